Background: an optimization exercise with open tools, aiming at small area. Do not read the settings as production practice. RTL that was checked went through simulation tests only; none was proved equivalent to the original. Order is by start time. A run may have started before the one above it ended, and the first run may already hold edits. The series may have gaps, and a smaller design here may also do less where the tests do not look. Function not checked in runs 1, 3, 4 and 14: the RTL went through the layout flow alone.

**flow/design.v**
```verilog
module memory (
    input  wire        clk,
    input  wire        rst,          
    input  wire        we,           
    input  wire [3:0]  write_addr,   
    input  wire [3:0]  read_addr_1,  
    input  wire [3:0]  read_addr_2,  
    input  wire [15:0] write_data,   
    output wire [15:0] read_data_1,  
    output wire [15:0] read_data_2   
);
    reg [15:0] RAM [0:15];
    integer i;
    assign read_data_1 = RAM[read_addr_1];
    assign read_data_2 = RAM[read_addr_2];
    always @(posedge clk) begin
        if (rst) begin
            for (i = 0; i < 16; i = i + 1) begin
                RAM[i] <= 16'd0;
            end
        end else if (we) begin
            RAM[write_addr] <= write_data;
        end
    end
endmodule
module module_alu (
    input  wire [2:0]  opcode,
    input  wire signed [15:0] operand_a,
    input  wire signed [15:0] operand_b,
    output reg  signed [15:0] result
);
    localparam OP_LOAD  = 3'b000;
    localparam OP_ADD   = 3'b001;
    localparam OP_ADDI  = 3'b010;
    localparam OP_SUB   = 3'b011;
    localparam OP_SUBI  = 3'b100;
    localparam OP_MUL   = 3'b101;
    localparam OP_CLEAR = 3'b110;
    localparam OP_DSPLY = 3'b111; 
    always @(*) begin
        case (opcode)
            OP_LOAD:  result = operand_b;         
            OP_ADD:   result = operand_a + operand_b;
            OP_ADDI:  result = operand_a + operand_b;
            OP_SUB:   result = operand_a - operand_b;
            OP_SUBI:  result = operand_a - operand_b;
            OP_MUL:   result = operand_a * operand_b;
            OP_CLEAR: result = 16'd0;             
            OP_DSPLY: result = operand_a;         
            default:  result = 16'd0;
        endcase
    end
endmodule
module module_mini_cpu (
    input  wire        clk,                                    
    input  wire        rst,
    input  wire        button_power,    
    input  wire        button_send,     
    input  wire [17:0] switches,     
    output reg         system_reset_out,     
    output reg         show_splash_req, 
    output reg         force_blank_req, 
    output reg         lcd_start,
    output reg [2:0]   lcd_opcode,
    output reg [3:0]   lcd_reg_index,
    output reg [15:0]  lcd_value,
    input  wire        lcd_busy
);
    localparam [2:0] OP_LOAD    = 3'b000;
    localparam [2:0] OP_ADD     = 3'b001;
    localparam [2:0] OP_ADDI    = 3'b010;
    localparam [2:0] OP_SUB     = 3'b011;
    localparam [2:0] OP_SUBI    = 3'b100;
    localparam [2:0] OP_MUL     = 3'b101;
    localparam [2:0] OP_CLEAR   = 3'b110;
    localparam [2:0] OP_DISPLAY = 3'b111;
    wire [2:0] op_code      = switches[17:15];
    wire [3:0] reg_dest     = switches[14:11];  
    wire [3:0] reg_source_1 = switches[10:7];   
    wire [3:0] reg_source_2 = switches[6:3];    
    wire [6:0] immediate_raw  = switches[6:0]; 
    wire       immediate_sign = immediate_raw[6];
    wire [5:0] immediate_mag  = immediate_raw[5:0];
    reg  memory_write_enable;
    reg  [15:0] memory_write_data;
    wire [15:0] memory_read_1, memory_read_2;
    reg  [15:0] alu_input_a, alu_input_b;
    wire signed [15:0] alu_result;
    reg clear_instruction_signal; 
    wire memory_reset = system_reset_out || clear_instruction_signal;
    wire [3:0] read_address_1;
    assign read_address_1 = (op_code == OP_DISPLAY) ? reg_dest : reg_source_1;
    wire signed [15:0] immediate_extended;
    assign immediate_extended = (immediate_sign) ? -{10'd0, immediate_mag} : {10'd0, immediate_mag};
    reg btn_send_last, btn_power_last;
    wire send_released  = (btn_send_last == 1'b1 && button_send == 1'b0);
    wire power_released = (btn_power_last == 1'b1 && button_power == 1'b0);
    always @(posedge clk) begin
        btn_send_last  <= button_send;
        btn_power_last <= button_power;
    end
    memory mem_unit (
        .clk(clk), 
        .rst(memory_reset), 
        .we(memory_write_enable), 
        .write_addr(reg_dest), 
        .write_data(memory_write_data),
        .read_addr_1(read_address_1),
        .read_addr_2(reg_source_2),
        .read_data_1(memory_read_1), 
        .read_data_2(memory_read_2)
    );
    module_alu alu_unit (
        .opcode(op_code), 
        .operand_a(alu_input_a), 
        .operand_b(alu_input_b), 
        .result(alu_result)
    );
    localparam STATE_OFF        = 0, 
               STATE_WAIT_BOOT  = 1, 
               STATE_SPLASH     = 2, 
               STATE_IDLE       = 3, 
               STATE_EXECUTE    = 4, 
               STATE_LATCH      = 5, 
               STATE_SHUTDOWN   = 6, 
               STATE_UPDATE_LCD = 7, 
               STATE_WAIT_LCD   = 8;
    reg [3:0] current_state;
    reg [15:0] wait_timer; 
    always @(posedge clk) begin
        clear_instruction_signal <= 0; 
        if (rst) begin
            current_state <= STATE_OFF;
            system_reset_out <= 1;
            memory_write_enable <= 0;
            lcd_start <= 0;
            show_splash_req <= 0;
            force_blank_req <= 0;
            wait_timer <= 0;
        end else
        case (current_state)
            STATE_OFF: begin
                system_reset_out <= 1; 
                memory_write_enable <= 0; 
                lcd_start <= 0; 
                show_splash_req <= 0; 
                force_blank_req <= 0; 
                wait_timer <= 0;
                if (power_released) begin 
                    system_reset_out <= 0; 
                    current_state <= STATE_WAIT_BOOT; 
                end
            end
            STATE_WAIT_BOOT: begin
                if (wait_timer < 1000) begin
                    wait_timer <= wait_timer + 1;
                end else if (!lcd_busy) begin
                    current_state <= STATE_SPLASH;
                end
            end
            STATE_SPLASH: begin 
                show_splash_req <= 1; 
                current_state <= STATE_UPDATE_LCD; 
            end
            STATE_IDLE: begin
                memory_write_enable <= 0; 
                lcd_start <= 0; 
                show_splash_req <= 0; 
                force_blank_req <= 0;
                if (power_released) begin
                    current_state <= STATE_SHUTDOWN;
                end else if (send_released) begin
                    current_state <= STATE_EXECUTE;
                end
            end
            STATE_SHUTDOWN: begin 
                force_blank_req <= 1; 
                current_state <= STATE_UPDATE_LCD; 
            end
            STATE_EXECUTE: begin
                case (op_code)
                    OP_LOAD: begin 
                        alu_input_a <= 0; 
                        alu_input_b <= immediate_extended; 
                    end 
                    OP_ADD, OP_SUB: begin 
                        alu_input_a <= memory_read_1; 
                        alu_input_b <= memory_read_2; 
                    end 
                    OP_ADDI, OP_SUBI, OP_MUL: begin 
                        alu_input_a <= memory_read_1; 
                        alu_input_b <= immediate_extended; 
                    end 
                    OP_CLEAR: begin 
                        alu_input_a <= 0; 
                        alu_input_b <= 0; 
                        clear_instruction_signal <= 1; 
                    end 
                    OP_DISPLAY: begin 
                        alu_input_a <= memory_read_1; 
                        alu_input_b <= 0; 
                    end 
                    default: begin alu_input_a <= 0; alu_input_b <= 0; end
                endcase
                current_state <= STATE_LATCH;
            end
            STATE_LATCH: begin
                if (op_code != OP_DISPLAY && op_code != OP_CLEAR) begin 
                    memory_write_enable <= 1; 
                    memory_write_data <= alu_result;
                end
                lcd_opcode <= op_code; 
                lcd_reg_index <= reg_dest; 
                lcd_value <= alu_result;
                current_state <= STATE_UPDATE_LCD;
            end
            STATE_UPDATE_LCD: begin 
                memory_write_enable <= 0; 
                lcd_start <= 1; 
                wait_timer <= 0; 
                current_state <= STATE_WAIT_LCD; 
            end
            STATE_WAIT_LCD: begin
                lcd_start <= 0; 
                if (wait_timer < 15) begin
                    wait_timer <= wait_timer + 1;
                end else if (!lcd_busy) begin
                    if (force_blank_req) current_state <= STATE_OFF;
                    else current_state <= STATE_IDLE;
                end
            end
        endcase
    end
endmodule
module lcd_init_hd44780 (
    input  wire        clk,
    input  wire        rst,
    input  wire        start,
    output reg         done,
    output reg  [7:0]  lcd_data,
    output reg         lcd_rs,
    output reg         lcd_rw,
    output reg         lcd_e
);
    localparam [7:0] CMD_FUNCTION_SET  = 8'h38;
    localparam [7:0] CMD_DISPLAY_ON    = 8'h0C;
    localparam [7:0] CMD_DISPLAY_CLEAR = 8'h01;
    localparam [7:0] CMD_ENTRY_MODE    = 8'h06;
    localparam integer NUM_CMDS = 4;
    localparam [31:0] DELAY_POWER_ON  = 32'd750_000;
    localparam [31:0] DELAY_STD_CMD   = 32'd2_000;
    localparam [31:0] DELAY_CLEAR_CMD = 32'd90_000;
    localparam [31:0] DELAY_PULSE_E   = 32'd50;
    localparam [2:0] S_IDLE=0, S_POWER_WAIT=1, S_SETUP=2, S_PULSE=3, S_WAIT=4, S_DONE=5;
    reg [2:0]  state, next_state;
    reg [31:0] delay_cnt, next_delay_cnt;
    reg [2:0]  cmd_idx, next_cmd_idx;
    reg [7:0] current_cmd;
    function [7:0] command_rom;
        input [2:0] idx;
        case (idx)
            3'd0: command_rom = CMD_FUNCTION_SET;
            3'd1: command_rom = CMD_DISPLAY_ON;
            3'd2: command_rom = CMD_DISPLAY_CLEAR;
            default: command_rom = CMD_ENTRY_MODE;
        endcase
    endfunction
    function [31:0] cmd_delay_rom;
        input [2:0] idx;
        case (idx)
            3'd2: cmd_delay_rom = DELAY_CLEAR_CMD;
            default: cmd_delay_rom = DELAY_STD_CMD;
        endcase
    endfunction
    always @(posedge clk or posedge rst) begin
        if (rst) begin
            state <= S_IDLE; delay_cnt <= 0; cmd_idx <= 0;
        end else begin
            state <= next_state; delay_cnt <= next_delay_cnt; cmd_idx <= next_cmd_idx;
        end
    end
    always @(*) begin
        next_state = state; next_delay_cnt = delay_cnt; next_cmd_idx = cmd_idx;
        case (state)
            S_IDLE: if (start) begin next_state = S_POWER_WAIT; next_delay_cnt = DELAY_POWER_ON; next_cmd_idx = 0; end
            S_POWER_WAIT: if (delay_cnt > 0) next_delay_cnt = delay_cnt - 1; else next_state = S_SETUP;
            S_SETUP: if (cmd_idx < NUM_CMDS) begin next_state = S_PULSE; next_delay_cnt = DELAY_PULSE_E; end else next_state = S_DONE;
            S_PULSE: if (delay_cnt > 0) next_delay_cnt = delay_cnt - 1; else begin next_state = S_WAIT; next_delay_cnt = cmd_delay_rom(cmd_idx); end
            S_WAIT: if (delay_cnt > 0) next_delay_cnt = delay_cnt - 1; else begin next_cmd_idx = cmd_idx + 1; next_state = S_SETUP; end
            S_DONE: next_state = S_DONE;
            default: next_state = S_IDLE;
        endcase
    end
    always @(*) begin
        lcd_data = 0; lcd_rs = 0; lcd_rw = 0; lcd_e = 0; done = 0;
        current_cmd = (cmd_idx < NUM_CMDS) ? command_rom(cmd_idx) : 8'h00;
        case (state)
            S_SETUP: begin lcd_data = current_cmd; end
            S_PULSE: begin lcd_data = current_cmd; lcd_e = 1; end
            S_WAIT:  begin lcd_data = current_cmd; end
            S_DONE:  begin done = 1; end
        endcase
    end
endmodule
module lcd_controller (
    input  wire        clk,
    input  wire        rst,
    input  wire        start_update,    
    input  wire        mode_splash,    
    input  wire        mode_blank,     
    input  wire [2:0]  instruction_opcode,     
    input  wire [3:0]  register_index,    
    input  wire signed [15:0] register_value, 
    output reg         busy_flag,          
    output wire [7:0] lcd_data,
    output wire       lcd_rs,
    output wire       lcd_rw,
    output wire       lcd_e
);
    wire init_done;
    reg  trigger_init;
    wire [7:0] init_data_bus;
    wire init_rs, init_rw, init_e;
    lcd_init_hd44780 lcd_init_inst (
        .clk(clk), .rst(rst), .start(trigger_init), .done(init_done),
        .lcd_data(init_data_bus), .lcd_rs(init_rs), .lcd_rw(init_rw), .lcd_e(init_e)
    );
    reg [7:0] write_data_bus;
    reg write_rs, write_e;
    assign lcd_data = (init_done) ? write_data_bus : init_data_bus;
    assign lcd_rs   = (init_done) ? write_rs       : init_rs;
    assign lcd_rw   = 1'b0;  
    assign lcd_e    = (init_done) ? write_e        : init_e;
    reg [7:0] lcd_buffer [0:31];  
    reg [15:0] absolute_value;
    reg [3:0]  digit_thou, digit_hund, digit_tens, digit_ones, digit_ten_thou; 
    integer i;
    function [39:0] get_opcode_string; 
        input [2:0] op;
        case(op)
            3'b000: get_opcode_string = "LOAD ";
            3'b001: get_opcode_string = "ADD  ";
            3'b010: get_opcode_string = "ADDI ";
            3'b011: get_opcode_string = "SUB  ";
            3'b100: get_opcode_string = "SUBI ";
            3'b101: get_opcode_string = "MUL  ";
            3'b110: get_opcode_string = "CLEAR"; 
            3'b111: get_opcode_string = "DPL  "; 
            default: get_opcode_string = "UNK  ";
        endcase
    endfunction
    reg [39:0] current_op_str;
    localparam S_IDLE        = 0, 
               S_FORMAT_TEXT = 1, 
               S_CMD_CLEAR   = 2, S_WAIT_CLEAR   = 3, 
               S_WRITE_LINE1 = 4, 
               S_CMD_NEWLINE = 5, S_WAIT_NEWLINE = 6, 
               S_WRITE_LINE2 = 7, 
               S_PULSE_EN    = 8; 
    reg [3:0] state;
    reg [3:0] return_state; 
    reg [31:0] delay_counter;
    reg [5:0] char_pointer;
    localparam DELAY_PULSE = 32'd50;     
    localparam DELAY_CHAR  = 32'd2500;   
    localparam DELAY_CMD   = 32'd80000;  
    always @(posedge clk or posedge rst) begin
        if (rst) begin
            state <= S_IDLE;
            trigger_init <= 0;
            busy_flag <= 1;
            write_e <= 0;
            write_rs <= 0;
            write_data_bus <= 8'h00;
            char_pointer <= 0;
        end else begin
            if (!trigger_init && !init_done) trigger_init <= 1;
            case (state)
                S_IDLE: begin
                    write_e <= 0;
                    if (init_done) begin
                        busy_flag <= 0;
                        if (start_update) begin
                            busy_flag <= 1;
                            state <= S_FORMAT_TEXT;
                        end
                    end
                end
                S_FORMAT_TEXT: begin
                    if (mode_blank) begin
                        for(i=0; i<32; i=i+1) lcd_buffer[i] = " "; 
                    end
                    else if (mode_splash) begin
                        lcd_buffer[0] = "-"; lcd_buffer[1] = "-"; 
                        lcd_buffer[2] = "-"; lcd_buffer[3] = "-";
                        for(i=4; i<10; i=i+1) lcd_buffer[i] = " ";
                        lcd_buffer[10] = "[";
                        lcd_buffer[11] = "0"; lcd_buffer[12] = "0";
                        lcd_buffer[13] = "0"; lcd_buffer[14] = "0";
                        lcd_buffer[15] = "]";
                        for(i=16; i<26; i=i+1) lcd_buffer[i] = " "; 
                        lcd_buffer[26] = "+";
                        for(i=27; i<32; i=i+1) lcd_buffer[i] = "0";
                    end 
                    else if (instruction_opcode == 3'b110) begin 
                        current_op_str = get_opcode_string(instruction_opcode); 
                        {lcd_buffer[0], lcd_buffer[1], lcd_buffer[2], lcd_buffer[3], lcd_buffer[4]} = current_op_str;
                        for(i=5; i<32; i=i+1) lcd_buffer[i] = " ";
                    end
                    else begin 
                        current_op_str = get_opcode_string(instruction_opcode);
                        {lcd_buffer[0], lcd_buffer[1], lcd_buffer[2], lcd_buffer[3], lcd_buffer[4]} = current_op_str;
                        for(i=5; i<10; i=i+1) lcd_buffer[i] = " ";
                        lcd_buffer[10] = "[";
                        lcd_buffer[11] = (register_index[3]) ? "1" : "0";
                        lcd_buffer[12] = (register_index[2]) ? "1" : "0";
                        lcd_buffer[13] = (register_index[1]) ? "1" : "0";
                        lcd_buffer[14] = (register_index[0]) ? "1" : "0";
                        lcd_buffer[15] = "]";
                        for(i=16; i<26; i=i+1) lcd_buffer[i] = " ";
                        if (register_value[15] == 1'b1) begin
                            lcd_buffer[26] = "-"; absolute_value = -register_value;
                        end else begin
                            lcd_buffer[26] = "+"; absolute_value = register_value;
                        end
                        digit_ten_thou = (absolute_value/10000)%10; 
                        digit_thou     = (absolute_value/1000)%10;
                        digit_hund     = (absolute_value/100)%10; 
                        digit_tens     = (absolute_value/10)%10; 
                        digit_ones     = absolute_value%10;
                        lcd_buffer[27] = {4'b0011, digit_ten_thou}; 
                        lcd_buffer[28] = {4'b0011, digit_thou};
                        lcd_buffer[29] = {4'b0011, digit_hund}; 
                        lcd_buffer[30] = {4'b0011, digit_tens};
                        lcd_buffer[31] = {4'b0011, digit_ones};
                    end
                    state <= S_CMD_CLEAR;
                end
                S_CMD_CLEAR: begin 
                    write_rs <= 0; write_data_bus <= 8'h01; write_e <= 1;
                    delay_counter <= DELAY_PULSE; state <= S_WAIT_CLEAR; 
                end
                S_WAIT_CLEAR: begin 
                    if (delay_counter > 0) begin delay_counter <= delay_counter - 1; if(delay_counter==DELAY_PULSE/2) write_e<=0; end 
                    else begin delay_counter <= DELAY_CMD; char_pointer <= 0; state <= S_WRITE_LINE1; end 
                end
                S_WRITE_LINE1: begin 
                    if (delay_counter > 0) delay_counter <= delay_counter - 1; 
                    else begin 
                        if (char_pointer < 16) begin 
                            write_rs <= 1; write_data_bus <= lcd_buffer[char_pointer];
                            write_e <= 1; delay_counter <= DELAY_CHAR; 
                            char_pointer <= char_pointer + 1; 
                            return_state <= S_WRITE_LINE1; state <= S_PULSE_EN; 
                        end else state <= S_CMD_NEWLINE; 
                    end 
                end
                S_CMD_NEWLINE: begin 
                    write_rs <= 0; write_data_bus <= 8'hC0; write_e <= 1;
                    delay_counter <= DELAY_PULSE; state <= S_WAIT_NEWLINE; 
                end
                S_WAIT_NEWLINE: begin 
                    if (delay_counter > 0) begin delay_counter <= delay_counter - 1; if(delay_counter==DELAY_PULSE/2) write_e<=0; end 
                    else begin delay_counter <= DELAY_CHAR; state <= S_WRITE_LINE2; end 
                end
                S_WRITE_LINE2: begin 
                    if (delay_counter > 0) delay_counter <= delay_counter - 1; 
                    else begin 
                        if (char_pointer < 32) begin 
                            write_rs <= 1; write_data_bus <= lcd_buffer[char_pointer];
                            write_e <= 1; delay_counter <= DELAY_CHAR; 
                            char_pointer <= char_pointer + 1; 
                            return_state <= S_WRITE_LINE2; state <= S_PULSE_EN; 
                        end else state <= S_IDLE; 
                    end 
                end
                S_PULSE_EN: begin 
                    if (delay_counter > 0) begin 
                        delay_counter <= delay_counter - 1; 
                        if(delay_counter == DELAY_PULSE/2) write_e <= 0; 
                    end else begin 
                        delay_counter <= DELAY_CHAR; state <= return_state; 
                    end 
                end
            endcase
        end
    end
endmodule
module DE2_115_Project_Top (
    input  wire        CLOCK_50,
    input  wire        RST,       
    input  wire [3:0]  KEY,       
    input  wire [17:0] SW,        
    output wire [7:0]  LCD_DATA,
    output wire        LCD_RS,
    output wire        LCD_RW,
    output wire        LCD_EN,
    output wire        LCD_ON,   
    output wire        LCD_BLON
);
    assign LCD_ON   = 1'b1;
    assign LCD_BLON = 1'b1;
    wire        cpu_lcd_start;
    wire [2:0]  cpu_lcd_opcode;
    wire [3:0]  cpu_lcd_reg_idx;
    wire [15:0] cpu_lcd_value;
    wire        lcd_is_busy;
    wire system_reset;          
    wire is_splash_screen;  
    wire is_shutdown_screen;  
    wire button_power = !KEY[0];
    wire button_send  = !KEY[1];
    module_mini_cpu cpu (
        .clk(CLOCK_50),
        .rst(RST),
        .button_power(button_power),
        .button_send(button_send),
        .switches(SW),
        .system_reset_out(system_reset),
        .show_splash_req(is_splash_screen),
        .force_blank_req(is_shutdown_screen),
        .lcd_start(cpu_lcd_start),
        .lcd_opcode(cpu_lcd_opcode),
        .lcd_reg_index(cpu_lcd_reg_idx),
        .lcd_value(cpu_lcd_value),
        .lcd_busy(lcd_is_busy)
    );
    lcd_controller display_ctrl (
        .clk(CLOCK_50),
        .rst(system_reset),         
        .start_update(cpu_lcd_start),
        .mode_splash(is_splash_screen),
        .mode_blank(is_shutdown_screen),
        .instruction_opcode(cpu_lcd_opcode),
        .register_index(cpu_lcd_reg_idx),
        .register_value(cpu_lcd_value),
        .busy_flag(lcd_is_busy),
        .lcd_data(LCD_DATA),
        .lcd_rs(LCD_RS),
        .lcd_rw(LCD_RW),
        .lcd_e(LCD_EN)
    );
endmodule
```
**flow/run.sh**
```bash
#!/bin/bash
# synth_recipe.tcl (not shown) runs the flow's synth.tcl, then flattens the netlist and writes it again
# the make line also repeats each setting of config.mk as NAME=value (left out here)
make -C /OpenROAD-flow-scripts/flow DESIGN_CONFIG=/design/flow/config.mk WORK_HOME=/design/flow/orfs CLKGATE_MAP_FILE= SYNTH_SCRIPT=/design/flow/synth_recipe.tcl finish
```
**flow/config.mk**
```make
export PLATFORM = sky130hd
export DESIGN_NAME = DE2_115_Project_Top
export DESIGN_NICKNAME = DE2_115_Project_Top
export VERILOG_FILES = /design/flow/design.v
export SDC_FILE = /design/flow/constraint.sdc
export NUM_CORES = 4
export LEC_CHECK = 0
export CAP_MARGIN = 20
export CORE_MARGIN = 2
export CORE_UTILIZATION = 40
export SLEW_MARGIN = 20
```
**flow/constraint.sdc**
```tcl
create_clock -name core_clock -period 20.0 [get_ports {CLOCK_50}]
set_input_delay 4.0000 -clock core_clock [delete_from_list [all_inputs] [get_ports {CLOCK_50}]]
set_output_delay 4.0000 -clock core_clock [all_outputs]
set_load 0.01 [all_outputs]
```
==> summary.txt, run 1 <==
WP data required=20.32 ns; worst r2r path cells=31; DR WL/cell=21.2 um; GPL Wtd Cong=0.884; Min-Delay Path Depth=2; min cycle time layout=10.29 ns; die area=95400 um2; vias in the first global route=27.8k; Mapped Cells=3668; Yosys reg bits=514; I/O Buffers=31; core area=91900 um2; Main synth FF type=edfxtp_1; Max Clk Rate=0.0972 GHz; CTS H-tree lvls=2; post-synthesis cell area=37200 um2; Slowest Stage Delay on Critical Path=0.86 ns; setup_tns=0 ns; total wire length=104000 um; status=finished clean; initial antenna violation count=1; Fin Hold WS=0.475 ns; final worst-path cycle share=0.515; Post-DP HPWL=70600 um; First DRT Iteration DRCs=2736; antenna diode count=0; area grow syn2layout=9.23%; Crit-path slowest cell=nor4_4; Final Slew Violations=0; Post-synth ARST share=0.117; Critical Path Start=cpu.lcd_value[1]$_DFFE_PP_; placed cell count=4782; RSZ-0062 raised after global routing=no; synth warn=6; Num Clock Sinks=514; Clk Latency, worst-skew pair=0.62 ns; Worst Tran Pin Value=1.13 ns; DRC violations left=0; layout cells sized above 1=0.116; Avg Cell Area, Syn=10.1 um2; global route total overflow=0; class of the worst hold path=register to register; DRT Pass-1 Iters=6; critical path startpoint category=register; min-delay src=cpu.wait_timer[15]$_SDFFE_PP0P_; Crit Path Max Fanout=23; DR vias=28.7k; DIE HEIGHT=309 um; initial cell density of the core=0.404; Total GRT Usage=0.216; Seq/Total Area, Yosys=0.395; worst setup path class=register to register; I/O pins=37; Layout Nets=3814; first-pass GRT wire length=162000 um; antenna-violating nets left=0; arrival time of the worst setup path=10.61 ns; fillers=8696; largest net degree at the start of global routing=67; Worst slew margin=0.244; Netlist cell types=127; internal reg-to-reg setup slack=9.71 ns; post-CTS sizing=0; Max Cap Violations=0; RR Endpoint=display_ctrl.lcd_buffer[29][3]$_SDFFCE_PP0P_; Finished Layout Cells=4881; TritonCTS clock tree=built; Num CTS Buffers=53; hold_buf cts=0; post-CTS setup buffers=0; root buf cell=clkbuf_16; worst hold endpoint=cpu.wait_timer[15]$_SDFFE_PP0P_; row cnt=111; die width=309 um; EDFF count, synth=408; Worst setup EP type=register; CTS Buffer Depth=3; Clock Skew=0.0371 ns; Crit Reg-Reg Startpoint=cpu.lcd_value[1]$_DFFE_PP_; routed vias/inst=5.89; final setup violation count=0; hold violation count in the final report=0; clk slew on worst S/H paths=0.06 ns
placed cells by master (no fill, tap or decap), types with 44 or more instances in the layout:
master	count
a211oi_1	54
buf_4	69
nand2_1	352
ha_1	114
a21oi_1	150
edfxtp_1	408
xor2_1	61
clkbuf_16	54
xnor2_1	96
nand3_1	67
o21ai_0	190
and2_1	342
dfrtp_1	59
nor3_1	84
inv_1	171
a31oi_1	46
fa_1	80
mux4_2	144
nor2_1	271
mux2i_1	44
dfxtp_1	46
state kept, by name (all words and copies together) (netlist names), 3 cells and up, named ones only:
register / flops
display_ctrl.write_data_bus: 8
display_ctrl.state: 4
cpu.lcd_opcode: 3
display_ctrl.delay_counter: 32
cpu.memory_write_data: 16
display_ctrl.char_pointer: 6
display_ctrl.lcd_buffer: 48
cpu.wait_timer: 16
cpu.lcd_value: 16
cpu.lcd_reg_index: 4
display_ctrl.lcd_init_inst.state: 3
cpu.mem_unit.RAM: 256
cpu.current_state: 4
cpu.alu_input_a: 16
display_ctrl.lcd_init_inst.cmd_idx: 3
display_ctrl.lcd_init_inst.delay_cnt: 32
cpu.alu_input_b: 16
how the worst max path moves through the flow:
stage | end | slack [ns] | cells after the start
2_1_floorplan | cpu.lcd_value[15]$_DFFE_PP_ | 11.62 | 26
3_3_place_gp | cpu.memory_write_data[15]$_DFFE_PP_ | 9.25 | 26
3_5_place_dp | cpu.memory_write_data[15]$_DFFE_PP_ | 9.18 | 26
4_1_cts | cpu.memory_write_data[15]$_DFFE_PP_ | 9.79 | 26
5_1_grt | display_ctrl.lcd_buffer[29][3]$_SDFFCE_PP0P_ | 9.09 | 30
6_report | display_ctrl.lcd_buffer[29][3]$_SDFFCE_PP0P_ | 9.71 | 31
worst max-delay path, delay by kind of cell, from the launching register on:
kind / cells / cell delay (ns)
AOI/OAI and AO/OA: 15 / 4.56
DFF: 1 / 0.45
muxes: 1 / 0.40
buffers and inverters: 1 / 0.09
and+or+nand+nor: 11 / 3.83
adders and majority gates: 3 / 0.68
through the flow:
stage          instance area [um2]  worst slack, ns  utilization
2_1_floorplan                37200            11.62            -
3_3_place_gp                 38800             9.25        0.422
3_5_place_dp                 38800             9.18        0.422
4_1_cts                      40500             9.79        0.441
5_1_grt                      40600             9.09        0.442
6_report                     40600             9.71        0.442
layer usage:
layer	global-route usage	up-vias	wire [um]
met2	0.359	1068	49000
met5	0	-	0
met4	0.0593	0	2700
met3	0.0253	139	6670
li1	-	13325	-
met1	0.299	14207	45200
cells in the mapped netlist, types with 14 or more instances:
library cell | count | area [um2]
nand2_1 | 352 | 1320
ha_1 | 114 | 1430
a21o_1 | 35 | 263
dfxtp_1 | 46 | 921
and2_1 | 342 | 2140
mux2i_1 | 48 | 480
a21oi_1 | 152 | 761
nor2_1 | 272 | 1020
and3_1 | 28 | 175
a221oi_1 | 14 | 123
o31ai_1 | 22 | 165
or4_1 | 16 | 120
nor3_1 | 86 | 430
nand2b_1 | 31 | 194
edfxtp_1 | 408 | 12300
nand3_1 | 67 | 335
o21a_1 | 18 | 135
o22ai_1 | 17 | 106
fa_1 | 80 | 1600
xor2_1 | 65 | 569
nand4_1 | 21 | 131
dfrtp_1 | 59 | 1480
or3_1 | 35 | 219
nor4_1 | 36 | 225
buf_1 | 15 | 56.3
xnor2_1 | 100 | 876
nor2b_1 | 37 | 231
o21ai_0 | 202 | 1010
inv_1 | 172 | 646
or2_2 | 18 | 113
a31oi_1 | 46 | 288
o211ai_1 | 22 | 165
a211oi_1 | 54 | 405
mux4_2 | 144 | 3240
o21bai_1 | 14 | 105
clkbuf_1 | 193 | 724
cell families (layout without fill, tap and decap cells):
group           Yosys count  count (layout)  share of synthesized area
buf+inv                 404             373                     0.0423
fa+ha+maj               198             198                     0.0825
xor+xnor                166             166                     0.0393
flops                   514             514                      0.395
simple gates           1386            1386                      0.191
other cells               2               3                   0.000202
compound gates          796             796                      0.147
mux                     202             202                      0.104
final cells by class:
cell class | instances | area [um2] | area share
Timing Repair Buffer | 101 | 842 | 0.0207
Sequential cell | 514 | 14700 | 0.361
Multi-Input combinational cell | 2751 | 21200 | 0.521
Inverter | 175 | 661 | 0.0163
Clock inverter | 33 | 298 | 0.00733
Clock buffer | 64 | 1420 | 0.0349
Tap cell | 1243 | 1560 | 0.0383
Power of run 1 is not shown: the default activity estimate is doubtful for this run.
==> run 2, diff against run 1 <==
==> flow/design.v (replaced) <==
module DE2_115_Project_Top (
    input  wire        CLOCK_50,
    input  wire        RST,       
    input  wire [3:0]  KEY,       
    input  wire [17:0] SW,
    output wire [7:0]  LCD_DATA,
    output wire        LCD_RS,
    output wire        LCD_RW,
    output wire        LCD_EN,
    output wire        LCD_ON,
    output wire        LCD_BLON
);
    assign LCD_ON   = 1'b1;
    assign LCD_BLON = 1'b1;
    assign LCD_RW   = 1'b0;
    wire clk = CLOCK_50;
    reg kp_last, ks_last;
    always @(posedge clk) begin
        kp_last <= ~KEY[0];
        ks_last <= ~KEY[1];
    end
    wire power_rel = kp_last & KEY[0];
    wire send_rel  = ks_last & KEY[1];
    localparam [3:0] ST_OFF1  = 4'd0,    
                     ST_OFF0  = 4'd1,    
                     ST_PWAIT = 4'd2,    
                     ST_QWAIT = 4'd3,    
                     ST_ISET  = 4'd4,    
                     ST_IPUL  = 4'd5,    
                     ST_IWAIT = 4'd6,    
                     ST_PRE   = 4'd7,    
                     ST_CMDE  = 4'd8,    
                     ST_CMDW  = 4'd9,    
                     ST_CHE   = 4'd10,   
                     ST_CHW   = 4'd11,   
                     ST_IDLE  = 4'd12;
    reg  [3:0]  st;
    reg  [19:0] cnt;
    reg  [4:0]  cp;           
    reg         m_splash, m_blank;
    reg  [7:0]  dbus;
    reg         rs_q, en_q;
    assign LCD_DATA = dbus;
    assign LCD_RS   = rs_q;
    assign LCD_EN   = en_q;
    function hit;
        input [19:0] c;
        input [19:0] k;
        hit = &(c | ~k);
    endfunction
    reg  [2:0]  op_l;
    reg  [3:0]  rd_l;
    reg  [3:0]  ra_l;         
    reg  [6:0]  im_l;         
    localparam [2:0] OP_LOAD = 3'd0, OP_ADD = 3'd1, OP_ADDI = 3'd2, OP_SUB = 3'd3,
                     OP_SUBI = 3'd4, OP_MUL = 3'd5, OP_CLEAR = 3'd6, OP_DPL = 3'd7;
    reg  [3:0]   ph;          
    reg  [255:0] rf;          
    reg  [15:0]  sc;          
    reg          dly;         
    reg          cy;
    reg          sign_q;
    reg  [3:0]   es;          
    reg  [3:0]   cntd;        
    localparam [3:0] ES_ABS = 4'd6, ES_SUB = 4'd7, ES_REST = 4'd8, ES_DONE = 4'd9, ES_WAIT = 4'd15;
    wire ph0  = (ph == 4'd0);
    wire ph15 = (ph == 4'd15);
    wire [15:0] taps;
    genvar gi;
    generate for (gi = 0; gi < 16; gi = gi + 1) begin : g_tap
        assign taps[gi] = rf[16*gi];
    end endgenerate
    wire addsub = (op_l == OP_ADD) || (op_l == OP_SUB);
    wire [3:0] raddr = (es == 4'd5 && addsub) ? im_l[6:3] : ra_l;
    wire port = taps[raddr];
    wire imbit = (ph[3:1] == 3'd0) ? im_l[ph[0]] :
                 (ph[3:1] == 3'd1) ? im_l[{2'b01, ph[0]}] :
                 (ph[3:1] == 3'd2) ? im_l[{2'b10, ph[0]}] : 1'b0;
    reg [15:0] kval;
    always @(*) begin
        if (cp[4:2] == 3'b111)
            case (cp[1:0])
                2'd0: kval = 16'd1000;
                2'd1: kval = 16'd100;
                2'd2: kval = 16'd10;
                default: kval = 16'd1;
            endcase
        else
            kval = 16'd10000;
    end
    wire kbit = kval[ph];
    reg mulbit;
    always @(*) begin
        case (es[2:0])
            3'd0: mulbit = im_l[5];
            3'd1: mulbit = im_l[4];
            3'd2: mulbit = im_l[3];
            3'd3: mulbit = im_l[2];
            3'd4: mulbit = im_l[1];
            default: mulbit = im_l[0];
        endcase
    end
    reg a_in, b_in, sub;
    always @(*) begin
        a_in = sc[0]; b_in = 1'b0; sub = 1'b0;
        if (es <= 4'd5) begin
            if (op_l == OP_MUL) begin
                a_in = (es == 4'd0) ? 1'b0 : (dly & ~ph0);
                b_in = mulbit & port;
                sub  = im_l[6];
            end else if (es != 4'd5) begin
                a_in = 1'b0;
                b_in = (op_l == OP_LOAD) ? 1'b0 : port;
            end else begin
                a_in = sc[0];
                case (op_l)
                    OP_LOAD, OP_ADDI: begin b_in = imbit; sub = im_l[6];  end
                    OP_SUBI:          begin b_in = imbit; sub = ~im_l[6]; end
                    OP_ADD:           begin b_in = port;  sub = 1'b0;     end
                    OP_SUB:           begin b_in = port;  sub = 1'b1;     end
                    default:          begin b_in = 1'b0;  sub = 1'b0;     end
                endcase
            end
        end else if (es == ES_ABS) begin
            a_in = 1'b0; b_in = sc[0]; sub = sign_q;
        end else if (es == ES_SUB) begin
            b_in = kbit; sub = 1'b1;
        end else if (es == ES_REST) begin
            b_in = kbit;
        end
    end
    wire bx   = b_in ^ sub;
    wire cin  = ph0 ? sub : cy;
    wire sum  = a_in ^ bx ^ cin;
    wire cout = (a_in & bx) | (a_in & cin) | (bx & cin);
    wire booting = (st == ST_OFF1) || (st == ST_PWAIT) || (st == ST_ISET) ||
                   (st == ST_IPUL) || (st == ST_IWAIT);
    wire clr = booting || (op_l == OP_CLEAR);
    wire wr  = (es == 4'd5);
    integer ri;
    always @(posedge clk) begin
        for (ri = 0; ri < 16; ri = ri + 1) begin
            rf[16*ri +: 15] <= rf[16*ri+1 +: 15];
            rf[16*ri+15]    <= clr ? 1'b0 : ((wr && rd_l == ri) ? sum : rf[16*ri]);
        end
        sc  <= {sum, sc[15:1]};
        dly <= sc[0];
        cy  <= cout;
    end
    reg [7:0] chr;
    reg [39:0] opstr;
    always @(*) begin
        case (op_l)
            3'd0: opstr = "LOAD ";
            3'd1: opstr = "ADD  ";
            3'd2: opstr = "ADDI ";
            3'd3: opstr = "SUB  ";
            3'd4: opstr = "SUBI ";
            3'd5: opstr = "MUL  ";
            3'd6: opstr = "CLEAR";
            default: opstr = "DPL  ";
        endcase
        if (m_splash) opstr = "---- ";
        chr = " ";
        if (m_blank) chr = " ";
        else if (!m_splash && op_l == OP_CLEAR) begin
            if (cp < 5) chr = opstr[8*(4-cp) +: 8];
        end else begin
            if (cp < 5) chr = opstr[8*(4-cp) +: 8];
            else if (cp == 10) chr = "[";
            else if (cp >= 11 && cp <= 14) chr = (rd_l[14-cp] && !m_splash) ? "1" : "0";
            else if (cp == 15) chr = "]";
            else if (cp == 26) chr = (sign_q && !m_splash) ? "-" : "+";
            else if (cp >= 27) chr = {4'b0011, m_splash ? 4'd0 : cntd};
        end
    end
    wire digit_wr = !m_blank && !m_splash && op_l != OP_CLEAR && (cp >= 27);
    always @(posedge clk) begin
        ph <= ph + 4'd1;
        cnt <= cnt + 20'd1;
        if (ph15) begin
            case (es)
                ES_WAIT: es <= 4'd0;
                4'd0, 4'd1, 4'd2, 4'd3, 4'd4: es <= es + 4'd1;
                4'd5: begin es <= ES_ABS; sign_q <= sum; end
                ES_ABS: es <= ES_SUB;
                ES_SUB: if (cout) cntd <= cntd + 4'd1; else es <= ES_REST;
                ES_REST: es <= ES_DONE;
                default: if (cntd == 4'd15) begin es <= ES_SUB; cntd <= 4'd0; end
            endcase
        end
        case (st)
            ST_OFF1: begin
                cp <= 5'd0; dbus <= 8'h00; rs_q <= 1'b0; en_q <= 1'b0;
                if (power_rel) begin
                    st <= ST_PWAIT; cnt <= 20'd0; m_splash <= 1'b1; m_blank <= 1'b0;
                end
            end
            ST_OFF0: begin
                cnt <= 20'd0;
                if (power_rel) begin
                    st <= ST_QWAIT; m_splash <= 1'b1; m_blank <= 1'b0;
                end else begin
                    st <= ST_OFF1; dbus <= 8'h00; rs_q <= 1'b0; en_q <= 1'b0;
                end
            end
            ST_PWAIT: if (hit(cnt, 20'd750002)) begin
                st <= ST_ISET; cnt <= 20'd0; dbus <= 8'h38;
            end
            ST_QWAIT: if (hit(cnt, 20'd997)) begin
                st <= ST_PRE; cnt <= 20'd0;
            end
            ST_ISET: begin
                st <= ST_IPUL; cnt <= 20'd0; en_q <= 1'b1;
            end
            ST_IPUL: if (hit(cnt, 20'd50)) begin
                st <= ST_IWAIT; cnt <= 20'd0; en_q <= 1'b0;
            end
            ST_IWAIT: if (hit(cnt, (cp[1:0] == 2'd2) ? 20'd90000 : 20'd2000)) begin
                cnt <= 20'd0;
                if (cp[1:0] == 2'd3) begin
                    st <= ST_PRE; cp <= 5'd0; dbus <= 8'h00;
                end else begin
                    st <= ST_ISET; cp <= cp + 5'd1;
                    case (cp[1:0])
                        2'd0: dbus <= 8'h0C;
                        2'd1: dbus <= 8'h01;
                        default: dbus <= 8'h06;
                    endcase
                end
            end
            ST_PRE: if (hit(cnt, m_blank ? 20'd4 : m_splash ? 20'd7 : 20'd5)) begin
                st <= ST_CMDE; cnt <= 20'd0;
                dbus <= 8'h01; rs_q <= 1'b0; en_q <= 1'b1;
            end
            ST_CMDE: if (hit(cnt, 20'd25)) begin
                st <= ST_CMDW; cnt <= 20'd0; en_q <= 1'b0;
            end
            ST_CMDW: if (hit(cnt, cp[4] ? 20'd2525 : 20'd80025)) begin
                st <= ST_CHE; cnt <= 20'd0;
                dbus <= chr; rs_q <= 1'b1; en_q <= 1'b1; cp <= cp + 5'd1;
                if (digit_wr) cntd <= 4'd15;
            end
            ST_CHE: if (hit(cnt, 20'd2475)) begin
                st <= ST_CHW; cnt <= 20'd0; en_q <= 1'b0;
            end
            ST_CHW: if (hit(cnt, (cp == 5'd16) ? 20'd2526 : (cp == 5'd0) ? 20'd2527 : 20'd2525)) begin
                cnt <= 20'd0;
                if (cp == 5'd16) begin
                    st <= ST_CMDE; dbus <= 8'hC0; rs_q <= 1'b0; en_q <= 1'b1;
                end else if (cp == 5'd0) begin
                    st <= m_blank ? ST_OFF0 : ST_IDLE;
                end else begin
                    st <= ST_CHE;
                    dbus <= chr; rs_q <= 1'b1; en_q <= 1'b1; cp <= cp + 5'd1;
                    if (digit_wr) cntd <= 4'd15;
                end
            end
            ST_IDLE: begin
                cnt <= 20'd0;
                if (power_rel) begin
                    st <= ST_PRE; m_blank <= 1'b1; m_splash <= 1'b0;
                end else if (send_rel) begin
                    st <= ST_PRE; m_blank <= 1'b0; m_splash <= 1'b0;
                    op_l <= SW[17:15];
                    rd_l <= SW[14:11];
                    ra_l <= (SW[17:15] == OP_DPL) ? SW[14:11] : SW[10:7];
                    im_l <= SW[6:0];
                    es   <= ES_WAIT;
                    cntd <= 4'd0;
                end
            end
            default: st <= ST_OFF1;
        endcase
        if (RST) begin
            st <= ST_OFF1;
            cp <= 5'd0;
            ph <= 4'd0;
            es <= ES_DONE;
            cntd <= 4'd0;
            op_l <= OP_LOAD;
            m_splash <= 1'b0;
            m_blank <= 1'b0;
            dbus <= 8'h00; rs_q <= 1'b0; en_q <= 1'b0;
        end
    end
endmodule
==> run 2 against run 1 <==
Against the previous run: still clean; synthesized area decreased by 69%; first-iteration DRC count decreased by 80%; die area decreased by 68%; global-route usage decreased by 6.3 points; final cell count decreased by 69%; critical path depth decreased by 24; synthesized cell count decreased by 71%; register-to-register slack improved by 5.2 ns; critical endpoint is now es[3]$_SDFF_PP1_.
==> summary.txt, run 2 <==
clk slew on worst S/H paths=0.06 ns; Top reg by flops=rf; internal reg-to-reg setup slack=14.93 ns; min-delay src=rf[246]$_DFF_P_; Layout Nets=1132; First DRT Iteration DRCs=555; Min-Delay Path Depth=0; RSZ-0062 raised after global routing=no; global route total overflow=0; Num Clock Sinks=348; DR WL/cell=15.4 um; Crit Path Max Fanout=20; DRT Pass-1 Iters=5; DR vias=7715; CTS Buffer Depth=3; Seq/Total Area, Yosys=0.619; worst r2r path cells=16; Worst slew margin=0.428; core area=28500 um2; GPL Wtd Cong=0.832; DRC violations left=0; cell taking the most area after synthesis=dfxtp_1; Worst setup EP type=register; WP data required=20.44 ns; RR Endpoint=cntd[3]$_SDFF_PP0_; area grow syn2layout=15.6%; hold violation count in the final report=0; arrival time of the worst setup path=6.17 ns; vias in the first global route=7470; EDFF count, synth=16; routed vias/inst=5.15; Crit Reg-Reg Startpoint=cp[0]$_SDFFE_PP0P_; setup_tns=0 ns; post-synthesis cell area=11500 um2; Yosys top cell area share=0.577; initial cell density of the core=0.403; Clock Skew=0.0232 ns; most common cell after layout, fill and taps aside=dfxtp_1; post-CTS setup buffers=0; placed cell count=1436; hold_buf cts=0; DIE HEIGHT=174 um; Avg Cell Area, Syn=10.8 um2; Mapped Cells=1069; TritonCTS clock tree=built; Critical Path Start=KEY[0]; Max Cap Violations=0; Crit-path slowest cell=nor2_4; die width=174 um; initial antenna violation count=0; final setup violation count=0; Worst Tran Pin Value=0.856 ns; Num CTS Buffers=35; root buf cell=clkbuf_16; min cycle time layout=5.73 ns; Post-DP HPWL=15600 um; critical path startpoint category=primary input; Netlist cell types=81; total wire length=23000 um; Synth area leaders=dfxtp_1, edfxtp_1, nor2_1, nand2_1, a21oi_1; post-CTS sizing=0; I/O Buffers=31; synth warn=1; fillers=2746; Post-synth ARST share=0; antenna-violating nets left=0; CTS H-tree lvls=2; first-pass GRT wire length=37700 um; Main synth FF type=dfxtp_1; Max Clk Rate=0.175 GHz; Yosys reg bits=348; Total GRT Usage=0.153; largest net degree at the start of global routing=30; Final Slew Violations=0; number of flip-flops in the largest register=256; worst-path cell chain=clkdlybuf4s50_1 -> nand2_1 -> nand4_1 -> nor2_4 -> or2_2 -> nor2_1 -> o21ai_0; most frequent cells in the layout=dfxtp_1, nor2_1, nand2_1; Slowest Stage Delay on Critical Path=0.66 ns; layout cells sized above 1=0.0727; die area=30200 um2; final worst-path cycle share=0.286; worst hold endpoint=rf[245]$_DFF_P_; row cnt=62; Clk Latency, worst-skew pair=0.53 ns; class of the worst hold path=register to register; Finished Layout Cells=1498; I/O pins=37; antenna diode count=0; worst setup path class=primary input to register; synth cell count leaders=dfxtp_1, nor2_1, nand2_1; status=finished clean; count leader, synth=dfxtp_1
run 2: cell types whose count changed in the layout (fill, tap and decap cells not counted), moves of 66 or more:
cell	before	now
and2_1	342	6
buf_4	69	3
nor3_1	84	18
nor2_1	271	93
inv_1	171	25
edfxtp_1	408	16
dfxtp_1	46	332
nand2_1	352	80
a21oi_1	150	59
fa_1	80	1
ha_1	114	18
o21ai_0	190	46
mux4_2	144	3
xnor2_1	96	11
run 2: worst max-delay path: cells and delay by family:
kind	cells	cell delay, ns
buf+inv	1	0.43
compound gates	1	0.07
simple gates	5	1.66
run 2: metal layers:
| layer | vias to the layer above | track usage | routed length [um] |
|---|---|---|---|
| met1 | 3684 | 0.207 | 11100 |
| li1 | 3802 | - | - |
| met3 | 47 | 0.0311 | 1070 |
| met4 | 0 | 0.0532 | 558 |
| met2 | 182 | 0.244 | 10300 |
| met5 | - | 0 | 0 |
run 2: cells by family after synthesis:
logic type / after synthesis / synth area share
adders and majority gates: 19 / 0.0213
DFF: 348 / 0.619
muxes: 29 / 0.0292
AOI/OAI and AO/OA: 232 / 0.134
buffers and inverters: 79 / 0.0284
xor gates and xnor gates: 28 / 0.0213
other: 2 / 0.000652
and+or+nand+nor: 332 / 0.146
run 2: how the worst max path moves through the flow:
stage,cells after the start,endpoint,slack (ns)
after global routing,7,es[3]$_SDFF_PP1_,14.16
after detailed placement,7,es[3]$_SDFF_PP1_,13.41
after floorplan,7,es[3]$_SDFF_PP1_,14.16
after global placement,7,es[3]$_SDFF_PP1_,13.47
final,7,es[3]$_SDFF_PP1_,14.27
after CTS,7,es[3]$_SDFF_PP1_,13.94
run 2: cell type report:
class | count | area, um2 | area share
Inverter | 27 | 101 | 0.00762
Clock buffer | 50 | 1000 | 0.0754
Clock inverter | 12 | 190 | 0.0143
Timing Repair Buffer | 34 | 333 | 0.0250
Tap cell | 384 | 480 | 0.0361
Sequential cell | 348 | 7130 | 0.536
Multi-Input combinational cell | 643 | 4070 | 0.306
run 2: per-stage QoR:
step | util | setup slack [ns] | hold slack [ns] | instance area, um2
after CTS | 0.466 | 13.94 | 0.308 | 13300
final | 0.466 | 14.27 | 0.303 | 13300
after global routing | 0.466 | 14.16 | 0.319 | 13300
after global placement | 0.424 | 13.47 | 0.310 | 12100
after floorplan | - | 14.16 | 0.310 | 11500
after detailed placement | 0.424 | 13.41 | 0.312 | 12100
Power of run 2 is not shown: the default activity estimate is doubtful for this run.
==> run 3, diff against run 2 <==
==> flow/design.v (replaced) <==
module regfile (
    input  wire       clk,
    input  wire       clr,
    input  wire       we,
    input  wire [3:0] waddr,
    input  wire       wdata,
    input  wire [3:0] raddr,
    output wire       rdata
);
    reg [255:0] rf;
    wire [15:0] taps;
    genvar gi;
    generate for (gi = 0; gi < 16; gi = gi + 1) begin : g_tap
        assign taps[gi] = rf[16*gi];
    end endgenerate
    assign rdata = taps[raddr];
    integer ri;
    always @(posedge clk) begin
        for (ri = 0; ri < 16; ri = ri + 1) begin
            rf[16*ri +: 15] <= rf[16*ri+1 +: 15];
            rf[16*ri+15]    <= clr ? 1'b0 : ((we && waddr == ri) ? wdata : rf[16*ri]);
        end
    end
endmodule
module serial_cpu (
    input  wire       clk,
    input  wire       rst,
    input  wire       start,
    input  wire       clr,
    input  wire [2:0] op,
    input  wire [3:0] rd,
    input  wire [3:0] ra,
    input  wire [6:0] im,
    input  wire [4:0] cp,
    input  wire       digit_wr,
    output reg        sign_q,
    output reg  [3:0] cntd
);
    localparam [2:0] OP_LOAD = 3'd0, OP_ADD = 3'd1, OP_ADDI = 3'd2, OP_SUB = 3'd3,
                     OP_SUBI = 3'd4, OP_MUL = 3'd5, OP_CLEAR = 3'd6, OP_DPL = 3'd7;
    localparam [3:0] ES_ABS = 4'd6, ES_SUB = 4'd7, ES_REST = 4'd8, ES_DONE = 4'd9, ES_WAIT = 4'd15;
    reg  [3:0]  ph;
    reg  [15:0] sc;
    reg         dly, cy;
    reg  [3:0]  es;
    wire ph0  = (ph == 4'd0);
    wire ph15 = (ph == 4'd15);
    wire addsub = (op == OP_ADD) || (op == OP_SUB);
    wire [3:0] raddr = (es == 4'd5 && addsub) ? im[6:3] : ra;
    wire port;
    wire sum;
    wire wr = (es == 4'd5);
    regfile u_rf (.clk(clk), .clr(clr), .we(wr), .waddr(rd), .wdata(sum), .raddr(raddr), .rdata(port));
    wire imbit = (ph[3:1] == 3'd0) ? im[ph[0]] :
                 (ph[3:1] == 3'd1) ? im[{2'b01, ph[0]}] :
                 (ph[3:1] == 3'd2) ? im[{2'b10, ph[0]}] : 1'b0;
    reg [15:0] kval;
    always @(*) begin
        if (cp[4:2] == 3'b111)
            case (cp[1:0])
                2'd0: kval = 16'd1000;
                2'd1: kval = 16'd100;
                2'd2: kval = 16'd10;
                default: kval = 16'd1;
            endcase
        else
            kval = 16'd10000;
    end
    wire kbit = kval[ph];
    reg mulbit;
    always @(*) begin
        case (es[2:0])
            3'd0: mulbit = im[5];
            3'd1: mulbit = im[4];
            3'd2: mulbit = im[3];
            3'd3: mulbit = im[2];
            3'd4: mulbit = im[1];
            default: mulbit = im[0];
        endcase
    end
    reg a_in, b_in, sub;
    always @(*) begin
        a_in = sc[0]; b_in = 1'b0; sub = 1'b0;
        if (es <= 4'd5) begin
            if (op == OP_MUL) begin
                a_in = (es == 4'd0) ? 1'b0 : (dly & ~ph0);
                b_in = mulbit & port;
                sub  = im[6];
            end else if (es != 4'd5) begin
                a_in = 1'b0;
                b_in = (op == OP_LOAD) ? 1'b0 : port;
            end else begin
                a_in = sc[0];
                case (op)
                    OP_LOAD, OP_ADDI: begin b_in = imbit; sub = im[6];  end
                    OP_SUBI:          begin b_in = imbit; sub = ~im[6]; end
                    OP_ADD:           begin b_in = port;  sub = 1'b0;   end
                    OP_SUB:           begin b_in = port;  sub = 1'b1;   end
                    default:          begin b_in = 1'b0;  sub = 1'b0;   end
                endcase
            end
        end else if (es == ES_ABS) begin
            a_in = 1'b0; b_in = sc[0]; sub = sign_q;
        end else if (es == ES_SUB) begin
            b_in = kbit; sub = 1'b1;
        end else if (es == ES_REST) begin
            b_in = kbit;
        end
    end
    wire bx   = b_in ^ sub;
    wire cin  = ph0 ? sub : cy;
    assign sum = a_in ^ bx ^ cin;
    wire cout = (a_in & bx) | (a_in & cin) | (bx & cin);
    always @(posedge clk) begin
        ph  <= ph + 4'd1;
        sc  <= {sum, sc[15:1]};
        dly <= sc[0];
        cy  <= cout;
        if (ph15) begin
            case (es)
                ES_WAIT: es <= 4'd0;
                4'd0, 4'd1, 4'd2, 4'd3, 4'd4: es <= es + 4'd1;
                4'd5: begin es <= ES_ABS; sign_q <= sum; end
                ES_ABS: es <= ES_SUB;
                ES_SUB: if (cout) cntd <= cntd + 4'd1; else es <= ES_REST;
                ES_REST: es <= ES_DONE;
                default: if (cntd == 4'd15) begin es <= ES_SUB; cntd <= 4'd0; end
            endcase
        end
        if (digit_wr) cntd <= 4'd15;
        if (start) begin
            es <= ES_WAIT;
            cntd <= 4'd0;
        end
        if (rst) begin
            ph <= 4'd0;
            es <= ES_DONE;
            cntd <= 4'd0;
        end
    end
endmodule
module lcd_chargen (
    input  wire [4:0] cp,
    input  wire [2:0] op,
    input  wire [3:0] rd,
    input  wire       sign_q,
    input  wire [3:0] cntd,
    input  wire       m_splash,
    input  wire       m_blank,
    output reg  [7:0] chr
);
    reg [6:0] t;    
    always @(*) begin
        case ({op, cp[2:0]})
            6'o00: t = "L"; 6'o01: t = "O"; 6'o02: t = "A"; 6'o03: t = "D";
            6'o10: t = "A"; 6'o11: t = "D"; 6'o12: t = "D";
            6'o20: t = "A"; 6'o21: t = "D"; 6'o22: t = "D"; 6'o23: t = "I";
            6'o30: t = "S"; 6'o31: t = "U"; 6'o32: t = "B";
            6'o40: t = "S"; 6'o41: t = "U"; 6'o42: t = "B"; 6'o43: t = "I";
            6'o50: t = "M"; 6'o51: t = "U"; 6'o52: t = "L";
            6'o60: t = "C"; 6'o61: t = "L"; 6'o62: t = "E"; 6'o63: t = "A"; 6'o64: t = "R";
            6'o70: t = "D"; 6'o71: t = "P"; 6'o72: t = "L";
            default: t = " ";
        endcase
        if (m_splash) t = (cp[2] ? " " : "-");
    end
    wire txt   = (cp[4:3] == 2'b00) && !(cp[2] && (cp[1] | cp[0]));    
    wire [3:0] low = cp[3:0];
    wire br_l  = !cp[4] && low == 4'd10;
    wire br_r  = !cp[4] && low == 4'd15;
    wire sgn   =  cp[4] && low == 4'd10;
    wire dig1  = !cp[4] && low >= 4'd11 && low <= 4'd14;
    wire dig2  =  cp[4] && low >= 4'd11;
    wire full  = !m_blank && !(op == 3'd6 && !m_splash);
    reg rdsel;
    always @(*) case (cp[1:0]) 2'd3: rdsel = rd[3]; 2'd0: rdsel = rd[2]; 2'd1: rdsel = rd[1]; default: rdsel = rd[0]; endcase
    wire rdbit = rdsel & !m_splash;    
    always @(*) begin
        chr = 8'h20;
        if (m_blank) chr = 8'h20;
        else if (txt) chr = {1'b0, t};
        else if (full) begin
            if (br_l) chr = 8'h5B;
            else if (br_r) chr = 8'h5D;
            else if (sgn) chr = (sign_q && !m_splash) ? 8'h2D : 8'h2B;
            else if (dig1) chr = {7'b0011000, rdbit};
            else if (dig2) chr = {4'b0011, m_splash ? 4'd0 : cntd};
        end
    end
endmodule
module lcd_seq (
    input  wire       clk,
    input  wire       rst,
    input  wire       power_rel,
    input  wire       send_rel,
    input  wire [7:0] chr,
    input  wire       op_clear,
    output wire       start,
    output wire       booting,
    output reg  [4:0] cp,           
    output reg        m_splash,
    output reg        m_blank,
    output wire       digit_wr,
    output reg  [7:0] lcd_data,
    output reg        lcd_rs,
    output wire       lcd_en
);
    localparam [3:0] ST_OFF1  = 4'd0,    
                     ST_ISET  = 4'd1,    
                     ST_IWAIT = 4'd2,    
                     ST_IPUL  = 4'd3,    
                     ST_OFF0  = 4'd4,    
                     ST_QWAIT = 4'd5,    
                     ST_PRE   = 4'd6,    
                     ST_IDLE  = 4'd7,
                     ST_CMDW  = 4'd8,    
                     ST_CMDE  = 4'd9,    
                     ST_CHW   = 4'd10,   
                     ST_CHE   = 4'd11;   
    reg [3:0]  st;
    reg [16:0] cnt;
    wire [17:0] cc;
    wire [16:0] cinc;
    assign cc[0] = 1'b1;
    genvar gi;
    generate for (gi = 0; gi < 17; gi = gi + 1) begin : g_inc
        assign cinc[gi]  = cnt[gi] ^ cc[gi];
        assign cc[gi+1]  = cnt[gi] & cc[gi];
    end endgenerate
    function hit;
        input [16:0] c;
        input [16:0] k;
        hit = &(c | ~k);
    endfunction
    assign booting = (st[3:2] == 2'b00);
    assign lcd_en  = (st == ST_IPUL) || (st == ST_CMDE) || (st == ST_CHE);
    assign start   = (st == ST_IDLE) && !power_rel && send_rel;
    wire cp16 = (cp == 5'd16);
    wire cp0  = (cp == 5'd0);
    wire cpw  = !(cp[4] & cp[3] & (cp[2] | (cp[1] & cp[0])));    
    wire t_iwait = hit(cnt, cpw ? 17'd124666 : (cp == 5'd30) ? 17'd90000 : 17'd2000);
    wire t_qwait = hit(cnt, 17'd997);
    wire t_ipul  = hit(cnt, 17'd50);
    wire t_pre   = hit(cnt, m_blank ? 17'd4 : m_splash ? 17'd7 : 17'd5);
    wire t_cmde  = hit(cnt, 17'd25);
    wire t_cmdw  = hit(cnt, cp[4] ? 17'd2525 : 17'd80025);
    wire t_che   = hit(cnt, 17'd2475);
    wire t_chw   = hit(cnt, cp16 ? 17'd2526 : cp0 ? 17'd2527 : 17'd2525);
    wire chwr = (st == ST_CMDW && t_cmdw) || (st == ST_CHW && t_chw && !cp16 && !cp0);
    assign digit_wr = chwr && !m_blank && !m_splash && !op_clear && (cp >= 5'd27);
    reg adv;
    always @(*) begin
        case (st)
            ST_OFF1:  adv = power_rel;
            ST_OFF0:  adv = 1'b1;
            ST_QWAIT: adv = t_qwait;
            ST_ISET:  adv = 1'b1;
            ST_IPUL:  adv = t_ipul;
            ST_IWAIT: adv = t_iwait;
            ST_PRE:   adv = t_pre;
            ST_CMDE:  adv = t_cmde;
            ST_CMDW:  adv = t_cmdw;
            ST_CHE:   adv = t_che;
            ST_CHW:   adv = t_chw;
            ST_IDLE:  adv = power_rel | send_rel;
            default:  adv = 1'b1;
        endcase
    end
    always @(posedge clk) begin
        cnt <= adv ? 17'd0 : cinc;
        if (adv) begin
            case (st)
                ST_OFF1: begin
                    st <= ST_IWAIT; m_splash <= 1'b1; m_blank <= 1'b0;
                end
                ST_OFF0: begin
                    if (power_rel) begin
                        st <= ST_QWAIT; m_splash <= 1'b1; m_blank <= 1'b0;
                    end else begin
                        st <= ST_OFF1; lcd_data <= 8'h00; lcd_rs <= 1'b0;
                    end
                end
                ST_QWAIT: st <= ST_PRE;
                ST_ISET:  st <= ST_IPUL;
                ST_IPUL:  st <= ST_IWAIT;
                ST_IWAIT: begin
                    cp <= cp + 5'd1;
                    if (!cpw) begin
                        st <= (cp == 5'd31) ? ST_PRE : ST_ISET;
                        case (cp[2:0])
                            3'd3: lcd_data <= 8'h38;
                            3'd4: lcd_data <= 8'h0C;
                            3'd5: lcd_data <= 8'h01;
                            3'd6: lcd_data <= 8'h06;
                            default: lcd_data <= 8'h00;
                        endcase
                    end
                end
                ST_PRE: begin
                    st <= ST_CMDE; lcd_data <= 8'h01; lcd_rs <= 1'b0;
                end
                ST_CMDE: st <= ST_CMDW;
                ST_CMDW: begin
                    st <= ST_CHE; lcd_data <= chr; lcd_rs <= 1'b1; cp <= cp + 5'd1;
                end
                ST_CHE: st <= ST_CHW;
                ST_CHW: begin
                    if (cp16) begin
                        st <= ST_CMDE; lcd_data <= 8'hC0; lcd_rs <= 1'b0;
                    end else if (cp0) begin
                        st <= m_blank ? ST_OFF0 : ST_IDLE;
                    end else begin
                        st <= ST_CHE; lcd_data <= chr; lcd_rs <= 1'b1; cp <= cp + 5'd1;
                    end
                end
                ST_IDLE: begin
                    st <= ST_PRE;
                    m_blank <= power_rel; m_splash <= 1'b0;
                end
                default: st <= ST_OFF1;
            endcase
        end
        if (st == ST_OFF1) begin
            cp <= 5'd21; lcd_data <= 8'h00; lcd_rs <= 1'b0;
        end
        if (rst) begin
            st <= ST_OFF1;
            m_splash <= 1'b0;
            m_blank <= 1'b0;
            lcd_data <= 8'h00; lcd_rs <= 1'b0;
        end
    end
endmodule
module DE2_115_Project_Top (
    input  wire        CLOCK_50,
    input  wire        RST,       
    input  wire [3:0]  KEY,       
    input  wire [17:0] SW,
    output wire [7:0]  LCD_DATA,
    output wire        LCD_RS,
    output wire        LCD_RW,
    output wire        LCD_EN,
    output wire        LCD_ON,
    output wire        LCD_BLON
);
    assign LCD_ON   = 1'b1;
    assign LCD_BLON = 1'b1;
    assign LCD_RW   = 1'b0;
    wire clk = CLOCK_50;
    reg kp_last, ks_last;
    always @(posedge clk) begin
        kp_last <= ~KEY[0];
        ks_last <= ~KEY[1];
    end
    wire power_rel = kp_last & KEY[0];
    wire send_rel  = ks_last & KEY[1];
    wire        start;           
    wire        booting;
    wire [4:0]  cp;
    wire        m_splash, m_blank;
    wire        digit_wr;
    wire [7:0]  chr;
    reg  [2:0]  op_l;
    reg  [3:0]  rd_l;
    reg  [3:0]  ra_l;         
    reg  [6:0]  im_l;         
    always @(posedge clk) begin
        if (start) begin
            op_l <= SW[17:15];
            rd_l <= SW[14:11];
            ra_l <= (SW[17:15] == 3'd7) ? SW[14:11] : SW[10:7];
            im_l <= SW[6:0];
        end
        if (RST) op_l <= 3'd0;
    end
    wire        sign_q;
    wire [3:0]  cntd;
    lcd_seq u_seq (
        .clk(clk), .rst(RST), .power_rel(power_rel), .send_rel(send_rel),
        .chr(chr), .op_clear(op_l == 3'd6),
        .start(start), .booting(booting), .cp(cp), .m_splash(m_splash), .m_blank(m_blank),
        .digit_wr(digit_wr),
        .lcd_data(LCD_DATA), .lcd_rs(LCD_RS), .lcd_en(LCD_EN)
    );
    lcd_chargen u_cg (
        .cp(cp), .op(op_l), .rd(rd_l), .sign_q(sign_q), .cntd(cntd),
        .m_splash(m_splash), .m_blank(m_blank), .chr(chr)
    );
    serial_cpu u_cpu (
        .clk(clk), .rst(RST), .start(start), .clr(booting || op_l == 3'd6),
        .op(op_l), .rd(rd_l), .ra(ra_l), .im(im_l), .cp(cp), .digit_wr(digit_wr),
        .sign_q(sign_q), .cntd(cntd)
    );
endmodule
==> run 3 against run 2 <==
Against the previous run: largest cell class unchanged; core utilization up 0.47 points; routed wire length decreased by 7.8%; sequential cell count fell by 4; highest routed layer unchanged; synthesized cell count shrank 9.2%; clock skew fell by 0.0037 ns; cell area down 4.6%; sequential share of layout area up 2.0 points.
==> summary.txt, run 3 <==
status=finished clean; WP data required=16.00 ns; number of flip-flops in the largest register=256; final worst-path cycle share=0.318; hold violation count in the final report=0; global route total overflow=0; Worst slew margin=0.384; row cnt=60; initial cell density of the core=0.407; Mapped Cells=971; die width=170 um; synth cell count leaders=dfxtp_1, nand2_1, nor2_1; DR vias=6968; class of the worst hold path=register to register; post-CTS sizing=0; I/O Buffers=31; Clock Skew=0.0195 ns; core area=27000 um2; cell taking the most area after synthesis=dfxtp_1; initial antenna violation count=0; synth warn=5; layout cells sized above 1=0.0747; DIE HEIGHT=170 um; die area=28800 um2; Total GRT Usage=0.147; Final Slew Violations=0; most frequent cells in the layout=dfxtp_1, nand2_1, nor2_1; GPL Wtd Cong=0.857; Num CTS Buffers=34; Seq/Total Area, Yosys=0.642; total wire length=21200 um; count leader, synth=dfxtp_1; largest net degree at the start of global routing=31; first-pass GRT wire length=33900 um; final setup violation count=0; I/O pins=37; min cycle time layout=6.37 ns; critical path startpoint category=register; antenna diode count=0; fillers=2439; DRT Pass-1 Iters=4; internal reg-to-reg setup slack=15.25 ns; Synth area leaders=dfxtp_1, edfxtp_1, ha_1, a21oi_1, nand2_1; Max Cap Violations=0; post-CTS setup buffers=0; Main synth FF type=dfxtp_1; CTS H-tree lvls=2; RSZ-0062 raised after global routing=no; First DRT Iteration DRCs=473; Yosys reg bits=344; Netlist cell types=79; root buf cell=clkbuf_16; DR WL/cell=15.6 um; Worst setup EP type=output port; Top reg by flops=u_cpu.u_rf.rf; vias in the first global route=6492; Worst Tran Pin Value=0.924 ns; clk slew on worst S/H paths=0.07 ns; Crit Path Max Fanout=22; Avg Cell Area, Syn=11.3 um2; Post-DP HPWL=14400 um; antenna-violating nets left=0; setup_tns=0 ns; most common cell after layout, fill and taps aside=dfxtp_1; worst setup path class=register to output port; hold_buf cts=0; CTS Buffer Depth=3; Layout Nets=1053; EDFF count, synth=16; area grow syn2layout=15.6%; Num Clock Sinks=344; Post-synth ARST share=0; Clk Latency, worst-skew pair=0.51 ns; Yosys top cell area share=0.598; Max Clk Rate=0.157 GHz; post-synthesis cell area=11000 um2; DRC violations left=0; TritonCTS clock tree=built; arrival time of the worst setup path=2.37 ns; routed vias/inst=5.13
==> run 3: final timing paths <==
check	startpoint	endpoint	cells past startpoint
worst max register to register	u_cpu.es[1]$_SDFFE_PP0P_	u_cpu.cntd[2]$_SDFFE_PP0P_	16
worst max-delay path	u_seq.st[2]$_SDFFE_PP0P_	LCD_EN	4
worst min-delay path	u_cpu.u_rf.rf[225]$_DFF_P_	u_cpu.u_rf.rf[224]$_DFF_P_	0
worst min register to register	u_cpu.u_rf.rf[225]$_DFF_P_	u_cpu.u_rf.rf[224]$_DFF_P_	0
==> run 3: cell families (layout without fill, tap and decap cells) <==
kind of cell               after synthesis  after routing  synth area share
AOI/OAI and AO/OA                      199            199             0.121
xor gates and xnor gates                 8              8           0.00638
adders and majority gates               37             37            0.0429
buffers and inverters                   73            119            0.0277
DFF                                    344            344             0.642
muxes                                   30             30            0.0282
other                                    2              3          0.000684
and+or+nand+nor                        278            278             0.131
==> run 3: final cells by class <==
class | count | area, um2 | area share
multi-input combinational | 555 | 3630 | 0.286
tap | 341 | 427 | 0.0336
timing repair buffer | 34 | 333 | 0.0262
sequential | 344 | 7050 | 0.555
inverter | 23 | 86.3 | 0.00681
clock inverter | 12 | 140 | 0.0110
clock buffer | 50 | 1020 | 0.0807
==> run 3: per-layer routing <==
layer	GRT usage	up-vias	wire length, um	part of all wire
met2	0.218	186	8860	0.42
met4	0.0565	0	652	0.031
met1	0.213	3252	10700	0.50
met5	0	-	0	0
li1	-	3480	-	-
met3	0.0250	50	1090	0.051
==> run 3: worst max-delay path: stages, from the launching register on <==
cell and delay (ns):
dfxtp_1 0.82, inv_1 0.32, nand2_1 0.17, nor2_1 0.06, clkdlybuf4s50_1 0.49
==> run 3: through the flow <==
step	setup WS (ns)	util	area, um2	hold slack [ns]	instances
after floorplan	14.47	-	11000	0.310	972
after global placement	13.20	0.428	11500	0.310	1297
after detailed placement	13.17	0.428	11500	0.312	1297
after CTS	13.65	0.471	12700	0.322	1359
after global routing	13.53	0.471	12700	0.325	1359
final	13.63	0.471	12700	0.316	1359
Power of run 3 is not shown: the default activity estimate is doubtful for this run.
==> run 4, diff against run 3 <==
--- a/flow/config.mk
+++ b/flow/config.mk
@@ -7,5 +7,8 @@
 export LEC_CHECK = 0
+export ABC_AREA = 1
 export CAP_MARGIN = 20
 export CORE_MARGIN = 2
-export CORE_UTILIZATION = 40
+export CORE_UTILIZATION = 60
+export CTS_BUF_LIST = sky130_fd_sc_hd__clkbuf_4 sky130_fd_sc_hd__clkbuf_8
+export CTS_CLUSTER_SIZE = 30
 export SLEW_MARGIN = 20
==> run 4 against run 3 <==
Against the previous run: register-to-register slack improved by 0.48 ns; sequential cell count unchanged; global-route usage increased by 9.0 points; still clean; via count increased by 6.6%; cell area decreased by 1.8%; highest routed layer unchanged; setup slack improved by 0.36 ns; clock skew increased by 0.0013 ns; critical path depth decreased by 1; critical endpoint unchanged.
==> summary.txt, run 4 <==
Num CTS Buffers=50; Seq/Total Area, Yosys=0.655; Num Clock Sinks=344; first-pass GRT wire length=34800 um; Worst slew margin=0.455; Buf/Inv on CP=2; Top reg by flops=u_cpu.u_rf.rf; EDFF count, synth=16; Slowest Stage Delay on Critical Path=0.60 ns; DR WL/cell=15.7 um; synth cell count leaders=dfxtp_1, nand2_1, inv_1; I/O Buffers=31; post-CTS setup buffers=0; status=finished clean; area grow syn2layout=15.9%; synth warn=5; arrival time of the worst setup path=2.01 ns; antenna-violating nets left=0; Post-Synth Adder-Cell Area=0.0438; compound-cell area share of the yosys netlist=0.0880; worst setup path class=register to output port; Yosys top cell area share=0.611; Mapped Cells=1085; Post-Synth XOR/XNOR Area=0.00163; WL met3=1310 um; post-CTS sizing=0; Clk Latency, worst-skew pair=0.58 ns; Total GRT Usage=0.237; Max Clk Rate=0.166 GHz; post-synthesis cell area=10800 um2; Post-DP HPWL=15200 um; CTS H-tree lvls=2; most common cell after layout, fill and taps aside=dfxtp_1; post-synthesis mux area share=0.00524; Worst setup EP type=output port; hold violation count in the final report=0; antenna diode count=0; Post-synth ARST share=0; Crit-path slowest cell=clkdlybuf4s50_1; DRC violations left=0; critical path startpoint category=register; final worst-path cycle share=0.301; First DRT Iteration DRCs=476; Yosys reg bits=344; met2 WL=9880 um; GPL Wtd Cong=0.932; total wire length=22200 um; global route total overflow=0; worst-path cell chain=inv_1 -> a211oi_1 -> clkdlybuf4s50_1; Layout Nets=1216; most frequent cells in the layout=dfxtp_1, nand2_1, inv_1; initial antenna violation count=0; clk slew on worst S/H paths=0.07 ns; Max Cap Violations=0; vias in the first global route=6982; Clock Skew=0.0208 ns; largest family of logic cells by synthesized area=simple AND/OR/NAND/NOR gates; root buf cell=clkbuf_8; hold_buf cts=0; DIE HEIGHT=138 um; routed length on met1=10600 um; layout cells sized above 1=0.0905; DRT Pass-1 Iters=5; Synth area leaders=dfxtp_1, nand2_1, edfxtp_1, ha_1, inv_1; routed vias/inst=5.23; family with the most delay on the worst path=buffers and inverters; TritonCTS clock tree=built; class of the worst hold path=register to register; Avg Cell Area, Syn=9.91 um2; cell taking the most area after synthesis=dfxtp_1; Post-Synth Simple-Gate Area=0.156; core area=17400 um2; number of flip-flops in the largest register=256; Netlist cell types=45; min cycle time layout=6.01 ns; die width=138 um; Main synth FF type=dfxtp_1; I/O pins=37; row cnt=48; Final Slew Violations=0; Worst Tran Pin Value=0.817 ns; final setup violation count=0; Crit Path Max Fanout=7; RSZ-0062 raised after global routing=no; DR vias=7425; CTS Buffer Depth=3; Finished Layout Cells=1419; placed cell count=1328; setup_tns=0 ns; WP data required=16.00 ns; die area=19000 um2; largest net degree at the start of global routing=25; count leader, synth=dfxtp_1; initial cell density of the core=0.617; max layer used=met4
==> run 4: changes by cell type in the layout (fill, tap and decap cells not counted), moves of 12 or more <==
| cell | before | now |
|---|---|---|
| nand3_1 | 37 | 78 |
| nand2_1 | 63 | 177 |
| nor2b_1 | 16 | 0 |
| clkbuf_4 | 0 | 12 |
| nor2_1 | 57 | 85 |
| and2_1 | 18 | 0 |
| mux2i_1 | 23 | 0 |
| inv_1 | 19 | 116 |
| clkbuf_8 | 7 | 68 |
| a21oi_1 | 51 | 64 |
| clkbuf_16 | 36 | 0 |
| o21ai_0 | 32 | 65 |
==> run 4: stage by stage <==
stage	area (um2)	hold WS (ns)	utilization	setup WS, ns
global placement	11300	0.310	0.647	13.88
finish	12500	0.313	0.716	13.99
detailed placement	11300	0.312	0.647	13.88
floorplan	10800	0.310	-	14.85
global route	12500	0.315	0.716	13.85
CTS	12500	0.303	0.716	13.95
==> run 4: cells by family after synthesis <==
logic type | count (synthesis)
and+or+nand+nor | 391
DFF | 344
AOI/OAI and AO/OA | 168
buffers and inverters | 136
adders and majority gates | 37
muxes | 5
other | 2
xor gates and xnor gates | 2
==> run 4: worst reg2reg max path, delay by kind of cell (launching register included) <==
kind,cells,cell delay [ns]
AND/OR/NAND/NOR,11,1.72
adder cells (fa/ha/maj),2,1.27
AO/OA/AOI/OAI,1,0.46
buffers and inverters,2,0.35
flip-flops,1,0.33
==> run 4: layout make-up <==
cell class	count	area, um2
Clock buffer	80	1030
Clock inverter	11	159
Fill cell	1301	4950
Inverter	122	458
Multi-Input combinational cell	606	3180
Sequential cell	344	7050
Tap cell	225	282
Timing Repair Buffer	31	310
==> run 4: per-layer routing <==
layer / vias up / track usage
met5: - / 0
met4: 0 / 0.0839
met3: 31 / 0.0479
met2: 229 / 0.377
met1: 3448 / 0.323
li1: 3717 / -
==> run 4: final timing paths <==
| path | slack [ns] | cells after the start | from | to |
|---|---|---|---|---|
| hold / removal | 0.31 | 0 | u_cpu.u_rf.rf[158]$_DFF_P_ | u_cpu.u_rf.rf[157]$_DFF_P_ |
| setup / recovery | 13.99 | 3 | u_seq.st[0]$_SDFFE_PP0P_ | LCD_EN |
| setup reg to reg | 15.73 | 16 | u_cpu.es[1]$_SDFFE_PP0P_ | u_cpu.u_rf.rf[111]$_SDFF_PP0_ |
| hold reg to reg | 0.31 | 0 | u_cpu.u_rf.rf[158]$_DFF_P_ | u_cpu.u_rf.rf[157]$_DFF_P_ |
Power of run 4 is not shown: the default activity estimate is doubtful for this run.
==> run 5, diff against run 4 <==
--- a/flow/design.v
+++ b/flow/design.v
@@ -1,25 +1 @@
-module regfile (
-    input  wire       clk,
-    input  wire       clr,
-    input  wire       we,
-    input  wire [3:0] waddr,
-    input  wire       wdata,
-    input  wire [3:0] raddr,
-    output wire       rdata
-);
-    reg [255:0] rf;
-    wire [15:0] taps;
-    genvar gi;
-    generate for (gi = 0; gi < 16; gi = gi + 1) begin : g_tap
-        assign taps[gi] = rf[16*gi];
-    end endgenerate
-    assign rdata = taps[raddr];
-    integer ri;
-    always @(posedge clk) begin
-        for (ri = 0; ri < 16; ri = ri + 1) begin
-            rf[16*ri +: 15] <= rf[16*ri+1 +: 15];
-            rf[16*ri+15]    <= clr ? 1'b0 : ((we && waddr == ri) ? wdata : rf[16*ri]);
-        end
-    end
-endmodule
 module serial_cpu (
@@ -40,7 +16,10 @@
                      OP_SUBI = 3'd4, OP_MUL = 3'd5, OP_CLEAR = 3'd6, OP_DPL = 3'd7;
-    localparam [3:0] ES_ABS = 4'd6, ES_SUB = 4'd7, ES_REST = 4'd8, ES_DONE = 4'd9, ES_WAIT = 4'd15;
-    reg  [3:0]  ph;
-    reg  [15:0] sc;
-    reg         dly, cy;
-    reg  [3:0]  es;
+    localparam [3:0] ES_WB = 4'd6, ES_ABS = 4'd7, ES_SUB = 4'd8, ES_REST = 4'd9,
+                     ES_DONE = 4'd10, ES_WAIT = 4'd15;
+    reg  [3:0]   ph;          
+    reg  [3:0]   tr;          
+    reg  [255:0] rf;
+    reg  [15:0]  sc;
+    reg          dly, cy;
+    reg  [3:0]   es;
     wire ph0  = (ph == 4'd0);
@@ -48,7 +27,5 @@
     wire addsub = (op == OP_ADD) || (op == OP_SUB);
-    wire [3:0] raddr = (es == 4'd5 && addsub) ? im[6:3] : ra;
-    wire port;
-    wire sum;
-    wire wr = (es == 4'd5);
-    regfile u_rf (.clk(clk), .clr(clr), .we(wr), .waddr(rd), .wdata(sum), .raddr(raddr), .rdata(port));
+    wire [3:0] need = (es == ES_WB) ? rd : (es == 4'd5 && addsub) ? im[6:3] : ra;
+    wire run  = (es[3] && !(es == ES_WAIT)) || es == ES_ABS || (tr == need);
+    wire port = rf[0];
     wire imbit = (ph[3:1] == 3'd0) ? im[ph[0]] :
@@ -83,3 +60,5 @@
         a_in = sc[0]; b_in = 1'b0; sub = 1'b0;
-        if (es <= 4'd5) begin
+        if (!run) begin
+            a_in = sc[0];
+        end else if (es <= 4'd5) begin
             if (op == OP_MUL) begin
@@ -111,6 +90,8 @@
     wire cin  = ph0 ? sub : cy;
-    assign sum = a_in ^ bx ^ cin;
+    wire sum  = a_in ^ bx ^ cin;
     wire cout = (a_in & bx) | (a_in & cin) | (bx & cin);
+    wire wr = run && (es == ES_WB);
     always @(posedge clk) begin
-        ph  <= ph + 4'd1;
+        rf  <= {clr ? 1'b0 : wr ? sc[0] : rf[0], rf[255:1]};
+        {tr, ph} <= {tr, ph} + 8'd1;
         sc  <= {sum, sc[15:1]};
@@ -121,5 +102,4 @@
                 ES_WAIT: es <= 4'd0;
-                4'd0, 4'd1, 4'd2, 4'd3, 4'd4: es <= es + 4'd1;
-                4'd5: begin es <= ES_ABS; sign_q <= sum; end
-                ES_ABS: es <= ES_SUB;
+                4'd0, 4'd1, 4'd2, 4'd3, 4'd4, 4'd5, ES_WB: if (run) es <= es + 4'd1;
+                ES_ABS: begin es <= ES_SUB; end
                 ES_SUB: if (cout) cntd <= cntd + 4'd1; else es <= ES_REST;
@@ -128,2 +108,3 @@
             endcase
+            if (es == 4'd5 && run) sign_q <= sum;
         end
@@ -135,3 +116,3 @@
         if (rst) begin
-            ph <= 4'd0;
+            {tr, ph} <= 8'd0;
             es <= ES_DONE;
--- a/flow/config.mk
+++ b/flow/config.mk
@@ -7,3 +7,2 @@
 export LEC_CHECK = 0
-export ABC_AREA = 1
 export CAP_MARGIN = 20
@@ -11,3 +10,4 @@
 export CORE_UTILIZATION = 60
-export CTS_BUF_LIST = sky130_fd_sc_hd__clkbuf_4 sky130_fd_sc_hd__clkbuf_8
+export CTS_BUF_LIST = sky130_fd_sc_hd__clkbuf_16
+export CTS_CLUSTER_DIAMETER = 80
 export CTS_CLUSTER_SIZE = 30
==> run 5 against run 4 <==
Against the previous run: cell area is 5.7% lower; via count is 14% lower; routed wire length is 10% lower; still clean on timing, DRC and antenna; critical endpoint unchanged; die area is 0.33% higher; sequential cell count is 4 higher; synthesized area is 0.34% higher.
==> summary.txt, run 5 <==
Num CTS Buffers=17; GPL Wtd Cong=0.880; Fin Hold WS=0.305 ns; critical path startpoint category=register; die area=19100 um2; Worst Tran Pin Value=1.01 ns; Total GRT Usage=0.210; Clk Latency, worst-skew pair=0.50 ns; clk slew on worst S/H paths=0.10 ns; TritonCTS clock tree=built; final worst-path cycle share=0.312; post-layout util=0.661; Crit Path Max Fanout=20; Worst slew margin=0.324; initial cell density of the core=0.607; global route total overflow=0; Mapped Cells=904; Layout Nets=976; arrival time of the worst setup path=2.25 ns; Clock Skew=0.0280 ns; CTS Buffer Depth=3; Final Slew Violations=0; internal reg-to-reg setup slack=15.91 ns; final setup violation count=0; DRT Pass-1 Iters=4; hold violation count in the final report=0; antenna diode count=0; DR vias=6365; Max Clk Rate=0.160 GHz; setup_tns=0 ns; Post-synth ARST share=0; vias in the first global route=6378; synth cell count leaders=dfxtp_1, a21oi_1, nand2_1; post-synthesis cell area=10800 um2; Post-Synth XOR/XNOR Area=0.0162; Post-Synth Adder-Cell Area=0.0424; Seq/Total Area, Yosys=0.661; Top reg by flops=u_cpu.rf; WP data required=16.00 ns; die width=138 um; first-pass GRT wire length=33300 um; DRC violations left=0; count leader, synth=dfxtp_1; Netlist cell types=79; initial antenna violation count=0; status=finished clean; synth warn=4; I/O Buffers=31; post-synthesis mux area share=0.0215; CTS H-tree lvls=1; hold_buf cts=0; Post-Synth Simple-Gate Area=0.121; largest family of logic cells by synthesized area=simple AND/OR/NAND/NOR gates; class of the worst hold path=register to register; most frequent cells in the layout=dfxtp_1, a21oi_1, nand2_1; Synth area leaders=dfxtp_1, edfxtp_1, ha_1, a21oi_1, nand2_1; worst setup path class=register to output port; Post-DP HPWL=13400 um; post-CTS setup buffers=0; routed vias/inst=5.54; Yosys top cell area share=0.616; area grow syn2layout=8.99%; total wire length=20000 um; First DRT Iteration DRCs=445; compound-cell area share of the yosys netlist=0.109; root buf cell=clkbuf_16; EDFF count, synth=16; Main synth FF type=dfxtp_1; Worst setup EP type=output port; number of flip-flops in the largest register=256; DR WL/cell=17.4 um; RSZ-0062 raised after global routing=no; I/O pins=37; Avg Cell Area, Syn=11.9 um2; Yosys reg bits=348; cell taking the most area after synthesis=dfxtp_1; DIE HEIGHT=138 um; layout cells sized above 1=0.0533; Num Clock Sinks=348; Max Cap Violations=0; min cycle time layout=6.25 ns; antenna-violating nets left=0; largest net degree at the start of global routing=32; row cnt=49; post-CTS sizing=0; most common cell after layout, fill and taps aside=dfxtp_1; core area=17800 um2
## run 5: cell types whose count changed in the layout (fill, tap and decap cells not counted), moves of 20 or more
cell	before	now
nor2_1	85	40
clkbuf_8	68	0
o21ai_0	65	24
nand2_1	177	42
nand3_1	78	23
inv_1	116	31
and2_1	0	20
## run 5: stage by stage
step                setup WS (ns)  instance area, um2  std cells
floorplan                   14.23               10800        905
global placement            13.19               11200       1126
detailed placement          13.45               11200       1126
CTS                         13.79               11800       1148
global route                13.61               11800       1148
finish                      13.75               11800       1148
## run 5: cell families (layout without fill, tap and decap cells)
| family | after synthesis | after routing |
|---|---|---|
| multiplexers | 20 | 20 |
| AO/OA/AOI/OAI | 169 | 169 |
| other | 2 | 3 |
| XOR/XNOR | 20 | 20 |
| flip-flops | 348 | 348 |
| buffers and inverters | 74 | 88 |
| adder cells (fa/ha/maj) | 36 | 36 |
| AND/OR/NAND/NOR | 235 | 235 |
## run 5: area by class of cell
cell class                 count  area [um2]
clock inverter                 5        91.3
timing repair buffer          34         333
sequential                   348        7130
multi-input combinational    483        3370
fill                        1320        6020
inverter                      32         120
clock buffer                  17         425
tap                          229         287
## run 5: worst paths after layout
check	startpoint	end	cells after the start
min	u_cpu.rf[167]$_DFF_P_	u_cpu.rf[166]$_DFF_P_	0
max	u_seq.st[3]$_SDFFE_PP0P_	LCD_EN	3
min reg2reg	u_cpu.rf[167]$_DFF_P_	u_cpu.rf[166]$_DFF_P_	0
max reg2reg	u_seq.cp[1]$_SDFFE_PP0P_	u_cpu.cntd[0]$_SDFFE_PP0P_	15
## run 5: critical path: stages, from the launching register on
cell and delay, ns:
dfxtp_1 0.79, nor2_1 0.17, nor3b_1 0.23, clkdlybuf4s50_1 0.57
## run 5: per-layer routing
layer | part of all wire | vias to the layer above | GRT usage
met4 | 0.021 | 0 | 0.0532
met1 | 0.47 | 3014 | 0.302
met2 | 0.47 | 157 | 0.342
met3 | 0.047 | 25 | 0.0270
met5 | 0 | - | 0
li1 | - | 3169 | -
Power of run 5 is not shown: the default activity estimate is doubtful for this run.
==> run 6, diff against run 5 <==
--- a/flow/config.mk
+++ b/flow/config.mk
@@ -10,5 +10,5 @@
 export CORE_UTILIZATION = 60
-export CTS_BUF_LIST = sky130_fd_sc_hd__clkbuf_16
-export CTS_CLUSTER_DIAMETER = 80
-export CTS_CLUSTER_SIZE = 30
+export CTS_BUF_LIST = sky130_fd_sc_hd__clkbuf_8
+export CTS_CLUSTER_DIAMETER = 60
+export CTS_CLUSTER_SIZE = 20
 export SLEW_MARGIN = 20
==> run 6 against run 5 <==
Against the previous run: still clean on timing, DRC and antenna; setup slack got worse by 0.061 ns; die area did not move; critical path type unchanged; clock-buffer cell count rose by 8.
==> summary.txt, run 6 <==
min cycle time layout=6.31 ns; most common cell after layout, fill and taps aside=dfxtp_1; DIE HEIGHT=138 um; GPL Wtd Cong=0.880; worst-path cell chain=nor2_1 -> nor3b_1 -> clkdlybuf4s50_1; row cnt=49; internal reg-to-reg setup slack=15.87 ns; post-CTS setup buffers=0; Clk Latency, worst-skew pair=0.55 ns; hold violation count in the final report=0; Max Cap Violations=0; class of the worst hold path=register to register; Max Clk Rate=0.159 GHz; Mapped Cells=904; first-pass GRT wire length=33300 um; DRC violations left=0; Synth area leaders=dfxtp_1, edfxtp_1, ha_1, a21oi_1, nand2_1; worst setup path class=register to output port; antenna-violating nets left=0; cell taking the most area after synthesis=dfxtp_1; Netlist cell types=79; count leader, synth=dfxtp_1; min-delay src=u_cpu.rf[86]$_DFF_P_; most frequent cells in the layout=dfxtp_1, a21oi_1, nand2_1; Worst slew margin=0.319; Clock Skew=0.0218 ns; number of flip-flops in the largest register=256; RR Endpoint=u_cpu.cntd[0]$_SDFFE_PP0P_; largest net degree at the start of global routing=29; Top reg by flops=u_cpu.rf; WL met3=1040 um; fillers=1342; Final Slew Violations=0; Total GRT Usage=0.210; synth warn=4; DR WL/cell=17.2 um; Layout Nets=982; post-CTS sizing=0; initial antenna violation count=0; DRT Pass-1 Iters=5; Post-DP HPWL=13400 um; worst hold endpoint=u_cpu.rf[85]$_DFF_P_; Crit Reg-Reg Startpoint=u_seq.cp[1]$_SDFFE_PP0P_; EDFF count, synth=16; vias in the first global route=6474; clk slew on worst S/H paths=0.11 ns; Main synth FF type=dfxtp_1; Min-Delay Path Depth=0; antenna diode count=0; Worst Tran Pin Value=1.02 ns; Seq/Total Area, Yosys=0.661; Yosys top cell area share=0.616; layout cells sized above 1=0.0615; WP data required=16.00 ns; DR vias=6431; post-synthesis cell area=10800 um2; I/O Buffers=31; synth cell count leaders=dfxtp_1, a21oi_1, nand2_1; CTS H-tree lvls=1; critical path startpoint category=register; global route total overflow=0; Crit Path Max Fanout=20; RSZ-0062 raised after global routing=no; Yosys reg bits=348; worst r2r path cells=15; area grow syn2layout=7.96%; TritonCTS clock tree=built; max layer used=met4; initial cell density of the core=0.607; status=finished clean; routed length on met1=9290 um; Post-synth ARST share=0; die area=19100 um2; final worst-path cycle share=0.315; CTS Buffer Depth=3; Worst setup EP type=output port; met2 WL=9060 um; die width=138 um; final setup violation count=0; Avg Cell Area, Syn=11.9 um2; I/O pins=37; hold_buf cts=0; Crit-path slowest cell=dfxtp_1; First DRT Iteration DRCs=450; arrival time of the worst setup path=2.31 ns; core area=17800 um2; total wire length=19900 um; Num Clock Sinks=348; root buf cell=clkbuf_8; Slowest Stage Delay on Critical Path=0.80 ns; routed vias/inst=5.56; setup_tns=0 ns; Num CTS Buffers=23
## run 6: cell type report
type	instances	area (um2)	share of cell area
clock buffers	25	344	0.0295
clock inverters	5	61.3	0.00526
inverters	32	120	0.0103
multi-input cells	483	3370	0.290
flip-flops and latches	348	7130	0.612
well taps	229	287	0.0246
repair buffers	34	333	0.0286
## run 6: through the flow
step                      std cells  hold slack (ns)  utilization  instance area (um2)  setup slack (ns)
final                          1156            0.329        0.655                11600             13.69
after detailed placement       1126            0.312        0.632                11200             13.45
after global routing           1156            0.333        0.655                11600             13.57
after global placement         1126            0.314        0.632                11200             13.19
after CTS                      1156            0.335        0.655                11600             13.73
after floorplan                 905            0.310            -                10800             14.23
## run 6: cell families (layout without fill, tap and decap cells)
kind of cell,Yosys count,in the layout,share of synthesized area
DFF,348,348,0.661
xor gates and xnor gates,20,20,0.0162
buffers and inverters,74,96,0.0278
muxes,20,20,0.0215
and+or+nand+nor,235,235,0.121
other,2,3,0.000696
adders and majority gates,36,36,0.0424
AOI/OAI and AO/OA,169,169,0.109
## run 6: routing by layer
layer	global-route usage	vias up
met4	0.0612	0
met3	0.0294	33
met5	0	-
li1	-	3189
met1	0.302	3040
met2	0.336	169
## run 6: worst max-delay path by stage
| stage | slack, ns | startpoint | cells after the start | to |
|---|---|---|---|---|
| 3_3_place_gp | 13.19 | KEY[0] | 8 | u_cpu.cntd[0]$_SDFFE_PP0P_ |
| 4_1_cts | 13.73 | u_seq.st[3]$_SDFFE_PP0P_ | 3 | LCD_EN |
| 2_1_floorplan | 14.23 | KEY[1] | 5 | u_cpu.es[3]$_SDFFE_PP1P_ |
| 6_report | 13.69 | u_seq.st[3]$_SDFFE_PP0P_ | 3 | LCD_EN |
| 5_1_grt | 13.57 | u_seq.st[3]$_SDFFE_PP0P_ | 3 | LCD_EN |
| 3_5_place_dp | 13.45 | KEY[0] | 8 | u_cpu.cntd[0]$_SDFFE_PP0P_ |
## run 6: worst max-delay path, delay by kind of cell (launching register included)
family                 cells  cell delay [ns]
buffers and inverters      1             0.57
flip-flops                 1             0.80
AND/OR/NAND/NOR            2             0.40
Power of run 6 is not shown: the default activity estimate is doubtful for this run.
==> run 7, diff against run 6 <==
==> flow/flow/run.sh (new file) <==
#!/bin/bash
# Own layout flow: the standard flow, except that the combinational logic
# of the standard synthesis is re-mapped for area (registers untouched), the
# ports are buffered with the smallest buffer, and the clock tree settings
# come from config.mk. Each tool's output goes to its own log file here.
set -euo pipefail
R=orfs/results/${FLOW_PLATFORM}/DE2_115_Project_Top/base

# 1. the standard synthesis
bash standard.sh synth > 1_synth_standard.log 2>&1

# 2. re-map the combinational logic for area
cp $R/1_2_yosys.v 1_2_yosys_std.v
yosys -c flow/remap.tcl > 1_remap_yosys.log 2>&1
cp 1_2_yosys_remap.v $R/1_2_yosys.v
rm -f $R/1_synth.odb

# 3. the rest of the standard flow
bash standard.sh finish "BUFFER_PORTS_ARGS=-buffer_cell sky130_fd_sc_hd__buf_1" > 2_layout_standard.log 2>&1
==> flow/flow/abc_area.script (new file) <==
strash
dch -f
map -a
topo
==> flow/flow/dont_use.txt (new file) <==
sky130_fd_sc_hd__probe_p_8 sky130_fd_sc_hd__probec_p_8 sky130_fd_sc_hd__lpflow_bleeder_1 sky130_fd_sc_hd__lpflow_clkbufkapwr_1 sky130_fd_sc_hd__lpflow_clkbufkapwr_16 sky130_fd_sc_hd__lpflow_clkbufkapwr_2 sky130_fd_sc_hd__lpflow_clkbufkapwr_4 sky130_fd_sc_hd__lpflow_clkbufkapwr_8 sky130_fd_sc_hd__lpflow_clkinvkapwr_1 sky130_fd_sc_hd__lpflow_clkinvkapwr_16 sky130_fd_sc_hd__lpflow_clkinvkapwr_2 sky130_fd_sc_hd__lpflow_clkinvkapwr_4 sky130_fd_sc_hd__lpflow_clkinvkapwr_8 sky130_fd_sc_hd__lpflow_decapkapwr_12 sky130_fd_sc_hd__lpflow_decapkapwr_3 sky130_fd_sc_hd__lpflow_decapkapwr_4 sky130_fd_sc_hd__lpflow_decapkapwr_6 sky130_fd_sc_hd__lpflow_decapkapwr_8 sky130_fd_sc_hd__lpflow_inputiso0n_1 sky130_fd_sc_hd__lpflow_inputiso0p_1 sky130_fd_sc_hd__lpflow_inputiso1n_1 sky130_fd_sc_hd__lpflow_inputiso1p_1 sky130_fd_sc_hd__lpflow_inputisolatch_1 sky130_fd_sc_hd__lpflow_isobufsrc_1 sky130_fd_sc_hd__lpflow_isobufsrc_16 sky130_fd_sc_hd__lpflow_isobufsrc_2 sky130_fd_sc_hd__lpflow_isobufsrc_4 sky130_fd_sc_hd__lpflow_isobufsrc_8 sky130_fd_sc_hd__lpflow_isobufsrckapwr_16 sky130_fd_sc_hd__lpflow_lsbuf_lh_hl_isowell_tap_1 sky130_fd_sc_hd__lpflow_lsbuf_lh_hl_isowell_tap_2 sky130_fd_sc_hd__lpflow_lsbuf_lh_hl_isowell_tap_4 sky130_fd_sc_hd__lpflow_lsbuf_lh_isowell_4 sky130_fd_sc_hd__lpflow_lsbuf_lh_isowell_tap_1 sky130_fd_sc_hd__lpflow_lsbuf_lh_isowell_tap_2 sky130_fd_sc_hd__lpflow_lsbuf_lh_isowell_tap_4 sky130_fd_sc_hd__fill_1 sky130_fd_sc_hd__fill_2 sky130_fd_sc_hd__fill_4 sky130_fd_sc_hd__fill_8 
==> flow/flow/remap.tcl (new file) <==
# Re-map the combinational logic of the standard synthesis netlist for area.
# The registers stay as they are: same cells, same instance names.
set lib $::env(FLOW_HOME)/platforms/$::env(FLOW_PLATFORM)/lib/sky130_fd_sc_hd__tt_025C_1v80.lib
set top $::env(FLOW_TOP)
set fd [open flow/dont_use.txt r]
set du {}
foreach c [split [string trim [read $fd]]] { if {$c ne ""} { lappend du -dont_use $c } }
close $fd

# cell functions from the library; the sequential cells used are black boxes
yosys read_liberty -ignore_miss_func -ignore_miss_dir $lib
set fd [open 1_2_yosys_std.v r]
set txt [read $fd]
close $fd
set seq [lsort -unique [regexp -all -inline {sky130_fd_sc_hd__(?:df|edf|sdf|sedf|dl)[a-z0-9_]*} $txt]]
yosys blackbox {*}$seq
yosys read_verilog 1_2_yosys_std.v
yosys hierarchy -top $top
yosys flatten
yosys rename -hide w:*.*
yosys opt_clean -purge
yosys opt
yosys setundef -zero
yosys abc -liberty $lib {*}$du -script flow/abc_area.script
yosys opt_clean -purge
yosys hilomap -singleton -hicell sky130_fd_sc_hd__conb_1 HI -locell sky130_fd_sc_hd__conb_1 LO
yosys opt_clean -purge
yosys stat -liberty $lib
yosys check
yosys write_verilog -noattr -nohex -nodec 1_2_yosys_remap.v
==> flow/standard.sh (new file) <==
#!/bin/bash
# synth_recipe.tcl (not shown) runs the flow's synth.tcl, then flattens the netlist and writes it again
# the make line also repeats each setting of config.mk as NAME=value (left out here)
make -C /OpenROAD-flow-scripts/flow DESIGN_CONFIG=/design/flow/config.mk WORK_HOME=/design/flow/orfs CLKGATE_MAP_FILE= SYNTH_SCRIPT=/design/flow/synth_recipe.tcl "${@:-finish}"
removed: flow/run.sh
==> run 7 against run 6 <==
Against the previous run: core utilization grew 1.5 points; routed wire length grew 1.3%; fmax is 7.5% lower; clock-buffer cell count decreased by 1; setup slack worse by 0.51 ns; clock skew down 0.0055 ns; non-clock buffer count is 1 lower; die area fell by 8.1%; cell area is 7.9% lower; first-iteration DRC count rose by 19%; sequential share of layout area increased by 5.3 points; register-to-register slack lost 0.61 ns.
==> summary.txt, run 7 <==
status=finished clean; post-CTS setup buffers=0; Worst setup EP type=register; Worst Tran Pin Value=0.771 ns; layout cells sized above 1=0.0414; Num CTS Buffers=23; Clock Skew=0.0163 ns; class of the worst hold path=register to register; Top reg by flops=u_cpu.rf; Layout Nets=1005; initial antenna violation count=0; largest net degree at the start of global routing=22; global route total overflow=0; WP data required=20.48 ns; DR WL/cell=16.7 um; DR vias=6474; I/O Buffers=31; initial cell density of the core=0.618; CTS H-tree lvls=1; CTS Buffer Depth=3; worst setup path class=primary input to register; Max Cap Violations=0; setup_tns=0 ns; Clk Latency, worst-skew pair=0.54 ns; first-pass GRT wire length=33100 um; Crit Path Max Fanout=20; Mapped Cells=922; Final Slew Violations=0; DRC violations left=0; area grow syn2layout=8.45%; final setup violation count=0; antenna-violating nets left=0; min cycle time layout=6.82 ns; DIE HEIGHT=132 um; Max Clk Rate=0.147 GHz; fillers=1217; arrival time of the worst setup path=7.30 ns; synth warn=4; Post-DP HPWL=14200 um; most common cell after layout, fill and taps aside=dfxtp_1; Num Clock Sinks=348; RSZ-0062 raised after global routing=no; GPL Wtd Cong=0.973; die width=132 um; First DRT Iteration DRCs=534; die area=17500 um2; post-CTS sizing=0; hold violation count in the final report=0; number of flip-flops in the largest register=256; Avg Cell Area, Syn=10.7 um2; internal reg-to-reg setup slack=15.26 ns; critical path startpoint category=primary input; vias in the first global route=6414; final worst-path cycle share=0.341; most frequent cells in the layout=dfxtp_1, nor2_1, clkinv_1; Total GRT Usage=0.233; hold_buf cts=0; post-synthesis cell area=9890 um2; DRT Pass-1 Iters=7; row cnt=46; total wire length=20200 um; antenna diode count=0; core area=16000 um2; root buf cell=clkbuf_8; TritonCTS clock tree=built; I/O pins=37; Worst slew margin=0.485; clk slew on worst S/H paths=0.11 ns; routed vias/inst=5.36
run 7: metrics by stage:
| step | hold WS, ns | cell area [um2] | utilization | std cells | worst slack [ns] |
|---|---|---|---|---|---|
| 5_1_grt | 0.337 | 10700 | 0.670 | 1207 | 12.73 |
| 2_1_floorplan | 0.310 | 9890 | - | 923 | 13.82 |
| 3_3_place_gp | 0.310 | 10300 | 0.643 | 1172 | 12.79 |
| 3_5_place_dp | 0.312 | 10300 | 0.643 | 1172 | 12.69 |
| 6_report | 0.327 | 10700 | 0.670 | 1207 | 13.18 |
| 4_1_cts | 0.330 | 10700 | 0.670 | 1207 | 13.25 |
run 7: area by class of cell:
cell class | count | area (um2) | area share
inverter | 111 | 417 | 0.0389
tap | 216 | 270 | 0.0252
multi-input combinational | 464 | 2350 | 0.219
clock buffer | 24 | 330 | 0.0308
timing repair buffer | 33 | 131 | 0.0123
clock inverter | 11 | 100 | 0.00933
sequential | 348 | 7130 | 0.665
run 7: final timing paths:
path,start,endpoint,cells past startpoint
worst max-delay path,KEY[0],u_seq.cp[2]$_SDFFE_PP1P_,17
worst min-delay path,u_cpu.rf[123]$_DFF_P_,u_cpu.rf[122]$_DFF_P_,0
worst max register to register,u_cpu.es[2]$_SDFFE_PP0P_,u_cpu.es[1]$_SDFFE_PP1P_,25
worst min register to register,u_cpu.rf[123]$_DFF_P_,u_cpu.rf[122]$_DFF_P_,0
run 7: critical path: stages:
cell	delay [ns]
buf_1	0.09
nand2_1	0.08
clkinv_1	0.08
nand2_1	0.07
nor2_1	0.19
clkinv_1	0.14
o311ai_0	0.11
nand2_1	0.10
o311ai_0	0.13
a2111oi_0	0.11
nand2_1	0.59
clkinv_1	0.45
nor3_1	0.47
clkinv_1	0.25
nor3_1	0.24
nor2_1	0.06
o21ai_0	0.14
run 7: per-layer routing:
| metal | vias up | part of all wire | global-route usage |
|---|---|---|---|
| li1 | 3197 | - | - |
| met1 | 2991 | 0.49 | 0.345 |
| met2 | 247 | 0.43 | 0.355 |
| met3 | 39 | 0.062 | 0.0434 |
| met4 | 0 | 0.019 | 0.0627 |
| met5 | - | 0 | 0 |
Power of run 7 is not shown: the default activity estimate is doubtful for this run.
==> run 8, diff against run 7 <==
--- a/flow/design.v
+++ b/flow/design.v
@@ -16,4 +16,4 @@
                      OP_SUBI = 3'd4, OP_MUL = 3'd5, OP_CLEAR = 3'd6, OP_DPL = 3'd7;
-    localparam [3:0] ES_WB = 4'd6, ES_ABS = 4'd7, ES_SUB = 4'd8, ES_REST = 4'd9,
-                     ES_DONE = 4'd10, ES_WAIT = 4'd15;
+    localparam [3:0] ES_WAIT = 4'd0, ES_LAST = 4'd6, ES_WB = 4'd7, ES_ABS = 4'd8,
+                     ES_SUB = 4'd9, ES_REST = 4'd10, ES_DONE = 4'd11;
     reg  [3:0]   ph;          
@@ -27,4 +27,4 @@
     wire addsub = (op == OP_ADD) || (op == OP_SUB);
-    wire [3:0] need = (es == ES_WB) ? rd : (es == 4'd5 && addsub) ? im[6:3] : ra;
-    wire run  = (es[3] && !(es == ES_WAIT)) || es == ES_ABS || (tr == need);
+    wire [3:0] need = (es == ES_WB || op == OP_DPL) ? rd : (es == ES_LAST && addsub) ? im[6:3] : ra;
+    wire run  = es[3] || (tr == need);
     wire port = rf[0];
@@ -49,7 +49,7 @@
         case (es[2:0])
-            3'd0: mulbit = im[5];
-            3'd1: mulbit = im[4];
-            3'd2: mulbit = im[3];
-            3'd3: mulbit = im[2];
-            3'd4: mulbit = im[1];
+            3'd1: mulbit = im[5];
+            3'd2: mulbit = im[4];
+            3'd3: mulbit = im[3];
+            3'd4: mulbit = im[2];
+            3'd5: mulbit = im[1];
             default: mulbit = im[0];
@@ -62,8 +62,8 @@
             a_in = sc[0];
-        end else if (es <= 4'd5) begin
+        end else if (es != ES_WAIT && es <= ES_LAST) begin
             if (op == OP_MUL) begin
-                a_in = (es == 4'd0) ? 1'b0 : (dly & ~ph0);
+                a_in = (es == 4'd1) ? 1'b0 : (dly & ~ph0);
                 b_in = mulbit & port;
                 sub  = im[6];
-            end else if (es != 4'd5) begin
+            end else if (es != ES_LAST) begin
                 a_in = 1'b0;
@@ -101,10 +101,8 @@
             case (es)
-                ES_WAIT: es <= 4'd0;
-                4'd0, 4'd1, 4'd2, 4'd3, 4'd4, 4'd5, ES_WB: if (run) es <= es + 4'd1;
-                ES_ABS: begin es <= ES_SUB; end
+                ES_WAIT, ES_ABS, ES_REST: es <= es + 4'd1;
                 ES_SUB: if (cout) cntd <= cntd + 4'd1; else es <= ES_REST;
-                ES_REST: es <= ES_DONE;
-                default: if (cntd == 4'd15) begin es <= ES_SUB; cntd <= 4'd0; end
+                ES_DONE: if (cntd == 4'd15) begin es <= ES_SUB; cntd <= 4'd0; end
+                default: if (run) es <= es + 4'd1;
             endcase
-            if (es == 4'd5 && run) sign_q <= sum;
+            if (es == ES_LAST && run) sign_q <= sum;
         end
@@ -345,3 +343,3 @@
     reg  [3:0]  rd_l;
-    reg  [3:0]  ra_l;         
+    reg  [3:0]  rs_l;         
     reg  [6:0]  im_l;         
@@ -351,3 +349,3 @@
             rd_l <= SW[14:11];
-            ra_l <= (SW[17:15] == 3'd7) ? SW[14:11] : SW[10:7];
+            rs_l <= SW[10:7];
             im_l <= SW[6:0];
@@ -371,3 +369,3 @@
         .clk(clk), .rst(RST), .start(start), .clr(booting || op_l == 3'd6),
-        .op(op_l), .rd(rd_l), .ra(ra_l), .im(im_l), .cp(cp), .digit_wr(digit_wr),
+        .op(op_l), .rd(rd_l), .ra(rs_l), .im(im_l), .cp(cp), .digit_wr(digit_wr),
         .sign_q(sign_q), .cntd(cntd)
==> flow/flow/abc_area.script (replaced) <==
strash
dc2
resub -K 8
dch -f
map -a
topo
--- a/flow/config.mk
+++ b/flow/config.mk
@@ -11,4 +11,4 @@
 export CTS_BUF_LIST = sky130_fd_sc_hd__clkbuf_8
-export CTS_CLUSTER_DIAMETER = 60
-export CTS_CLUSTER_SIZE = 20
+export CTS_CLUSTER_DIAMETER = 50
+export CTS_CLUSTER_SIZE = 15
 export SLEW_MARGIN = 20
==> run 8 against run 7 <==
Against the previous run: still clean; clock-buffer cell count is 7 higher; sequential cell count unchanged; synthesized cell count grew 0.33%; sequential share of layout area is 0.39 points lower; cell area is 0.58% higher; die area is 0.36% lower; routed wire length up 3.0%; via count up 2.6%; highest routed layer unchanged.
==> summary.txt, run 8 <==
vias in the first global route=6445; DR WL/cell=17.0 um; Num CTS Buffers=30; total wire length=20800 um; root buf cell=clkbuf_8; class of the worst hold path=register to register; setup_tns=0 ns; initial antenna violation count=0; I/O pins=37; Max Clk Rate=0.165 GHz; antenna-violating nets left=0; antenna diode count=0; family with the most delay on the worst path=simple AND/OR/NAND/NOR gates; Worst setup EP type=register; First DRT Iteration DRCs=476; most frequent cells in the layout=dfxtp_1, nor2_1, clkinv_1; number of flip-flops in the largest register=256; Avg Cell Area, Syn=10.6 um2; final worst-path cycle share=0.303; hold violation count in the final report=0; global route total overflow=0; arrival time of the worst setup path=6.50 ns; area grow syn2layout=9.49%; Crit-path slowest cell=nor2_2; Register Area=7130 um2; critical path startpoint category=primary input; RSZ-0062 raised after global routing=no; Num Clock Sinks=348; initial cell density of the core=0.618; die area=17500 um2; Top reg by flops=u_cpu.rf; Worst Tran Pin Value=0.817 ns; min cycle time layout=6.06 ns; final setup violation count=0; dpl ws=13.02 ns; DRT Pass-1 Iters=5; status=finished clean; Buf/Inv on CP=3; PnR worst setup slack=13.94 ns; Final Slew Violations=0; Clk Latency, worst-skew pair=0.58 ns; CTS H-tree lvls=1; largest net degree at the start of global routing=22; area taken by multi-input logic gates=2310 um2; row cnt=46; clk slew on worst S/H paths=0.09 ns; Crit Path Max Fanout=18; hold_buf cts=0; Post-DP HPWL=14700 um; synth warn=4; Clock Skew=0.0152 ns; fillers=1209; Max Cap Violations=0; I/O Buffers=31; Layout Nets=1014; most common cell after layout, fill and taps aside=dfxtp_1; layout cells sized above 1=0.0469; DIE HEIGHT=132 um; Worst slew margin=0.456; worst-path cell chain=buf_1 -> nand2_1 -> o21ai_0 -> a21oi_1 -> nand4_1 -> nor2_2 -> clkinv_1 -> nand2_1 -> clkinv_1 -> o21ai_0 -> or3_2 -> o221ai_1; DRC violations left=0; first-pass GRT wire length=33700 um; DR vias=6642; worst setup path class=primary input to register; WP data required=20.45 ns; post-CTS setup buffers=0; Total GRT Usage=0.240; Fin Hold WS=0.319 ns; die width=132 um; TritonCTS clock tree=built; routed vias/inst=5.45; Slowest Stage Delay on Critical Path=0.61 ns; Mapped Cells=925; CTS Buffer Depth=3; post-CTS sizing=0; core area=15900 um2; GPL Wtd Cong=0.923; post-synthesis cell area=9850 um2
-- run 8: final timing paths --
check	endpoint	slack (ns)	cells past startpoint	from
worst max-delay path	u_cpu.cntd[2]$_SDFFE_PP0P_	13.94	12	KEY[0]
worst min-delay path	u_cpu.rf[21]$_DFF_P_	0.32	0	u_cpu.rf[22]$_DFF_P_
worst max register to register	u_seq.lcd_data[6]$_SDFFE_PP0P_	15.56	15	u_seq.cp[1]$_SDFFE_PP0P_
worst min register to register	u_cpu.rf[21]$_DFF_P_	0.32	0	u_cpu.rf[22]$_DFF_P_
-- run 8: cell type report --
class / count / share of cell area
Clock buffer: 31 / 0.0396
Clock inverter: 14 / 0.00974
Inverter: 113 / 0.0393
Multi-Input combinational cell: 465 / 0.214
Sequential cell: 348 / 0.661
Tap cell: 216 / 0.0251
Timing Repair Buffer: 32 / 0.0115
-- run 8: routing by layer --
metal,GRT usage,part of all wire,up-vias
li1,-,-,3226
met3,0.0431,0.070,51
met1,0.350,0.47,3133
met4,0.0791,0.027,0
met2,0.365,0.44,232
met5,0,0,-
-- run 8: worst reg2reg max path, cell delays in order, from the launching register on --
cell and delay [ns]:
dfxtp_1 0.51, clkinv_1 0.32, nor2_1 0.45, nor2_1 0.14, nor2_1 0.27, nand3_1 0.13
a2111oi_0 0.58, nor2_1 0.09, nand4_1 0.15, nor2_2 0.18, clkinv_1 0.22, nand2_1 0.12
a21oi_1 0.65, clkinv_1 0.23, a21oi_1 0.22, a21oi_1 0.09
-- run 8: metrics by stage --
step | cells | area [um2] | util
2_1_floorplan | 926 | 9850 | -
6_report | 1219 | 10800 | 0.677
3_3_place_gp | 1174 | 10300 | 0.643
5_1_grt | 1219 | 10800 | 0.677
3_5_place_dp | 1174 | 10300 | 0.643
4_1_cts | 1219 | 10800 | 0.676
Power of run 8 is not shown: the default activity estimate is doubtful for this run.
==> run 9, diff against run 8 <==
--- a/flow/config.mk
+++ b/flow/config.mk
@@ -10,5 +10,5 @@
 export CORE_UTILIZATION = 60
-export CTS_BUF_LIST = sky130_fd_sc_hd__clkbuf_8
-export CTS_CLUSTER_DIAMETER = 50
-export CTS_CLUSTER_SIZE = 15
+export CTS_BUF_LIST = sky130_fd_sc_hd__clkbuf_16
+export CTS_CLUSTER_DIAMETER = 60
+export CTS_CLUSTER_SIZE = 24
 export SLEW_MARGIN = 20
==> run 9 against run 8 <==
Against the previous run: critical endpoint unchanged; final cell count shrank 1.1%; hold slack about the same; clock-buffer cell count decreased by 11; critical path type unchanged; die area unchanged; via count increased by 1.2%; setup slack got worse by 0.088 ns; core utilization grew 0.57 points; cell area up 0.84%; synthesized area unchanged; routed wire length rose by 8.1%.
==> summary.txt, run 9 <==
status=finished clean; DR WL/cell=18.6 um; I/O pins=37; worst r2r path cells=16; total wire length=22500 um; WP data required=20.40 ns; min cycle time layout=6.14 ns; min-delay src=u_cpu.rf[123]$_DFF_P_; Crit Path Max Fanout=18; hold_buf cts=0; post-CTS sizing=0; worst setup path class=primary input to register; most common cell after layout, fill and taps aside=dfxtp_1; Total GRT Usage=0.262; GPL Wtd Cong=0.923; CTS Buffer Depth=3; synth warn=4; number of flip-flops in the largest register=256; row cnt=46; critical path startpoint category=primary input; worst hold endpoint=u_cpu.rf[122]$_DFF_P_; RR Endpoint=u_cpu.cntd[2]$_SDFFE_PP0P_; I/O Buffers=31; antenna-violating nets left=0; arrival time of the worst setup path=6.54 ns; initial cell density of the core=0.618; layout cells sized above 1=0.0344; global route total overflow=0; Avg Cell Area, Syn=10.6 um2; routed vias/inst=5.58; DIE HEIGHT=132 um; Crit Reg-Reg Startpoint=u_seq.cp[1]$_SDFFE_PP0P_; RSZ-0062 raised after global routing=no; Final Slew Violations=0; Max Cap Violations=0; Top reg by flops=u_cpu.rf; Worst Tran Pin Value=0.806 ns; Num Clock Sinks=348; final setup violation count=0; TritonCTS clock tree=built; most frequent cells in the layout=dfxtp_1, nor2_1, clkinv_1; root buf cell=clkbuf_16; die area=17500 um2; clk slew on worst S/H paths=0.09 ns; post-synthesis cell area=9850 um2; post-CTS setup buffers=0; area grow syn2layout=10.4%; final worst-path cycle share=0.307; antenna diode count=0; DRC violations left=0; class of the worst hold path=register to register; Layout Nets=1004; first-pass GRT wire length=36100 um; Clock Skew=0.0247 ns; DR vias=6721; vias in the first global route=6529; Worst slew margin=0.463; Num CTS Buffers=20; largest net degree at the start of global routing=26; internal reg-to-reg setup slack=15.49 ns; Post-DP HPWL=14700 um; First DRT Iteration DRCs=555; CTS H-tree lvls=1; Max Clk Rate=0.163 GHz; Worst setup EP type=register; Mapped Cells=925; hold violation count in the final report=0; core area=15900 um2; Clk Latency, worst-skew pair=0.54 ns; die width=132 um; initial antenna violation count=0; DRT Pass-1 Iters=5; Min-Delay Path Depth=0; setup_tns=0 ns
run 9: cell count changes in the layout (fill, tap and decap cells not counted), sizes merged:
cell and delta:
clkbuf -11, clkinvlp -2, inv -1
run 9: layout make-up:
class                           count  area, um2
Clock buffer                       20        500
Clock inverter                     11        121
Fill cell                        1158       5070
Inverter                          113        424
Multi-Input combinational cell    465       2310
Sequential cell                   348       7130
Tap cell                          216        270
Timing Repair Buffer               32        124
run 9: per-stage QoR:
stage	worst slack, ns	util	std cells	hold WS, ns	instance area, um2
2_1_floorplan	14.09	-	926	0.310	9850
3_3_place_gp	13.14	0.643	1174	0.309	10300
3_5_place_dp	13.02	0.643	1174	0.312	10300
4_1_cts	13.50	0.682	1205	0.320	10900
5_1_grt	13.65	0.682	1205	0.320	10900
6_report	13.86	0.682	1205	0.319	10900
run 9: metal layers:
metal / vias to the layer above / wire [um] / GRT usage
li1: 3195 / - / -
met1: 3214 / 9940 / 0.371
met2: 273 / 10500 / 0.423
met3: 39 / 1520 / 0.0404
met4: 0 / 518 / 0.0707
met5: - / 0 / 0
run 9: how the worst max path moves through the flow:
stage,start,endpoint,slack (ns),cells past startpoint
4_1_cts,KEY[0],u_cpu.cntd[2]$_SDFFE_PP0P_,13.50,12
3_5_place_dp,KEY[0],u_cpu.cntd[2]$_SDFFE_PP0P_,13.02,12
2_1_floorplan,KEY[0],u_seq.lcd_data[4]$_SDFFE_PP0P_,14.09,9
6_report,KEY[0],u_cpu.cntd[2]$_SDFFE_PP0P_,13.86,12
5_1_grt,KEY[0],u_seq.lcd_data[2]$_SDFFE_PP0P_,13.65,11
3_3_place_gp,KEY[0],u_cpu.cntd[2]$_SDFFE_PP0P_,13.14,12
run 9: critical path, stage by stage:
cell	delay [ns]
buf_1	0.09
nand2_1	0.12
o21ai_0	0.09
a21oi_1	0.16
nand4_1	0.19
nor2_2	0.62
clkinv_1	0.49
nand2_1	0.21
clkinv_1	0.09
o21ai_0	0.15
or3_2	0.22
o221ai_1	0.11
Power of run 9 is not shown: the default activity estimate is doubtful for this run.
==> run 10, diff against run 9 <==
--- a/flow/config.mk
+++ b/flow/config.mk
@@ -10,5 +10,5 @@
 export CORE_UTILIZATION = 60
-export CTS_BUF_LIST = sky130_fd_sc_hd__clkbuf_16
-export CTS_CLUSTER_DIAMETER = 60
-export CTS_CLUSTER_SIZE = 24
+export CTS_BUF_LIST = sky130_fd_sc_hd__clkbuf_8
+export CTS_CLUSTER_DIAMETER = 55
+export CTS_CLUSTER_SIZE = 18
 export SLEW_MARGIN = 20
==> run 10 against run 9 <==
Against the previous run: still clean on timing, DRC and antenna; synthesized cell count stayed put; via count is 0.74% lower; fmax is 1.7% higher; hold slack better by 0.0048 ns; synthesized area stayed put; die area stayed put; highest routed layer unchanged.
==> summary.txt, run 10 <==
Layout Nets=1009; total wire length=20900 um; Worst slew margin=0.462; Total GRT Usage=0.242; final worst-path cycle share=0.302; final setup violation count=0; antenna-violating nets left=0; I/O Buffers=31; arrival time of the worst setup path=6.49 ns; DRT Pass-1 Iters=5; die width=132 um; Clk Latency, worst-skew pair=0.58 ns; class of the worst hold path=register to register; met3 usage=0.0446; internal reg-to-reg setup slack=15.53 ns; fillers=1206; first-pass GRT wire length=33900 um; Worst Tran Pin Value=0.807 ns; post-CTS sizing=0; Crit-path slowest cell=nor2_2; Crit Reg-Reg Startpoint=u_seq.cp[1]$_SDFFE_PP0P_; root buf cell=clkbuf_8; Max Clk Rate=0.165 GHz; number of flip-flops in the largest register=256; CTS Buffer Depth=3; post-CTS setup buffers=0; synth warn=4; worst r2r path cells=15; worst-path cell chain=buf_1 -> nand2_1 -> o21ai_0 -> a21oi_1 -> nand4_1 -> nor2_2 -> clkinv_1 -> nand2_1 -> clkinv_1 -> o21ai_0 -> or3_2 -> o221ai_1; GR peak layer=met2; CTS H-tree lvls=1; RR Endpoint=u_seq.lcd_data[6]$_SDFFE_PP0P_; Top reg by flops=u_cpu.rf; Slowest Stage Delay on Critical Path=0.60 ns; status=finished clean; routing usage on met2=0.376; met1 track utilization from global routing=0.349; core area=15900 um2; area grow syn2layout=8.47%; DR WL/cell=17.3 um; Critical Path Sink=u_cpu.cntd[2]$_SDFFE_PP0P_; family with the most delay on the worst path=simple AND/OR/NAND/NOR gates; TritonCTS clock tree=built; row cnt=46; most frequent cells in the layout=dfxtp_1, nor2_1, clkinv_1; Critical Path Start=KEY[0]; GPL Wtd Cong=0.923; hold_buf cts=0; initial cell density of the core=0.618; DR vias=6671; Clock Skew=0.0178 ns; First DRT Iteration DRCs=538; worst setup path class=primary input to register; Crit Path Max Fanout=18; initial antenna violation count=0; global route total overflow=0; critical path depth=12; vias in the first global route=6470; most common cell after layout, fill and taps aside=dfxtp_1; post-synthesis cell area=9850 um2; Num Clock Sinks=348; WP data required=20.44 ns; Num CTS Buffers=25; largest net degree at the start of global routing=22; routed vias/inst=5.51; hold violation count in the final report=0; Min-Delay Path Depth=0; RSZ-0062 raised after global routing=no; DRC violations left=0; clk slew on worst S/H paths=0.11 ns; Post-DP HPWL=14700 um; setup_tns=0 ns; Worst setup EP type=register; min cycle time layout=6.04 ns; antenna diode count=0; critical path startpoint category=primary input; Max Cap Violations=0; I/O pins=37; Final Slew Violations=0; die area=17500 um2; DIE HEIGHT=132 um; Buf/Inv on CP=3; Mapped Cells=925; Avg Cell Area, Syn=10.6 um2; layout cells sized above 1=0.0412
==> run 10: cell type report <==
class,instances,area [um2],area share
Multi-Input combinational cell,465,2310,0.216
Clock buffer,25,344,0.0322
Clock inverter,12,87.6,0.00820
Sequential cell,348,7130,0.667
Timing Repair Buffer,32,124,0.0116
Tap cell,216,270,0.0253
Inverter,113,424,0.0397
==> run 10: metal layers <==
metal,vias to the layer above,part of all wire
li1,3214,-
met2,247,0.45
met3,43,0.068
met5,-,0
met1,3167,0.46
met4,0,0.023
==> run 10: worst register-to-register path, cell delays in order, from the launching register on <==
cell	delay [ns]
dfxtp_1	0.52
clkinv_1	0.31
nor2_1	0.47
nor2_1	0.14
nor2_1	0.27
nand3_1	0.13
a2111oi_0	0.57
nor2_1	0.09
nand4_1	0.16
nor2_2	0.17
clkinv_1	0.23
nand2_1	0.12
a21oi_1	0.64
clkinv_1	0.23
a21oi_1	0.22
a21oi_1	0.09
==> run 10: worst min-delay path by stage <==
stage                          startpoint                    end  slack (ns)
finish               u_cpu.rf[59]$_DFF_P_   u_cpu.rf[58]$_DFF_P_        0.32
global route        u_cpu.rf[165]$_DFF_P_  u_cpu.rf[164]$_DFF_P_        0.32
CTS                  u_cpu.rf[59]$_DFF_P_   u_cpu.rf[58]$_DFF_P_        0.32
detailed placement  u_cpu.rf[139]$_DFF_P_  u_cpu.rf[138]$_DFF_P_        0.31
global placement      u_cpu.sc[4]$_DFF_P_    u_cpu.sc[3]$_DFF_P_        0.31
floorplan             u_cpu.rf[1]$_DFF_P_    u_cpu.rf[0]$_DFF_P_        0.31
==> run 10: per-stage QoR <==
stage | setup WS [ns] | std cells | hold WS [ns] | util | cell area (um2)
after CTS | 13.63 | 1211 | 0.324 | 0.670 | 10700
final | 13.96 | 1211 | 0.324 | 0.670 | 10700
after floorplan | 14.09 | 926 | 0.310 | - | 9850
after detailed placement | 13.02 | 1174 | 0.312 | 0.643 | 10300
after global placement | 13.14 | 1174 | 0.309 | 0.643 | 10300
after global routing | 13.72 | 1211 | 0.325 | 0.670 | 10700
Power of run 10 is not shown: the default activity estimate is doubtful for this run.
==> run 11, diff against run 10 <==
--- a/flow/config.mk
+++ b/flow/config.mk
@@ -9,5 +9,5 @@
 export CORE_MARGIN = 2
-export CORE_UTILIZATION = 60
+export CORE_UTILIZATION = 70
 export CTS_BUF_LIST = sky130_fd_sc_hd__clkbuf_8
-export CTS_CLUSTER_DIAMETER = 55
+export CTS_CLUSTER_DIAMETER = 50
 export CTS_CLUSTER_SIZE = 18
==> run 11 against run 10 <==
Against the previous run: register-to-register slack worse by 0.14 ns; first-iteration DRC count up 88%; still clean on timing, DRC and antenna; critical path type unchanged; critical path depth unchanged; core utilization up 10 points; non-clock buffer count unchanged; setup slack better by 0.11 ns; largest cell class unchanged.
==> summary.txt, run 11 <==
CTS H-tree lvls=1; most common cell after layout, fill and taps aside=dfxtp_1; min-delay src=u_cpu.rf[214]$_DFF_P_; Worst slew margin=0.427; synth warn=4; post-synthesis cell area=9850 um2; Worst Tran Pin Value=0.838 ns; root buf cell=clkbuf_8; Worst setup EP type=register; total wire length=23900 um; First DRT Iteration DRCs=1010; post-CTS setup buffers=0; vias in the first global route=6864; min cycle time layout=5.93 ns; Top reg by flops=u_cpu.rf; Mapped Cells=925; PnR worst setup slack=14.07 ns; Layout Nets=1008; DRC violations left=0; routed vias/inst=6.05; GPL Wtd Cong=0.986; layout cells sized above 1=0.0372; die width=123 um; DIE HEIGHT=123 um; post-CTS sizing=0; WP data required=20.45 ns; most frequent cells in the layout=dfxtp_1, nor2_1, clkinv_1; Crit Reg-Reg Startpoint=u_seq.cp[1]$_SDFFE_PP0P_; Total GRT Usage=0.328; area grow syn2layout=8.09%; DR vias=7098; post-layout util=0.770; hold violation count in the final report=0; I/O pins=37; family with the most delay on the worst path=compound AO/OA/AOI/OAI gates; arrival time of the worst setup path=6.38 ns; RR Endpoint=u_seq.lcd_data[6]$_SDFFE_PP0P_; critical path startpoint category=primary input; CTS Buffer Depth=3; final setup violation count=0; Slowest Stage Delay on Critical Path=0.68 ns; initial cell density of the core=0.712; DRT Pass-1 Iters=8; Post-DP HPWL=15400 um; internal reg-to-reg setup slack=15.39 ns; class of the worst hold path=register to register; dpl ws=13.62 ns; Clock Skew=0.0230 ns; hold_buf cts=0; die area=15000 um2; row cnt=43; RSZ-0062 raised after global routing=no; worst-path cell chain=buf_1 -> nand2_1 -> o21ai_0 -> a21oi_1 -> nand4_1 -> nor2_1 -> clkinv_1 -> nand2_1 -> a21oi_1 -> clkinv_1 -> a21oi_1 -> a21oi_1; worst hold endpoint=u_cpu.rf[213]$_DFF_P_; worst r2r path cells=15; Crit Path Max Fanout=13; CP most frequent cell=a21oi_1; status=finished clean; DR WL/cell=20.4 um; Max Cap Violations=0; fillers=774; Crit-path slowest cell=a21oi_1; antenna diode count=0; Final Slew Violations=0; Buf/Inv on CP=3; I/O Buffers=31; initial antenna violation count=0; Min-Delay Path Depth=0; Avg Cell Area, Syn=10.6 um2; global route total overflow=0; Num Clock Sinks=348; largest net degree at the start of global routing=22; setup_tns=0 ns; Max Clk Rate=0.169 GHz; first-pass GRT wire length=37600 um; clk slew on worst S/H paths=0.12 ns; number of flip-flops in the largest register=256; TritonCTS clock tree=built; worst setup path class=primary input to register; antenna-violating nets left=0; Clk Latency, worst-skew pair=0.58 ns; final worst-path cycle share=0.296; Num CTS Buffers=24; core area=13800 um2
## run 11: area by class of cell
cell class / count / area, um2 / area share
inverter: 113 / 424 / 0.0398
timing repair buffer: 32 / 124 / 0.0116
multi-input combinational: 465 / 2310 / 0.217
clock inverter: 12 / 106 / 0.00999
clock buffer: 24 / 330 / 0.0310
tap: 180 / 225 / 0.0212
sequential: 348 / 7130 / 0.669
## run 11: through the flow
step	area, um2	hold slack [ns]	std cells
finish	10600	0.323	1174
global route	10600	0.326	1174
CTS	10600	0.326	1174
detailed placement	10200	0.312	1138
global placement	10200	0.312	1138
floorplan	9850	0.310	926
## run 11: how the worst max path moves through the flow
stage	from	end	slack, ns	depth (start not counted)
3_5_place_dp	KEY[0]	u_seq.lcd_data[6]$_SDFFE_PP0P_	13.62	12
6_report	KEY[0]	u_seq.lcd_data[6]$_SDFFE_PP0P_	14.07	12
2_1_floorplan	KEY[0]	u_seq.lcd_data[4]$_SDFFE_PP0P_	14.09	9
4_1_cts	KEY[0]	u_seq.lcd_data[6]$_SDFFE_PP0P_	14.19	12
5_1_grt	KEY[0]	u_seq.lcd_data[6]$_SDFFE_PP0P_	13.78	12
3_3_place_gp	KEY[0]	u_seq.lcd_data[6]$_SDFFE_PP0P_	13.72	12
## run 11: worst reg2reg max path: cells and delay by family, from the launching register on
kind / cells / cell delay [ns]
AOI/OAI and AO/OA: 4 / 1.61
buffers and inverters: 3 / 0.81
DFF: 1 / 0.57
and+or+nand+nor: 8 / 1.50
## run 11: per-layer routing
layer  part of all wire  routed length (um)  track usage
met4              0.056                1330        0.154
met3              0.098                2350       0.0725
met5                  0                   0            0
met2               0.45               10700        0.519
met1               0.40                9510        0.433
Power of run 11 is not shown: the default activity estimate is doubtful for this run.
==> run 12, diff against run 11 <==
--- a/flow/design.v
+++ b/flow/design.v
@@ -304,8 +304,3 @@
         end
-        if (rst) begin
-            st <= ST_OFF1;
-            m_splash <= 1'b0;
-            m_blank <= 1'b0;
-            lcd_data <= 8'h00; lcd_rs <= 1'b0;
-        end
+        if (rst) st <= ST_OFF1;
     end
--- a/flow/config.mk
+++ b/flow/config.mk
@@ -9,6 +9,6 @@
 export CORE_MARGIN = 2
-export CORE_UTILIZATION = 70
+export CORE_UTILIZATION = 60
 export CTS_BUF_LIST = sky130_fd_sc_hd__clkbuf_8
 export CTS_CLUSTER_DIAMETER = 50
-export CTS_CLUSTER_SIZE = 18
+export CTS_CLUSTER_SIZE = 17
 export SLEW_MARGIN = 20
==> run 12 against run 11 <==
Against the previous run: still clean; via count shrank 7.9%; synthesized cell count shrank 2.3%; hold slack gained 0.0022 ns; clock skew grew 0.0078 ns; global-route usage shrank 8.4 points; synthesized area shrank 0.79%; routed wire length shrank 12%; critical path depth is the same; cell area is essentially flat; setup slack lost 0.28 ns; core utilization shrank 10 points; critical path type unchanged; critical endpoint unchanged.
==> summary.txt, run 12 <==
status=finished clean; worst setup path class=primary input to register; die width=132 um; WP data required=20.46 ns; global route total overflow=0; most common cell after layout, fill and taps aside=dfxtp_1; CTS H-tree lvls=1; vias in the first global route=6428; Clk Latency, worst-skew pair=0.58 ns; final worst-path cycle share=0.310; clk slew on worst S/H paths=0.10 ns; internal reg-to-reg setup slack=14.88 ns; DIE HEIGHT=132 um; hold_buf cts=0; row cnt=46; routed vias/inst=5.48; Final Slew Violations=0; RR Endpoint=u_cpu.es[2]$_SDFFE_PP0P_; RSZ-0062 raised after global routing=no; class of the worst hold path=register to register; First DRT Iteration DRCs=595; root buf cell=clkbuf_8; Layout Nets=989; total wire length=21100 um; first-pass GRT wire length=33900 um; Crit Reg-Reg Startpoint=u_cpu.es[1]$_SDFFE_PP1P_; Num Clock Sinks=348; DRC violations left=0; Clock Skew=0.0309 ns; min-delay src=u_cpu.rf[143]$_DFF_P_; Avg Cell Area, Syn=10.8 um2; Mapped Cells=904; antenna-violating nets left=0; Fin Hold WS=0.325 ns; PnR worst setup slack=13.79 ns; Worst Tran Pin Value=0.987 ns; DR WL/cell=17.7 um; GPL Wtd Cong=0.980; worst hold endpoint=u_cpu.rf[142]$_DFF_P_; largest net degree at the start of global routing=19; I/O pins=37; area grow syn2layout=8.90%; Min-Delay Path Depth=0; post-synthesis cell area=9770 um2; DR vias=6537; TritonCTS clock tree=built; Total GRT Usage=0.244; critical path startpoint category=primary input; worst r2r path cells=22; post-CTS sizing=0; Max Cap Violations=0; synth warn=4; I/O Buffers=31; layout cells sized above 1=0.0369; dpl ws=13.27 ns; DRT Pass-1 Iters=6; hold violation count in the final report=0; arrival time of the worst setup path=6.66 ns; Num CTS Buffers=27; Max Clk Rate=0.161 GHz; final setup violation count=0; Crit Path Max Fanout=17; Post-DP HPWL=14200 um; setup_tns=0 ns; min cycle time layout=6.21 ns; post-CTS setup buffers=0; initial cell density of the core=0.615; Top reg by flops=u_cpu.rf; number of flip-flops in the largest register=256; most frequent cells in the layout=dfxtp_1, nor2_1, clkinv_1; Worst slew margin=0.325; die area=17300 um2; Worst setup EP type=register; CTS Buffer Depth=3; antenna diode count=0; core area=15900 um2; initial antenna violation count=0
## run 12: how the worst max path moves through the flow
stage,start,end
2_1_floorplan,KEY[0],u_seq.lcd_data[6]$_SDFFE_PP0P_
3_3_place_gp,KEY[0],u_seq.lcd_data[6]$_SDFFE_PP0P_
3_5_place_dp,KEY[0],u_seq.lcd_data[6]$_SDFFE_PP0P_
4_1_cts,KEY[0],u_seq.lcd_data[6]$_SDFFE_PP0P_
5_1_grt,KEY[0],u_seq.lcd_data[6]$_SDFFE_PP0P_
6_report,KEY[0],u_seq.lcd_data[6]$_SDFFE_PP0P_
## run 12: area by class of cell
class,count,area [um2]
tap,216,270
clock buffer,27,372
inverter,105,394
sequential,348,7150
timing repair buffer,31,116
fill,1151,5240
multi-input combinational,452,2240
clock inverter,13,108
## run 12: layer usage
layer / part of all wire / wire [um] / vias to the layer above / global-route usage
met3: 0.071 / 1490 / 59 / 0.0475
met5: 0 / 0 / - / 0
li1: - / - / 3151 / -
met1: 0.44 / 9350 / 3043 / 0.340
met2: 0.46 / 9680 / 284 / 0.385
met4: 0.026 / 546 / 0 / 0.0809
## run 12: critical path, stage by stage
cell,delay (ns)
buf_1,0.11
nand2_1,0.17
nor2_1,0.20
clkinv_1,0.11
a21oi_1,0.12
o21ai_0,0.08
nand4_1,0.63
nand2_1,0.23
nor3_1,0.34
clkinv_1,0.28
a31oi_1,0.28
a21oi_1,0.10
## run 12: through the flow
step | instances | util | area, um2
3_5_place_dp | 1152 | 0.640 | 10200
2_1_floorplan | 905 | - | 9780
5_1_grt | 1192 | 0.670 | 10600
3_3_place_gp | 1152 | 0.640 | 10200
6_report | 1192 | 0.670 | 10600
4_1_cts | 1192 | 0.670 | 10600
Power of run 12 is not shown: the default activity estimate is doubtful for this run.
==> run 13, diff against run 12 <==
--- a/flow/flow/run.sh
+++ b/flow/flow/run.sh
@@ -18,2 +18,3 @@
 # 3. the rest of the standard flow
-bash standard.sh finish "BUFFER_PORTS_ARGS=-buffer_cell sky130_fd_sc_hd__buf_1" > 2_layout_standard.log 2>&1
+bash standard.sh finish "BUFFER_PORTS_ARGS=-buffer_cell sky130_fd_sc_hd__buf_1" \
+  "CTS_ARGS=-sink_clustering_enable -repair_clock_nets -buf_list sky130_fd_sc_hd__clkbuf_8 -sink_clustering_size 17 -sink_clustering_max_diameter 50 -dont_use_dummy_load" > 2_layout_standard.log 2>&1
==> run 13 against run 12 <==
Against the previous run: still clean; non-clock buffer count unchanged; sequential cell count did not move; via count up 0.26%; hold slack got worse by 0.045 ns; synthesized cell count unchanged; first-iteration DRC count grew 15%; setup slack got worse by 0.12 ns; clock skew grew 0.062 ns; synthesized area is the same; die area did not move; routed wire length shrank 0.43%; sequential share of layout area is 0.69 points higher; largest cell class unchanged; highest routed layer unchanged.
==> summary.txt, run 13 <==
clk slew on worst S/H paths=0.10 ns; RSZ-0062 raised after global routing=no; antenna-violating nets left=0; DRT Pass-1 Iters=8; Top reg by flops=u_cpu.rf; area grow syn2layout=7.80%; hold violation count in the final report=0; status=finished clean; largest net degree at the start of global routing=18; placed cell count=1152; Post-DP HPWL=14200 um; worst setup path class=primary input to register; most frequent cells in the layout=dfxtp_1, nor2_1, clkinv_1; global route total overflow=0; vias in the first global route=6342; Avg Cell Area, Syn=10.8 um2; post-synthesis cell area=9770 um2; Worst Tran Pin Value=1.00 ns; root buf cell=clkbuf_8; GPL Wtd Cong=0.980; synth warn=4; initial cell density of the core=0.615; Clk Latency, worst-skew pair=0.56 ns; Num Clock Sinks=348; die area=17300 um2; CTS H-tree lvls=1; post-layout util=0.663; Max Clk Rate=0.158 GHz; initial antenna violation count=0; min cycle time layout=6.33 ns; Max Cap Violations=0; DRC violations left=0; most common cell after layout, fill and taps aside=dfxtp_1; I/O Buffers=31; Finished Layout Cells=1179; Clock Skew=0.0927 ns; final setup violation count=0; Mapped Cells=904; antenna diode count=0; arrival time of the worst setup path=6.74 ns; hold_buf cts=0; Total GRT Usage=0.243; DR vias=6554; number of flip-flops in the largest register=256; core area=15900 um2; total wire length=21000 um; post-CTS sizing=0; row cnt=46; critical path startpoint category=primary input; final worst-path cycle share=0.316; DR WL/cell=17.8 um; Crit Path Max Fanout=17; DIE HEIGHT=132 um; I/O pins=37; layout cells sized above 1=0.0301; setup_tns=0 ns; post-CTS setup buffers=0; die width=132 um; WP data required=20.41 ns; CTS Buffer Depth=3; Fin Hold WS=0.280 ns; Final Slew Violations=0; Worst slew margin=0.316; fillers=1177; first-pass GRT wire length=33700 um; First DRT Iteration DRCs=686; routed vias/inst=5.56; Worst setup EP type=register; Num CTS Buffers=27; TritonCTS clock tree=built; class of the worst hold path=register to register; Layout Nets=989
==> run 13: cell count changes in the layout (fill, tap and decap cells not counted) <==
cell / before / now
inv_6: 1 / 0
clkinv_8: 2 / 0
inv_12: 1 / 0
inv_8: 2 / 0
inv_1: 6 / 0
clkinv_2: 1 / 0
==> run 13: path summary, 6_finish.rpt <==
| kind | from | slack [ns] | end | cells past startpoint |
|---|---|---|---|---|
| max | KEY[0] | 13.67 | u_seq.lcd_data[6]$_SDFFE_PP0P_ | 12 |
| max reg2reg | u_cpu.es[1]$_SDFFE_PP1P_ | 14.84 | u_cpu.es[2]$_SDFFE_PP0P_ | 22 |
| min reg2reg | u_cpu.rf[239]$_DFF_P_ | 0.28 | u_cpu.rf[238]$_DFF_P_ | 0 |
| min | u_cpu.rf[239]$_DFF_P_ | 0.28 | u_cpu.rf[238]$_DFF_P_ | 0 |
==> run 13: routing by layer <==
layer,global-route usage,vias to the layer above,wire (um),share of wire
met5,0,-,0,0
met4,0.0688,0,549,0.026
met3,0.0417,57,1380,0.066
met2,0.390,289,9670,0.46
met1,0.341,3070,9390,0.45
li1,-,3138,-,-
==> run 13: layout make-up <==
class / count / area (um2) / share of cell area
multi-input cells: 452 / 2240 / 0.212
flip-flops and latches: 348 / 7150 / 0.678
clock buffers: 27 / 372 / 0.0353
repair buffers: 31 / 116 / 0.0110
inverters: 105 / 394 / 0.0374
well taps: 216 / 270 / 0.0257
==> run 13: metrics by stage <==
step,cell area [um2],setup slack [ns]
detailed placement,10200,13.27
floorplan,9780,14.11
CTS,10500,13.77
finish,10500,13.67
global route,10500,13.37
global placement,10200,13.31
==> run 13: worst max-delay path, cell delays in order <==
cell,delay (ns)
buf_1,0.11
nand2_1,0.17
nor2_1,0.20
clkinv_1,0.11
a21oi_1,0.12
o21ai_0,0.08
nand4_1,0.64
nand2_1,0.24
nor3_1,0.36
clkinv_1,0.29
a31oi_1,0.30
a21oi_1,0.11
Power of run 13 is not shown: the default activity estimate is doubtful for this run.
==> run 14, diff against run 13 <==
--- a/flow/design.v
+++ b/flow/design.v
@@ -12,3 +12,5 @@
     output reg        sign_q,
-    output reg  [3:0] cntd
+    output reg  [3:0] cntd,
+    output wire [7:0] tp,         
+    input  wire       tp_clr      
 );
@@ -24,2 +26,3 @@
     reg  [3:0]   es;
+    assign tp = {tr, ph};
     wire ph0  = (ph == 4'd0);
@@ -113,2 +116,3 @@
         end
+        if (tp_clr) {tr, ph} <= 8'd0;
         if (rst) begin
@@ -182,2 +186,5 @@
     output wire       digit_wr,
+    output wire [4:0] cpx,          
+    input  wire [7:0] tp,           
+    output wire       tp_clr,       
     output reg  [7:0] lcd_data,
@@ -199,8 +206,11 @@
     reg [3:0]  st;
-    reg [16:0] cnt;
-    wire [17:0] cc;
-    wire [16:0] cinc;
-    assign cc[0] = 1'b1;
+    reg [12:0] cnt;
+    reg        adv;         
+    wire boot_st = (st[3:2] == 2'b00);
+    wire [20:0] tb = {cnt, tp};
+    wire [13:0] cc;
+    wire [12:0] cinc;
+    assign cc[0] = !boot_st || (&tp);
     genvar gi;
-    generate for (gi = 0; gi < 17; gi = gi + 1) begin : g_inc
+    generate for (gi = 0; gi < 13; gi = gi + 1) begin : g_inc
         assign cinc[gi]  = cnt[gi] ^ cc[gi];
@@ -209,6 +219,11 @@
     function hit;
-        input [16:0] c;
-        input [16:0] k;
+        input [12:0] c;
+        input [12:0] k;
         hit = &(c | ~k);
     endfunction
+    function hitb;
+        input [20:0] c;
+        input [20:0] k;
+        hitb = &(c | ~k);
+    endfunction
     assign booting = (st[3:2] == 2'b00);
@@ -218,14 +233,16 @@
     wire cp0  = (cp == 5'd0);
-    wire cpw  = !(cp[4] & cp[3] & (cp[2] | (cp[1] & cp[0])));    
-    wire t_iwait = hit(cnt, cpw ? 17'd124666 : (cp == 5'd30) ? 17'd90000 : 17'd2000);
-    wire t_qwait = hit(cnt, 17'd997);
-    wire t_ipul  = hit(cnt, 17'd50);
-    wire t_pre   = hit(cnt, m_blank ? 17'd4 : m_splash ? 17'd7 : 17'd5);
-    wire t_cmde  = hit(cnt, 17'd25);
-    wire t_cmdw  = hit(cnt, cp[4] ? 17'd2525 : 17'd80025);
-    wire t_che   = hit(cnt, 17'd2475);
-    wire t_chw   = hit(cnt, cp16 ? 17'd2526 : cp0 ? 17'd2527 : 17'd2525);
-    wire chwr = (st == ST_CMDW && t_cmdw) || (st == ST_CHW && t_chw && !cp16 && !cp0);
+    wire cw15 = (cp[3:0] == 4'd15);
+    wire t_iwait = hitb(tb, (cp == 5'd27) ? 21'd750002 : (cp == 5'd30) ? 21'd90000 : 21'd2000);
+    wire t_ipul  = hitb(tb, 21'd50);
+    wire t_qwait = hit(cnt, 13'd997);
+    wire t_pre   = hit(cnt, m_blank ? 13'd4 : m_splash ? 13'd7 : 13'd5);
+    wire t_cmde  = hit(cnt, 13'd25);
+    wire t_cmdw  = hit(cnt, cp[4] ? 13'd2525 : cw15 ? 13'd2475 : 13'd5169);
+    wire t_che   = hit(cnt, 13'd2475);
+    wire t_chw   = hit(cnt, cp16 ? 13'd2526 : cp0 ? 13'd2527 : 13'd2525);
+    wire cmdw_step = (st == ST_CMDW) && !cp[4] && !cw15;    
+    assign cpx = (st == ST_CMDW && !cp[4]) ? 5'd0 : cp;
+    assign tp_clr = boot_st && adv;
+    wire chwr = (st == ST_CMDW && t_cmdw && !cmdw_step) || (st == ST_CHW && t_chw && !cp16 && !cp0);
     assign digit_wr = chwr && !m_blank && !m_splash && !op_clear && (cp >= 5'd27);
-    reg adv;
     always @(*) begin
@@ -248,3 +265,3 @@
     always @(posedge clk) begin
-        cnt <= adv ? 17'd0 : cinc;
+        cnt <= adv ? 13'd0 : cinc;
         if (adv) begin
@@ -266,12 +283,10 @@
                     cp <= cp + 5'd1;
-                    if (!cpw) begin
-                        st <= (cp == 5'd31) ? ST_PRE : ST_ISET;
-                        case (cp[2:0])
-                            3'd3: lcd_data <= 8'h38;
-                            3'd4: lcd_data <= 8'h0C;
-                            3'd5: lcd_data <= 8'h01;
-                            3'd6: lcd_data <= 8'h06;
-                            default: lcd_data <= 8'h00;
-                        endcase
-                    end
+                    st <= (cp == 5'd31) ? ST_PRE : ST_ISET;
+                    case (cp[2:0])
+                        3'd3: lcd_data <= 8'h38;
+                        3'd4: lcd_data <= 8'h0C;
+                        3'd5: lcd_data <= 8'h01;
+                        3'd6: lcd_data <= 8'h06;
+                        default: lcd_data <= 8'h00;
+                    endcase
                 end
@@ -282,3 +297,8 @@
                 ST_CMDW: begin
-                    st <= ST_CHE; lcd_data <= chr; lcd_rs <= 1'b1; cp <= cp + 5'd1;
+                    if (cmdw_step) begin
+                        cp <= cp + 5'd1;
+                    end else begin
+                        st <= ST_CHE; lcd_data <= chr; lcd_rs <= 1'b1;
+                        cp <= cp[4] ? cp + 5'd1 : 5'd1;
+                    end
                 end
@@ -302,3 +322,3 @@
         if (st == ST_OFF1) begin
-            cp <= 5'd21; lcd_data <= 8'h00; lcd_rs <= 1'b0;
+            cp <= 5'd27; lcd_data <= 8'h00; lcd_rs <= 1'b0;
         end
@@ -336,2 +356,5 @@
     wire [7:0]  chr;
+    wire [4:0]  cpx;
+    wire [7:0]  tp;
+    wire        tp_clr;
     reg  [2:0]  op_l;
@@ -355,3 +378,3 @@
         .start(start), .booting(booting), .cp(cp), .m_splash(m_splash), .m_blank(m_blank),
-        .digit_wr(digit_wr),
+        .digit_wr(digit_wr), .cpx(cpx), .tp(tp), .tp_clr(tp_clr),
         .lcd_data(LCD_DATA), .lcd_rs(LCD_RS), .lcd_en(LCD_EN)
@@ -359,3 +382,3 @@
     lcd_chargen u_cg (
-        .cp(cp), .op(op_l), .rd(rd_l), .sign_q(sign_q), .cntd(cntd),
+        .cp(cpx), .op(op_l), .rd(rd_l), .sign_q(sign_q), .cntd(cntd),
         .m_splash(m_splash), .m_blank(m_blank), .chr(chr)
@@ -365,3 +388,3 @@
         .op(op_l), .rd(rd_l), .ra(rs_l), .im(im_l), .cp(cp), .digit_wr(digit_wr),
-        .sign_q(sign_q), .cntd(cntd)
+        .sign_q(sign_q), .cntd(cntd), .tp(tp), .tp_clr(tp_clr)
     );
--- a/flow/flow/run.sh
+++ b/flow/flow/run.sh
@@ -3,4 +3,5 @@
 # of the standard synthesis is re-mapped for area (registers untouched), the
-# ports are buffered with the smallest buffer, and the clock tree settings
-# come from config.mk. Each tool's output goes to its own log file here.
+# ports are buffered with the smallest buffer, and the clock tree uses
+# clkbuf_8 clusters of at most 17 sinks without dummy loads.
+# Each tool's output goes to its own log file here.
 set -euo pipefail
@@ -19,2 +20,2 @@
 bash standard.sh finish "BUFFER_PORTS_ARGS=-buffer_cell sky130_fd_sc_hd__buf_1" \
-  "CTS_ARGS=-sink_clustering_enable -repair_clock_nets -buf_list sky130_fd_sc_hd__clkbuf_8 -sink_clustering_size 17 -sink_clustering_max_diameter 50 -dont_use_dummy_load" > 2_layout_standard.log 2>&1
+  "CTS_ARGS=-sink_clustering_enable -repair_clock_nets -buf_list sky130_fd_sc_hd__clkbuf_4 -sink_clustering_size 10 -sink_clustering_max_diameter 35 -dont_use_dummy_load" > 2_layout_standard.log 2>&1
==> run 14 against run 13 <==
Against the previous run: die area rose by 0.61%; critical endpoint is now u_seq.lcd_data[5]$_SDFFE_PP0P_; register-to-register slack got worse by 0.03 ns; global-route usage rose by 0.44 points; first-iteration DRC count fell by 24%; synthesized cell count rose by 2.7%; largest cell class unchanged; via count rose by 2.8%; hold slack improved by 0.0065 ns; setup slack got worse by 0.58 ns; synthesized area rose by 0.63%; cell area rose by 0.40%; non-clock buffer count rose by 1.
==> summary.txt, run 14 <==
final setup violation count=0; Final Slew Violations=0; Post-DP HPWL=14900 um; Clock Skew=0.0899 ns; initial cell density of the core=0.617; DR vias=6737; GPL Wtd Cong=1.01; min-delay src=u_cpu.rf[128]$_DFF_P_; Clk Latency, worst-skew pair=0.67 ns; Avg Cell Area, Syn=10.6 um2; RR Endpoint=u_seq.lcd_data[5]$_SDFFE_PP0P_; Num CTS Buffers=45; row cnt=46; Crit Path Max Fanout=15; most common cell after layout, fill and taps aside=dfxtp_1; worst-path cell chain=buf_1 -> nand2_1 -> clkinv_1 -> nand3_1 -> a21oi_1 -> nor2_1 -> o21ai_0 -> a41oi_1 -> nand3_1 -> clkinv_1 -> a21oi_1 -> o311ai_0 -> nor2_1 -> o21ai_0 -> clkinv_1 -> nor2_1 -> a22o_2; Register Area=7070 um2; post-CTS setup buffers=0; final worst-path cycle share=0.346; hold violation count in the final report=0; WP data required=20.48 ns; global route total overflow=0; critical path startpoint category=primary input; post-synthesis cell area=9830 um2; RSZ-0062 raised after global routing=no; setup_tns=0 ns; routed vias/inst=5.51; Worst slew margin=0.350; core area=15900 um2; Max Clk Rate=0.145 GHz; TritonCTS clock tree=built; layout cells sized above 1=0.0547; Top reg by flops=u_cpu.rf; first-pass GRT wire length=34300 um; arrival time of the worst setup path=7.39 ns; Critical Path Start=KEY[0]; First DRT Iteration DRCs=524; internal reg-to-reg setup slack=14.81 ns; CTS H-tree lvls=2; Max Cap Violations=0; Layout Nets=1032; antenna-violating nets left=0; DR WL/cell=17.1 um; most frequent cells in the layout=dfxtp_1, nor2_1, clkinv_1; status=finished clean; Min-Delay Path Depth=0; Crit Reg-Reg Startpoint=u_seq.cp[1]$_SDFFE_PP1P_; post-CTS sizing=0; initial antenna violation count=1; fillers=1164; Finished Layout Cells=1223; I/O pins=37; Crit-path slowest cell=a21oi_1; number of flip-flops in the largest register=256; Total GRT Usage=0.247; largest net degree at the start of global routing=22; synth warn=4; DIE HEIGHT=132 um; Mapped Cells=928; Slowest Stage Delay on Critical Path=0.72 ns; DRC violations left=0; Num Clock Sinks=344; worst hold endpoint=u_cpu.rf[127]$_DFF_P_; min cycle time layout=6.91 ns; placed cell count=1177; die area=17400 um2; Worst setup EP type=register; worst setup path class=primary input to register; area grow syn2layout=7.56%; root buf cell=clkbuf_4; vias in the first global route=6822; clk slew on worst S/H paths=0.10 ns; die width=132 um; total wire length=20900 um; class of the worst hold path=register to register; hold_buf cts=0; DRT Pass-1 Iters=6; Fin Hold WS=0.287 ns; worst r2r path cells=20; I/O Buffers=31; Worst Tran Pin Value=0.964 ns; CTS Buffer Depth=3; area taken by multi-input logic gates=2310 um2
-- run 14: cell types whose count changed in the layout (fill, tap and decap cells not counted), moves of 4 or more --
cell and change:
clkbuf_8 -27, o211ai_1 +4, nor3_1 -16, dfxtp_1 -4, clkbuf_4 +45, o311ai_0 +4, nor2_1 +21, clkinv_1 +18
o22ai_1 -8
-- run 14: worst max-delay path, delay by kind of cell --
family	cells	cell delay, ns
buffers and inverters	4	0.71
and+or+nand+nor	6	0.78
AOI/OAI and AO/OA	7	1.89
-- run 14: worst max-delay path by stage --
stage                                                end  slack [ns]  cells after the start
final                     u_seq.lcd_data[5]$_SDFFE_PP0P_       13.09                     17
after global routing      u_seq.lcd_data[5]$_SDFFE_PP0P_       12.75                     17
after CTS                 u_seq.lcd_data[5]$_SDFFE_PP0P_       13.20                     17
after detailed placement  u_seq.lcd_data[5]$_SDFFE_PP0P_       12.58                     17
after global placement    u_seq.lcd_data[4]$_SDFFE_PP0P_       12.62                     17
after floorplan                     op_l[0]$_SDFFE_PP0P_       13.60                      6
-- run 14: layout make-up --
cell class,count,area share
Tap cell,216,0.0256
Timing Repair Buffer,32,0.0117
Sequential cell,344,0.668
Antenna cell,1,0.000237
Inverter,123,0.0436
Clock buffer,45,0.0319
Multi-Input combinational cell,462,0.219
-- run 14: routing by layer --
| metal | wire length, um | GRT usage | vias up |
|---|---|---|---|
| li1 | - | - | 3244 |
| met4 | 771 | 0.115 | 0 |
| met1 | 9410 | 0.331 | 3166 |
| met2 | 9320 | 0.387 | 255 |
| met3 | 1430 | 0.0538 | 72 |
| met5 | 0 | 0 | - |
-- run 14: metrics by stage --
stage | utilization | cell area, um2 | worst slack, ns
floorplan | - | 9840 | 13.60
global placement | 0.642 | 10200 | 12.62
detailed placement | 0.642 | 10200 | 12.58
CTS | 0.663 | 10600 | 13.20
global route | 0.663 | 10600 | 12.75
finish | 0.663 | 10600 | 13.09
Power of run 14 is not shown: the default activity estimate is doubtful for this run.
==> run 15, diff against run 14 <==
--- a/flow/design.v
+++ b/flow/design.v
@@ -11,3 +11,3 @@
     input  wire       digit_wr,
-    output reg        sign_q,
+    output wire       sign_q,
     output reg  [3:0] cntd,
@@ -18,4 +18,4 @@
                      OP_SUBI = 3'd4, OP_MUL = 3'd5, OP_CLEAR = 3'd6, OP_DPL = 3'd7;
-    localparam [3:0] ES_WAIT = 4'd0, ES_LAST = 4'd6, ES_WB = 4'd7, ES_ABS = 4'd8,
-                     ES_SUB = 4'd9, ES_REST = 4'd10, ES_DONE = 4'd11;
+    localparam [3:0] ES_WAIT = 4'd0, ES_LAST = 4'd6;
+    localparam [1:0] SP_WB = 2'd0, SP_SUB = 2'd1, SP_REST = 2'd2, SP_DONE = 2'd3;
     reg  [3:0]   ph;          
@@ -27,9 +27,13 @@
     assign tp = {tr, ph};
+    assign sign_q = es[2];
     wire ph0  = (ph == 4'd0);
     wire ph15 = (ph == 4'd15);
+    wire post = es[3];                        
+    wire [1:0] step = es[1:0];
+    wire wbp  = post && step == SP_WB;
     wire addsub = (op == OP_ADD) || (op == OP_SUB);
-    wire [3:0] need = (es == ES_WB || op == OP_DPL) ? rd : (es == ES_LAST && addsub) ? im[6:3] : ra;
-    wire run  = es[3] || (tr == need);
+    wire [3:0] need = (post || op == OP_DPL) ? rd : (es == ES_LAST && addsub) ? im[6:3] : ra;
+    wire run  = (post && step != SP_WB) || (tr == need);
     wire port = rf[0];
-    wire imbit = (ph[3:1] == 3'd0) ? im[ph[0]] :
+    wire imbit = (ph[3:1] == 3'd0) ? im[{2'b00, ph[0]}] :
                  (ph[3:1] == 3'd1) ? im[{2'b01, ph[0]}] :
@@ -65,3 +69,3 @@
             a_in = sc[0];
-        end else if (es != ES_WAIT && es <= ES_LAST) begin
+        end else if (!post && es != ES_WAIT) begin
             if (op == OP_MUL) begin
@@ -83,7 +87,7 @@
             end
-        end else if (es == ES_ABS) begin
+        end else if (wbp) begin
             a_in = 1'b0; b_in = sc[0]; sub = sign_q;
-        end else if (es == ES_SUB) begin
+        end else if (post && step == SP_SUB) begin
             b_in = kbit; sub = 1'b1;
-        end else if (es == ES_REST) begin
+        end else if (post && step == SP_REST) begin
             b_in = kbit;
@@ -95,3 +99,3 @@
     wire cout = (a_in & bx) | (a_in & cin) | (bx & cin);
-    wire wr = run && (es == ES_WB);
+    wire wr = run && wbp;
     always @(posedge clk) begin
@@ -103,9 +107,13 @@
         if (ph15) begin
-            case (es)
-                ES_WAIT, ES_ABS, ES_REST: es <= es + 4'd1;
-                ES_SUB: if (cout) cntd <= cntd + 4'd1; else es <= ES_REST;
-                ES_DONE: if (cntd == 4'd15) begin es <= ES_SUB; cntd <= 4'd0; end
-                default: if (run) es <= es + 4'd1;
-            endcase
-            if (es == ES_LAST && run) sign_q <= sum;
+            if (!post) begin
+                if (es == ES_WAIT) es <= 4'd1;
+                else if (run) es <= (es == ES_LAST) ? {2'b10, 2'b00} | {1'b0, sum, 2'b00} : es + 4'd1;
+            end else begin
+                case (step)
+                    SP_WB:   if (run) es[1:0] <= SP_SUB;
+                    SP_SUB:  if (cout) cntd <= cntd + 4'd1; else es[1:0] <= SP_REST;
+                    SP_REST: es[1:0] <= SP_DONE;
+                    default: if (cntd == 4'd15) begin es[1:0] <= SP_SUB; cntd <= 4'd0; end
+                endcase
+            end
         end
@@ -119,3 +127,3 @@
             {tr, ph} <= 8'd0;
-            es <= ES_DONE;
+            es <= {2'b10, SP_DONE};
             cntd <= 4'd0;
--- a/flow/flow/run.sh
+++ b/flow/flow/run.sh
@@ -20,2 +20,2 @@
 bash standard.sh finish "BUFFER_PORTS_ARGS=-buffer_cell sky130_fd_sc_hd__buf_1" \
-  "CTS_ARGS=-sink_clustering_enable -repair_clock_nets -buf_list sky130_fd_sc_hd__clkbuf_4 -sink_clustering_size 10 -sink_clustering_max_diameter 35 -dont_use_dummy_load" > 2_layout_standard.log 2>&1
+  "CTS_ARGS=-sink_clustering_enable -repair_clock_nets -buf_list sky130_fd_sc_hd__clkbuf_8 -sink_clustering_size 17 -sink_clustering_max_diameter 50 -dont_use_dummy_load" > 2_layout_standard.log 2>&1
==> flow/flow/abc_area.script (replaced) <==
strash
&get -n
&deepsyn -T 30
&put
dch -f
map -a
topo
==> run 15 against run 14 <==
Against the previous run: core utilization rose by 0.18 points; first-iteration DRC count is 0.57% higher; non-clock buffer count stayed put; synthesized area down 3.9%; global-route usage fell by 2.1 points; fmax fell by 1.7%; setup slack lost 0.12 ns; cell area is 3.7% lower; clock-buffer cell count down 20; sequential cell count decreased by 1; critical path type unchanged; critical endpoint is now u_seq.lcd_data[4]$_SDFFE_PP0P_; highest routed layer unchanged.
==> summary.txt, run 15 <==
status=finished clean; post-CTS sizing=0; WP data required=20.43 ns; Register Area=7040 um2; CTS Buffer Depth=3; Post-DP HPWL=12800 um; area grow syn2layout=7.84%; Worst Tran Pin Value=0.969 ns; fillers=1178; Min-Delay Path Depth=0; Max Clk Rate=0.142 GHz; clk slew on worst S/H paths=0.10 ns; class of the worst hold path=register to register; Crit Reg-Reg Startpoint=u_seq.cp[0]$_SDFFE_PP1P_; arrival time of the worst setup path=7.47 ns; worst hold endpoint=u_cpu.rf[34]$_DFF_P_; hold_buf cts=0; setup_tns=0 ns; row cnt=45; DRT Pass-1 Iters=5; die area=16800 um2; Top reg by flops=u_cpu.rf; root buf cell=clkbuf_8; Max Cap Violations=0; Avg Cell Area, Syn=11.0 um2; most frequent cells in the layout=dfxtp_1, nor2_1, clkinv_1; internal reg-to-reg setup slack=14.88 ns; initial antenna violation count=0; post-CTS setup buffers=0; post-layout util=0.665; DR WL/cell=16.2 um; DR vias=6047; Worst setup EP type=register; First DRT Iteration DRCs=527; antenna-violating nets left=0; Clk Latency, worst-skew pair=0.56 ns; routed vias/inst=5.38; I/O Buffers=31; synth warn=4; Total GRT Usage=0.226; GPL Wtd Cong=0.938; critical path startpoint category=primary input; area taken by multi-input logic gates=2020 um2; post-synthesis cell area=9450 um2; antenna diode count=0; RR Endpoint=u_seq.lcd_data[4]$_SDFFE_PP0P_; layout cells sized above 1=0.0328; core area=15300 um2; largest net degree at the start of global routing=19; die width=129 um; RSZ-0062 raised after global routing=no; DRC violations left=0; Clock Skew=0.0793 ns; min-delay src=u_cpu.rf[35]$_DFF_P_; total wire length=18200 um; initial cell density of the core=0.617; hold violation count in the final report=0; number of flip-flops in the largest register=256; first-pass GRT wire length=29900 um; Layout Nets=940; min cycle time layout=7.03 ns; Num Clock Sinks=343; CTS H-tree lvls=1; DIE HEIGHT=129 um; Mapped Cells=856; most common cell after layout, fill and taps aside=dfxtp_1; I/O pins=37; global route total overflow=0; final setup violation count=0; worst r2r path cells=17; final worst-path cycle share=0.352; vias in the first global route=5875; Final Slew Violations=0; TritonCTS clock tree=built; Num CTS Buffers=25; Crit Path Max Fanout=11; worst setup path class=primary input to register; Worst slew margin=0.348
==> run 15: through the flow <==
stage	std cells	hold slack (ns)	cell area, um2	setup slack (ns)
floorplan	857	0.310	9450	13.56
global placement	1100	0.310	9840	12.62
detailed placement	1100	0.312	9840	12.52
CTS	1125	0.317	10200	13.08
global route	1125	0.314	10200	12.59
finish	1125	0.310	10200	12.97
==> run 15: layer usage <==
| metal | routed length, um | vias up | global-route usage |
|---|---|---|---|
| met5 | 0 | - | 0 |
| met1 | 8610 | 2826 | 0.324 |
| met4 | 434 | 0 | 0.0626 |
| met2 | 7980 | 231 | 0.361 |
| met3 | 1180 | 40 | 0.0376 |
| li1 | - | 2950 | - |
==> run 15: layout make-up <==
cell class,instances,share of cell area
sequential,343,0.691
inverter,106,0.0391
multi-input combinational,408,0.198
clock buffer,25,0.0338
timing repair buffer,32,0.0122
tap,211,0.0259
==> run 15: worst max-delay path, cell delays in order <==
cell and delay [ns]:
buf_1 0.11, nand2_1 0.16, clkinv_1 0.12, nand2_1 0.10, a21oi_1 0.07, nand3b_1 0.16
o21a_1 0.11, a21oi_1 0.22, nand2_1 0.17, nor2_1 0.59, a21oi_1 0.23, clkinv_1 0.11
a21oi_1 0.07, nand4_1 0.20, clkinv_1 0.19, nor2_1 0.46, mux2_2 0.39
==> run 15: worst max-delay path by stage <==
stage / start / to
detailed placement: KEY[0] / u_seq.lcd_data[4]$_SDFFE_PP0P_
global route: KEY[0] / u_seq.lcd_data[4]$_SDFFE_PP0P_
finish: KEY[0] / u_seq.lcd_data[4]$_SDFFE_PP0P_
CTS: KEY[0] / u_seq.lcd_data[4]$_SDFFE_PP0P_
floorplan: KEY[0] / u_seq.lcd_data[4]$_SDFFE_PP0P_
global placement: KEY[0] / u_seq.lcd_data[4]$_SDFFE_PP0P_
Power of run 15 is not shown: the default activity estimate is doubtful for this run.
==> run 16, diff against run 15 <==
==> flow/flow/abc_area.script (replaced) <==
strash
dc2
resub -K 8
dch -f
map -a
topo
==> run 16 against run 15 <==
Against the previous run: critical path depth decreased by 3; sequential share of layout area decreased by 2.5 points; setup slack improved by 0.13 ns; still clean; clock-buffer cell count increased by 2; final cell count increased by 7.2%; first-iteration DRC count increased by 48%; synthesized area increased by 3.7%; synthesized cell count increased by 8.6%; sequential cell count unchanged.
==> summary.txt, run 16 <==
status=finished clean; row cnt=46; Mapped Cells=930; class of the worst hold path=register to register; Avg Cell Area, Syn=10.5 um2; global route total overflow=0; Crit-path slowest cell=nor3_1; DR WL/cell=16.7 um; clk slew on worst S/H paths=0.09 ns; Num CTS Buffers=27; TritonCTS clock tree=built; layout cells sized above 1=0.0354; synth warn=4; Clk Latency, worst-skew pair=0.56 ns; post-synthesis cell area=9800 um2; antenna diode count=0; CTS Buffer Depth=3; Min-Delay Path Depth=0; critical path startpoint category=primary input; WP data required=20.39 ns; Max Clk Rate=0.145 GHz; total wire length=20100 um; arrival time of the worst setup path=7.29 ns; core area=15900 um2; First DRT Iteration DRCs=780; DRT Pass-1 Iters=6; CTS H-tree lvls=1; antenna-violating nets left=0; min-delay src=u_cpu.rf[175]$_DFF_P_; routed vias/inst=5.56; GPL Wtd Cong=0.961; Worst setup EP type=register; die area=17400 um2; min cycle time layout=6.90 ns; Clock Skew=0.0634 ns; hold_buf cts=0; Crit Reg-Reg Startpoint=op_l[2]$_SDFFE_PP0P_; Max Cap Violations=0; number of flip-flops in the largest register=256; fillers=1212; root buf cell=clkbuf_8; post-layout util=0.663; DRC violations left=0; vias in the first global route=6488; worst-path cell chain=buf_1 -> nand4_1 -> a31oi_1 -> a311oi_1 -> nand4_1 -> a311oi_1 -> nand2_1 -> clkinv_1 -> a21oi_1 -> nand2_1 -> nor3_1 -> clkinv_1 -> nand3_1 -> o21ai_0; worst r2r path cells=22; most common cell after layout, fill and taps aside=dfxtp_1; hold violation count in the final report=0; I/O Buffers=31; Critical Path Start=KEY[1]; initial cell density of the core=0.615; final setup violation count=0; RSZ-0062 raised after global routing=no; Worst slew margin=0.426; most frequent cells in the layout=dfxtp_1, nor2_1, clkinv_1; post-CTS sizing=0; largest net degree at the start of global routing=21; Top reg by flops=u_cpu.rf; Layout Nets=1016; Slowest Stage Delay on Critical Path=0.64 ns; Final Slew Violations=0; worst setup path class=primary input to register; DR vias=6708; first-pass GRT wire length=33500 um; setup_tns=0 ns; Total GRT Usage=0.236; Worst Tran Pin Value=0.853 ns; final worst-path cycle share=0.345; Crit Path Max Fanout=12; Post-DP HPWL=13900 um; area grow syn2layout=7.93%; initial antenna violation count=0; die width=132 um; Num Clock Sinks=343; DIE HEIGHT=132 um; I/O pins=37; post-CTS setup buffers=0
run 16: critical path, delay by kind of cell:
kind / cells / cell delay (ns)
AO/OA/AOI/OAI: 5 / 0.96
buffers and inverters: 3 / 0.86
AND/OR/NAND/NOR: 6 / 1.46
run 16: path summary, 6_finish.rpt:
| check | endpoint | slack, ns |
|---|---|---|
| setup / recovery | u_seq.lcd_data[0]$_SDFFE_PP0P_ | 13.10 |
| hold reg to reg | u_cpu.rf[174]$_DFF_P_ | 0.30 |
| hold / removal | u_cpu.rf[174]$_DFF_P_ | 0.30 |
| setup reg to reg | u_cpu.cntd[3]$_SDFFE_PP0P_ | 14.52 |
run 16: layout make-up:
class / instances / area [um2] / area share
sequential: 343 / 7040 / 0.665
timing repair buffer: 32 / 124 / 0.0117
inverter: 99 / 372 / 0.0351
tap: 216 / 270 / 0.0256
clock buffer: 27 / 372 / 0.0351
multi-input combinational: 489 / 2400 / 0.227
run 16: metal layers:
layer  vias up  wire (um)  GRT usage
li1       3247          -          -
met1      3074       9060      0.340
met2       324       8820      0.364
met3        63       1670     0.0446
met4         0        559     0.0737
met5         -          0          0
run 16: metrics by stage:
| step | instances | setup slack, ns | hold slack (ns) | area [um2] |
|---|---|---|---|---|
| 6_report | 1206 | 13.10 | 0.299 | 10600 |
| 5_1_grt | 1206 | 12.54 | 0.309 | 10600 |
| 2_1_floorplan | 931 | 13.67 | 0.310 | 9800 |
| 4_1_cts | 1206 | 13.20 | 0.300 | 10600 |
| 3_3_place_gp | 1179 | 12.77 | 0.312 | 10200 |
| 3_5_place_dp | 1179 | 12.68 | 0.312 | 10200 |
Power of run 16 is not shown: the default activity estimate is doubtful for this run.
==> run 17, diff against run 16 <==
==> flow/flow/abc_area.script (replaced) <==
strash
&get -n
&deepsyn -T 120
&put
dch -f
amap
topo
==> run 17 against run 16 <==
Against the previous run: still clean on timing, DRC and antenna; register-to-register slack worse by 0.17 ns; global-route usage down 1.1 points; sequential cell count unchanged; die area down 5.0%; synthesized cell count down 15%; clock skew up 0.016 ns; hold slack worse by 0.0055 ns; synthesized area down 5.1%; critical endpoint is now u_cpu.cntd[3]$_SDFFE_PP0P_; largest cell class unchanged; highest routed layer unchanged.
==> summary.txt, run 17 <==
status=finished clean; arrival time of the worst setup path=7.28 ns; Clk Latency, worst-skew pair=0.57 ns; GR peak layer=met2; post-synthesis cell area=9290 um2; post-CTS sizing=0; routed vias/inst=5.55; Max Clk Rate=0.145 GHz; DRC violations left=0; first-pass GRT wire length=29200 um; Critical Path Start=KEY[0]; most frequent cells in the layout=dfxtp_1, nor2_1, clkinv_1; antenna diode count=0; Post-DP HPWL=12700 um; met1 track utilization from global routing=0.314; number of flip-flops in the largest register=256; initial cell density of the core=0.614; Crit Path Max Fanout=13; critical path startpoint category=primary input; class of the worst hold path=register to register; TritonCTS clock tree=built; Worst Tran Pin Value=1.10 ns; final setup violation count=0; setup_tns=0 ns; Top reg by flops=u_cpu.rf; synth warn=4; initial antenna violation count=0; global route total overflow=0; Num CTS Buffers=26; Clock Skew=0.0791 ns; die width=128 um; most common cell after layout, fill and taps aside=dfxtp_1; CTS H-tree lvls=1; routing usage on met2=0.357; WP data required=20.36 ns; antenna-violating nets left=0; root buf cell=clkbuf_8; min cycle time layout=6.92 ns; hold_buf cts=0; fillers=1108; Min-Delay Path Depth=0; CTS Buffer Depth=3; worst r2r path cells=26; worst setup path class=primary input to register; largest net degree at the start of global routing=19; DRT Pass-1 Iters=5; Crit Reg-Reg Startpoint=op_l[0]$_SDFFE_PP0P_; Total GRT Usage=0.225; core area=15100 um2; min-delay src=u_cpu.rf[136]$_DFF_P_; post-CTS setup buffers=0; row cnt=45; final worst-path cycle share=0.346; Register Area=7040 um2; internal reg-to-reg setup slack=14.35 ns; area grow syn2layout=7.89%; Worst setup EP type=register; worst hold endpoint=u_cpu.rf[135]$_DFF_P_; Worst slew margin=0.250; RSZ-0062 raised after global routing=no; Avg Cell Area, Syn=11.7 um2; RR Endpoint=u_cpu.cntd[3]$_SDFFE_PP0P_; DIE HEIGHT=128 um; hold violation count in the final report=0; Final Slew Violations=0; area taken by multi-input logic gates=2030 um2; vias in the first global route=5622; First DRT Iteration DRCs=581; Num Clock Sinks=343; Mapped Cells=793; total wire length=18200 um; I/O Buffers=31; I/O pins=37; Layout Nets=879; Max Cap Violations=0; GPL Wtd Cong=0.907; die area=16500 um2; layout cells sized above 1=0.0340; DR vias=5782; clk slew on worst S/H paths=0.09 ns; met3 usage=0.0474; DR WL/cell=17.5 um
## run 17: worst max path at each step
stage	endpoint	slack, ns
after floorplan	u_cpu.cntd[0]$_SDFFE_PP0P_	13.48
after global placement	u_cpu.cntd[3]$_SDFFE_PP0P_	12.75
after detailed placement	u_cpu.cntd[1]$_SDFFE_PP0P_	12.65
after CTS	u_cpu.cntd[3]$_SDFFE_PP0P_	13.15
after global routing	u_cpu.cntd[3]$_SDFFE_PP0P_	12.66
final	u_cpu.cntd[3]$_SDFFE_PP0P_	13.08
## run 17: critical path, cell delays in order
cell	delay [ns]
buf_1	0.10
nand2_1	0.11
o21ai_0	0.41
nand2_1	0.18
o32ai_1	0.38
a311oi_1	0.13
o21ai_0	0.12
buf_4	0.23
clkinv_1	0.12
a31oi_1	0.29
clkinv_1	0.20
a2111oi_0	0.59
or3_1	0.31
o31ai_1	0.10
## run 17: cell type report
class	instances	share of cell area
well taps	188	0.0235
repair buffers	33	0.0131
multi-input cells	387	0.202
clock buffers	26	0.0357
flip-flops and latches	343	0.702
inverters	64	0.0240
## run 17: through the flow
step | utilization | setup WS [ns] | area, um2 | std cells | hold WS (ns)
after floorplan | - | 13.48 | 9300 | 794 | 0.310
after global placement | 0.638 | 12.75 | 9670 | 1015 | 0.312
after detailed placement | 0.638 | 12.65 | 9670 | 1015 | 0.312
after CTS | 0.662 | 13.15 | 10000 | 1041 | 0.290
after global routing | 0.662 | 12.66 | 10000 | 1041 | 0.301
final | 0.662 | 13.08 | 10000 | 1041 | 0.293
## run 17: routing by layer
layer	routed length, um	part of all wire
met5	0	0
met4	392	0.022
met3	1250	0.069
met2	8290	0.46
met1	8250	0.45
Power of run 17 is not shown: the default activity estimate is doubtful for this run.
==> run 18, diff against run 17 <==
--- a/flow/flow/run.sh
+++ b/flow/flow/run.sh
@@ -4,3 +4,3 @@
 # ports are buffered with the smallest buffer, and the clock tree uses
-# clkbuf_8 clusters of at most 17 sinks without dummy loads.
+# clkbuf_8 clusters of at most 18 sinks without dummy loads.
 # Each tool's output goes to its own log file here.
@@ -20,2 +20,2 @@
 bash standard.sh finish "BUFFER_PORTS_ARGS=-buffer_cell sky130_fd_sc_hd__buf_1" \
-  "CTS_ARGS=-sink_clustering_enable -repair_clock_nets -buf_list sky130_fd_sc_hd__clkbuf_8 -sink_clustering_size 17 -sink_clustering_max_diameter 50 -dont_use_dummy_load" > 2_layout_standard.log 2>&1
+  "CTS_ARGS=-sink_clustering_enable -repair_clock_nets -buf_list sky130_fd_sc_hd__clkbuf_8 -sink_clustering_size 18 -sink_clustering_max_diameter 55 -dont_use_dummy_load" > 2_layout_standard.log 2>&1
==> flow/flow/abc_area.script (replaced) <==
strash
&get -n
&deepsyn -T 300
&put
dch -f
amap
topo
--- a/flow/config.mk
+++ b/flow/config.mk
@@ -11,4 +11,4 @@
 export CTS_BUF_LIST = sky130_fd_sc_hd__clkbuf_8
-export CTS_CLUSTER_DIAMETER = 50
-export CTS_CLUSTER_SIZE = 17
+export CTS_CLUSTER_DIAMETER = 55
+export CTS_CLUSTER_SIZE = 18
 export SLEW_MARGIN = 20
==> run 18 against run 17 <==
Against the previous run: still clean; hold slack better by 0.011 ns; sequential share of layout area grew 0.45 points; final cell count down 0.96%; critical path type unchanged; critical endpoint is now u_seq.lcd_data[3]$_SDFFE_PP0P_.
==> summary.txt, run 18 <==
synth warn=4; Worst slew margin=0.370; total wire length=17700 um; final worst-path cycle share=0.339; Num Clock Sinks=343; clk slew on worst S/H paths=0.10 ns; Num CTS Buffers=24; initial antenna violation count=1; number of flip-flops in the largest register=256; most frequent cells in the layout=dfxtp_1, nor2_1, clkinv_1; DRT Pass-1 Iters=7; Max Cap Violations=0; Crit Path Max Fanout=9; first-pass GRT wire length=28600 um; RSZ-0062 raised after global routing=no; hold violation count in the final report=0; RR Endpoint=u_seq.lcd_data[3]$_SDFFE_PP0P_; hold_buf cts=0; post-CTS sizing=0; min-delay src=u_cpu.rf[57]$_DFF_P_; First DRT Iteration DRCs=478; post-CTS setup buffers=0; DR vias=5753; status=finished clean; DR WL/cell=17.1 um; die area=16500 um2; Worst setup EP type=register; post-layout util=0.658; I/O pins=37; final setup violation count=0; worst setup path class=primary input to register; Crit Reg-Reg Startpoint=u_seq.cp[1]$_SDFFE_PP1P_; Clock Skew=0.0813 ns; worst r2r path cells=16; internal reg-to-reg setup slack=14.95 ns; setup_tns=0 ns; I/O Buffers=31; min cycle time layout=6.79 ns; TritonCTS clock tree=built; CTS Buffer Depth=3; Top reg by flops=u_cpu.rf; Total GRT Usage=0.220; core area=15100 um2; Worst Tran Pin Value=0.935 ns; Min-Delay Path Depth=0; Post-DP HPWL=12000 um; Avg Cell Area, Syn=11.8 um2; Mapped Cells=786; routed vias/inst=5.58; vias in the first global route=5546; worst hold endpoint=u_cpu.rf[56]$_DFF_P_; area grow syn2layout=7.42%; Max Clk Rate=0.147 GHz; PnR worst setup slack=13.21 ns; die width=128 um; root buf cell=clkbuf_8; post-synthesis cell area=9280 um2; antenna-violating nets left=0; row cnt=45; layout cells sized above 1=0.0285; arrival time of the worst setup path=7.19 ns; CTS H-tree lvls=1; GPL Wtd Cong=0.889; critical path startpoint category=primary input; Final Slew Violations=0; most common cell after layout, fill and taps aside=dfxtp_1; dpl ws=12.81 ns; Clk Latency, worst-skew pair=0.57 ns; DIE HEIGHT=128 um; global route total overflow=0; WP data required=20.40 ns; initial cell density of the core=0.612; largest net degree at the start of global routing=19; Layout Nets=868; DRC violations left=0; class of the worst hold path=register to register
## run 18: cell count changes in the layout (fill, tap and decap cells not counted), sizes merged, moves of 3 or more
cell	change
nor2	-12
a31oi	-6
o21ai	+5
o22ai	+5
o32ai	-5
a31o	+4
and3	-4
nand3	+4
o32a	+4
clkinv	+3
nand2b	-3
o21a	+3
or3	-3
## run 18: how the worst max path moves through the flow
| stage | slack, ns | to | cells past startpoint | startpoint |
|---|---|---|---|---|
| 3_5_place_dp | 12.81 | u_seq.lcd_data[3]$_SDFFE_PP0P_ | 15 | KEY[0] |
| 4_1_cts | 13.35 | u_seq.lcd_data[3]$_SDFFE_PP0P_ | 15 | KEY[0] |
| 2_1_floorplan | 13.58 | u_seq.lcd_data[3]$_SDFFE_PP0P_ | 14 | KEY[0] |
| 3_3_place_gp | 12.89 | u_seq.lcd_data[3]$_SDFFE_PP0P_ | 15 | KEY[0] |
| 5_1_grt | 13.02 | u_seq.lcd_data[3]$_SDFFE_PP0P_ | 15 | KEY[0] |
| 6_report | 13.21 | u_seq.lcd_data[3]$_SDFFE_PP0P_ | 15 | KEY[0] |
## run 18: stage by stage
stage                     hold WS, ns  area, um2  cells
after global routing            0.314       9960   1030
final                           0.304       9960   1031
after global placement          0.312       9630   1006
after detailed placement        0.312       9630   1006
after floorplan                 0.310       9280    787
after CTS                       0.303       9960   1030
## run 18: critical path: stages
cell and delay [ns]:
buf_1 0.12, nand2_1 0.14, o22ai_1 0.24, clkinv_1 0.14, o32a_1 0.32, o21ai_0 0.16, a21oi_1 0.22, nor2_1 0.20
o21ai_0 0.14, nor3_1 0.44, nor2_1 0.24, clkinv_1 0.16, o21ai_0 0.13, or4_1 0.42, o21a_1 0.11
## run 18: final cells by class
class,instances,area (um2)
sequential,343,7040
fill,1109,5180
multi-input combinational,377,1990
clock buffer,24,330
inverter,67,251
tap,188,235
timing repair buffer,31,116
antenna,1,2.50
## run 18: routing by layer
layer  vias up  routed length (um)  GRT usage
li1       2796                   -          -
met1      2705                8530      0.328
met2       208                7540      0.328
met3        44                1110     0.0395
met4         0                 482     0.0705
met5         -                   0          0
Power of run 18 is not shown: the default activity estimate is doubtful for this run.

port drivers added, routing unchanged:
How much do the figures lean on ideal ports? The routed layouts below were timed once more, with nothing changed but the port constraints.
Step 1 (the two cells are an assumption about what drives the block):
set clk [get_ports {CLOCK_50}]
set_driving_cell -lib_cell sky130_fd_sc_hd__clkbuf_16 $clk
set_driving_cell -lib_cell sky130_fd_sc_hd__buf_2 [delete_from_list [all_inputs] $clk]
Step 2 also shifts input and output timing later by t, the mid clock arrival at the registers, as if the neighbouring blocks saw the same clock.
Three values: no drivers, after step 1, after step 2; two values: the first two.
run | t, ns | setup WS [ns] | clock arrival spread, ns
run 1 | 0.659 | 9.709 / 9.709 / 9.451 | 0.037 / 0.037
run 2 | 0.560 | 14.273 / 14.294 / 13.734 | 0.024 / 0.024
run 3 | 0.548 | 13.632 / 13.587 / 13.211 | 0.022 / 0.022
run 4 | 0.607 | 13.988 / 13.950 / 13.848 | 0.021 / 0.021
run 5 | 0.528 | 13.754 / 13.708 / 13.478 | 0.030 / 0.031
run 6 | 0.580 | 13.693 / 13.652 / 13.464 | 0.022 / 0.022
run 7 | 0.575 | 13.182 / 13.189 / 12.615 | 0.016 / 0.017
run 8 | 0.613 | 13.944 / 13.962 / 13.350 | 0.015 / 0.015
run 9 | 0.575 | 13.856 / 13.879 / 13.303 | 0.025 / 0.025
run 10 | 0.609 | 13.957 / 13.974 / 13.366 | 0.023 / 0.023
run 11 | 0.603 | 14.072 / 14.088 / 13.485 | 0.025 / 0.025
run 12 | 0.605 | 13.793 / 13.811 / 13.205 | 0.033 / 0.033
run 13 | 0.554 | 13.672 / 13.689 / 13.134 | 0.093 / 0.093
run 14 | 0.665 | 13.087 / 13.098 / 12.433 | 0.090 / 0.090
run 15 | 0.560 | 12.965 / 12.979 / 12.419 | 0.079 / 0.080
run 16 | 0.570 | 13.100 / 13.110 / 12.540 | 0.066 / 0.066
run 17 | 0.570 | 13.082 / 13.099 / 12.529 | 0.080 / 0.079
run 18 | 0.564 | 13.211 / 13.228 / 12.664 | 0.082 / 0.082
After both steps setup and hold are still met in every run listed. The setup slack of run 14, which loses most, moves by +0.011 ns with the drivers and by -0.654 ns with both steps.
